This is an optimization exercise on Yosys and OpenROAD, whose aim is small area, a short achievable clock period and few clock cycles, not a production implementation. RTL that was checked went through simulation tests only; none was proved equivalent to the original. Runs are listed by start time; runs that overlapped did not see each other's results, and the first one shown may already differ from the original design. Not every run is shown, and edits may drop behaviour that the tests do not exercise. Only the layout flow was run in runs 1 and 2; the RTL was not checked for function there.

[flow/config.mk]
export PLATFORM = sky130hd
export DESIGN_NAME = CHIP
export DESIGN_NICKNAME = CHIP
export VERILOG_FILES = /design/flow/design.v
export SDC_FILE = /design/flow/constraint.sdc
export NUM_CORES = 8
export LEC_CHECK = 0
export CAP_MARGIN = 20
export CORE_MARGIN = 2
export CORE_UTILIZATION = 40
export SLEW_MARGIN = 20
[flow/constraint.sdc]
create_clock -name core_clock -period 13.0 [get_ports {clk}]
set_input_delay 2.6000 -clock core_clock [delete_from_list [all_inputs] [get_ports {clk}]]
set_output_delay 2.6000 -clock core_clock [all_outputs]
set_load 0.01 [all_outputs]
[flow/design.v]
module alu_control (
    Funct7_i,
    Funct3_i,
    ALUOp_i,
    ALUCtrl_o
);
    input        Funct7_i;  
    input  [2:0] Funct3_i;
    input  [1:0] ALUOp_i;  
    output [3:0] ALUCtrl_o;
    wire isSUB = (Funct7_i == 1'b1) & (Funct3_i == 3'b000) & (ALUOp_i == 2'd0);  
    wire isBEQ = (Funct3_i[0] == 1'b0) & (ALUOp_i == 2'd2);  
    wire isAND = (Funct3_i == 3'b111);  
    wire isOR = (Funct3_i == 3'b110);  
    wire isSLT = (Funct3_i == 3'b010) & ((ALUOp_i == 2'd0) || (ALUOp_i == 2'd1));  
    wire isXOR = (Funct3_i == 3'b100);  
    wire isSLL = (Funct3_i == 3'b001) & (ALUOp_i == 2'd1);  
    wire isSRL = (Funct7_i == 1'b0) & (Funct3_i == 3'b101);  
    wire isSRA = (Funct7_i == 1'b1) & (Funct3_i == 3'b101);  
    wire isBNE = (Funct3_i[0] == 1'b1) & (ALUOp_i == 2'd2);  
    assign ALUCtrl_o = (isXOR || isBEQ) ? 4'd5 : 
                       isAND ? 4'd2 :
                       isOR  ? 4'd3 :
                       isSLT ? 4'd4 :
                       isSUB ? 4'd1 :
                       isSLL ? 4'd6 :
                       isSRL ? 4'd7 :
                       isSRA ? 4'd8 :
                       isBNE ? 4'd9 : 4'd0;  
endmodule
module alu (
    ALUCtrl_i,
    data1_i,
    data2_i,
    zero_o,
    data_o
);
    input      [31:0] data1_i, data2_i;
    input      [3:0]  ALUCtrl_i;
    output reg        zero_o;
    output reg [31:0] data_o;
    reg [31:0] add_result, sub_result, and_result, or_result, xor_result, sll_result, srl_result, sra_result;
    always @(*) begin
        add_result = data1_i + data2_i;
        sub_result = data1_i - data2_i;
        and_result = data1_i & data2_i;
        or_result  = data1_i | data2_i;
        xor_result = data1_i ^ data2_i;
        sll_result = data1_i << data2_i[4:0];
        srl_result = data1_i >> data2_i[4:0];
        sra_result = $signed(data1_i) >>> data2_i[4:0];
    end
    always @(*) begin
        case (ALUCtrl_i)
            4'd0: begin
                data_o = add_result;
                zero_o = 1'b0;
            end
            4'd1: begin
                data_o = sub_result;
                zero_o = 1'b0;
            end
            4'd2: begin
                data_o = and_result;
                zero_o = 1'b0;
            end
            4'd3: begin
                data_o = or_result;
                zero_o = 1'b0;
            end
            4'd4: begin
                data_o = {31'd0, sub_result[31]};
                zero_o = 1'b0;
            end
            4'd5: begin
                data_o = xor_result;
                zero_o = (xor_result == 32'd0) ? 1'b1 : 1'b0;  
            end
            4'd6: begin
                data_o = sll_result;
                zero_o = 1'b0;
            end
            4'd7: begin
                data_o = srl_result;
                zero_o = 1'b0;
            end
            4'd8: begin
                data_o = sra_result;
                zero_o = 1'b0;
            end
            default: begin  
                data_o = 32'd0;
                zero_o = (xor_result == 32'd0) ? 1'b0 : 1'b1;  
            end
        endcase
    end
endmodule
module control (
    Opcode_i,
    Jalr_o,
    Jal_o,
    Branch_o,
    MemtoReg_o,
    ALUOp_o,
    MemWrite_o,
    MemRead_o,
    ALUSrc_o,
    RegWrite_o
);
    input  [6:0] Opcode_i;
    output       Jalr_o, Jal_o, Branch_o;
    output       MemtoReg_o, MemWrite_o, MemRead_o;
    output       ALUSrc_o, RegWrite_o;
    output [1:0] ALUOp_o;
    assign Jalr_o = ((Opcode_i[2] == 1'b1) && (Opcode_i[3] == 1'b0)) ? 1'b1 : 1'b0;
    assign Jal_o = ((Opcode_i[2] == 1'b1) && (Opcode_i[3] == 1'b1)) ? 1'b1 : 1'b0;
    assign Branch_o = (Opcode_i == 7'b1100011) ? 1'b1 : 1'b0;
    assign MemtoReg_o = (Opcode_i == 7'b0000011) ? 1'b1 : 1'b0;
    assign MemWrite_o = (Opcode_i == 7'b0100011) ? 1'b1 : 1'b0;
    assign MemRead_o = (Opcode_i == 7'b0000011) ? 1'b1 : 1'b0;
    assign RegWrite_o = ((Opcode_i == 7'b0100011) | (Opcode_i == 7'b1100011)) ? 1'b0 : 1'b1;
    assign ALUSrc_o = ((Opcode_i == 7'b0110011) | (Opcode_i == 7'b1100011)) ? 1'b0 : 1'b1;
    assign ALUOp_o = ((Opcode_i[5] == 1'b1) && (Opcode_i[4] == 1'b1)) ? 2'd0 :
                     ((Opcode_i[5] == 1'b0) && (Opcode_i[4] == 1'b1)) ? 2'd1 :
                     ((Opcode_i[6] == 1'b1) && (Opcode_i[2] == 1'b0)) ? 2'd2 : 2'd3;
endmodule
module immgen (
    instruction_i,
    immgen_o
);
    input      [31:0] instruction_i;
    output reg [31:0] immgen_o;
    always @(*) begin
        if ((instruction_i[14:12] == 3'b101) || ((instruction_i[14:12] == 3'b001) && (instruction_i[6] == 1'b0))) begin  
            immgen_o = {{28{instruction_i[24]}}, instruction_i[23:20]};
        end
        else begin
            if (instruction_i[6:0] == 7'b1100011) begin  
                immgen_o = {{20{instruction_i[31]}}, instruction_i[7], instruction_i[30:25], instruction_i[11:8], 1'b0};
            end
            else begin
               if (instruction_i[6:0] == 7'b0100011) begin  
                    immgen_o = {{21{instruction_i[31]}}, instruction_i[30:25], instruction_i[11:7]};
                end
                else begin
                    if (instruction_i[3] == 1'b1) begin  
                        immgen_o = {{12{instruction_i[31]}}, instruction_i[19:12], instruction_i[20], instruction_i[30:21], 1'b0};
                    end
                    else begin  
                        immgen_o = {{21{instruction_i[31]}}, instruction_i[30:20]};
                    end
                end
            end
        end
    end
endmodule
module register_file (
    clk_i,
    rst_n_i,
    RegWrite_i,
    RD_address_i,
    RD_data_i,
    RS1_address_i,
    RS2_address_i,
    RS1_data_o,
    RS2_data_o
);
input             clk_i, rst_n_i;
input             RegWrite_i;
input      [4:0]  RD_address_i, RS1_address_i, RS2_address_i;
input      [31:0] RD_data_i;
output reg [31:0] RS1_data_o, RS2_data_o;
reg [31:0] reg_r[0:31];
integer i;
always@(*) begin
    RS1_data_o = reg_r[RS1_address_i];
    RS2_data_o = reg_r[RS2_address_i];
    if (RS1_address_i == RD_address_i && RegWrite_i == 1'b1 && RD_address_i != 5'd0) begin
        RS1_data_o = RD_data_i;
    end
    if (RS2_address_i == RD_address_i && RegWrite_i == 1'b1 && RD_address_i != 5'd0) begin
        RS2_data_o = RD_data_i;
    end
end
always@(posedge clk_i) begin
    if (rst_n_i == 1'b0) begin
        for (i = 0; i < 32; i = i+1) begin
            reg_r[i] = 32'd0;
        end
    end
    else begin
        for (i = 0; i < 32; i = i+1) begin
            reg_r[i] = reg_r[i];
        end
        if (RegWrite_i == 1'b1 && RD_address_i != 5'd0) begin
            reg_r[RD_address_i] = RD_data_i;
        end
    end
end	
endmodule
module IFID(
    clk,
    rst_n,
    Stall,
    Flush,
    instr_i,
    PC_i,
    instr_o,
    PC_o
);
    input             Stall, Flush, clk, rst_n;
    input      [31:0] PC_i;
    input      [31:0] instr_i;
    output reg [31:0] instr_o, PC_o;
    always @(posedge clk) begin
        if (!rst_n | Flush) begin
            instr_o <= {27'd0, 5'b10011};   
            PC_o    <= 32'd0;
        end
        else if (Stall) begin
            instr_o <= instr_o;
            PC_o    <= PC_o;
        end
        else begin
            instr_o <= instr_i;
            PC_o    <= PC_i;
        end
    end
endmodule
module IDEX( 
    clk,                   
    rst_n,
    compress_i,  
    Stall,
    Flush,
    PC_i,
    Jalr_i,
    Jal_i,
    Branch_i,
    ALUOp_i,               
    ALUSrc_i,
    MemRead_i,             
    MemWrite_i,
    RegWrite_i,            
    MemtoReg_i,
    RS1data_i,             
    RS2data_i,
    RS1addr_i,
    RS2addr_i,
    RDaddr_i,
    funct_i,               
    imm_i,
    PC_o,
    Jalr_o,
    Jal_o,
    Branch_o,
    ALUOp_o,
    ALUSrc_o,
    MemRead_o,
    MemWrite_o,
    RegWrite_o,
    MemtoReg_o,
    RS1data_o,
    RS2data_o,
    RS1addr_o,
    RS2addr_o,
    RDaddr_o,
    funct_o,
    imm_o,
    compress_o
);
    input             clk, rst_n, compress_i, Stall, Flush, Jalr_i, Jal_i, Branch_i, ALUSrc_i, RegWrite_i, MemtoReg_i, MemRead_i, MemWrite_i;
    input      [1:0]  ALUOp_i;
    input      [31:0] RS1data_i, RS2data_i, PC_i, imm_i;
    input      [3:0]  funct_i;
    input      [4:0]  RS1addr_i, RS2addr_i, RDaddr_i;
    output reg [1:0]  ALUOp_o;
    output reg        Jalr_o, Jal_o, Branch_o, ALUSrc_o, RegWrite_o, MemtoReg_o, MemRead_o, MemWrite_o, compress_o;
    output reg [31:0] RS1data_o, RS2data_o, PC_o, imm_o;
    output reg [3:0]  funct_o;
    output reg [4:0]  RS1addr_o, RS2addr_o, RDaddr_o;
    always @(posedge clk) begin
        if (!rst_n | Flush) begin
            compress_o <= 1'b0;
            Jalr_o     <= 1'b0;
            Jal_o      <= 1'b0;
            Branch_o   <= 1'b0;
            RegWrite_o <= 1'b0;
            MemtoReg_o <= 1'b0;
            MemRead_o  <= 1'b0;
            MemWrite_o <= 1'b0;
            ALUOp_o    <= 2'd0;
            ALUSrc_o   <= 1'b0;
            RS1data_o  <= 32'd0;
            RS2data_o  <= 32'd0;
            funct_o    <= 4'd0;
            RS1addr_o  <= 5'd0;
            RS2addr_o  <= 5'd0;
            RDaddr_o   <= 5'd0;
            PC_o       <= 32'd0;
            imm_o      <= 32'd0;
        end 
        else if (Stall) begin
            compress_o <= compress_o;
            Jalr_o     <= Jalr_o;
            Jal_o      <= Jal_o;
            Branch_o   <= Branch_o;
            RegWrite_o <= RegWrite_o;
            MemtoReg_o <= MemtoReg_o;
            MemRead_o  <= MemRead_o;
            MemWrite_o <= MemWrite_o;
            ALUOp_o    <= ALUOp_o;
            ALUSrc_o   <= ALUSrc_o;
            RS1data_o  <= RS1data_o;
            RS2data_o  <= RS2data_o;
            funct_o    <= funct_o;
            RS1addr_o  <= RS1addr_o;
            RS2addr_o  <= RS2addr_o;
            RDaddr_o   <= RDaddr_o;
            PC_o       <= PC_o;
            imm_o      <= imm_o;
        end
        else begin
            compress_o <= compress_i;
            Jalr_o     <= Jalr_i;
            Jal_o      <= Jal_i;
            Branch_o   <= Branch_i;
            RegWrite_o <= RegWrite_i;
            MemtoReg_o <= MemtoReg_i;
            MemRead_o  <= MemRead_i;
            MemWrite_o <= MemWrite_i;
            ALUOp_o    <= ALUOp_i;
            ALUSrc_o   <= ALUSrc_i;
            RS1data_o  <= RS1data_i;
            RS2data_o  <= RS2data_i;
            funct_o    <= funct_i;
            RS1addr_o  <= RS1addr_i;
            RS2addr_o  <= RS2addr_i;
            RDaddr_o   <= RDaddr_i;
            PC_o       <= PC_i;
            imm_o      <= imm_i;
        end
    end
endmodule
module EXMEM(
    clk,
    rst_n,
    Stall,
    PC_i,
    Jalr_i,
    Jal_i,
    RegWrite_i,
    MemtoReg_i,
    MemRead_i,
    MemWrite_i,
    ALUResult_i,
    RS2data_i,
    RDaddr_i,
    PC_o,
    Jalr_o,
    Jal_o,
    RegWrite_o,
    MemtoReg_o,
    MemRead_o,
    MemWrite_o,
    ALUResult_o,
    RS2data_o,
    RDaddr_o
);
    input             clk, rst_n, Stall, Jalr_i, Jal_i, RegWrite_i, MemtoReg_i, MemRead_i, MemWrite_i;
    input      [31:0] PC_i, ALUResult_i, RS2data_i;
    input      [4:0]  RDaddr_i;
    output reg        Jalr_o, Jal_o, RegWrite_o, MemtoReg_o, MemRead_o, MemWrite_o;
    output reg [31:0] PC_o, ALUResult_o, RS2data_o;
    output reg [4:0]  RDaddr_o;
    always @(posedge clk) begin
        if (!rst_n) begin
            Jalr_o      <= 1'b0; 
            Jal_o       <= 1'b0;
            RegWrite_o  <= 1'b0;
            MemtoReg_o  <= 1'b0;
            MemRead_o   <= 1'b0;
            MemWrite_o  <= 1'b0;
            ALUResult_o <= 32'd0;
            RS2data_o   <= 32'd0;
            RDaddr_o    <= 5'd0;
            PC_o        <= 32'd0;
        end
        else if (Stall) begin
            Jalr_o      <= Jalr_o; 
            Jal_o       <= Jal_o;
            RegWrite_o  <= RegWrite_o;
            MemtoReg_o  <= MemtoReg_o;
            MemRead_o   <= MemRead_o;
            MemWrite_o  <= MemWrite_o;
            ALUResult_o <= ALUResult_o;
            RS2data_o   <= RS2data_o;
            RDaddr_o    <= RDaddr_o;
            PC_o        <= PC_o;
        end
        else begin
            Jalr_o      <= Jalr_i; 
            Jal_o       <= Jal_i;
            RegWrite_o  <= RegWrite_i;
            MemtoReg_o  <= MemtoReg_i;
            MemRead_o   <= MemRead_i;
            MemWrite_o  <= MemWrite_i;
            ALUResult_o <= ALUResult_i;
            RS2data_o   <= RS2data_i;
            RDaddr_o    <= RDaddr_i;
            PC_o        <= PC_i;
        end
    end
endmodule
module MEMWB(
    clk,
    rst_n,
    Stall,
    PC_i,
    Jalr_i,
    Jal_i,
    RegWrite_i,
    MemtoReg_i,
    ALUResult_i,
    MemData_i,
    RDaddr_i,
    PC_o,
    Jalr_o,
    Jal_o,
    RegWrite_o,
    MemtoReg_o,
    ALUResult_o,
    MemData_o,
    RDaddr_o
);
    input             clk, rst_n, Stall, Jalr_i, Jal_i, RegWrite_i, MemtoReg_i;
    input      [31:0] PC_i, ALUResult_i, MemData_i;
    input      [4:0]  RDaddr_i;
    output reg        Jalr_o, Jal_o, RegWrite_o, MemtoReg_o;
    output reg [31:0] PC_o, ALUResult_o, MemData_o;
    output reg [4:0]  RDaddr_o;
    always @(posedge clk) begin
        if (!rst_n) begin
            Jalr_o      <= 1'b0;
            Jal_o       <= 1'b0;
            RegWrite_o  <= 1'b0;
            MemtoReg_o  <= 1'b0;
            ALUResult_o <= 32'd0;
            MemData_o   <= 32'd0;
            RDaddr_o    <= 5'd0;
            PC_o        <= 32'd0;
        end
        else if (Stall) begin
            Jalr_o      <= Jalr_o;
            Jal_o       <= Jal_o;
            RegWrite_o  <= RegWrite_o;
            MemtoReg_o  <= MemtoReg_o;
            ALUResult_o <= ALUResult_o;
            MemData_o   <= MemData_o;
            RDaddr_o    <= RDaddr_o;
            PC_o        <= PC_o;
        end
        else begin
            Jalr_o      <= Jalr_i;
            Jal_o       <= Jal_i;
            RegWrite_o  <= RegWrite_i;
            MemtoReg_o  <= MemtoReg_i;
            ALUResult_o <= ALUResult_i;
            MemData_o   <= MemData_i;
            RDaddr_o    <= RDaddr_i;
            PC_o        <= PC_i;
        end
    end
endmodule
module Forwarding_Unit(
    RS1addr_i,
    RS2addr_i,
    RDaddr_EXMEM_i,
    RegWrite_EXMEM_i,
    RDaddr_MEMWB_i,
    RegWrite_MEMWB_i,
    ForwardA_o,
    ForwardB_o
);
input        RegWrite_EXMEM_i, RegWrite_MEMWB_i;
input  [4:0] RDaddr_EXMEM_i, RDaddr_MEMWB_i, RS1addr_i, RS2addr_i;
output [1:0] ForwardA_o, ForwardB_o;
wire cA1 = RegWrite_EXMEM_i & (RDaddr_EXMEM_i != 5'b0) & (RDaddr_EXMEM_i == RS1addr_i);
wire cB1 = RegWrite_EXMEM_i & (RDaddr_EXMEM_i != 5'b0) & (RDaddr_EXMEM_i == RS2addr_i);
wire cA2 = RegWrite_MEMWB_i & (RDaddr_MEMWB_i != 5'b0) & (RDaddr_MEMWB_i == RS1addr_i);
wire cB2 = RegWrite_MEMWB_i & (RDaddr_MEMWB_i != 5'b0) & (RDaddr_MEMWB_i == RS2addr_i);
wire [1:0] tmpA = cA2 ? 2'b01 : 2'b00;
assign ForwardA_o = cA1 ? 2'b10 : tmpA;
wire [1:0] tmpB = cB2 ? 2'b01 : 2'b00;
assign ForwardB_o = cB1 ? 2'b10 : tmpB;
endmodule
module Hazard_Detection_Unit(
    MemRead_i,
    Jalr_ID_i,
    RDaddr_i,
    RS1addr_i,
    RS2addr_i,
    Branch_ID_i,
    Predict_wrong_i,
    Jal_IF_i,
    Jal_EX_i,
    Stall_load_use_o,
    Stall_jal_o,
    Flush_IFID_o,
    Flush_IDEX_o
);
    input        MemRead_i, Branch_ID_i, Jal_IF_i, Jal_EX_i, Jalr_ID_i, Predict_wrong_i;
    input  [4:0] RDaddr_i, RS1addr_i, RS2addr_i;
    output       Stall_load_use_o, Stall_jal_o, Flush_IFID_o, Flush_IDEX_o;
    wire RDRS1, RDRS2;
    assign RDRS1 = (RDaddr_i == RS1addr_i);
    assign RDRS2 = (RDaddr_i == RS2addr_i);
    assign tmp                 = RDRS1 | RDRS2;
    assign Stall_load_use_o    = (RDaddr_i != 5'd0) & (((MemRead_i | Jal_EX_i) & tmp));
    assign Stall_jal_o         = Jal_IF_i & (Jalr_ID_i | Branch_ID_i);
    assign Flush_IDEX_o        = Stall_load_use_o | Predict_wrong_i;
    assign Flush_IFID_o        = Stall_jal_o | Predict_wrong_i;
endmodule
module decompressor (
    instr_i,
    decompress_i,
    instr_o
);
    input  [31:0] instr_i;
    input         decompress_i;
    output [31:0] instr_o;
    reg    [31:0] decompressed_instr;
    wire          is_lw, is_sw, is_addi, is_jal, is_srli, is_srai, is_andi, is_j, is_beqz, is_bnez, is_slli, is_jr, is_mv, is_jalr, is_add;
    assign instr_o = (decompress_i == 1'b1) ? decompressed_instr : instr_i;
    assign is_lw = ((instr_i[1:0] == 2'b00) & (instr_i[15] == 1'b0));                                                         
    assign is_sw = ((instr_i[1:0] == 2'b00) & (instr_i[15] == 1'b1));                                                         
    assign is_addi = ((instr_i[1:0] == 2'b01) & (instr_i[15] == 1'b0) & (instr_i[13] == 1'b0));                               
    assign is_jal = ((instr_i[1:0] == 2'b01) & (instr_i[15] == 1'b0) & (instr_i[13] == 1'b1));                                
    assign is_srli = ((instr_i[1:0] == 2'b01) & (instr_i[15:13] == 3'b100) & (instr_i[11:10] == 2'b00));                      
    assign is_srai = ((instr_i[1:0] == 2'b01) & (instr_i[15:13] == 3'b100) & (instr_i[10] == 1'b1));                          
    assign is_andi = ((instr_i[1:0] == 2'b01) & (instr_i[15:13] == 3'b100) & (instr_i[11] == 1'b1));                          
    assign is_j = ((instr_i[1:0] == 2'b01) & (instr_i[15:13] == 3'b101));                                                     
    assign is_beqz = ((instr_i[1:0] == 2'b01) & (instr_i[14:13] == 2'b10));                                                   
    assign is_bnez = ((instr_i[1:0] == 2'b01) & (instr_i[14:13] == 2'b11));                                                   
    assign is_slli = ((instr_i[1:0] == 2'b10) & (instr_i[15] == 1'b0));                                                       
    assign is_jr = ((instr_i[1:0] == 2'b10) & (instr_i[15] == 1'b1) & (instr_i[12] == 1'b0) & (instr_i[6:2] == 5'd0));        
    assign is_mv = ((instr_i[1:0] == 2'b10) & (instr_i[15] == 1'b1) & (instr_i[12] == 1'b0) & (instr_i[6:2] != 5'd0));        
    assign is_jalr = ((instr_i[1:0] == 2'b10) & (instr_i[15] == 1'b1) & (instr_i[12] == 1'b1) & (instr_i[6:2] == 5'd0));      
    assign is_add = ((instr_i[1:0] == 2'b10) & (instr_i[15] == 1'b1) & (instr_i[12] == 1'b1) & (instr_i[6:2] != 5'd0));       
    always @(*) begin
        if (is_jr | is_mv | is_jalr | is_add) begin
            if (is_jr | is_mv) begin
                if (is_jr) begin  
                    decompressed_instr = {12'd0, instr_i[11:7], 3'd0, 5'd0, 7'b1100111};
                end
                else begin  
                    decompressed_instr = {7'd0, instr_i[6:2], 5'd0, 3'd0, instr_i[11:7], 7'b0110011};
                end
            end
            else begin
                if (is_jalr) begin  
                    decompressed_instr = {12'd0, instr_i[11:7], 3'd0, 5'd1, 7'b1100111};
                end
                else begin  
                    decompressed_instr = {7'd0, instr_i[6:2], instr_i[11:7], 3'd0, instr_i[11:7], 7'b0110011};
                end
            end
        end
        else if (is_srli | is_srai | is_andi) begin
            if (is_srli) begin  
                decompressed_instr = {7'd0, instr_i[6:2], 2'b01, instr_i[9:7], 3'b101, 2'b01, instr_i[9:7], 7'b0010011};
            end
            else if (is_srai) begin  
                decompressed_instr = {7'b0100000, instr_i[6:2], 2'b01, instr_i[9:7], 3'b101, 2'b01, instr_i[9:7], 7'b0010011};
            end
            else begin  
                decompressed_instr = {{7{instr_i[12]}}, instr_i[6:2], 2'b01, instr_i[9:7], 3'b111, 2'b01, instr_i[9:7], 7'b0010011};
            end
        end
        else begin
            if (is_lw | is_sw | is_addi | is_jal) begin
                if (is_lw | is_sw) begin
                    if (is_lw) begin  
                        decompressed_instr = {5'd0, instr_i[5], instr_i[12:10], instr_i[6], 2'd0, 2'b01, instr_i[9:7], 3'b010, 2'b01, instr_i[4:2], 7'b0000011};
                    end
                    else begin  
                        decompressed_instr = {5'd0, instr_i[5], instr_i[12], 2'b01, instr_i[4:2], 2'b01, instr_i[9:7], 3'b010, instr_i[11:10], instr_i[6], 2'd0, 7'b0100011};
                    end
                end
                else begin
                    if (is_addi) begin  
                        decompressed_instr = {{7{instr_i[12]}}, instr_i[6:2], instr_i[11:7], 3'b000, instr_i[11:7], 7'b0010011};
                    end
                    else begin  
                        decompressed_instr = {instr_i[12], instr_i[8], instr_i[10:9], instr_i[6], instr_i[7], instr_i[2], instr_i[11], instr_i[5:3], instr_i[12], {8{instr_i[12]}}, 5'd1, 7'b1101111};
                    end
                end
            end
            else begin
                if (is_slli | is_bnez) begin
                    if (is_slli) begin  
                        decompressed_instr = {7'd0, instr_i[6:2], instr_i[11:7], 3'b001, instr_i[11:7], 7'b0010011};
                    end
                    else begin  
                        decompressed_instr = {instr_i[12], {3{instr_i[12]}}, instr_i[6:5], instr_i[2], 5'd0, 2'b01, instr_i[9:7], 3'b001, instr_i[11:10], instr_i[4:3], instr_i[12], 7'b1100011};
                    end
                end
                else begin
                    if (is_beqz) begin  
                        decompressed_instr = {instr_i[12], {3{instr_i[12]}}, instr_i[6:5], instr_i[2], 5'd0, 2'b01, instr_i[9:7], 3'b000, instr_i[11:10], instr_i[4:3], instr_i[12], 7'b1100011};
                    end
                    else begin  
                        decompressed_instr = {instr_i[12], instr_i[8], instr_i[10:9], instr_i[6], instr_i[7], instr_i[2], instr_i[11], instr_i[5:3], instr_i[12], {8{instr_i[12]}}, 5'd0, 7'b1101111};
                    end
                end
            end
        end
    end
endmodule
module PC_predictor (
    PC,
    instr,         
    PC_predict
);
    input  [31:0] PC, instr;
    output signed [31:0] PC_predict;
    wire is_compress;
    reg [31:0] imm;
    assign is_compress = (instr[1] == 1'b0);
    assign PC_predict = $signed(PC) + $signed(imm);
    always @(*) begin
        if (is_compress) begin
            imm = {{21{instr[12]}}, instr[8], instr[10:9], instr[6], instr[7], instr[2], instr[11], instr[5:3], 1'b0};
        end
        else begin
            imm = {{12{instr[31]}}, instr[19:12], instr[20], instr[30:21], 1'b0};
        end
    end
endmodule
module RISCV_Pipeline (
		clk, 
		rst_n,
		ICACHE_ren,
		ICACHE_wen,
		ICACHE_addr,
		ICACHE_wdata,
		ICACHE_stall,
		ICACHE_rdata,
		DCACHE_ren,
		DCACHE_wen,
		DCACHE_addr,
		DCACHE_wdata,
		DCACHE_stall,
		DCACHE_rdata,
		PC
	);
    input         clk, rst_n ;
    output        ICACHE_ren;
    output        ICACHE_wen;
    output [29:0] ICACHE_addr;
    output [31:0] ICACHE_wdata;
    input         ICACHE_stall;
    input  [31:0] ICACHE_rdata;
    output        DCACHE_ren;
    output        DCACHE_wen;
    output [29:0] DCACHE_addr;
    output [31:0] DCACHE_wdata;
    input         DCACHE_stall;
    input  [31:0] DCACHE_rdata;
    output [31:0] PC;
    reg    [31:0] PC_r;
    wire   [4:0]  RS1addr_IDEX, RS2addr_IDEX, RDaddr_IDEX, RDaddr_EXMEM, RDaddr_MEMWB;
    wire   [31:0] instruction_w, PC_r_IFID, PC_r_IDEX, PC_r_IDEX_plus4, PC_r_EXMEM_plus4, PC_r_MEMWB_plus4, RS1_data_IDEX, PC_r_plus2;
    wire   [31:0] RS2_data_IDEX, RS2_data_EXMEM, immgen_result_IDEX, alu_result_EXMEM, alu_result_MEMWB, mem_data_MEMWB;
    wire   [1:0]  ALUOp, ALUOp_IDEX, ForwardA, ForwardB; 
    wire   [3:0]  ALUCtrl, ALUCtrl_in;
    wire   [31:0] RS1_data, RS2_data, immgen_result, mem_data, decompressed_instruction, mux9, mux10, instruction_IFID; 
    wire   [31:0] mux1, mux2, mux3, mux4, mux5, mux6, mux7, mux8, alu_result, PC_predict, PC_add_imm;
    wire          zero, stall_mem, branch_or_jump, stall, stall_load_use, Flush_IFID, Flush_IDEX, Stall_jal;
    wire          Jalr, Jal, Branch, MemtoReg, MemWrite, MemRead, ALUSrc, RegWrite;
    wire          Jalr_IDEX, Jal_IDEX, Branch_IDEX, ALUSrc_IDEX, MemRead_IDEX, MemWrite_IDEX, MemtoReg_IDEX, RegWrite_IDEX;
    wire          Jalr_EXMEM, Jal_EXMEM, MemRead_EXMEM, MemWrite_EXMEM, MemtoReg_EXMEM, RegWrite_EXMEM;
    wire          Jalr_MEMWB, Jal_MEMWB, MemtoReg_MEMWB, RegWrite_MEMWB;
    reg    [15:0] compression_buffer_r, compression_buffer_w;  
    reg    [1:0]  state_r, state_w;  
    reg    [31:0] true_instruction;
    wire          is_compress, is_jal;
    wire          compress_IDEX;
    wire          predict_wrong;
    parameter COMPLETE = 2'd0;    
    parameter INCOMPLETE = 2'd1;  
    parameter PREPARE = 2'd2;     
    assign ICACHE_ren = !branch_or_jump;
    assign ICACHE_wen = 1'b0;
    assign ICACHE_addr = (state_r == PREPARE) ? PC_r[31:2] : PC_r_plus2[31:2];
    assign ICACHE_wdata = 32'd0;
    assign DCACHE_ren = MemRead_EXMEM;
    assign DCACHE_wen = MemWrite_EXMEM;
    assign DCACHE_addr = alu_result_EXMEM[31:2];
    assign DCACHE_wdata = {RS2_data_EXMEM[7:0], RS2_data_EXMEM[15:8], RS2_data_EXMEM[23:16], RS2_data_EXMEM[31:24]};
    assign PC = PC_r;
    assign mem_data = {DCACHE_rdata[7:0], DCACHE_rdata[15:8], DCACHE_rdata[23:16], DCACHE_rdata[31:24]};
    assign instruction_w = {ICACHE_rdata[7:0], ICACHE_rdata[15:8], ICACHE_rdata[23:16], ICACHE_rdata[31:24]};
    assign mux1 = ((Jal_MEMWB | Jalr_MEMWB) == 1'b0) ? mux5 : PC_r_MEMWB_plus4;
    assign mux2 = (ALUSrc_IDEX == 1'b0) ? mux7 : immgen_result_IDEX;
    assign mux3 = (Jalr_IDEX) ? alu_result : PC_add_imm;
    assign mux4 = (branch_or_jump) ? mux3 : mux10; 
    assign mux5 = (MemtoReg_MEMWB == 1'b0) ? alu_result_MEMWB : mem_data_MEMWB;
    assign branch_or_jump = predict_wrong | Jalr_IDEX;
    assign predict_wrong = Branch_IDEX & zero;
    assign stall_mem = (ICACHE_stall & ~ branch_or_jump) | DCACHE_stall;  
    assign stall = stall_mem | stall_load_use | Stall_jal;       
    assign PC_r_IDEX_plus4 = (compress_IDEX == 1'b1) ? PC_r_IDEX + 2 : PC_r_IDEX + 4;
    assign mux6 = (ForwardA[1])? mux8 : (ForwardA[0])? mux1 : RS1_data_IDEX;  
    assign mux7 = (ForwardB[1])? mux8 : (ForwardB[0])? mux1 : RS2_data_IDEX; 
    assign mux8 = (Jal_EXMEM | Jalr_EXMEM) ? PC_r_EXMEM_plus4 : alu_result_EXMEM;
    assign is_compress = (instruction_IFID[1:0] != 2'b11);
    assign mux9 = (true_instruction[1:0] == 2'b11) ? PC_r + 4 : PC_r + 2;
    assign PC_r_plus2 = PC_r + 2;
    assign mux10 = (is_jal)? PC_predict : mux9;
    assign is_jal = (true_instruction[6:0] == 7'b1101111) | ((true_instruction[14:13] == 2'b01) & (true_instruction[1:0] == 2'b01));
    assign PC_add_imm = PC_r_IDEX + immgen_result_IDEX;
    always @(*) begin
        case (state_r)
            COMPLETE: begin
                if (branch_or_jump | is_jal) begin
                    if (mux4[1] == 1'b1) begin
                        state_w = PREPARE;
                    end
                    else begin
                        state_w = COMPLETE;
                    end
                    compression_buffer_w = 16'd0;
                end
                else if (instruction_w[1:0] == 2'b11) begin
                    state_w = COMPLETE;
                    compression_buffer_w = 16'd0;
                end
                else begin
                    state_w = INCOMPLETE;
                    compression_buffer_w = instruction_w[31:16];
                end
            end
            INCOMPLETE: begin
                if (branch_or_jump | is_jal) begin
                    if (mux4[1] == 1'b1) begin
                        state_w = PREPARE;
                    end
                    else begin
                        state_w = COMPLETE;
                    end
                    compression_buffer_w = 16'd0;
                end
                else if (compression_buffer_r[1:0] == 2'b11) begin
                    state_w = INCOMPLETE;
                    compression_buffer_w = instruction_w[31:16];
                end
                else begin
                    state_w = COMPLETE;
                    compression_buffer_w = 16'd0;
                end
            end
            PREPARE: begin
                state_w = INCOMPLETE;
                compression_buffer_w = instruction_w[31:16];
            end
            default: begin
                state_w = COMPLETE;
                compression_buffer_w = 16'd0;
            end
        endcase
    end
    always @(posedge clk) begin
        if(rst_n == 1'b0) begin
            state_r <= COMPLETE;
            compression_buffer_r <= 16'd0;
        end
        else if (stall) begin
            state_r <= state_r;
            compression_buffer_r <= compression_buffer_r;
        end
        else begin
            state_r <= state_w;
            compression_buffer_r <= compression_buffer_w;
        end
    end
    always @(*) begin
        case (state_r)
            COMPLETE: begin
                true_instruction = instruction_w;
            end
            INCOMPLETE: begin
                true_instruction = {instruction_w[15:0], compression_buffer_r};
            end
            PREPARE: begin
               true_instruction = 32'b000000000000_00000_000_00000_0010011;  
            end
            default: begin
               true_instruction = 32'b000000000000_00000_000_00000_0010011;  
            end
        endcase
    end
    always @(posedge clk) begin
        if(rst_n == 1'b0) begin
            PC_r <= 32'd0;
        end
        else if (stall | state_r == PREPARE) begin
            PC_r <= PC_r;
        end
        else begin
            PC_r <= mux4;
        end
    end
    decompressor decompressor (
        .instr_i(instruction_IFID),
        .decompress_i(is_compress),
        .instr_o(decompressed_instruction)
    );
    alu_control alu_control (
        .Funct7_i(ALUCtrl_in[3]),
        .Funct3_i(ALUCtrl_in[2:0]),
        .ALUOp_i(ALUOp_IDEX),
        .ALUCtrl_o(ALUCtrl)
    );
    alu alu (
        .ALUCtrl_i(ALUCtrl),
        .data1_i(mux6),
        .data2_i(mux2),
        .zero_o(zero),
        .data_o(alu_result)
    );
    control control (
        .Opcode_i(decompressed_instruction[6:0]),
        .Jalr_o(Jalr),
        .Jal_o(Jal),
        .Branch_o(Branch),
        .MemtoReg_o(MemtoReg),
        .ALUOp_o(ALUOp),
        .MemWrite_o(MemWrite),
        .MemRead_o(MemRead),
        .ALUSrc_o(ALUSrc),
        .RegWrite_o(RegWrite)
    );
    immgen immgen (
        .instruction_i(decompressed_instruction),
        .immgen_o(immgen_result)
    );
    register_file register_file (
        .clk_i(clk),
        .rst_n_i(rst_n),
        .RegWrite_i(RegWrite_MEMWB),
        .RD_address_i(RDaddr_MEMWB),
        .RD_data_i(mux1),
        .RS1_address_i(decompressed_instruction[19:15]),
        .RS2_address_i(decompressed_instruction[24:20]),
        .RS1_data_o(RS1_data),
        .RS2_data_o(RS2_data)
    );
    Forwarding_Unit Forwarding_Unit (
        .RS1addr_i(RS1addr_IDEX),
        .RS2addr_i(RS2addr_IDEX),
        .RDaddr_EXMEM_i(RDaddr_EXMEM),
        .RegWrite_EXMEM_i(RegWrite_EXMEM),
        .RDaddr_MEMWB_i(RDaddr_MEMWB),
        .RegWrite_MEMWB_i(RegWrite_MEMWB),
        .ForwardA_o(ForwardA),
        .ForwardB_o(ForwardB)
    );
    Hazard_Detection_Unit Hazard_Detection_Unit (
        .MemRead_i(MemRead_IDEX),
        .Jalr_ID_i(Jalr),
        .RDaddr_i(RDaddr_IDEX),
        .RS1addr_i(decompressed_instruction[19:15]),
        .RS2addr_i(decompressed_instruction[24:20]),
        .Branch_ID_i(Branch),
        .Predict_wrong_i(branch_or_jump),
        .Jal_IF_i(is_jal),
        .Jal_EX_i(Jal_IDEX),
        .Stall_load_use_o(stall_load_use),
        .Stall_jal_o(Stall_jal),
        .Flush_IFID_o(Flush_IFID),
        .Flush_IDEX_o(Flush_IDEX)
    );
    PC_predictor PC_predictor (
        .PC(PC_r),
        .instr(true_instruction),
        .PC_predict(PC_predict)
    );
    IFID IFID (
        .clk(clk),
        .rst_n(rst_n),
        .Stall(stall_mem | stall_load_use),
        .Flush(Flush_IFID & (~(stall_mem | stall_load_use))),
        .instr_i(true_instruction),
        .PC_i(PC_r),
        .instr_o(instruction_IFID),
        .PC_o(PC_r_IFID)
    );
    IDEX IDEX (
        .clk(clk),                   
        .rst_n(rst_n),
        .compress_i(is_compress),
        .Stall(stall_mem),
        .Flush(Flush_IDEX & (~stall_mem)),
        .PC_i(PC_r_IFID),
        .Jalr_i(Jalr),
        .Jal_i(Jal),
        .Branch_i(Branch),
        .ALUOp_i(ALUOp),               
        .ALUSrc_i(ALUSrc),
        .MemRead_i(MemRead),             
        .MemWrite_i(MemWrite),
        .RegWrite_i(RegWrite),            
        .MemtoReg_i(MemtoReg),
        .RS1data_i(RS1_data),             
        .RS2data_i(RS2_data),
        .RS1addr_i(decompressed_instruction[19:15]),
        .RS2addr_i(decompressed_instruction[24:20]),
        .RDaddr_i(decompressed_instruction[11:7]),
        .funct_i({decompressed_instruction[30], decompressed_instruction[14:12]}),               
        .imm_i(immgen_result),
        .PC_o(PC_r_IDEX),
        .Jalr_o(Jalr_IDEX),
        .Jal_o(Jal_IDEX),
        .Branch_o(Branch_IDEX),
        .ALUOp_o(ALUOp_IDEX),
        .ALUSrc_o(ALUSrc_IDEX),
        .MemRead_o(MemRead_IDEX),
        .MemWrite_o(MemWrite_IDEX),
        .RegWrite_o(RegWrite_IDEX),
        .MemtoReg_o(MemtoReg_IDEX),
        .RS1data_o(RS1_data_IDEX),
        .RS2data_o(RS2_data_IDEX),
        .RS1addr_o(RS1addr_IDEX),
        .RS2addr_o(RS2addr_IDEX),
        .RDaddr_o(RDaddr_IDEX),
        .funct_o(ALUCtrl_in),
        .imm_o(immgen_result_IDEX),
        .compress_o(compress_IDEX)
    );
    EXMEM EXMEM (
        .clk(clk),
        .rst_n(rst_n),
        .Stall(stall_mem),
        .PC_i(PC_r_IDEX_plus4),
        .Jalr_i(Jalr_IDEX),
        .Jal_i(Jal_IDEX),
        .RegWrite_i(RegWrite_IDEX),
        .MemtoReg_i(MemtoReg_IDEX),
        .MemRead_i(MemRead_IDEX),
        .MemWrite_i(MemWrite_IDEX),
        .ALUResult_i(alu_result),
        .RS2data_i(mux7),
        .RDaddr_i(RDaddr_IDEX),
        .PC_o(PC_r_EXMEM_plus4),
        .Jalr_o(Jalr_EXMEM),
        .Jal_o(Jal_EXMEM),
        .RegWrite_o(RegWrite_EXMEM),
        .MemtoReg_o(MemtoReg_EXMEM),
        .MemRead_o(MemRead_EXMEM),
        .MemWrite_o(MemWrite_EXMEM),
        .ALUResult_o(alu_result_EXMEM),
        .RS2data_o(RS2_data_EXMEM),
        .RDaddr_o(RDaddr_EXMEM)
    );
    MEMWB MEMWB (
        .clk(clk),
        .rst_n(rst_n),
        .Stall(stall_mem),
        .PC_i(PC_r_EXMEM_plus4),
        .Jalr_i(Jalr_EXMEM),
        .Jal_i(Jal_EXMEM),
        .RegWrite_i(RegWrite_EXMEM),
        .MemtoReg_i(MemtoReg_EXMEM),
        .ALUResult_i(alu_result_EXMEM),
        .MemData_i(mem_data),
        .RDaddr_i(RDaddr_EXMEM),
        .PC_o(PC_r_MEMWB_plus4),
        .Jalr_o(Jalr_MEMWB),
        .Jal_o(Jal_MEMWB),
        .RegWrite_o(RegWrite_MEMWB),
        .MemtoReg_o(MemtoReg_MEMWB),
        .ALUResult_o(alu_result_MEMWB),
        .MemData_o(mem_data_MEMWB),
        .RDaddr_o(RDaddr_MEMWB)
    );
endmodule
module cache(
    clk,
    proc_reset,
    proc_read,
    proc_write,
    proc_addr,
    proc_rdata,
    proc_wdata,
    proc_stall,
    mem_read,
    mem_write,
    mem_addr,
    mem_rdata,
    mem_wdata,
    mem_ready
);
    input          clk;
    input          proc_reset;
    input          proc_read, proc_write;
    input   [29:0] proc_addr;  
    input   [31:0] proc_wdata;
    output         proc_stall;
    output  [31:0] proc_rdata;
    input  [127:0] mem_rdata;
    input          mem_ready;
    output         mem_read, mem_write;
    output  [27:0] mem_addr;
    output [127:0] mem_wdata;
    reg    [2-1:0] state_r;
    reg    [2-1:0] state_w;
    reg  [128-1:0] cache_r[0:4-1][0:2-1];  
    reg  [128-1:0] cache_w[0:4-1][0:2-1];  
    reg            valid_r[0:4-1][0:2-1];  
    reg            valid_w[0:4-1][0:2-1];  
    reg            modified_r[0:4-1][0:2-1];  
    reg            modified_w[0:4-1][0:2-1];  
    reg   [26-1:0] tag_r[0:4-1][0:2-1];  
    reg   [26-1:0] tag_w[0:4-1][0:2-1];  
    reg            recent_r[0:4-1];  
    reg            recent_w[0:4-1];  
    wire  [26-1:0] proc_tag;
    wire   [2-1:0] proc_modulo;
    wire   [2-1:0] proc_offset;
    wire           hit;
    wire           read_miss;
    wire           read_hit;
    wire           write_miss;
    wire           write_hit;
    wire           old_valid_and_modified;
    wire           index;
    integer        i, j;
    parameter      STATE_READY = 2'd0;
    parameter      STATE_READ  = 2'd1;  
    parameter      STATE_WRITE = 2'd3;  
    assign proc_tag = proc_addr[26+2+2-1:2+2];
    assign proc_modulo = proc_addr[2+2-1:2];
    assign proc_offset = proc_addr[2-1:0];
    assign index = proc_tag == tag_r[proc_modulo][1];
    assign hit = (proc_tag == tag_r[proc_modulo][0] && valid_r[proc_modulo][0]) || (proc_tag == tag_r[proc_modulo][1] && valid_r[proc_modulo][1]);
    assign read_hit = proc_read && hit;
    assign read_miss = proc_read && !hit;
    assign write_hit = proc_write && hit;
    assign write_miss = proc_write && !hit;
    assign old_valid_and_modified = valid_r[proc_modulo][!recent_r[proc_modulo]] && modified_r[proc_modulo][!recent_r[proc_modulo]];
    always @(*) begin
        case (state_r)
            STATE_READY:
                if (read_miss || write_miss) begin
                    if (old_valid_and_modified) begin
                        state_w = STATE_WRITE;
                    end
                    else begin
                        state_w = STATE_READ;
                    end
                end
                else begin
                    state_w = STATE_READY;
                end
            STATE_WRITE:
                if (mem_ready) begin
                    state_w = STATE_READ;
                end
                else begin
                    state_w = STATE_WRITE;
                end
            STATE_READ:
                if (mem_ready) begin
                    state_w = STATE_READY;
                end
                else begin
                    state_w = STATE_READ;
                end
            default: 
                state_w = STATE_READY;
        endcase
    end
    always@(posedge clk) begin
        if(proc_reset) begin
            state_r <= STATE_READY;
        end
        else begin
            state_r <= state_w;
        end
    end
    always @(*) begin
        for (i = 0; i < 4; i = i + 1) begin
            for (j = 0; j < 2; j = j + 1) begin
                cache_w[i][j] = cache_r[i][j];
            end
        end
        if (state_r == STATE_READ && mem_ready) begin
            cache_w[proc_modulo][!recent_r[proc_modulo]] = mem_rdata;
        end
        else if (write_hit) begin
            cache_w[proc_modulo][index][(proc_offset+1)*32-1-:32] = proc_wdata;
        end
    end
    always@(posedge clk) begin
        if(proc_reset) begin
            for (i = 0; i < 4; i = i + 1) begin
                for (j = 0; j < 2; j = j + 1) begin
                    cache_r[i][j] <= 128'd0;
                end
            end
        end
        else begin
            for (i = 0; i < 4; i = i + 1) begin
                for (j = 0; j < 2; j = j + 1) begin
                    cache_r[i][j] <= cache_w[i][j];
                end
            end
        end
    end
    always @(*) begin
        for (i = 0; i < 4; i = i + 1) begin
            for (j = 0; j < 2; j = j + 1) begin
                valid_w[i][j] = valid_r[i][j];
            end
        end
        if (state_r == STATE_READ && mem_ready) begin
            valid_w[proc_modulo][!recent_r[proc_modulo]] = 1'b1;
        end
    end
    always@(posedge clk) begin
        if(proc_reset) begin
            for (i = 0; i < 4; i = i + 1) begin
                for (j = 0; j < 2; j = j + 1) begin
                    valid_r[i][j] <= 1'b0;
                end
            end
        end
        else begin
            for (i = 0; i < 4; i = i + 1) begin
                for (j = 0; j < 2; j = j + 1) begin
                    valid_r[i][j] <= valid_w[i][j];
                end
            end
        end
    end
    always @(*) begin
        for (i = 0; i < 4; i = i + 1) begin
            for (j = 0; j < 2; j = j + 1) begin
                tag_w[i][j] = tag_r[i][j];
            end
        end
        if (state_r == STATE_READ && mem_ready) begin
            tag_w[proc_modulo][!recent_r[proc_modulo]] = proc_tag;
        end
    end
    always@(posedge clk) begin
        if(proc_reset) begin
            for (i = 0; i < 4; i = i + 1) begin
                for (j = 0; j < 2; j = j + 1) begin
                    tag_r[i][j] <= 26'd0;
                end
            end
        end
        else begin
            for (i = 0; i < 4; i = i + 1) begin
                for (j = 0; j < 2; j = j + 1) begin
                    tag_r[i][j] <= tag_w[i][j];
                end
            end
        end
    end
    always @(*) begin
        for (i = 0; i < 4; i = i + 1) begin
            recent_w[i] = recent_r[i];
        end
        if (read_hit || write_hit) begin
            recent_w[proc_modulo] = index;
        end
    end
    always@(posedge clk) begin
        if(proc_reset) begin
            for (i = 0; i < 4; i = i + 1) begin
                recent_r[i] <= 1'b0;
            end
        end
        else begin
            for (i = 0; i < 4; i = i + 1) begin
                recent_r[i] <= recent_w[i];
            end
        end
    end
    always @(*) begin
        for (i = 0; i < 4; i = i + 1) begin
            for (j = 0; j < 2; j = j + 1) begin
                modified_w[i][j] = modified_r[i][j];
            end
        end
        if (state_r == STATE_READ && mem_ready) begin
            modified_w[proc_modulo][!recent_r[proc_modulo]] = 1'b0;
        end
        else 
        if (write_hit) begin
            modified_w[proc_modulo][index] = 1'b1;
        end
    end
    always@(posedge clk) begin
        if(proc_reset) begin
            for (i = 0; i < 4; i = i + 1) begin
                for (j = 0; j < 2; j = j + 1) begin
                    modified_r[i][j] <= 1'b0;
                end
            end
        end
        else begin
            for (i = 0; i < 4; i = i + 1) begin
                for (j = 0; j < 2; j = j + 1) begin
                    modified_r[i][j] <= modified_w[i][j];
                end
            end
        end
    end
    assign proc_stall = read_miss || write_miss;
    assign proc_rdata = cache_r[proc_modulo][index][(proc_offset+1)*32-1-:32];
    assign mem_read = state_r == STATE_READ & ~ mem_ready;
    assign mem_write = state_r == STATE_WRITE & ~ mem_ready;
    assign mem_addr = state_r == STATE_READ ? {proc_tag, proc_modulo} : {tag_r[proc_modulo][!recent_r[proc_modulo]], proc_modulo};
    assign mem_wdata = cache_r[proc_modulo][!recent_r[proc_modulo]];
endmodule
module cache_read_only(
    clk,
    proc_reset,
    proc_read,
    proc_write,
    proc_addr,
    proc_rdata,
    proc_wdata,
    proc_stall,
    mem_read,
    mem_write,
    mem_addr,
    mem_rdata,
    mem_wdata,
    mem_ready
);
    input          clk;
    input          proc_reset;
    input          proc_read, proc_write;
    input   [29:0] proc_addr;  
    input   [31:0] proc_wdata;
    output         proc_stall;
    output  [31:0] proc_rdata;
    input  [127:0] mem_rdata;
    input          mem_ready;
    output         mem_read, mem_write;
    output  [27:0] mem_addr;
    output [127:0] mem_wdata;
    reg            state_r;
    reg            state_w;
    reg  [128-1:0] cache_r[0:4-1][0:2-1];  
    reg  [128-1:0] cache_w[0:4-1][0:2-1];  
    reg            valid_r[0:4-1][0:2-1];  
    reg            valid_w[0:4-1][0:2-1];  
    reg   [26-1:0] tag_r[0:4-1][0:2-1];  
    reg   [26-1:0] tag_w[0:4-1][0:2-1];  
    reg            recent_r[0:4-1];  
    reg            recent_w[0:4-1];  
    wire  [26-1:0] proc_tag;
    wire   [2-1:0] proc_modulo;
    wire   [2-1:0] proc_offset;
    wire           hit;
    wire           read_miss;
    wire           read_hit;
    wire           index;
    reg   [26-1:0] miss_tag_r;     
    reg    [2-1:0] miss_modulo_r;  
    integer        i, j;
    parameter      STATE_READY = 1'd0;
    parameter      STATE_READ  = 1'd1;  
    assign proc_tag = proc_addr[26+2+2-1:2+2];
    assign proc_modulo = proc_addr[2+2-1:2];
    assign proc_offset = proc_addr[2-1:0];
    assign index = proc_tag == tag_r[proc_modulo][1];
    assign hit = (proc_tag == tag_r[proc_modulo][0] && valid_r[proc_modulo][0]) || (proc_tag == tag_r[proc_modulo][1] && valid_r[proc_modulo][1]);
    assign read_hit = proc_read && hit;
    assign read_miss = proc_read && !hit;
    always @(*) begin
        case (state_r)
            STATE_READY:
                if (read_miss) begin
                    state_w = STATE_READ;
                end
                else begin
                    state_w = STATE_READY;
                end
            STATE_READ:
                if (mem_ready) begin
                    state_w = STATE_READY;
                end
                else begin
                    state_w = STATE_READ;
                end
        endcase
    end
    always@(posedge clk) begin
        if(proc_reset) begin
            state_r <= STATE_READY;
        end
        else begin
            state_r <= state_w;
        end
    end
    always@(posedge clk) begin
        if(proc_reset) begin
            miss_tag_r <= 26'd0;
            miss_modulo_r <= 2'd0;
        end
        else if (state_r == STATE_READY && read_miss) begin
            miss_tag_r <= proc_tag;
            miss_modulo_r <= proc_modulo;
        end
    end
    always @(*) begin
        for (i = 0; i < 4; i = i + 1) begin
            for (j = 0; j < 2; j = j + 1) begin
                cache_w[i][j] = cache_r[i][j];
            end
        end
        if (state_r == STATE_READ && mem_ready) begin
            cache_w[miss_modulo_r][!recent_r[miss_modulo_r]] = mem_rdata;
        end
    end
    always@(posedge clk) begin
        if(proc_reset) begin
            for (i = 0; i < 4; i = i + 1) begin
                for (j = 0; j < 2; j = j + 1) begin
                    cache_r[i][j] <= 128'd0;
                end
            end
        end
        else begin
            for (i = 0; i < 4; i = i + 1) begin
                for (j = 0; j < 2; j = j + 1) begin
                    cache_r[i][j] <= cache_w[i][j];
                end
            end
        end
    end
    always @(*) begin
        for (i = 0; i < 4; i = i + 1) begin
            for (j = 0; j < 2; j = j + 1) begin
                valid_w[i][j] = valid_r[i][j];
            end
        end
        if (state_r == STATE_READ && mem_ready) begin
            valid_w[miss_modulo_r][!recent_r[miss_modulo_r]] = 1'b1;
        end
    end
    always@(posedge clk) begin
        if(proc_reset) begin
            for (i = 0; i < 4; i = i + 1) begin
                for (j = 0; j < 2; j = j + 1) begin
                    valid_r[i][j] <= 1'b0;
                end
            end
        end
        else begin
            for (i = 0; i < 4; i = i + 1) begin
                for (j = 0; j < 2; j = j + 1) begin
                    valid_r[i][j] <= valid_w[i][j];
                end
            end
        end
    end
    always @(*) begin
        for (i = 0; i < 4; i = i + 1) begin
            for (j = 0; j < 2; j = j + 1) begin
                tag_w[i][j] = tag_r[i][j];
            end
        end
        if (state_r == STATE_READ && mem_ready) begin
            tag_w[miss_modulo_r][!recent_r[miss_modulo_r]] = miss_tag_r;
        end
    end
    always@(posedge clk) begin
        if(proc_reset) begin
            for (i = 0; i < 4; i = i + 1) begin
                for (j = 0; j < 2; j = j + 1) begin
                    tag_r[i][j] <= 26'd0;
                end
            end
        end
        else begin
            for (i = 0; i < 4; i = i + 1) begin
                for (j = 0; j < 2; j = j + 1) begin
                    tag_r[i][j] <= tag_w[i][j];
                end
            end
        end
    end
    always @(*) begin
        for (i = 0; i < 4; i = i + 1) begin
            recent_w[i] = recent_r[i];
        end
        if (read_hit) begin
            recent_w[proc_modulo] = index;
        end
    end
    always@(posedge clk) begin
        if(proc_reset) begin
            for (i = 0; i < 4; i = i + 1) begin
                recent_r[i] <= 1'b0;
            end
        end
        else begin
            for (i = 0; i < 4; i = i + 1) begin
                recent_r[i] <= recent_w[i];
            end
        end
    end
    assign proc_stall = read_miss;
    assign proc_rdata = cache_r[proc_modulo][index][(proc_offset+1)*32-1-:32];
    assign mem_read = state_r == STATE_READ & ~ mem_ready;
    assign mem_write = 1'b0;
    assign mem_addr = {miss_tag_r, miss_modulo_r};
    assign mem_wdata = 128'd0;
endmodule
module CHIP (	clk,
				rst_n,
				mem_read_D,
				mem_write_D,
				mem_addr_D,
				mem_wdata_D,
				mem_rdata_D,
				mem_ready_D,
				mem_read_I,
				mem_write_I,
				mem_addr_I,
				mem_wdata_I,
				mem_rdata_I,
				mem_ready_I,
				DCACHE_addr, 
				DCACHE_wdata,
				DCACHE_wen,
				PC   
			);
input			clk, rst_n;
output			mem_read_D;
output			mem_write_D;
output	[31:4]	mem_addr_D;
output	[127:0]	mem_wdata_D;
input	[127:0]	mem_rdata_D;
input			mem_ready_D;
output			mem_read_I;
output			mem_write_I;
output	[31:4]	mem_addr_I;
output	[127:0]	mem_wdata_I;
input	[127:0]	mem_rdata_I;
input			mem_ready_I;
output	[29:0]	DCACHE_addr;
output	[31:0]	DCACHE_wdata;
output			DCACHE_wen;
output	[31:0]	PC;
wire        ICACHE_ren;
wire        ICACHE_wen;
wire [29:0] ICACHE_addr;
wire [31:0] ICACHE_wdata;
wire        ICACHE_stall;
wire [31:0] ICACHE_rdata;
wire        DCACHE_ren;
wire        DCACHE_wen;
wire [29:0] DCACHE_addr;
wire [31:0] DCACHE_wdata;
wire        DCACHE_stall;
wire [31:0] DCACHE_rdata;
wire [31:0] PC;
wire [127:0] mem_rdata_D_wire;
wire         mem_ready_D_wire;
wire [127:0] mem_rdata_I_wire;
wire         mem_ready_I_wire;
reg [127:0] mem_rdata_I_reg;
reg         mem_ready_I_reg;
reg [127:0] mem_rdata_D_reg;
reg         mem_ready_D_reg;
	RISCV_Pipeline i_RISCV(
		.clk            (clk)           , 
		.rst_n          (rst_n)         ,
		.ICACHE_ren     (ICACHE_ren)    ,
		.ICACHE_wen     (ICACHE_wen)    ,
		.ICACHE_addr    (ICACHE_addr)   ,
		.ICACHE_wdata   (ICACHE_wdata)  ,
		.ICACHE_stall   (ICACHE_stall)  ,
		.ICACHE_rdata   (ICACHE_rdata)  ,
		.DCACHE_ren     (DCACHE_ren)    ,
		.DCACHE_wen     (DCACHE_wen)    ,
		.DCACHE_addr    (DCACHE_addr)   ,
		.DCACHE_wdata   (DCACHE_wdata)  ,
		.DCACHE_stall   (DCACHE_stall)  ,
		.DCACHE_rdata   (DCACHE_rdata)	,
		.PC(PC)
	);
	cache D_cache(
        .clk        (clk)         ,
        .proc_reset (~rst_n)      ,
        .proc_read  (DCACHE_ren)  ,
        .proc_write (DCACHE_wen)  ,
        .proc_addr  (DCACHE_addr) ,
        .proc_rdata (DCACHE_rdata),
        .proc_wdata (DCACHE_wdata),
        .proc_stall (DCACHE_stall),
        .mem_read   (mem_read_D)  ,
        .mem_write  (mem_write_D) ,
        .mem_addr   (mem_addr_D)  ,
        .mem_wdata  (mem_wdata_D) ,
        .mem_rdata  (mem_rdata_D_wire) ,
        .mem_ready  (mem_ready_D_wire)
	);
	cache_read_only I_cache(
        .clk        (clk)         ,
        .proc_reset (~rst_n)      ,
        .proc_read  (ICACHE_ren)  ,
        .proc_write (ICACHE_wen)  ,
        .proc_addr  (ICACHE_addr) ,
        .proc_rdata (ICACHE_rdata),
        .proc_wdata (ICACHE_wdata),
        .proc_stall (ICACHE_stall),
        .mem_read   (mem_read_I)  ,
        .mem_write  (mem_write_I) ,
        .mem_addr   (mem_addr_I)  ,
        .mem_wdata  (mem_wdata_I) ,
        .mem_rdata  (mem_rdata_I_wire) ,
        .mem_ready  (mem_ready_I_wire)
	);
	assign mem_rdata_I_wire = mem_rdata_I_reg;
    assign mem_ready_I_wire = mem_ready_I_reg;
	assign mem_rdata_D_wire = mem_rdata_D_reg;
    assign mem_ready_D_wire = mem_ready_D_reg;
	always @(posedge clk) begin
		mem_rdata_I_reg <= mem_rdata_I;
		mem_ready_I_reg <= mem_ready_I;
		mem_rdata_D_reg <= mem_rdata_D;
		mem_ready_D_reg <= mem_ready_D;
	end
endmodule
[flow/run.sh]
#!/bin/bash
# synth_recipe.tcl (not shown) runs the flow's synth.tcl, then flattens the netlist and writes it again
# the make line also repeats each setting of config.mk as NAME=value (left out here)
make -C /OpenROAD-flow-scripts/flow DESIGN_CONFIG=/design/flow/config.mk WORK_HOME=/design/flow/orfs CLKGATE_MAP_FILE= SYNTH_SCRIPT=/design/flow/synth_recipe.tcl finish
==> reports/results.tsv, run 1 <==
metric	value	unit
final_max_slew_viol_count	0	
drv_cap	0	
dpl.cell_count	34800	
muxShareOfSynthArea	0.0598	
post_cts_resized	0	
antenna_found_initial	136	
first_pass_iters	17	
tritoncts	yes	
rsz0062_at_grt	false	
htreeDepth	5	
hpwl	720	mm
wl_per_cell	34.1	um
min_period	11250	ps
die_area	549000	sq um
fillers	53600	
path_clk_slew	60	ps
endpoint_kind	flop	
finClkSkew	111	ps
drt-total-wl	1220	mm
worstMarginPinSlew	1400	ps
layout-drive-gt1-share	0.0771	
ys_types	118	
hold_class	reg -> reg	
r2r_setup_slack	1750	ps
postCtsSetupRepairBufs	0	
pin_count	671	
overflow	0	
portBuffers	541	
multiInputGateArea	121000	sq um
ys_seq_area_frac	0.394	
grt_usage	0.420	
slowest_stage	a221oi_1	
grt_pass1_vias	217000	
finalSetupViolations	0	
nets	28500	
status	complete, no violations	
synth_fa_ha_area_frac	0.00999	
startpoint_type	flop	
ys_seq_elements	4280	
path_common_cell	a21oi_1	
synth_top_area_frac	0.394	
vias	243000	
yosys_warnings	33	
syn2layout_area_growth	12.6	%
antenna_left	0	
fp.dieW	741	um
die_h	741	um
numCtsBuffers	477	
cp_max_fo	70	
final-hold-violation-count	0	
yosysTopAreaCell	dfxtp_1	
drc	0	
synth_top_family_by_area	compound AO/OA/AOI/OAI gates	
grt_pass1_wl	1680	mm
tns	0	ps
core_area	541000	sq um
timing.fmax	88.9	MHz
clk-insertion-delay-late	1240	ps
clkSinkCount	4280	
max_stage_delay	860	ps
synth-edff-count	0	
async_flop_share	0	
crit_required	14050	ps
synthSimpleGateAreaFrac	0.197	
syn_area_per_cell	7.44	sq um
worstSetupPathType	reg -> reg	
clk_path_buf_depth	4	
yosys_most_used_dff	dfxtp_1	
grt_max_degree	254	
relSlewSlack	0.0670	
crit_arrival	12290	ps
synth_compound_area_frac	0.268	
synthCells	29200	
yosys.area_share.xor_xnor	0.0110	
cts_hold_buffers	0	
cts_root_buf	clkbuf_16	
netlist_area	217000	sq um
fin_util	0.452	
fin_cells	35900	
period_share	0.865	
initial_core_util	0.402	
rows	270	
regArea	85700	sq um
viasPerCell	6.78	
place_congestion	1.03	
drtIter0Drc	44100	
synth.area.top_cells	dfxtp_1 39%, nand2_1 12%, a21oi_1 10%	
[cell usage in the layout (no fill, tap or decap), types with 80 or more instances in the layout]
master           instances
dfxtp_1               4271
a22o_1                 292
o22ai_1                119
o21ai_0               2572
buf_4                  624
a22oi_1                561
clkdlybuf4s50_1        540
nor2b_1                133
xor2_1                  81
a221oi_1               450
clkbuf_16              484
conb_1                 129
mux2_2                 113
and3_1                  91
a21oi_1               4385
mux4_2                 196
ha_1                   163
nor2_1                2070
a211oi_1               368
o211ai_1               110
nand2_1               6771
mux2i_1                722
nor3_1                 161
nand2b_1               123
diode_2                136
clkbuf_1               103
inv_1                  150
a31oi_1                115
nand3_1                308
xnor2_1                181
nand4_1                281
and2_1                  80
clkbuf_8               108
nor2_4                 117
o31ai_1                168
[path summary, 6_finish.rpt]
| kind | start | endpoint | depth (start not counted) |
|---|---|---|---|
| min | i_RISCV.IFID.PC_o[14] | i_RISCV.IDEX.PC_o[14] | 2 |
| max | i_RISCV.PC_r[3] | i_RISCV.PC_r[28] | 37 |
| max reg2reg | i_RISCV.PC_r[3] | i_RISCV.PC_r[28] | 37 |
| min reg2reg | i_RISCV.IFID.PC_o[14] | i_RISCV.IDEX.PC_o[14] | 2 |
[cell type report]
type	count	share of cell area
multi-input combinational	22000	0.495
sequential	4280	0.350
clock buffer	695	0.0572
timing repair buffer	1215	0.0451
tap	7208	0.0369
clock inverter	189	0.0110
inverter	161	0.00251
antenna	136	0.00139
[cell usage after synthesis, drive strengths merged (120+ instances only)]
cell and count:
buf 628, o22ai 123, nand4 281, a221oi 454
ha 167, nand2b 128, a21oi 4394, o21ai 2635
nor3 172, mux2i 723, xnor2 183, a22o 292
inv 155, nand2 6837, mux4 198, nor2 2197
o31ai 175, nor2b 136, dfxtp 4280, a31oi 120
nand3 323, a22oi 562, a211oi 372, clkbuf 2296
[layer usage]
| metal | global-route usage | vias to the layer above | routed length (um) |
|---|---|---|---|
| met5 | 0.0148 | - | 1790 |
| met4 | 0.341 | 85 | 124000 |
| met3 | 0.178 | 6585 | 191000 |
| met2 | 0.579 | 21600 | 479000 |
| met1 | 0.504 | 115000 | 426000 |
| li1 | - | 100000 | - |
[stage by stage]
step | hold WS, ps | instance area [sq um] | worst slack (ps)
floorplan | 431 | 218000 | 5120
global placement | 438 | 227000 | 2210
detailed placement | 443 | 227000 | 2220
CTS | 376 | 244000 | 2160
global route | 410 | 244000 | 1390
finish | 413 | 245000 | 1750
[cells by family after synthesis]
family | Yosys count
compound gates | 9874
fa+ha+maj | 171
mux | 1035
simple gates | 10500
flops | 4280
other cells | 1
xor+xnor | 268
buf+inv | 3085
[critical path: cells and delay by family (launching register included)]
| kind | cells | cell delay [ps] |
|---|---|---|
| mux | 2 | 950 |
| buf+inv | 5 | 1690 |
| compound gates | 16 | 4340 |
| fa+ha+maj | 2 | 700 |
| flops | 1 | 450 |
| xor+xnor | 3 | 1060 |
| simple gates | 9 | 1770 |
Power of run 1 is not shown: the default activity estimate is doubtful for this run.
==> run 2, diff against run 1 <==
==> flow/design.v (replaced) <==
module alu (
    input      [31:0] a,
    input      [31:0] b,
    input             sub,      
    input             s_add,    
    input             s_and,
    input             s_or,
    input             s_xor,
    input             s_slt,
    input             s_sh,     
    input             sh_left,
    input             sh_arith,
    output     [31:0] y
);
    wire [31:0] sum = a + (b ^ {32{sub}}) + {31'd0, sub};
    wire [31:0] a_rev;
    genvar k;
    generate
        for (k = 0; k < 32; k = k + 1) begin : g_rev
            assign a_rev[k] = a[31-k];
        end
    endgenerate
    wire [31:0] sh_in = sh_left ? a_rev : a;
    wire        fill  = sh_arith & a[31];
    wire [63:0] sh_ext = {{32{fill}}, sh_in};
    wire [31:0] sh_r = sh_ext >> b[4:0];
    wire [31:0] sh_out;
    generate
        for (k = 0; k < 32; k = k + 1) begin : g_rev2
            assign sh_out[k] = sh_left ? sh_r[31-k] : sh_r[k];
        end
    endgenerate
    assign y = ({32{s_add}} & sum)
             | ({32{s_and}} & (a & b))
             | ({32{s_or}}  & (a | b))
             | ({32{s_xor}} & (a ^ b))
             | ({32{s_slt}} & {31'd0, sum[31]})
             | ({32{s_sh}}  & sh_out);
endmodule
module register_file (
    input             clk,
    input             rst_n,
    input             we,
    input      [4:0]  wa,
    input      [31:0] wd,
    input      [4:0]  ra1,
    input      [4:0]  ra2,
    output     [31:0] rd1,
    output     [31:0] rd2
);
    reg [31:0] r [1:31];
    reg [31:1] ok;
    integer i;
    always @(posedge clk) begin
        for (i = 1; i < 32; i = i + 1)
            if (we && wa == i) r[i] <= wd;
    end
    always @(posedge clk) begin
        if (!rst_n) ok <= 31'd0;
        else if (we) ok[wa] <= 1'b1;
    end
    wire [31:0] okz = {ok, 1'b0};
    wire [31:0] v1 = r[ra1] & {32{okz[ra1]}};
    wire [31:0] v2 = r[ra2] & {32{okz[ra2]}};
    assign rd1 = (we && wa == ra1) ? wd : v1;
    assign rd2 = (we && wa == ra2) ? wd : v2;
endmodule
module RISCV_Pipeline #(
    parameter IB  = 3,    
    parameter DSB = 2,    
    parameter DW  = 2     
) (
    input          clk,
    input          rst_n,
    output         mem_read_I,
    output [27:0]  mem_addr_I,
    input  [127:0] mem_rdata_I,
    input          mem_ready_I,
    output         mem_read_D,
    output         mem_write_D,
    output [27:0]  mem_addr_D,
    output [127:0] mem_wdata_D,
    input  [127:0] mem_rdata_D,
    input          mem_ready_D,
    output         st_en,
    output [29:0]  st_addr,
    output [31:0]  st_data,
    output [31:0]  pc_out
);
    function [31:0] bswap;
        input [31:0] w;
        bswap = {w[7:0], w[15:8], w[23:16], w[31:24]};
    endfunction
    reg  [31:0] pc;
    reg  [9:0]  fl;           
    reg  [15:0] stash;        
    reg         stash_v;
    reg         ifid_v;
    reg  [31:0] ifid_ins;
    reg  [31:0] ifid_pc;
    reg         idex_v;
    reg  [31:0] idex_a, idex_b, idex_t;
    reg  [4:0]  idex_rd;
    reg         idex_rw, idex_ld, idex_st, idex_br, idex_bne, idex_pred, idex_link, idex_jalr;
    reg         idex_sub, idex_sadd, idex_sand, idex_sor, idex_sxor, idex_sslt, idex_ssh, idex_shl, idex_sha;
    reg         idex_fa_ex, idex_fa_wb, idex_fb_ex, idex_fb_wb, idex_ft_ex, idex_ft_wb, idex_fs_late;
    reg         exmem_v;
    reg  [31:0] exmem_res;
    reg  [31:0] exmem_sd;
    reg  [4:0]  exmem_rd;
    reg         exmem_rw, exmem_ld, exmem_st, exmem_fs_late;
    reg         memwb_v;
    reg  [4:0]  memwb_rd;
    reg  [31:0] memwb_val;
    wire        freeze;       
    wire        ex_redir;
    wire [31:0] ex_tgt;
    wire        ld_use;
    wire        id_redir_raw, id_redir;
    wire [31:0] id_tgt;
    wire [2:0]  off       = pc[3:1];
    wire        at7       = &off;
    wire        use_stash = at7 & stash_v;
    wire        stash32   = &stash[1:0];
    wire        need_line = ~(use_stash & ~stash32);
    wire        ihit;
    wire [127:0] iline_m;     
    wire [127:0] iline;       
    genvar gw;
    generate
        for (gw = 0; gw < 4; gw = gw + 1) begin : g_iw
            assign iline[32*gw +: 32] = bswap(iline_m[32*gw +: 32]);
        end
    endgenerate
    wire [15:0] h_off  = iline[16*off +: 16];
    wire [2:0]  offn   = off + 3'd1;
    wire [15:0] h_next = iline[16*offn +: 16];
    wire [15:0] hw0    = use_stash ? stash : h_off;
    wire [15:0] hw1    = h_next;
    wire        is32   = &hw0[1:0];
    wire        split_wait = at7 & ~stash_v & is32;
    wire        if_ok  = (~need_line | ihit) & ~split_wait;
    wire [9:0]  pcl1   = pc[13:4] + 10'd1;
    wire        pc_hi  = |pc[31:14];
    cache_read_only #(.IB(IB)) I_cache (
        .clk       (clk),
        .rst_n     (rst_n),
        .fl        (fl),
        .pc_hi     (pc[31:14]),
        .hi        (pc_hi),
        .want      (need_line & ~ihit & ~ex_redir & ~id_redir_raw),
        .hit       (ihit),
        .line      (iline_m),
        .mem_read  (mem_read_I),
        .mem_addr  (mem_addr_I),
        .mem_rdata (mem_rdata_I),
        .mem_ready (mem_ready_I)
    );
    always @(posedge clk) begin
        if (!rst_n) begin
            pc      <= 32'd0;
            fl      <= 10'd0;
            stash_v <= 1'b0;
        end else if (!freeze) begin
            if (ex_redir) begin
                pc      <= ex_tgt;
                fl      <= ex_tgt[13:4];
                stash_v <= 1'b0;
            end else if (id_redir) begin
                pc      <= id_tgt;
                fl      <= id_tgt[13:4];
                stash_v <= 1'b0;
            end else if (!ld_use) begin
                if (if_ok) begin
                    pc <= pc + (is32 ? 32'd4 : 32'd2);
                    if (!at7) begin
                        if (off == 3'd6 && is32) begin
                            stash_v <= 1'b0;
                            fl      <= pcl1;
                        end else begin
                            stash   <= iline[127:112];
                            stash_v <= 1'b1;
                            if ((off == 3'd6) || (off == 3'd5 && is32)) fl <= pcl1;
                        end
                    end else if (stash_v) begin
                        stash   <= iline[127:112];
                        stash_v <= stash32;
                    end else begin
                        stash_v <= 1'b0;
                        fl      <= pcl1;
                    end
                end else if (split_wait & ihit) begin
                    stash   <= iline[127:112];
                    stash_v <= 1'b1;
                    fl      <= pcl1;
                end
            end
        end
    end
    always @(posedge clk) begin
        if (!rst_n) begin
            ifid_v <= 1'b0;
        end else if (!freeze) begin
            if (ex_redir | id_redir) begin
                ifid_v <= 1'b0;
            end else if (!ld_use) begin
                ifid_v <= if_ok;
                if (if_ok) begin
                    ifid_ins <= {hw1, hw0};
                    ifid_pc  <= pc;
                end
            end
        end
    end
    wire [31:0] ins = ifid_ins;
    wire        cmp = ~&ins[1:0];
    wire [2:0]  cf3 = ins[15:13];
    wire [4:0]  r_rd  = ins[11:7];
    wire [4:0]  r_rs1 = ins[19:15];
    wire [4:0]  r_rs2 = ins[24:20];
    wire [4:0]  c_r   = ins[11:7];
    wire [4:0]  c_r2  = ins[6:2];
    wire [4:0]  c_rp2 = {2'b01, ins[4:2]};
    wire [4:0]  c_rp1 = {2'b01, ins[9:7]};
    wire [31:0] imm_i  = {{20{ins[31]}}, ins[31:20]};
    wire [31:0] imm_s  = {{20{ins[31]}}, ins[31:25], ins[11:7]};
    wire [31:0] imm_b  = {{20{ins[31]}}, ins[7], ins[30:25], ins[11:8], 1'b0};
    wire [31:0] imm_j  = {{12{ins[31]}}, ins[19:12], ins[20], ins[30:21], 1'b0};
    wire [31:0] imm_cl = {25'd0, ins[5], ins[12:10], ins[6], 2'b00};
    wire [31:0] imm_ci = {{27{ins[12]}}, ins[6:2]};
    wire [31:0] imm_cj = {{21{ins[12]}}, ins[8], ins[10:9], ins[6], ins[7], ins[2], ins[11], ins[5:3], 1'b0};
    wire [31:0] imm_cb = {{24{ins[12]}}, ins[6:5], ins[2], ins[11:10], ins[4:3], 1'b0};
    reg  [4:0]  d_rs1, d_rs2, d_rd;
    reg  [31:0] d_imm;
    reg         d_ld, d_st, d_br, d_bne, d_jal, d_jalr, d_imm_b;
    reg  [2:0]  d_op;       
    reg         d_shl, d_sha;
    always @(*) begin
        d_rs1 = 5'd0; d_rs2 = 5'd0; d_rd = 5'd0; d_imm = imm_i;
        d_ld = 1'b0; d_st = 1'b0; d_br = 1'b0; d_bne = 1'b0; d_jal = 1'b0; d_jalr = 1'b0;
        d_imm_b = 1'b1; d_op = 3'd0; d_shl = 1'b0; d_sha = 1'b0;
        if (!cmp) begin
            case (ins[6:2])
                5'b01100: begin  
                    d_rs1 = r_rs1; d_rs2 = r_rs2; d_rd = r_rd; d_imm_b = 1'b0;
                    case (ins[14:12])
                        3'b000: d_op = ins[30] ? 3'd1 : 3'd0;
                        3'b111: d_op = 3'd2;
                        3'b110: d_op = 3'd3;
                        3'b100: d_op = 3'd4;
                        3'b010: d_op = 3'd5;
                        3'b001: begin d_op = 3'd6; d_shl = 1'b1; end
                        default: begin d_op = 3'd6; d_sha = ins[30]; end
                    endcase
                end
                5'b00100: begin  
                    d_rs1 = r_rs1; d_rd = r_rd;
                    case (ins[14:12])
                        3'b000: d_op = 3'd0;
                        3'b111: d_op = 3'd2;
                        3'b110: d_op = 3'd3;
                        3'b100: d_op = 3'd4;
                        3'b010: d_op = 3'd5;
                        3'b001: begin d_op = 3'd6; d_shl = 1'b1; end
                        default: begin d_op = 3'd6; d_sha = ins[30]; end
                    endcase
                end
                5'b00000: begin  
                    d_rs1 = r_rs1; d_rd = r_rd; d_ld = 1'b1;
                end
                5'b01000: begin  
                    d_rs1 = r_rs1; d_rs2 = r_rs2; d_st = 1'b1; d_imm = imm_s;
                end
                5'b11000: begin  
                    d_rs1 = r_rs1; d_rs2 = r_rs2; d_br = 1'b1; d_bne = ins[12]; d_imm = imm_b; d_imm_b = 1'b0;
                end
                5'b11011: begin  
                    d_rd = r_rd; d_jal = 1'b1; d_imm = imm_j;
                end
                5'b11001: begin  
                    d_rs1 = r_rs1; d_rd = r_rd; d_jalr = 1'b1;
                end
                default: ;
            endcase
        end else begin
            case ({ins[1:0], cf3})
                5'b00_010: begin  
                    d_rs1 = c_rp1; d_rd = c_rp2; d_ld = 1'b1; d_imm = imm_cl;
                end
                5'b00_110: begin  
                    d_rs1 = c_rp1; d_rs2 = c_rp2; d_st = 1'b1; d_imm = imm_cl;
                end
                5'b01_000: begin  
                    d_rs1 = c_r; d_rd = c_r; d_imm = imm_ci;
                end
                5'b01_001: begin  
                    d_rd = 5'd1; d_jal = 1'b1; d_imm = imm_cj;
                end
                5'b01_101: begin  
                    d_jal = 1'b1; d_imm = imm_cj;
                end
                5'b01_100: begin  
                    d_rs1 = c_rp1; d_rd = c_rp1; d_imm = imm_ci;
                    case (ins[11:10])
                        2'b00: d_op = 3'd6;
                        2'b01: begin d_op = 3'd6; d_sha = 1'b1; end
                        default: d_op = 3'd2;
                    endcase
                end
                5'b01_110: begin  
                    d_rs1 = c_rp1; d_br = 1'b1; d_imm = imm_cb; d_imm_b = 1'b0;
                end
                5'b01_111: begin  
                    d_rs1 = c_rp1; d_br = 1'b1; d_bne = 1'b1; d_imm = imm_cb; d_imm_b = 1'b0;
                end
                5'b10_000: begin  
                    d_rs1 = c_r; d_rd = c_r; d_imm = imm_ci; d_op = 3'd6; d_shl = 1'b1;
                end
                5'b10_100: begin
                    if (c_r2 == 5'd0) begin  
                        d_rs1 = c_r; d_rd = {4'd0, ins[12]}; d_jalr = 1'b1; d_imm = 32'd0;
                    end else begin           
                        d_rs1 = ins[12] ? c_r : 5'd0; d_rs2 = c_r2; d_rd = c_r; d_imm_b = 1'b0;
                    end
                end
                default: ;
            endcase
        end
    end
    wire        d_rw   = |d_rd;
    wire [31:0] rf1, rf2;
    register_file register_file (
        .clk   (clk),
        .rst_n (rst_n),
        .we    (memwb_v),
        .wa    (memwb_rd),
        .wd    (memwb_val),
        .ra1   (d_rs1),
        .ra2   (d_rs2),
        .rd1   (rf1),
        .rd2   (rf2)
    );
    wire [31:0] id_link = ifid_pc + (cmp ? 32'd2 : 32'd4);
    assign      id_tgt  = ifid_pc + d_imm;
    wire        d_pred  = d_br & d_imm[31];
    wire p1_ex = idex_v & idex_rw & (idex_rd == d_rs1);
    wire p2_ex = idex_v & idex_rw & (idex_rd == d_rs2);
    wire p1_wb = exmem_v & exmem_rw & (exmem_rd == d_rs1);
    wire p2_wb = exmem_v & exmem_rw & (exmem_rd == d_rs2);
    assign ld_use = ifid_v & idex_ld & (p1_ex | (p2_ex & ~d_st));
    assign id_redir_raw = ifid_v & (d_jal | d_pred);
    assign id_redir = id_redir_raw & ~ld_use & ~ex_redir;
    always @(posedge clk) begin
        if (!rst_n) begin
            idex_v <= 1'b0;
        end else if (!freeze) begin
            idex_v <= ifid_v & ~ld_use & ~ex_redir;
        end
    end
    always @(posedge clk) begin
        if (!freeze) begin
            idex_a    <= rf1;
            idex_b    <= d_imm_b ? d_imm : rf2;
            idex_t    <= d_st ? rf2 : ((d_br & ~d_pred) ? id_tgt : id_link);
            idex_rd   <= d_rd;
            idex_rw   <= d_rw;
            idex_ld   <= d_ld;
            idex_st   <= d_st;
            idex_br   <= d_br;
            idex_bne  <= d_bne;
            idex_pred <= d_pred;
            idex_link <= d_jal | d_jalr;
            idex_jalr <= d_jalr;
            idex_sub  <= (d_op == 3'd1) | (d_op == 3'd5);
            idex_sadd <= (d_op == 3'd0) | (d_op == 3'd1);
            idex_sand <= (d_op == 3'd2);
            idex_sor  <= (d_op == 3'd3);
            idex_sxor <= (d_op == 3'd4);
            idex_sslt <= (d_op == 3'd5);
            idex_ssh  <= (d_op == 3'd6);
            idex_shl  <= d_shl;
            idex_sha  <= d_sha;
            idex_fa_ex <= p1_ex;
            idex_fa_wb <= ~p1_ex & p1_wb;
            idex_fb_ex <= ~d_imm_b & p2_ex;
            idex_fb_wb <= ~d_imm_b & ~p2_ex & p2_wb;
            idex_ft_ex <= d_st & p2_ex & ~idex_ld;
            idex_ft_wb <= d_st & ~p2_ex & p2_wb;
            idex_fs_late <= d_st & p2_ex & idex_ld;
        end
    end
    wire [31:0] ex_a = idex_fa_ex ? exmem_res : idex_fa_wb ? memwb_val : idex_a;
    wire [31:0] ex_b = idex_fb_ex ? exmem_res : idex_fb_wb ? memwb_val : idex_b;
    wire [31:0] ex_t = idex_ft_ex ? exmem_res : idex_ft_wb ? memwb_val : idex_t;
    wire [31:0] alu_y;
    alu alu (
        .a        (ex_a),
        .b        (ex_b),
        .sub      (idex_sub),
        .s_add    (idex_sadd),
        .s_and    (idex_sand),
        .s_or     (idex_sor),
        .s_xor    (idex_sxor),
        .s_slt    (idex_sslt),
        .s_sh     (idex_ssh),
        .sh_left  (idex_shl),
        .sh_arith (idex_sha),
        .y        (alu_y)
    );
    wire ex_eq    = (ex_a == ex_b);
    wire ex_taken = ex_eq ^ idex_bne;
    assign ex_redir = idex_v & ((idex_br & (ex_taken ^ idex_pred)) | idex_jalr);
    assign ex_tgt   = idex_jalr ? alu_y : idex_t;
    always @(posedge clk) begin
        if (!rst_n) begin
            exmem_v <= 1'b0;
        end else if (!freeze) begin
            exmem_v <= idex_v;
        end
    end
    always @(posedge clk) begin
        if (!freeze) begin
            exmem_res     <= idex_link ? idex_t : alu_y;
            exmem_sd      <= ex_t;
            exmem_rd      <= idex_rd;
            exmem_rw      <= idex_rw;
            exmem_ld      <= idex_ld;
            exmem_st      <= idex_st;
            exmem_fs_late <= idex_fs_late;
        end
    end
    wire [31:0] m_sd = exmem_fs_late ? memwb_val : exmem_sd;
    wire [31:0] d_rdata;
    assign st_en   = exmem_v & exmem_st;
    assign st_addr = exmem_res[31:2];
    assign st_data = bswap(m_sd);
    cache #(.SB(DSB), .W(DW)) D_cache (
        .clk       (clk),
        .rst_n     (rst_n),
        .req       (exmem_v & (exmem_ld | exmem_st)),
        .st        (exmem_st),
        .addr      (exmem_res[31:2]),
        .wdata     (st_data),
        .stall     (freeze),
        .rdata     (d_rdata),
        .mem_read  (mem_read_D),
        .mem_write (mem_write_D),
        .mem_addr  (mem_addr_D),
        .mem_wdata (mem_wdata_D),
        .mem_rdata (mem_rdata_D),
        .mem_ready (mem_ready_D)
    );
    always @(posedge clk) begin
        if (!rst_n) begin
            memwb_v <= 1'b0;
        end else if (!freeze) begin
            memwb_v <= exmem_v & exmem_rw;
        end
    end
    always @(posedge clk) begin
        if (!freeze) begin
            memwb_rd  <= exmem_rd;
            memwb_val <= exmem_ld ? bswap(d_rdata) : exmem_res;
        end
    end
    assign pc_out = ifid_pc;
endmodule
module cache #(
    parameter SB = 2,
    parameter W  = 2
) (
    input              clk,
    input              rst_n,
    input              req,       
    input              st,        
    input      [31:2]  addr,
    input      [31:0]  wdata,     
    output             stall,
    output     [31:0]  rdata,     
    output reg         mem_read,
    output reg         mem_write,
    output reg [27:0]  mem_addr,
    output     [127:0] mem_wdata,
    input      [127:0] mem_rdata,
    input              mem_ready
);
    localparam S  = 1 << SB;
    localparam N  = S * W;
    localparam TW = 11 - SB;
    reg [127:0]  data  [0:N-1];
    reg [TW-1:0] tag   [0:N-1];
    reg [N-1:0]  valid;
    reg [N-1:0]  dirty;
    reg [S-1:0]  lru;             
    reg          vway;
    reg [17:0]   hipage;
    wire [31:0]   ba   = {addr, 2'b00};
    wire [SB-1:0] idx  = ba[4+SB-1:4];
    wire [1:0]    off  = ba[3:2];
    wire          hi   = |ba[31:14];
    wire [TW-1:0] ltag = {hi, ba[13:4+SB]};
    wire [SB:0] e0 = {1'b0, idx};
    wire [SB:0] e1 = {1'b1, idx};
    wire h0 = valid[e0] & (tag[e0] == ltag);
    wire h1 = (W == 2) ? (valid[e1] & (tag[e1] == ltag)) : 1'b0;
    wire dhit = h0 | h1;
    wire fill_now = mem_read & mem_ready;
    wire idle = ~mem_read & ~mem_write;
    assign stall = req & ~dhit & ~fill_now;
    wire [127:0] hline = h1 ? data[e1] : data[e0];
    wire [127:0] sline = fill_now ? mem_rdata : hline;
    assign rdata = sline[32*off +: 32];
    wire vw = (W == 2) ? (~valid[e0] ? 1'b0 : ~valid[e1] ? 1'b1 : lru[idx]) : 1'b0;
    wire [SB:0] ev = {vw, idx};
    wire [SB:0] ef = {vway, idx};
    wire [TW-1:0] vtag = tag[ev];
    wire [27:0] vaddr = {vtag[TW-1] ? hipage : 18'd0, vtag[TW-2:0], idx};
    assign mem_wdata = data[ef];
    reg [127:0] fline;
    always @(*) begin
        fline = mem_rdata;
        if (st) fline[32*off +: 32] = wdata;
    end
    wire [SB:0] eh = {h1, idx};
    always @(posedge clk) begin
        if (fill_now) begin
            data[ef] <= fline;
            tag[ef]  <= ltag;
            dirty[ef] <= st;
        end else if (req & st & dhit) begin
            data[eh][32*off +: 32] <= wdata;
            dirty[eh] <= 1'b1;
        end
    end
    always @(posedge clk) begin
        if (!rst_n) begin
            valid     <= {N{1'b0}};
            lru       <= {S{1'b0}};
            mem_read  <= 1'b0;
            mem_write <= 1'b0;
        end else begin
            if (fill_now) begin
                valid[ef] <= 1'b1;
                if (W == 2) lru[idx] <= ~vway;
                mem_read <= 1'b0;
            end else if (req & dhit) begin
                if (W == 2) lru[idx] <= ~h1;
            end
            if (idle & req & ~dhit) begin
                vway <= vw;
                if (valid[ev] & dirty[ev]) begin
                    mem_write <= 1'b1;
                    mem_addr  <= vaddr;
                end else begin
                    mem_read <= 1'b1;
                    mem_addr <= ba[31:4];
                    if (hi) hipage <= ba[31:14];
                end
            end
            if (mem_write & mem_ready) begin
                mem_write <= 1'b0;
                mem_read  <= 1'b1;
                mem_addr  <= ba[31:4];
                if (hi) hipage <= ba[31:14];
            end
        end
    end
endmodule
module cache_read_only #(
    parameter IB = 3
) (
    input              clk,
    input              rst_n,
    input      [9:0]   fl,        
    input      [17:0]  pc_hi,     
    input              hi,        
    input              want,      
    output             hit,
    output     [127:0] line,
    output reg         mem_read,
    output reg [27:0]  mem_addr,
    input      [127:0] mem_rdata,
    input              mem_ready
);
    localparam N  = 1 << IB;
    localparam TW = 11 - IB;
    reg [127:0]  data [0:N-1];
    reg [TW-1:0] tag  [0:N-1];
    reg [N-1:0]  valid;
    wire [IB-1:0] idx = fl[IB-1:0];
    wire [TW-1:0] ltag = {hi, fl[9:IB]};
    wire fill_hit = mem_read & mem_ready & (mem_addr == {pc_hi, fl});
    assign hit  = (valid[idx] & (tag[idx] == ltag)) | fill_hit;
    assign line = fill_hit ? mem_rdata : data[idx];
    wire [IB-1:0] fidx = mem_addr[IB-1:0];
    always @(posedge clk) begin
        if (mem_read & mem_ready) begin
            data[fidx] <= mem_rdata;
            tag[fidx]  <= {|mem_addr[27:10], mem_addr[9:IB]};
        end
    end
    always @(posedge clk) begin
        if (!rst_n) begin
            valid    <= {N{1'b0}};
            mem_read <= 1'b0;
        end else begin
            if (mem_read & mem_ready) valid[fidx] <= 1'b1;
            if (want & (~mem_read | mem_ready)) begin
                mem_read <= 1'b1;
                mem_addr <= {pc_hi, fl};
            end else if (mem_ready) begin
                mem_read <= 1'b0;
            end
        end
    end
endmodule
module CHIP (	clk,
				rst_n,
				mem_read_D,
				mem_write_D,
				mem_addr_D,
				mem_wdata_D,
				mem_rdata_D,
				mem_ready_D,
				mem_read_I,
				mem_write_I,
				mem_addr_I,
				mem_wdata_I,
				mem_rdata_I,
				mem_ready_I,
				DCACHE_addr,
				DCACHE_wdata,
				DCACHE_wen,
				PC
			);
input			clk, rst_n;
output			mem_read_D;
output			mem_write_D;
output	[31:4]	mem_addr_D;
output	[127:0]	mem_wdata_D;
input	[127:0]	mem_rdata_D;
input			mem_ready_D;
output			mem_read_I;
output			mem_write_I;
output	[31:4]	mem_addr_I;
output	[127:0]	mem_wdata_I;
input	[127:0]	mem_rdata_I;
input			mem_ready_I;
output	[29:0]	DCACHE_addr;
output	[31:0]	DCACHE_wdata;
output			DCACHE_wen;
output	[31:0]	PC;
	assign mem_write_I = 1'b0;
	assign mem_wdata_I = 128'd0;
	RISCV_Pipeline i_RISCV (
		.clk         (clk),
		.rst_n       (rst_n),
		.mem_read_I  (mem_read_I),
		.mem_addr_I  (mem_addr_I),
		.mem_rdata_I (mem_rdata_I),
		.mem_ready_I (mem_ready_I),
		.mem_read_D  (mem_read_D),
		.mem_write_D (mem_write_D),
		.mem_addr_D  (mem_addr_D),
		.mem_wdata_D (mem_wdata_D),
		.mem_rdata_D (mem_rdata_D),
		.mem_ready_D (mem_ready_D),
		.st_en       (DCACHE_wen),
		.st_addr     (DCACHE_addr),
		.st_data     (DCACHE_wdata),
		.pc_out      (PC)
	);
endmodule
==> run 2 against run 1 <==
Still clean on timing, DRC and antenna. Die area down 19%. Sequential cell count down 600. Critical path depth down 15. Routed wire length down 42%. Clock skew down 47 ps. Register-to-register slack better by 4100 ps. First-iteration DRC count down 51%. Maximum frequency up 46%. Core utilization up 0.76 points. Cell count down 48%. Global-route usage down 11 points. Synthesized area down 19%.
==> reports/results.tsv, run 2 <==
metric	value	unit	change
drv_cap	0		unchanged
crit_required	13900	ps	was 14,050 ps
cp_cell_sequence	clkdlybuf4s50_1 > nand2_1 > nor2_1 > nand4_1 > or3_2 > buf_4 > mux2_2 > a221o_1 > or2_2 > o22a_1 > nand2_1 > ha_1 > inv_1 > fa_1 > nor2b_1 > nand2b_1 > or2_2 > nor2_1 > nand4_1 > xnor2_1 > a221o_1 > o221a_1		
yosys_most_used_dff	edfxtp_1		was dfxtp_1
cts_root_buf	clkbuf_16		unchanged
initial_core_util	0.401		was 0.402
min_period	7680	ps	was 11,250 ps
die_h	667	um	was 741 um
drc	0		unchanged
synth-edff-count	3574		was 0
slowest_stage	clkdlybuf4s50_1		was a221oi_1
first_pass_iters	10		was 17
crit_arrival	8580	ps	was 12,290 ps
final-hold-violation-count	0		unchanged
die_area	445000	sq um	was 549,000 sq um
final_common_cell	edfxtp_1		was nand2_1
antenna_found_initial	88		was 136
viasPerCell	6.68		was 6.78
htreeDepth	5		unchanged
finClkSkew	64.3	ps	was 111 ps
timing.fmax	130	MHz	was 88.9 MHz
async_flop_share	0		unchanged
yosysTopAreaCell	edfxtp_1		was dfxtp_1
worstMarginPinSlew	1310	ps	was 1400 ps
grt_max_degree	143		was 254
hpwl	449	mm	was 720 mm
syn_area_per_cell	14.5	sq um	was 7.44 sq um
fp.dieW	667	um	was 741 um
drt-total-wl	703	mm	was 1220 mm
grt_usage	0.306		was 0.420
layout.cells.most_common_list	3,574 x edfxtp_1, 1,200 x nand2_1, 929 x mux4_2, 608 x nor2_1, 608 x a22oi_1		was 6,771 x nand2_1, 4,385 x a21oi_1, 4,271 x dfxtp_1, 2,572 x o21ai_0, 2,070 x nor2_1
synthCells	12100		was 29,200
clk-insertion-delay-late	1020	ps	was 1240 ps
grt_pass1_vias	117000		was 217,000
finalSetupViolations	0		unchanged
cp_max_fo	39		was 70
worstSetupPathType	in -> reg		was reg -> reg
rows	243		was 270
place_congestion	1.02		was 1.03
nets	13000		was 28,500
rsz0062_at_grt	false		unchanged
final_max_slew_viol_count	0		unchanged
ys_seq_elements	3680		was 4,280
numCtsBuffers	384		was 477
fillers	38300		was 53,600
grt_pass1_wl	956	mm	was 1680 mm
synth_top_area_frac	0.611		was 0.394
wl_per_cell	37.6	um	was 34.1 um
synth_common_cells	3,574 x edfxtp_1, 1,202 x nand2_1, 929 x mux4_2		was 6,837 x nand2_1, 4,394 x a21oi_1, 4,280 x dfxtp_1
hold_class	reg -> reg		unchanged
netlist_area	176000	sq um	was 217,000 sq um
yosysMostFrequentCell	edfxtp_1		was nand2_1
startpoint_type	input pin		was flop
synth.area.top_cells	edfxtp_1 61%, mux4_2 12%, mux2i_1 2.7%		was dfxtp_1 39%, nand2_1 12%, a21oi_1 10%
postCtsSetupRepairBufs	0		unchanged
tritoncts	yes		unchanged
clk_path_buf_depth	4		unchanged
pin_count	671		unchanged
antenna_left	0		unchanged
status	complete, no violations		unchanged
ys_types	94		was 118
layout-drive-gt1-share	0.170		was 0.0771
fin_util	0.460		was 0.452
portBuffers	541		unchanged
clkSinkCount	3680		was 4,280
ys_seq_area_frac	0.623		was 0.394
endpoint_kind	flop		unchanged
syn2layout_area_growth	14.5	%	was 12.6%
cts_hold_buffers	0		unchanged
drtIter0Drc	21800		was 44,100
yosys_warnings	37		was 33
relSlewSlack	0.124		was 0.0670
vias	125000		was 243,000
post_cts_resized	0		unchanged
core_area	438000	sq um	was 541,000 sq um
path_clk_slew	70	ps	was 60 ps
max_stage_delay	520	ps	was 860 ps
overflow	0		unchanged
period_share	0.591		was 0.865
tns	0	ps	unchanged
run 2: cell count changes in the layout (fill, tap and decap cells not counted), moves of 120 or more:
cell	before	now
nand3_1	308	180
mux2i_1	722	473
nand4_1	281	161
a221oi_1	450	151
edfxtp_1	0	3574
mux4_2	196	929
buf_4	624	390
dfxtp_1	4271	98
nor2_1	2070	608
o31ai_1	168	15
nand2_1	6771	1200
a21oi_1	4385	567
a211oi_1	368	42
o21ai_0	2572	441
run 2: cell type report:
cell class,instances,area (sq um),area share
Sequential cell,3680,109000,0.544
Clock buffer,470,10100,0.0500
Inverter,179,684,0.00340
Multi-Input combinational cell,7391,62800,0.312
Tap cell,5757,7200,0.0358
Antenna cell,36,90.1,0.000447
Clock inverter,234,2290,0.0114
Timing Repair Buffer,951,8740,0.0434
run 2: final timing paths:
path	startpoint	endpoint	slack, ps	cells past startpoint
max	mem_ready_I	i_RISCV.pc[25]	5320	22
min	i_RISCV.idex_fs_late	i_RISCV.exmem_fs_late	440	0
max reg2reg	i_RISCV.ifid_ins[3]	i_RISCV.idex_t[29]	5850	18
min reg2reg	i_RISCV.idex_fs_late	i_RISCV.exmem_fs_late	440	0
run 2: kinds of logic after synthesis:
logic type / after synthesis / share of synthesized area
other cells: 1 / 0.0000213
buf+inv: 1186 / 0.0294
simple gates: 2686 / 0.0676
compound gates: 2691 / 0.105
xor+xnor: 236 / 0.0118
fa+ha+maj: 166 / 0.0120
mux: 1483 / 0.151
flops: 3680 / 0.623
run 2: through the flow:
stage          std cells  instance area [sq um]  hold slack, ps  setup WS [ps]
5_1_grt            18700                 201000             444           4900
6_report           18700                 201000             437           5320
4_1_cts            18700                 201000             434           5410
2_1_floorplan      12300                 176000             400            162
3_5_place_dp       18000                 189000             419           4360
3_3_place_gp       18000                 189000             404           4350
run 2: layer usage:
| layer | global-route usage | routed length, um | share of wire | vias to the layer above |
|---|---|---|---|---|
| li1 | - | - | - | 49500 |
| met1 | 0.387 | 247000 | 0.35 | 63100 |
| met2 | 0.458 | 305000 | 0.43 | 9904 |
| met3 | 0.106 | 100000 | 0.14 | 2372 |
| met4 | 0.172 | 50700 | 0.072 | 90 |
| met5 | 0.000543 | 718 | 0.0010 | - |
run 2: worst max-delay path: cells and delay by family:
family                     cells  cell delay, ps
and+or+nand+nor               11            2660
AOI/OAI and AO/OA              4            1150
buffers and inverters          3             910
adders and majority gates      2             660
muxes                          1             400
xor gates and xnor gates       1             160
Power of run 2 is not shown: the default activity estimate is doubtful for this run.
==> run 3, diff against run 2 <==
--- a/flow/design.v
+++ b/flow/design.v
@@ -1,3 +1,29 @@
+module add32 (
+    input  [31:0] a,
+    input  [31:0] b,
+    input         cin,
+    output [31:0] s
+);
+    wire [32:0] g [0:5];
+    wire [32:0] p [0:5];
+    assign g[0] = {a & b, cin};
+    assign p[0] = {a ^ b, 1'b0};
+    genvar l, i;
+    generate
+        for (l = 0; l < 5; l = l + 1) begin : g_lvl
+            for (i = 0; i < 33; i = i + 1) begin : g_bit
+                if (i >= (1 << l)) begin : g_op
+                    assign g[l+1][i] = g[l][i] | (p[l][i] & g[l][i - (1 << l)]);
+                    assign p[l+1][i] = p[l][i] & p[l][i - (1 << l)];
+                end else begin : g_pass
+                    assign g[l+1][i] = g[l][i];
+                    assign p[l+1][i] = p[l][i];
+                end
+            end
+        end
+    endgenerate
+    assign s = (a ^ b) ^ g[5][31:0];
+endmodule
 module alu (
     input      [31:0] a,
     input      [31:0] b,
@@ -12,7 +38,13 @@
     input             sh_arith,
     output     [31:0] y
 );
-    wire [31:0] sum = a + (b ^ {32{sub}}) + {31'd0, sub};
+    wire [31:0] sum;
+    add32 add (
+        .a   (a),
+        .b   (b ^ {32{sub}}),
+        .cin (sub),
+        .s   (sum)
+    );
     wire [31:0] a_rev;
     genvar k;
     generate
@@ -59,15 +91,21 @@
         if (!rst_n) ok <= 31'd0;
         else if (we) ok[wa] <= 1'b1;
     end
-    wire [31:0] okz = {ok, 1'b0};
-    wire [31:0] v1 = r[ra1] & {32{okz[ra1]}};
-    wire [31:0] v2 = r[ra2] & {32{okz[ra2]}};
+    reg [31:0] v1, v2;
+    always @(*) begin
+        v1 = 32'd0;
+        v2 = 32'd0;
+        for (i = 1; i < 32; i = i + 1) begin
+            v1 = v1 | ({32{ra1 == i && ok[i]}} & r[i]);
+            v2 = v2 | ({32{ra2 == i && ok[i]}} & r[i]);
+        end
+    end
     assign rd1 = (we && wa == ra1) ? wd : v1;
     assign rd2 = (we && wa == ra2) ? wd : v2;
 endmodule
 module RISCV_Pipeline #(
     parameter IB  = 3,    
-    parameter DSB = 2,    
+    parameter DSB = 1,    
     parameter DW  = 2     
 ) (
     input          clk,
@@ -91,6 +129,27 @@
         input [31:0] w;
         bswap = {w[7:0], w[15:8], w[23:16], w[31:24]};
     endfunction
+    function [4:0] rs1_of;
+        input [31:0] i;
+        if (&i[1:0])
+            rs1_of = (i[6:2] == 5'b11011) ? 5'd0 : i[19:15];
+        else case ({i[1:0], i[15:13]})
+            5'b00_010, 5'b00_110, 5'b01_100, 5'b01_110, 5'b01_111: rs1_of = {2'b01, i[9:7]};
+            5'b01_000, 5'b10_000: rs1_of = i[11:7];
+            5'b10_100: rs1_of = (i[6:2] == 5'd0 || i[12]) ? i[11:7] : 5'd0;
+            default: rs1_of = 5'd0;
+        endcase
+    endfunction
+    function [4:0] rs2_of;
+        input [31:0] i;
+        if (&i[1:0])
+            rs2_of = (i[6:2] == 5'b01100 || i[6:2] == 5'b01000 || i[6:2] == 5'b11000) ? i[24:20] : 5'd0;
+        else case ({i[1:0], i[15:13]})
+            5'b00_110: rs2_of = {2'b01, i[4:2]};
+            5'b10_100: rs2_of = i[6:2];
+            default: rs2_of = 5'd0;
+        endcase
+    endfunction
     reg  [31:0] pc;
     reg  [9:0]  fl;           
     reg  [15:0] stash;        
@@ -98,6 +157,8 @@
     reg         ifid_v;
     reg  [31:0] ifid_ins;
     reg  [31:0] ifid_pc;
+    reg  [4:0]  ifid_rs1, ifid_rs2;
+    reg         ifid_bp;      
     reg         idex_v;
     reg  [31:0] idex_a, idex_b, idex_t;
     reg  [4:0]  idex_rd;
@@ -106,30 +167,37 @@
     reg         idex_fa_ex, idex_fa_wb, idex_fb_ex, idex_fb_wb, idex_ft_ex, idex_ft_wb, idex_fs_late;
     reg         exmem_v;
     reg  [31:0] exmem_res;
-    reg  [31:0] exmem_sd;
+    reg  [31:0] exmem_sd;     
     reg  [4:0]  exmem_rd;
-    reg         exmem_rw, exmem_ld, exmem_st, exmem_fs_late;
+    reg         exmem_rw, exmem_ld, exmem_st, exmem_wen;
     reg         memwb_v;
     reg  [4:0]  memwb_rd;
     reg  [31:0] memwb_val;
     wire        freeze;       
     wire        ex_redir;
+    wire        ex_taken;     
+    wire        id_hold;      
+    wire        sj;           
+    wire        if_adv;       
     wire [31:0] ex_tgt;
     wire        ld_use;
     wire        id_redir_raw, id_redir;
     wire [31:0] id_tgt;
+    wire [31:0] d_rdata;      
     wire [2:0]  off       = pc[3:1];
     wire        at7       = &off;
     wire        use_stash = at7 & stash_v;
     wire        stash32   = &stash[1:0];
-    wire        need_line = ~(use_stash & ~stash32);
     wire        ihit;
     wire [127:0] iline_m;     
     wire [127:0] iline;       
+    wire [127:0] vline_m;     
+    wire [127:0] vline;
     genvar gw;
     generate
         for (gw = 0; gw < 4; gw = gw + 1) begin : g_iw
             assign iline[32*gw +: 32] = bswap(iline_m[32*gw +: 32]);
+            assign vline[32*gw +: 32] = bswap(vline_m[32*gw +: 32]);
         end
     endgenerate
     wire [15:0] h_off  = iline[16*off +: 16];
@@ -138,80 +206,109 @@
     wire [15:0] hw0    = use_stash ? stash : h_off;
     wire [15:0] hw1    = h_next;
     wire        is32   = &hw0[1:0];
-    wire        split_wait = at7 & ~stash_v & is32;
-    wire        if_ok  = (~need_line | ihit) & ~split_wait;
+    wire        split_wait = at7 & ~stash_v;
+    wire        if_ok  = ihit & ~split_wait;
+    wire        if_jal = (hw0[6:0] == 7'b1101111) | ((hw0[14:13] == 2'b01) & (hw0[1:0] == 2'b01));
+    wire [15:0] v_off  = vline[16*off +: 16];
+    wire [15:0] vh0    = use_stash ? stash : v_off;
+    wire        v_jal  = (vh0[6:0] == 7'b1101111) | ((vh0[14:13] == 2'b01) & (vh0[1:0] == 2'b01));
     wire [9:0]  pcl1   = pc[13:4] + 10'd1;
+    wire [31:0] pc2    = pc + 32'd2;
+    wire [31:0] pc4    = pc + 32'd4;
     wire        pc_hi  = |pc[31:14];
-    cache_read_only #(.IB(IB)) I_cache (
+    cache_read_only I_cache (
         .clk       (clk),
         .rst_n     (rst_n),
         .fl        (fl),
         .pc_hi     (pc[31:14]),
         .hi        (pc_hi),
-        .want      (need_line & ~ihit & ~ex_redir & ~id_redir_raw),
+        .acc       (~ex_taken & ~id_redir_raw),
         .hit       (ihit),
         .line      (iline_m),
+        .vline     (vline_m),
         .mem_read  (mem_read_I),
         .mem_addr  (mem_addr_I),
         .mem_rdata (mem_rdata_I),
         .mem_ready (mem_ready_I)
     );
+    wire go_if = freeze ? ~ifid_v : ~id_hold;
+    localparam BK = 2;
+    reg  [BK-1:0] bv;
+    reg  [13:0]   btag [0:BK-1];
+    reg  [13:0]   btgt [0:BK-1];
+    reg           bptr;
+    wire [13:0]   f_tag = {pc_hi, pc[13:1]};
+    reg           bhit;
+    reg  [13:0]   bt;
+    integer bk;
+    always @(*) begin
+        bhit = 1'b0;
+        bt   = 14'd0;
+        for (bk = 0; bk < BK; bk = bk + 1)
+            if (bv[bk] && btag[bk] == f_tag) begin
+                bhit = 1'b1;
+                bt   = bt | btgt[bk];
+            end
+    end
+    wire [31:0] b_tgt = {pc[31:14], bt};
     always @(posedge clk) begin
         if (!rst_n) begin
             pc      <= 32'd0;
             fl      <= 10'd0;
             stash_v <= 1'b0;
-        end else if (!freeze) begin
-            if (ex_redir) begin
-                pc      <= ex_tgt;
-                fl      <= ex_tgt[13:4];
-                stash_v <= 1'b0;
-            end else if (id_redir) begin
-                pc      <= id_tgt;
-                fl      <= id_tgt[13:4];
+        end else if (!freeze & ex_redir) begin
+            pc      <= ex_tgt;
+            fl      <= ex_tgt[13:4];
+            stash_v <= 1'b0;
+        end else if (!freeze & id_redir) begin
+            pc      <= id_tgt;
+            fl      <= id_tgt[13:4];
+            stash_v <= 1'b0;
+        end else if (go_if & ~ex_taken) begin
+            if (if_adv & bhit) begin
+                pc      <= b_tgt;
+                fl      <= bt[13:4];
                 stash_v <= 1'b0;
-            end else if (!ld_use) begin
-                if (if_ok) begin
-                    pc <= pc + (is32 ? 32'd4 : 32'd2);
-                    if (!at7) begin
-                        if (off == 3'd6 && is32) begin
-                            stash_v <= 1'b0;
-                            fl      <= pcl1;
-                        end else begin
-                            stash   <= iline[127:112];
-                            stash_v <= 1'b1;
-                            if ((off == 3'd6) || (off == 3'd5 && is32)) fl <= pcl1;
-                        end
-                    end else if (stash_v) begin
-                        stash   <= iline[127:112];
-                        stash_v <= stash32;
-                    end else begin
+            end else if (if_adv) begin
+                pc <= is32 ? pc4 : pc2;
+                if (!at7) begin
+                    if (off == 3'd6 && is32) begin
                         stash_v <= 1'b0;
                         fl      <= pcl1;
+                    end else begin
+                        stash_v <= 1'b1;
+                        if ((off == 3'd6) || (off == 3'd5 && is32)) fl <= pcl1;
                     end
-                end else if (split_wait & ihit) begin
-                    stash   <= iline[127:112];
-                    stash_v <= 1'b1;
-                    fl      <= pcl1;
+                end else begin
+                    stash_v <= stash32;
                 end
+            end else if (split_wait & ihit) begin
+                stash_v <= 1'b1;
+                fl      <= pcl1;
             end
         end
     end
     always @(posedge clk) begin
+        if (go_if & ~ex_taken & ihit & (if_adv | split_wait)) stash <= iline[127:112];
+    end
+    always @(posedge clk) begin
         if (!rst_n) begin
             ifid_v <= 1'b0;
-        end else if (!freeze) begin
-            if (ex_redir | id_redir) begin
-                ifid_v <= 1'b0;
-            end else if (!ld_use) begin
-                ifid_v <= if_ok;
-                if (if_ok) begin
-                    ifid_ins <= {hw1, hw0};
-                    ifid_pc  <= pc;
-                end
-            end
+        end else if (!freeze & (ex_taken | id_redir)) begin
+            ifid_v <= 1'b0;
+        end else if (go_if) begin
+            ifid_v <= if_adv;
         end
     end
+    always @(posedge clk) begin
+        if (go_if) begin
+            ifid_bp  <= bhit;
+            ifid_ins <= {hw1, hw0};
+            ifid_rs1 <= rs1_of({hw1, hw0});
+            ifid_rs2 <= rs2_of({hw1, hw0});
+        end
+        if (go_if & ~id_redir_raw) ifid_pc <= pc;
+    end
     wire [31:0] ins = ifid_ins;
     wire        cmp = ~&ins[1:0];
     wire [2:0]  cf3 = ins[15:13];
@@ -335,26 +432,50 @@
         .we    (memwb_v),
         .wa    (memwb_rd),
         .wd    (memwb_val),
-        .ra1   (d_rs1),
-        .ra2   (d_rs2),
+        .ra1   (ifid_rs1),
+        .ra2   (ifid_rs2),
         .rd1   (rf1),
         .rd2   (rf2)
     );
     wire [31:0] id_link = ifid_pc + (cmp ? 32'd2 : 32'd4);
-    assign      id_tgt  = ifid_pc + d_imm;
-    wire        d_pred  = d_br & d_imm[31];
-    wire p1_ex = idex_v & idex_rw & (idex_rd == d_rs1);
-    wire p2_ex = idex_v & idex_rw & (idex_rd == d_rs2);
-    wire p1_wb = exmem_v & exmem_rw & (exmem_rd == d_rs1);
-    wire p2_wb = exmem_v & exmem_rw & (exmem_rd == d_rs2);
+    wire [31:0] tgt32, tgt16;
+    add32 add_t32 (.a(ifid_pc), .b(ins[2]  ? imm_j  : imm_b),  .cin(1'b0), .s(tgt32));
+    add32 add_t16 (.a(ifid_pc), .b(ins[14] ? imm_cb : imm_cj), .cin(1'b0), .s(tgt16));
+    assign      id_tgt  = cmp ? tgt16 : tgt32;
+    wire        d_pred  = 1'b0;    
+    wire        d_brj   = d_br | d_jalr;
+    wire p1_ex = idex_v & idex_rw & (idex_rd == ifid_rs1);
+    wire p2_ex = idex_v & idex_rw & (idex_rd == ifid_rs2);
+    wire p1_wb = exmem_v & exmem_rw & (exmem_rd == ifid_rs1);
+    wire p2_wb = exmem_v & exmem_rw & (exmem_rd == ifid_rs2);
     assign ld_use = ifid_v & idex_ld & (p1_ex | (p2_ex & ~d_st));
-    assign id_redir_raw = ifid_v & (d_jal | d_pred);
-    assign id_redir = id_redir_raw & ~ld_use & ~ex_redir;
+    assign sj      = ifid_v & d_brj & ihit & if_jal;
+    assign if_adv  = if_ok & ~sj;
+    wire   brj_hold = ifid_v & d_brj & ~if_ok & ~sj;
+    assign id_hold = ld_use | brj_hold;
+    assign id_redir_raw = ifid_v & ~ifid_bp & (d_jal | d_pred);
+    assign id_redir = id_redir_raw & ~id_hold & ~ex_taken;
+    reg bpend;
+    always @(posedge clk) begin
+        if (!rst_n) begin
+            bv    <= {BK{1'b0}};
+            bptr  <= 1'b0;
+            bpend <= 1'b0;
+        end else begin
+            bpend <= ~freeze & id_redir;
+            if (bpend && (pc_hi == (|ifid_pc[31:14]))) begin
+                bv[bptr]   <= 1'b1;
+                btag[bptr] <= {|ifid_pc[31:14], ifid_pc[13:1]};
+                btgt[bptr] <= pc[13:0];
+                bptr       <= ~bptr;
+            end
+        end
+    end
     always @(posedge clk) begin
         if (!rst_n) begin
             idex_v <= 1'b0;
         end else if (!freeze) begin
-            idex_v <= ifid_v & ~ld_use & ~ex_redir;
+            idex_v <= ifid_v & ~id_hold & ~ex_taken;
         end
     end
     always @(posedge clk) begin
@@ -408,32 +529,33 @@
         .y        (alu_y)
     );
     wire ex_eq    = (ex_a == ex_b);
-    wire ex_taken = ex_eq ^ idex_bne;
-    assign ex_redir = idex_v & ((idex_br & (ex_taken ^ idex_pred)) | idex_jalr);
+    wire ex_cond  = ex_eq ^ idex_bne;
+    assign ex_taken = idex_v & ((idex_br & ex_cond) | idex_jalr);
+    wire   e1       = ex_taken & ifid_v & d_brj & v_jal;
+    assign ex_redir = ex_taken & ~e1;
     assign ex_tgt   = idex_jalr ? alu_y : idex_t;
     always @(posedge clk) begin
         if (!rst_n) begin
-            exmem_v <= 1'b0;
+            exmem_v   <= 1'b0;
+            exmem_wen <= 1'b0;
         end else if (!freeze) begin
-            exmem_v <= idex_v;
+            exmem_v   <= idex_v;
+            exmem_wen <= idex_v & idex_st;
         end
     end
     always @(posedge clk) begin
         if (!freeze) begin
             exmem_res     <= idex_link ? idex_t : alu_y;
-            exmem_sd      <= ex_t;
+            exmem_sd      <= idex_fs_late ? d_rdata : bswap(ex_t);
             exmem_rd      <= idex_rd;
             exmem_rw      <= idex_rw;
             exmem_ld      <= idex_ld;
             exmem_st      <= idex_st;
-            exmem_fs_late <= idex_fs_late;
         end
     end
-    wire [31:0] m_sd = exmem_fs_late ? memwb_val : exmem_sd;
-    wire [31:0] d_rdata;
-    assign st_en   = exmem_v & exmem_st;
+    assign st_en   = exmem_wen;
     assign st_addr = exmem_res[31:2];
-    assign st_data = bswap(m_sd);
+    assign st_data = exmem_sd;
     cache #(.SB(DSB), .W(DW)) D_cache (
         .clk       (clk),
         .rst_n     (rst_n),
@@ -466,7 +588,7 @@
     assign pc_out = ifid_pc;
 endmodule
 module cache #(
-    parameter SB = 2,
+    parameter SB = 1,
     parameter W  = 2
 ) (
     input              clk,
@@ -480,7 +602,7 @@
     output reg         mem_read,
     output reg         mem_write,
     output reg [27:0]  mem_addr,
-    output     [127:0] mem_wdata,
+    output reg [127:0] mem_wdata,
     input      [127:0] mem_rdata,
     input              mem_ready
 );
@@ -494,6 +616,8 @@
     reg [S-1:0]  lru;             
     reg          vway;
     reg [17:0]   hipage;
+    reg          wbp;             
+    reg [27:0]   wb_addr;
     wire [31:0]   ba   = {addr, 2'b00};
     wire [SB-1:0] idx  = ba[4+SB-1:4];
     wire [1:0]    off  = ba[3:2];
@@ -505,7 +629,6 @@
     wire h1 = (W == 2) ? (valid[e1] & (tag[e1] == ltag)) : 1'b0;
     wire dhit = h0 | h1;
     wire fill_now = mem_read & mem_ready;
-    wire idle = ~mem_read & ~mem_write;
     assign stall = req & ~dhit & ~fill_now;
     wire [127:0] hline = h1 ? data[e1] : data[e0];
     wire [127:0] sline = fill_now ? mem_rdata : hline;
@@ -515,21 +638,34 @@
     wire [SB:0] ef = {vway, idx};
     wire [TW-1:0] vtag = tag[ev];
     wire [27:0] vaddr = {vtag[TW-1] ? hipage : 18'd0, vtag[TW-2:0], idx};
-    assign mem_wdata = data[ef];
-    reg [127:0] fline;
+    wire free  = (~mem_read & ~mem_write) | mem_ready;
+    wire start = free & ~wbp & stall;
+    reg [127:0] wbus;
+    reg [3:0]   wsel;             
+    integer w;
     always @(*) begin
-        fline = mem_rdata;
-        if (st) fline[32*off +: 32] = wdata;
+        for (w = 0; w < 4; w = w + 1) begin
+            wbus[32*w +: 32] = (fill_now & ~(st & off == w)) ? mem_rdata[32*w +: 32] : wdata;
+            wsel[w] = fill_now | (off == w);
+        end
     end
     wire [SB:0] eh = {h1, idx};
+    wire [SB:0] ew = fill_now ? ef : eh;          
+    wire        wr = fill_now | (req & st & dhit);
     always @(posedge clk) begin
-        if (fill_now) begin
-            data[ef] <= fline;
-            tag[ef]  <= ltag;
-            dirty[ef] <= st;
-        end else if (req & st & dhit) begin
-            data[eh][32*off +: 32] <= wdata;
-            dirty[eh] <= 1'b1;
+        for (w = 0; w < 4; w = w + 1)
+            if (wr & wsel[w]) data[ew][32*w +: 32] <= wbus[32*w +: 32];
+        if (fill_now) tag[ef] <= ltag;
+        if (wr) dirty[ew] <= st;
+    end
+    always @(posedge clk) begin
+        if (start) begin
+            vway <= vw;
+            if (hi) hipage <= ba[31:14];
+            if (valid[ev] & dirty[ev]) begin
+                mem_wdata <= data[ev];
+                wb_addr   <= vaddr;
+            end
         end
     end
     always @(posedge clk) begin
@@ -538,76 +674,123 @@
             lru       <= {S{1'b0}};
             mem_read  <= 1'b0;
             mem_write <= 1'b0;
+            wbp       <= 1'b0;
         end else begin
             if (fill_now) begin
                 valid[ef] <= 1'b1;
                 if (W == 2) lru[idx] <= ~vway;
-                mem_read <= 1'b0;
             end else if (req & dhit) begin
                 if (W == 2) lru[idx] <= ~h1;
             end
-            if (idle & req & ~dhit) begin
-                vway <= vw;
-                if (valid[ev] & dirty[ev]) begin
-                    mem_write <= 1'b1;
-                    mem_addr  <= vaddr;
-                end else begin
-                    mem_read <= 1'b1;
-                    mem_addr <= ba[31:4];
-                    if (hi) hipage <= ba[31:14];
-                end
-            end
-            if (mem_write & mem_ready) begin
+            if (mem_ready) begin
+                mem_read  <= 1'b0;
                 mem_write <= 1'b0;
-                mem_read  <= 1'b1;
-                mem_addr  <= ba[31:4];
-                if (hi) hipage <= ba[31:14];
+            end
+            if (free & wbp) begin
+                mem_write <= 1'b1;
+                mem_addr  <= wb_addr;
+                wbp       <= 1'b0;
+            end else if (start) begin
+                mem_read <= 1'b1;
+                mem_addr <= ba[31:4];
+                wbp      <= valid[ev] & dirty[ev];
             end
         end
     end
 endmodule
-module cache_read_only #(
-    parameter IB = 3
-) (
+module cache_read_only (
     input              clk,
     input              rst_n,
     input      [9:0]   fl,        
     input      [17:0]  pc_hi,     
     input              hi,        
-    input              want,      
-    output             hit,
+    input              acc,       
+    output             hit,       
     output     [127:0] line,
+    output     [127:0] vline,     
     output reg         mem_read,
     output reg [27:0]  mem_addr,
     input      [127:0] mem_rdata,
     input              mem_ready
 );
-    localparam N  = 1 << IB;
-    localparam TW = 11 - IB;
-    reg [127:0]  data [0:N-1];
-    reg [TW-1:0] tag  [0:N-1];
-    reg [N-1:0]  valid;
-    wire [IB-1:0] idx = fl[IB-1:0];
-    wire [TW-1:0] ltag = {hi, fl[9:IB]};
-    wire fill_hit = mem_read & mem_ready & (mem_addr == {pc_hi, fl});
-    assign hit  = (valid[idx] & (tag[idx] == ltag)) | fill_hit;
-    assign line = fill_hit ? mem_rdata : data[idx];
-    wire [IB-1:0] fidx = mem_addr[IB-1:0];
-    always @(posedge clk) begin
-        if (mem_read & mem_ready) begin
-            data[fidx] <= mem_rdata;
-            tag[fidx]  <= {|mem_addr[27:10], mem_addr[9:IB]};
+    reg [127:0] data0 [0:3];
+    reg [127:0] data1 [0:3];
+    reg [8:0]   tag0  [0:3];
+    reg [8:0]   tag1  [0:3];
+    reg [3:0]   v0, v1;
+    reg [3:0]   recent;
+    reg         dem;              
+    reg         sb_v;             
+    reg [10:0]  sb_a;             
+    reg [127:0] sb_d;
+    wire [1:0] s    = fl[1:0];
+    wire [8:0] ltag = {hi, fl[9:2]};
+    wire [8:0] t1   = v1[s] ? tag1[s] : 9'd0;       
+    wire       way  = (ltag == t1);
+    wire       h0   = v0[s] & (tag0[s] == ltag);
+    wire       h1   = v1[s] & (tag1[s] == ltag);
+    wire       chit = h0 | h1;
+    wire       dbusy = mem_read & dem;
+    wire       sb_hit = sb_v & (sb_a == {hi, fl});
+    assign vline = way ? (v1[s] ? data1[s] : 128'd0) : (v0[s] ? data0[s] : 128'd0);
+    assign hit   = (chit | sb_hit) & ~dbusy;
+    assign line  = chit ? vline : sb_d;
+    wire       miss   = acc & ~dbusy & ~chit;
+    wire       ffill  = miss & sb_hit;              
+    wire       mfill  = mem_read & mem_ready & dem;
+    wire       pfill  = mem_read & mem_ready & ~dem;
+    wire [1:0]   fs = ffill ? s : mem_addr[1:0];
+    wire         fw = ~recent[fs];                   
+    wire [8:0]   ft = ffill ? ltag : {|mem_addr[27:10], mem_addr[9:2]};
+    wire [127:0] fd = ffill ? sb_d : mem_rdata;
+    wire         fill = ffill | mfill;
+    always @(posedge clk) begin
+        if (fill & ~fw) begin
+            data0[fs] <= fd;
+            tag0[fs]  <= ft;
+        end
+        if (fill & fw) begin
+            data1[fs] <= fd;
+            tag1[fs]  <= ft;
+        end
+    end
+    wire [9:0] nl   = fl + 10'd1;
+    wire [1:0] ns   = nl[1:0];
+    wire [8:0] ntag = {hi, nl[9:2]};
+    wire       n_in = (v0[ns] & (tag0[ns] == ntag)) | (v1[ns] & (tag1[ns] == ntag));
+    wire       n_sb = sb_v & (sb_a == {hi, nl});
+    wire       free = ~mem_read | mem_ready;
+    wire       pf   = acc & chit & ~&fl & ~n_in & ~n_sb &
+                      ~(mem_read & ~dem & (mem_addr[9:0] == nl));
+    always @(posedge clk) begin
+        if (pfill) begin
+            sb_d <= mem_rdata;
+            sb_a <= {|mem_addr[27:10], mem_addr[9:0]};
         end
     end
     always @(posedge clk) begin
         if (!rst_n) begin
-            valid    <= {N{1'b0}};
+            v0       <= 4'd0;
+            v1       <= 4'd0;
+            recent   <= 4'd0;
             mem_read <= 1'b0;
+            dem      <= 1'b0;
+            sb_v     <= 1'b0;
         end else begin
-            if (mem_read & mem_ready) valid[fidx] <= 1'b1;
-            if (want & (~mem_read | mem_ready)) begin
+            if (fill & ~fw) v0[fs] <= 1'b1;
+            if (fill & fw)  v1[fs] <= 1'b1;
+            if (fill) recent[fs] <= fw;
+            if (acc & ~dbusy & chit) recent[s] <= way;
+            if (pfill) sb_v <= 1'b1;
+            else if (ffill) sb_v <= 1'b0;
+            if (miss & ~sb_hit & free & ~(mem_read & ~dem & (mem_addr[9:0] == fl))) begin
                 mem_read <= 1'b1;
                 mem_addr <= {pc_hi, fl};
+                dem      <= 1'b1;
+            end else if (pf & free) begin
+                mem_read <= 1'b1;
+                mem_addr <= {pc_hi, nl};
+                dem      <= 1'b0;
             end else if (mem_ready) begin
                 mem_read <= 1'b0;
             end
==> flow/flow/run.sh (new file) <==
#!/bin/bash
# Layout flow: the standard ORFS flow (standard.sh, unchanged synthesis
# and steps) with these make variables:
#  - BUFFER_PORTS_ARGS: every port still gets its own buffer, a plain
#    sky130_fd_sc_hd__buf_4 instead of the default delay-cell buffer;
set -euo pipefail
bash standard.sh \
    SETUP_SLACK_MARGIN=8.0 \
    'BUFFER_PORTS_ARGS=-buffer_cell sky130_fd_sc_hd__buf_4' \
    CTS_CLUSTER_SIZE=20 \
    CTS_CLUSTER_DIAMETER=100 \
    finish > standard.log 2>&1
==> flow/standard.sh (new file) <==
#!/bin/bash
# synth_recipe.tcl (not shown) runs the flow's synth.tcl, then flattens the netlist and writes it again
# the make line also repeats each setting of config.mk as NAME=value (left out here)
make -C /OpenROAD-flow-scripts/flow DESIGN_CONFIG=/design/flow/config.mk WORK_HOME=/design/flow/orfs CLKGATE_MAP_FILE= SYNTH_SCRIPT=/design/flow/synth_recipe.tcl "${@:-finish}"
removed: flow/run.sh
==> run 3 against run 2 <==
Count of clock-buffer cells in the layout decreased by 225. First-iteration DRC count grew 0.13%. Sequential share of layout area down 1.8 points. Maximum frequency rose by 32%. Sequential cell count decreased by 176. Non-clock buffer count rose by 772. Critical path depth is 3 higher. Largest cell class unchanged.
==> reports/results.tsv, run 3 <==
metric	value	unit	change
status	complete, no violations		unchanged
tritoncts	yes		unchanged
ys_types	117		was 94
ys_seq_area_frac	0.629		was 0.623
design_area	198000	sq um	was 201,000 sq um
largest_reg_flops	992		
die_area	419000	sq um	was 445,000 sq um
wl_per_cell	39.9	um	was 37.6 um
worstSetupPathType	reg -> reg		was in -> reg
overflow	0		unchanged
yosys_warnings	6		was 37
synth.area.top_cells	edfxtp_1 62%, mux4_2 8.5%, mux2_2 2.6%		was edfxtp_1 61%, mux4_2 12%, mux2i_1 2.7%
fp.dieW	647	um	was 667 um
muxShareOfSynthArea	0.127		was 0.151
nets	13000		about the same
synth-edff-count	3394		was 3,574
reg2regPathDepth	25		was 18
startpoint_type	flop		was input pin
ys_seq_elements	3504		was 3,680
yosys_most_used_dff	edfxtp_1		unchanged
final-hold-violation-count	0		unchanged
grt_max_degree	142		was 143
antenna_found_initial	52		was 88
grt_pass1_vias	117000		about the same
post_dp_cell_area	176000	sq um	was 189,000 sq um
clk-insertion-delay-late	1020	ps	about the same
timing.fmax	172	MHz	was 130 MHz
first_pass_iters	14		was 10
period_share	0.447		was 0.591
layout.cells.most_common_list	3,394 x edfxtp_1, 1,163 x buf_4, 742 x nand2_1, 658 x nor2_1, 625 x mux4_2		was 3,574 x edfxtp_1, 1,200 x nand2_1, 929 x mux4_2, 608 x nor2_1, 608 x a22oi_1
dpl_worst_slack	4760	ps	was 4360 ps
numCtsBuffers	204		was 384
yosysMostFrequentCell	edfxtp_1		unchanged
path_clk_slew	90	ps	was 70 ps
synth_top_area_frac	0.616		was 0.611
layout-drive-gt1-share	0.277		was 0.170
endpoint_kind	flop		unchanged
die_h	647	um	was 667 um
dpl.cell_count	17000		was 18,000
drv_cap	0		unchanged
min_period	5820	ps	was 7680 ps
slowest_stage	edfxtp_1		was clkdlybuf4s50_1
hpwl	420	mm	was 449 mm
place_congestion	0.997		was 1.02
async_flop_share	0		unchanged
whs_path_depth	0		unchanged
antenna_left	0		unchanged
yosysTopAreaCell	edfxtp_1		unchanged
yosys.area_share.xor_xnor	0.0175		was 0.0118
cts_hold_buffers	0		unchanged
crit_arrival	6500	ps	was 8580 ps
cp.depth	25		was 22
syn2layout_area_growth	19.7	%	was 14.5%
drt-total-wl	724	mm	was 703 mm
max_stage_delay	410	ps	was 520 ps
cts_root_buf	clkbuf_16		unchanged
layout_setup_ws	7180	ps	was 5320 ps
crit_buf_inv	10		was 3
viasPerCell	6.82		was 6.68
drc	0		unchanged
r2r_setup_slack	7180	ps	was 5850 ps
synthCells	11500		was 12,100
rows	236		was 243
clk_path_buf_depth	4		unchanged
path_common_cell	buf_12		
crit_family	buffers and inverters		was simple AND/OR/NAND/NOR gates
portBuffers	541		unchanged
fin_cells	18200		was 18,700
drtIter0Drc	21800		about the same
initial_core_util	0.401		about the same
rsz0062_at_grt	true		was false
cp_max_fo	7		was 39
finClkSkew	85.1	ps	was 64.3 ps
core_area	413000	sq um	was 438,000 sq um
grt_pass1_wl	962	mm	was 956 mm
final_max_slew_viol_count	0		unchanged
synth_top_family_by_area	multiplexers		unchanged
synthSimpleGateAreaFrac	0.0671		was 0.0676
hold_class	reg -> reg		unchanged
finalSetupViolations	0		unchanged
vias	124000		was 125,000
grt_usage	0.329		was 0.306
synth_common_cells	3,394 x edfxtp_1, 758 x nand2_1, 731 x nor2_1		was 3,574 x edfxtp_1, 1,202 x nand2_1, 929 x mux4_2
synth_fa_ha_area_frac	0.0145		was 0.0120
largest_register	i_RISCV.register_file.r		
final_common_cell	edfxtp_1		unchanged
fin_util	0.480		was 0.460
crit_required	13690	ps	was 13,900 ps
worstMarginPinSlew	1380	ps	was 1310 ps
relSlewSlack	0.0711		was 0.124
netlist_area	165000	sq um	was 176,000 sq um
htreeDepth	4		was 5
synth_compound_area_frac	0.114		was 0.105
pin_count	671		unchanged
clkSinkCount	3504		was 3,680
syn_area_per_cell	14.4	sq um	was 14.5 sq um
[run 3: cell count changes in the layout (fill, tap and decap cells not counted), sizes merged, moves of 82 or more]
cell / previous run / this run
o21ai: 465 / 363
clkdlybuf4s50: 540 / 0
mux4: 929 / 625
clkbuf: 470 / 285
edfxtp: 3574 / 3394
mux2i: 479 / 249
buf: 411 / 1659
nand2: 1203 / 759
a22o: 229 / 311
clkinv: 172 / 20
mux2: 75 / 390
a22oi: 611 / 472
a221oi: 152 / 306
[run 3: repair_timing]
action,in CTS,in global routing
endpoints found under the setup margin,2976,2299
setup buffers,455,159
gates resized for setup,780,329
pin swaps,139,117
cloned,166,43
[run 3: routing by layer]
| metal | wire length [um] | global-route usage | vias to the layer above | share of wire |
|---|---|---|---|---|
| li1 | - | - | 47800 | - |
| met1 | 250000 | 0.412 | 62600 | 0.35 |
| met2 | 314000 | 0.499 | 10800 | 0.43 |
| met3 | 99300 | 0.104 | 2680 | 0.14 |
| met4 | 60000 | 0.196 | 42 | 0.083 |
| met5 | 480 | 0.00197 | - | 0.00066 |
[run 3: worst paths after layout]
check | start | to
setup / recovery | i_RISCV.idex_fa_wb | i_RISCV.I_cache.data1[1][69]
hold / removal | i_RISCV.idex_rw | i_RISCV.exmem_rw
setup reg to reg | i_RISCV.idex_fa_wb | i_RISCV.I_cache.data1[1][69]
hold reg to reg | i_RISCV.idex_rw | i_RISCV.exmem_rw
[run 3: logic make-up (layout without fill, tap and decap cells)]
group,after synthesis,after routing
flops,3504,3504
buf+inv,1159,2176
simple gates,2403,2406
compound gates,2645,2649
fa+ha+maj,190,190
mux,1263,1264
other cells,1,160
xor+xnor,331,331
[run 3: metrics by stage]
step	hold slack (ps)	TNS (ps)
6_report	458	0
5_1_grt	476	0
4_1_cts	456	0
3_5_place_dp	443	0
3_3_place_gp	441	0
2_1_floorplan	427	-17520
[run 3: cell type report]
class	count	area (sq um)
diodes	31	77.6
clock buffers	245	5370
clock inverters	24	342
fillers	34800	214000
inverters	177	719
multi-input cells	6969	60300
flip-flops and latches	3504	104000
well taps	5474	6850
repair buffers	1723	20200
repair inverters	7	101
[run 3: worst register-to-register path: stages, from the launching register on]
cell	delay, ps
edfxtp_1	410
buf_8	180
buf_16	170
buf_12	140
buf_4	130
mux2_2	290
mux2i_4	170
ha_1	290
nor4_2	320
nand4_1	190
nor2_4	210
xor2_2	110
a21o_4	250
a21oi_4	170
nand2_2	110
nor3_4	250
buf_12	160
mux2i_4	350
mux2i_2	330
buf_4	170
mux2_4	200
nor2b_4	200
buf_12	160
clkbuf_16	230
buf_12	150
clkbuf_16	170
Testbench counts for the RTL of run 3, summed over its fixed seeds: cycles 288,050.
Power of run 3 is not shown: the default activity estimate is doubtful for this run.
==> run 4, diff against run 3 <==
--- a/flow/design.v
+++ b/flow/design.v
@@ -36,9 +36,9 @@
     input             s_sh,     
     input             sh_left,
     input             sh_arith,
-    output     [31:0] y
+    output     [31:0] y,
+    output     [31:0] sum       
 );
-    wire [31:0] sum;
     add32 add (
         .a   (a),
         .b   (b ^ {32{sub}}),
@@ -104,7 +104,6 @@
     assign rd2 = (we && wa == ra2) ? wd : v2;
 endmodule
 module RISCV_Pipeline #(
-    parameter IB  = 3,    
     parameter DSB = 1,    
     parameter DW  = 2     
 ) (
@@ -129,6 +128,21 @@
         input [31:0] w;
         bswap = {w[7:0], w[15:8], w[23:16], w[31:24]};
     endfunction
+    function hi_of_sum;
+        input [31:0] a;
+        input [31:0] b;
+        reg   [17:0] x, y;
+        reg   [14:0] lo;
+        reg          z0, z1;
+        begin
+            x  = a[31:14];
+            y  = b[31:14];
+            lo = {1'b0, a[13:0]} + {1'b0, b[13:0]};
+            z0 = ((x ^ y) == {x[16:0] | y[16:0], 1'b0});
+            z1 = (~(x ^ y) == {x[16:0] & y[16:0], 1'b0});
+            hi_of_sum = ~(lo[14] ? z1 : z0);
+        end
+    endfunction
     function [4:0] rs1_of;
         input [31:0] i;
         if (&i[1:0])
@@ -161,8 +175,9 @@
     reg         ifid_bp;      
     reg         idex_v;
     reg  [31:0] idex_a, idex_b, idex_t;
+    reg         idex_thi;     
     reg  [4:0]  idex_rd;
-    reg         idex_rw, idex_ld, idex_st, idex_br, idex_bne, idex_pred, idex_link, idex_jalr;
+    reg         idex_rw, idex_ld, idex_st, idex_br, idex_bne, idex_link, idex_jalr;
     reg         idex_sub, idex_sadd, idex_sand, idex_sor, idex_sxor, idex_sslt, idex_ssh, idex_shl, idex_sha;
     reg         idex_fa_ex, idex_fa_wb, idex_fb_ex, idex_fb_wb, idex_ft_ex, idex_ft_wb, idex_fs_late;
     reg         exmem_v;
@@ -184,38 +199,51 @@
     wire        id_redir_raw, id_redir;
     wire [31:0] id_tgt;
     wire [31:0] d_rdata;      
+    wire [31:0] alu_y;
+    wire [31:0] alu_sum;
+    wire [31:0] ex_a;         
+    wire        id_thi;       
     wire [2:0]  off       = pc[3:1];
     wire        at7       = &off;
     wire        use_stash = at7 & stash_v;
     wire        stash32   = &stash[1:0];
     wire        ihit;
-    wire [127:0] iline_m;     
-    wire [127:0] iline;       
-    wire [127:0] vline_m;     
-    wire [127:0] vline;
-    genvar gw;
-    generate
-        for (gw = 0; gw < 4; gw = gw + 1) begin : g_iw
-            assign iline[32*gw +: 32] = bswap(iline_m[32*gw +: 32]);
-            assign vline[32*gw +: 32] = bswap(vline_m[32*gw +: 32]);
+    wire [127:0] c_d0, c_d1, c_sb;     
+    wire        c_hit, c_way, c_v0, c_v1;
+    function [15:0] hw_of;
+        input [127:0] m;
+        input [2:0]   o;
+        reg   [31:0]  w;
+        begin
+            w = m[32*o[2:1] +: 32];
+            hw_of = o[0] ? {w[7:0], w[15:8]} : {w[23:16], w[31:24]};
         end
-    endgenerate
-    wire [15:0] h_off  = iline[16*off +: 16];
-    wire [2:0]  offn   = off + 3'd1;
-    wire [15:0] h_next = iline[16*offn +: 16];
-    wire [15:0] hw0    = use_stash ? stash : h_off;
-    wire [15:0] hw1    = h_next;
-    wire        is32   = &hw0[1:0];
+    endfunction
+    function is_jal16;        
+        input [15:0] h;
+        is_jal16 = (h[6:0] == 7'b1101111) | ((h[14:13] == 2'b01) & (h[1:0] == 2'b01));
+    endfunction
+    wire [2:0]  offn  = off + 3'd1;
+    wire [15:0] ho0 = hw_of(c_d0, off),  ho1 = hw_of(c_d1, off),  ho2 = hw_of(c_sb, off);
+    wire [15:0] hn0 = hw_of(c_d0, offn), hn1 = hw_of(c_d1, offn), hn2 = hw_of(c_sb, offn);
+    wire [15:0] h70 = hw_of(c_d0, 3'd7), h71 = hw_of(c_d1, 3'd7), h72 = hw_of(c_sb, 3'd7);
+    wire        s0 = c_hit & ~c_way, s1 = c_hit & c_way, s2 = ~c_hit;
+    wire [15:0] h_off = ({16{s0}} & ho0) | ({16{s1}} & ho1) | ({16{s2}} & ho2);
+    wire [15:0] h_next = ({16{s0}} & hn0) | ({16{s1}} & hn1) | ({16{s2}} & hn2);
+    wire [15:0] h_7   = ({16{s0}} & h70) | ({16{s1}} & h71) | ({16{s2}} & h72);
+    wire [15:0] hw0   = use_stash ? stash : h_off;
+    wire [15:0] hw1   = h_next;
+    wire        is32  = use_stash ? stash32 : ((s0 & (&ho0[1:0])) | (s1 & (&ho1[1:0])) | (s2 & (&ho2[1:0])));
     wire        split_wait = at7 & ~stash_v;
     wire        if_ok  = ihit & ~split_wait;
-    wire        if_jal = (hw0[6:0] == 7'b1101111) | ((hw0[14:13] == 2'b01) & (hw0[1:0] == 2'b01));
-    wire [15:0] v_off  = vline[16*off +: 16];
-    wire [15:0] vh0    = use_stash ? stash : v_off;
-    wire        v_jal  = (vh0[6:0] == 7'b1101111) | ((vh0[14:13] == 2'b01) & (vh0[1:0] == 2'b01));
+    wire        j_st   = is_jal16(stash);
+    wire        j0 = is_jal16(ho0), j1 = is_jal16(ho1), j2 = is_jal16(ho2);
+    wire        if_jal = use_stash ? j_st : ((s0 & j0) | (s1 & j1) | (s2 & j2));
+    wire        v_jal  = use_stash ? j_st : (c_way ? (c_v1 & j1) : (c_v0 & j0));
     wire [9:0]  pcl1   = pc[13:4] + 10'd1;
     wire [31:0] pc2    = pc + 32'd2;
     wire [31:0] pc4    = pc + 32'd4;
-    wire        pc_hi  = |pc[31:14];
+    reg         pc_hi;        
     cache_read_only I_cache (
         .clk       (clk),
         .rst_n     (rst_n),
@@ -223,9 +251,16 @@
         .pc_hi     (pc[31:14]),
         .hi        (pc_hi),
         .acc       (~ex_taken & ~id_redir_raw),
+        .bx        (idex_v & (idex_br | idex_jalr)),
+        .idr       (id_redir_raw),
         .hit       (ihit),
-        .line      (iline_m),
-        .vline     (vline_m),
+        .d0        (c_d0),
+        .d1        (c_d1),
+        .sbd       (c_sb),
+        .chit      (c_hit),
+        .way       (c_way),
+        .v0s       (c_v0),
+        .v1s       (c_v1),
         .mem_read  (mem_read_I),
         .mem_addr  (mem_addr_I),
         .mem_rdata (mem_rdata_I),
@@ -254,14 +289,17 @@
     always @(posedge clk) begin
         if (!rst_n) begin
             pc      <= 32'd0;
+            pc_hi   <= 1'b0;
             fl      <= 10'd0;
             stash_v <= 1'b0;
         end else if (!freeze & ex_redir) begin
             pc      <= ex_tgt;
+            pc_hi   <= idex_jalr ? hi_of_sum(ex_a, idex_b) : idex_thi;
             fl      <= ex_tgt[13:4];
             stash_v <= 1'b0;
         end else if (!freeze & id_redir) begin
             pc      <= id_tgt;
+            pc_hi   <= id_thi;
             fl      <= id_tgt[13:4];
             stash_v <= 1'b0;
         end else if (go_if & ~ex_taken) begin
@@ -270,7 +308,8 @@
                 fl      <= bt[13:4];
                 stash_v <= 1'b0;
             end else if (if_adv) begin
-                pc <= is32 ? pc4 : pc2;
+                pc    <= is32 ? pc4 : pc2;
+                pc_hi <= is32 ? |pc4[31:14] : |pc2[31:14];
                 if (!at7) begin
                     if (off == 3'd6 && is32) begin
                         stash_v <= 1'b0;
@@ -289,7 +328,7 @@
         end
     end
     always @(posedge clk) begin
-        if (go_if & ~ex_taken & ihit & (if_adv | split_wait)) stash <= iline[127:112];
+        if (go_if & ~ex_taken & ihit & (if_adv | split_wait)) stash <= h_7;
     end
     always @(posedge clk) begin
         if (!rst_n) begin
@@ -327,19 +366,19 @@
     wire [31:0] imm_ci = {{27{ins[12]}}, ins[6:2]};
     wire [31:0] imm_cj = {{21{ins[12]}}, ins[8], ins[10:9], ins[6], ins[7], ins[2], ins[11], ins[5:3], 1'b0};
     wire [31:0] imm_cb = {{24{ins[12]}}, ins[6:5], ins[2], ins[11:10], ins[4:3], 1'b0};
-    reg  [4:0]  d_rs1, d_rs2, d_rd;
+    reg  [4:0]  d_rd;
     reg  [31:0] d_imm;
     reg         d_ld, d_st, d_br, d_bne, d_jal, d_jalr, d_imm_b;
     reg  [2:0]  d_op;       
     reg         d_shl, d_sha;
     always @(*) begin
-        d_rs1 = 5'd0; d_rs2 = 5'd0; d_rd = 5'd0; d_imm = imm_i;
+        d_rd = 5'd0; d_imm = imm_i;
         d_ld = 1'b0; d_st = 1'b0; d_br = 1'b0; d_bne = 1'b0; d_jal = 1'b0; d_jalr = 1'b0;
         d_imm_b = 1'b1; d_op = 3'd0; d_shl = 1'b0; d_sha = 1'b0;
         if (!cmp) begin
             case (ins[6:2])
                 5'b01100: begin  
-                    d_rs1 = r_rs1; d_rs2 = r_rs2; d_rd = r_rd; d_imm_b = 1'b0;
+                    d_rd = r_rd; d_imm_b = 1'b0;
                     case (ins[14:12])
                         3'b000: d_op = ins[30] ? 3'd1 : 3'd0;
                         3'b111: d_op = 3'd2;
@@ -351,7 +390,7 @@
                     endcase
                 end
                 5'b00100: begin  
-                    d_rs1 = r_rs1; d_rd = r_rd;
+                    d_rd = r_rd;
                     case (ins[14:12])
                         3'b000: d_op = 3'd0;
                         3'b111: d_op = 3'd2;
@@ -363,32 +402,32 @@
                     endcase
                 end
                 5'b00000: begin  
-                    d_rs1 = r_rs1; d_rd = r_rd; d_ld = 1'b1;
+                    d_rd = r_rd; d_ld = 1'b1;
                 end
                 5'b01000: begin  
-                    d_rs1 = r_rs1; d_rs2 = r_rs2; d_st = 1'b1; d_imm = imm_s;
+                    d_st = 1'b1; d_imm = imm_s;
                 end
                 5'b11000: begin  
-                    d_rs1 = r_rs1; d_rs2 = r_rs2; d_br = 1'b1; d_bne = ins[12]; d_imm = imm_b; d_imm_b = 1'b0;
+                    d_br = 1'b1; d_bne = ins[12]; d_imm = imm_b; d_imm_b = 1'b0;
                 end
                 5'b11011: begin  
                     d_rd = r_rd; d_jal = 1'b1; d_imm = imm_j;
                 end
                 5'b11001: begin  
-                    d_rs1 = r_rs1; d_rd = r_rd; d_jalr = 1'b1;
+                    d_rd = r_rd; d_jalr = 1'b1;
                 end
                 default: ;
             endcase
         end else begin
             case ({ins[1:0], cf3})
                 5'b00_010: begin  
-                    d_rs1 = c_rp1; d_rd = c_rp2; d_ld = 1'b1; d_imm = imm_cl;
+                    d_rd = c_rp2; d_ld = 1'b1; d_imm = imm_cl;
                 end
                 5'b00_110: begin  
-                    d_rs1 = c_rp1; d_rs2 = c_rp2; d_st = 1'b1; d_imm = imm_cl;
+                    d_st = 1'b1; d_imm = imm_cl;
                 end
                 5'b01_000: begin  
-                    d_rs1 = c_r; d_rd = c_r; d_imm = imm_ci;
+                    d_rd = c_r; d_imm = imm_ci;
                 end
                 5'b01_001: begin  
                     d_rd = 5'd1; d_jal = 1'b1; d_imm = imm_cj;
@@ -397,7 +436,7 @@
                     d_jal = 1'b1; d_imm = imm_cj;
                 end
                 5'b01_100: begin  
-                    d_rs1 = c_rp1; d_rd = c_rp1; d_imm = imm_ci;
+                    d_rd = c_rp1; d_imm = imm_ci;
                     case (ins[11:10])
                         2'b00: d_op = 3'd6;
                         2'b01: begin d_op = 3'd6; d_sha = 1'b1; end
@@ -405,19 +444,19 @@
                     endcase
                 end
                 5'b01_110: begin  
-                    d_rs1 = c_rp1; d_br = 1'b1; d_imm = imm_cb; d_imm_b = 1'b0;
+                    d_br = 1'b1; d_imm = imm_cb; d_imm_b = 1'b0;
                 end
                 5'b01_111: begin  
-                    d_rs1 = c_rp1; d_br = 1'b1; d_bne = 1'b1; d_imm = imm_cb; d_imm_b = 1'b0;
+                    d_br = 1'b1; d_bne = 1'b1; d_imm = imm_cb; d_imm_b = 1'b0;
                 end
                 5'b10_000: begin  
-                    d_rs1 = c_r; d_rd = c_r; d_imm = imm_ci; d_op = 3'd6; d_shl = 1'b1;
+                    d_rd = c_r; d_imm = imm_ci; d_op = 3'd6; d_shl = 1'b1;
                 end
                 5'b10_100: begin
                     if (c_r2 == 5'd0) begin  
-                        d_rs1 = c_r; d_rd = {4'd0, ins[12]}; d_jalr = 1'b1; d_imm = 32'd0;
+                        d_rd = {4'd0, ins[12]}; d_jalr = 1'b1; d_imm = 32'd0;
                     end else begin           
-                        d_rs1 = ins[12] ? c_r : 5'd0; d_rs2 = c_r2; d_rd = c_r; d_imm_b = 1'b0;
+                        d_rd = c_r; d_imm_b = 1'b0;
                     end
                 end
                 default: ;
@@ -442,7 +481,8 @@
     add32 add_t32 (.a(ifid_pc), .b(ins[2]  ? imm_j  : imm_b),  .cin(1'b0), .s(tgt32));
     add32 add_t16 (.a(ifid_pc), .b(ins[14] ? imm_cb : imm_cj), .cin(1'b0), .s(tgt16));
     assign      id_tgt  = cmp ? tgt16 : tgt32;
-    wire        d_pred  = 1'b0;    
+    assign      id_thi  = cmp ? hi_of_sum(ifid_pc, ins[14] ? imm_cb : imm_cj)
+                              : hi_of_sum(ifid_pc, ins[2]  ? imm_j  : imm_b);
     wire        d_brj   = d_br | d_jalr;
     wire p1_ex = idex_v & idex_rw & (idex_rd == ifid_rs1);
     wire p2_ex = idex_v & idex_rw & (idex_rd == ifid_rs2);
@@ -453,7 +493,7 @@
     assign if_adv  = if_ok & ~sj;
     wire   brj_hold = ifid_v & d_brj & ~if_ok & ~sj;
     assign id_hold = ld_use | brj_hold;
-    assign id_redir_raw = ifid_v & ~ifid_bp & (d_jal | d_pred);
+    assign id_redir_raw = ifid_v & ~ifid_bp & d_jal;
     assign id_redir = id_redir_raw & ~id_hold & ~ex_taken;
     reg bpend;
     always @(posedge clk) begin
@@ -482,14 +522,14 @@
         if (!freeze) begin
             idex_a    <= rf1;
             idex_b    <= d_imm_b ? d_imm : rf2;
-            idex_t    <= d_st ? rf2 : ((d_br & ~d_pred) ? id_tgt : id_link);
+            idex_t    <= d_st ? rf2 : (d_br ? id_tgt : id_link);
+            idex_thi  <= id_thi;
             idex_rd   <= d_rd;
             idex_rw   <= d_rw;
             idex_ld   <= d_ld;
             idex_st   <= d_st;
             idex_br   <= d_br;
             idex_bne  <= d_bne;
-            idex_pred <= d_pred;
             idex_link <= d_jal | d_jalr;
             idex_jalr <= d_jalr;
             idex_sub  <= (d_op == 3'd1) | (d_op == 3'd5);
@@ -510,10 +550,9 @@
             idex_fs_late <= d_st & p2_ex & idex_ld;
         end
     end
-    wire [31:0] ex_a = idex_fa_ex ? exmem_res : idex_fa_wb ? memwb_val : idex_a;
+    assign      ex_a = idex_fa_ex ? exmem_res : idex_fa_wb ? memwb_val : idex_a;
     wire [31:0] ex_b = idex_fb_ex ? exmem_res : idex_fb_wb ? memwb_val : idex_b;
     wire [31:0] ex_t = idex_ft_ex ? exmem_res : idex_ft_wb ? memwb_val : idex_t;
-    wire [31:0] alu_y;
     alu alu (
         .a        (ex_a),
         .b        (ex_b),
@@ -526,14 +565,15 @@
         .s_sh     (idex_ssh),
         .sh_left  (idex_shl),
         .sh_arith (idex_sha),
-        .y        (alu_y)
+        .y        (alu_y),
+        .sum      (alu_sum)
     );
     wire ex_eq    = (ex_a == ex_b);
     wire ex_cond  = ex_eq ^ idex_bne;
     assign ex_taken = idex_v & ((idex_br & ex_cond) | idex_jalr);
     wire   e1       = ex_taken & ifid_v & d_brj & v_jal;
     assign ex_redir = ex_taken & ~e1;
-    assign ex_tgt   = idex_jalr ? alu_y : idex_t;
+    assign ex_tgt   = idex_jalr ? alu_sum : idex_t;
     always @(posedge clk) begin
         if (!rst_n) begin
             exmem_v   <= 1'b0;
@@ -705,9 +745,16 @@
     input      [17:0]  pc_hi,     
     input              hi,        
     input              acc,       
+    input              bx,        
+    input              idr,       
     output             hit,       
-    output     [127:0] line,
-    output     [127:0] vline,     
+    output     [127:0] d0,        
+    output     [127:0] d1,        
+    output     [127:0] sbd,       
+    output             chit,
+    output             way,       
+    output             v0s,       
+    output             v1s,
     output reg         mem_read,
     output reg [27:0]  mem_addr,
     input      [127:0] mem_rdata,
@@ -726,17 +773,20 @@
     wire [1:0] s    = fl[1:0];
     wire [8:0] ltag = {hi, fl[9:2]};
     wire [8:0] t1   = v1[s] ? tag1[s] : 9'd0;       
-    wire       way  = (ltag == t1);
+    assign     way  = (ltag == t1);
     wire       h0   = v0[s] & (tag0[s] == ltag);
     wire       h1   = v1[s] & (tag1[s] == ltag);
-    wire       chit = h0 | h1;
+    assign     chit = h0 | h1;
     wire       dbusy = mem_read & dem;
     wire       sb_hit = sb_v & (sb_a == {hi, fl});
-    assign vline = way ? (v1[s] ? data1[s] : 128'd0) : (v0[s] ? data0[s] : 128'd0);
-    assign hit   = (chit | sb_hit) & ~dbusy;
-    assign line  = chit ? vline : sb_d;
-    wire       miss   = acc & ~dbusy & ~chit;
-    wire       ffill  = miss & sb_hit;              
+    assign d0  = data0[s];
+    assign d1  = data1[s];
+    assign sbd = sb_d;
+    assign v0s = v0[s];
+    assign v1s = v1[s];
+    assign hit   = (chit | (sb_hit & ~bx)) & ~dbusy;
+    wire       miss   = ~idr & ~dbusy & ~chit;
+    wire       ffill  = ~dbusy & ~chit & sb_hit & ~bx & ~idr;    
     wire       mfill  = mem_read & mem_ready & dem;
     wire       pfill  = mem_read & mem_ready & ~dem;
     wire [1:0]   fs = ffill ? s : mem_addr[1:0];
@@ -760,7 +810,7 @@
     wire       n_in = (v0[ns] & (tag0[ns] == ntag)) | (v1[ns] & (tag1[ns] == ntag));
     wire       n_sb = sb_v & (sb_a == {hi, nl});
     wire       free = ~mem_read | mem_ready;
-    wire       pf   = acc & chit & ~&fl & ~n_in & ~n_sb &
+    wire       pf   = ~bx & ~idr & chit & ~&fl & ~n_in & ~n_sb &
                       ~(mem_read & ~dem & (mem_addr[9:0] == nl));
     always @(posedge clk) begin
         if (pfill) begin
@@ -783,7 +833,7 @@
             if (acc & ~dbusy & chit) recent[s] <= way;
             if (pfill) sb_v <= 1'b1;
             else if (ffill) sb_v <= 1'b0;
-            if (miss & ~sb_hit & free & ~(mem_read & ~dem & (mem_addr[9:0] == fl))) begin
+            if (miss & ~bx & ~sb_hit & free & ~(mem_read & ~dem & (mem_addr[9:0] == fl))) begin
                 mem_read <= 1'b1;
                 mem_addr <= {pc_hi, fl};
                 dem      <= 1'b1;
==> run 4 against run 3 <==
Critical endpoint is now i_RISCV.pc[30]. Die area is 3.0% higher. Still clean on timing, DRC and antenna. Non-clock buffer count decreased by 633. Sequential cell count grew 2. Highest routed layer unchanged. Routed wire length down 7.2%. Cell count decreased by 0.86%. Critical path type unchanged. First-iteration DRC count is 10% lower.
==> reports/results.tsv, run 4 <==
metric	value	unit	change
status	complete, no violations		unchanged
initial_core_util	0.402		was 0.401
worstSetupPathType	reg -> reg		unchanged
synth_common_cells	3,395 x edfxtp_1, 892 x nand2_1, 746 x mux4_2		was 3,394 x edfxtp_1, 758 x nand2_1, 731 x nor2_1
endpoint_kind	flop		unchanged
wl_per_cell	37.3	um	was 39.9 um
synth.area.top_cells	edfxtp_1 60%, mux4_2 9.9%, mux2i_1 2.4%		was edfxtp_1 62%, mux4_2 8.5%, mux2_2 2.6%
netlist_area	170000	sq um	was 165,000 sq um
fp.dieW	657	um	was 647 um
tritoncts	yes		unchanged
relSlewSlack	0.149		was 0.0711
yosys_warnings	6		unchanged
path_clk_slew	90	ps	about the same
rsz0062_at_grt	true		unchanged
crit_start	i_RISCV.idex_fa_wb		unchanged
timing.fmax	199	MHz	was 172 MHz
numCtsBuffers	203		was 204
async_flop_share	0		unchanged
layout-drive-gt1-share	0.213		was 0.277
ys_seq_area_frac	0.611		was 0.629
antenna_left	0		unchanged
post_dp_cell_area	181000	sq um	was 176,000 sq um
die_h	657	um	was 647 um
worstMarginPinSlew	1260	ps	was 1380 ps
r2r-end	i_RISCV.pc[30]		was i_RISCV.I_cache.data1[1][69]
grt_pass1_wl	922	mm	was 962 mm
overflow	0		unchanged
slowest_stage	edfxtp_1		unchanged
largest_reg_flops	992		unchanged
yosysMostFrequentCell	edfxtp_1		unchanged
cp_cell_sequence	buf_12 > clkbuf_16 > mux2_2 > mux2i_4 > ha_1 > nor4_4 > nand4_1 > nor2_4 > o211ai_1 > buf_4 > or3_1 > o22ai_1 > nand3_2 > o21ai_1 > buf_6 > o211ai_1 > o221a_2		
finClkSkew	136	ps	was 85.1 ps
hold_class	reg -> reg		unchanged
synth_top_area_frac	0.598		was 0.616
min_period	5020	ps	was 5820 ps
cts_root_buf	clkbuf_16		unchanged
place_congestion	0.983		was 0.997
drtIter0Drc	19600		was 21,800
antenna_found_initial	48		was 52
pin_count	671		unchanged
nets	12800		was 13,000
drv_cap	0		unchanged
syn_area_per_cell	14.5	sq um	was 14.4 sq um
drt-total-wl	672	mm	was 724 mm
first_pass_iters	14		unchanged
syn2layout_area_growth	11.8	%	was 19.7%
cp_max_fo	21		was 7
design_area	191000	sq um	was 198,000 sq um
largest_register	i_RISCV.register_file.r		unchanged
synthCells	11800		was 11,500
rows	239		was 236
clkSinkCount	3506		was 3,504
drc	0		unchanged
r2r_setup_slack	7980	ps	was 7180 ps
ys_seq_elements	3506		was 3,504
vias	120000		was 124,000
period_share	0.386		was 0.447
hpwl	428	mm	was 420 mm
yosys_most_used_dff	edfxtp_1		unchanged
portBuffers	541		unchanged
finalSetupViolations	0		unchanged
crit_arrival	5860	ps	was 6500 ps
worstHoldStart	i_RISCV.D_cache.valid[0]		was i_RISCV.idex_rw
final_common_cell	edfxtp_1		unchanged
min_to	i_RISCV.D_cache.valid[0]		was i_RISCV.exmem_rw
viasPerCell	6.65		was 6.82
max_stage_delay	460	ps	was 410 ps
crit_required	13840	ps	was 13,690 ps
whs_path_depth	2		was 0
startpoint_type	flop		unchanged
htreeDepth	4		unchanged
clk-insertion-delay-late	1060	ps	was 1020 ps
hold_ws	479	ps	was 458 ps
synth-edff-count	3395		was 3,394
grt_pass1_vias	116000		was 117,000
path_common_cell	o211ai_1		was buf_12
reg2regPathDepth	17		was 25
grt_usage	0.301		was 0.329
yosysTopAreaCell	edfxtp_1		unchanged
final_max_slew_viol_count	0		unchanged
grt_max_degree	137		was 142
layout.cells.most_common_list	3,395 x edfxtp_1, 986 x buf_4, 885 x nand2_1, 746 x mux4_2, 545 x nor2_1		was 3,394 x edfxtp_1, 1,163 x buf_4, 742 x nand2_1, 658 x nor2_1, 625 x mux4_2
clk_path_buf_depth	4		unchanged
core_area	424000	sq um	was 413,000 sq um
final-hold-violation-count	0		unchanged
timing.rr.start	i_RISCV.idex_fa_wb		unchanged
ys_types	108		was 117
die_area	431000	sq um	was 419,000 sq um
[run 4: cell count changes after synthesis, moves of 32 or more]
cell / previous run / this run
mux2i_1: 249 / 415
a21oi_1: 566 / 486
fa_1: 3 / 35
mux2_2: 389 / 239
ha_1: 187 / 270
nor2_1: 731 / 603
nand2_1: 758 / 892
mux4_2: 625 / 746
a22oi_1: 472 / 368
inv_1: 165 / 216
nand4_1: 127 / 174
xnor2_1: 201 / 281
o21ai_0: 348 / 272
a211oi_1: 44 / 79
[run 4: per-layer routing]
layer | up-vias | track usage | routed length [um]
met4 | 2 | 0.166 | 46400
li1 | 47400 | - | -
met5 | - | 0 | 37
met1 | 60900 | 0.393 | 244000
met2 | 9268 | 0.463 | 300000
met3 | 2069 | 0.0716 | 80900
[run 4: layout make-up]
class	instances	area [sq um]
fillers	37400	234000
clock inverters	22	300
inverters	224	880
multi-input cells	7189	63000
well taps	5663	7090
repair buffers	1090	9570
flip-flops and latches	3506	104000
clock buffers	267	5430
diodes	37	92.6
[run 4: worst max-delay path by stage]
| stage | end | cells past startpoint |
|---|---|---|
| after floorplan | i_RISCV.D_cache.mem_wdata[0] | 7 |
| after global placement | i_RISCV.pc[3] | 14 |
| after detailed placement | i_RISCV.pc[9] | 14 |
| after CTS | i_RISCV.pc[28] | 18 |
| after global routing | i_RISCV.ifid_rs1[2] | 16 |
| final | i_RISCV.pc[30] | 17 |
[run 4: cell families (layout without fill, tap and decap cells)]
group | Yosys count | after routing | share of synthesized area
compound gates | 2389 | 2389 | 0.101
xor+xnor | 431 | 431 | 0.0221
fa+ha+maj | 305 | 305 | 0.0239
buf+inv | 1209 | 1603 | 0.0324
flops | 3506 | 3506 | 0.611
mux | 1417 | 1417 | 0.141
other cells | 1 | 166 | 0.0000220
simple gates | 2514 | 2518 | 0.0687
[run 4: per-stage QoR]
step | worst slack, ps | setup TNS [ps] | instances | util
after global routing | 7890 | 0 | 18000 | 0.449
after detailed placement | 5640 | 0 | 17500 | 0.428
final | 7980 | 0 | 18000 | 0.449
after CTS | 7990 | 0 | 17900 | 0.446
after floorplan | -312 | -48850 | 11900 | -
after global placement | 5510 | 0 | 17500 | 0.427
[run 4: critical path, delay by kind of cell, from the launching register on]
family	cells	cell delay, ps
compound gates	5	1070
fa+ha+maj	1	300
buf+inv	4	790
flops	1	460
mux	2	550
simple gates	5	1630
[run 4: repair_timing]
action / in CTS / in global routing
setup buffers: 56 / 68
gates cloned: 19 / 5
hold buffers: 0 / 0
gates resized for setup: 243 / 102
endpoints found under the setup margin: 2079 / 1003
pin swaps: 26 / 27
Testbench counts for the RTL of run 4, summed over its fixed seeds: cycles 288,146.
Power of run 4 is not shown: the default activity estimate is doubtful for this run.
==> run 5, diff against run 4 <==
--- a/flow/design.v
+++ b/flow/design.v
@@ -208,8 +208,8 @@
     wire        use_stash = at7 & stash_v;
     wire        stash32   = &stash[1:0];
     wire        ihit;
-    wire [127:0] c_d0, c_d1, c_sb;     
-    wire        c_hit, c_way, c_v0, c_v1;
+    wire [127:0] c_line;      
+    wire [7:0]  c_vjw;        
     function [15:0] hw_of;
         input [127:0] m;
         input [2:0]   o;
@@ -224,22 +224,17 @@
         is_jal16 = (h[6:0] == 7'b1101111) | ((h[14:13] == 2'b01) & (h[1:0] == 2'b01));
     endfunction
     wire [2:0]  offn  = off + 3'd1;
-    wire [15:0] ho0 = hw_of(c_d0, off),  ho1 = hw_of(c_d1, off),  ho2 = hw_of(c_sb, off);
-    wire [15:0] hn0 = hw_of(c_d0, offn), hn1 = hw_of(c_d1, offn), hn2 = hw_of(c_sb, offn);
-    wire [15:0] h70 = hw_of(c_d0, 3'd7), h71 = hw_of(c_d1, 3'd7), h72 = hw_of(c_sb, 3'd7);
-    wire        s0 = c_hit & ~c_way, s1 = c_hit & c_way, s2 = ~c_hit;
-    wire [15:0] h_off = ({16{s0}} & ho0) | ({16{s1}} & ho1) | ({16{s2}} & ho2);
-    wire [15:0] h_next = ({16{s0}} & hn0) | ({16{s1}} & hn1) | ({16{s2}} & hn2);
-    wire [15:0] h_7   = ({16{s0}} & h70) | ({16{s1}} & h71) | ({16{s2}} & h72);
+    wire [15:0] h_off = hw_of(c_line, off);
+    wire [15:0] h_next = hw_of(c_line, offn);
+    wire [15:0] h_7   = hw_of(c_line, 3'd7);
     wire [15:0] hw0   = use_stash ? stash : h_off;
     wire [15:0] hw1   = h_next;
-    wire        is32  = use_stash ? stash32 : ((s0 & (&ho0[1:0])) | (s1 & (&ho1[1:0])) | (s2 & (&ho2[1:0])));
+    wire        is32  = use_stash ? stash32 : (&h_off[1:0]);
     wire        split_wait = at7 & ~stash_v;
     wire        if_ok  = ihit & ~split_wait;
     wire        j_st   = is_jal16(stash);
-    wire        j0 = is_jal16(ho0), j1 = is_jal16(ho1), j2 = is_jal16(ho2);
-    wire        if_jal = use_stash ? j_st : ((s0 & j0) | (s1 & j1) | (s2 & j2));
-    wire        v_jal  = use_stash ? j_st : (c_way ? (c_v1 & j1) : (c_v0 & j0));
+    wire        if_jal = use_stash ? j_st : is_jal16(h_off);
+    wire        v_jal  = use_stash ? j_st : c_vjw[off];
     wire [9:0]  pcl1   = pc[13:4] + 10'd1;
     wire [31:0] pc2    = pc + 32'd2;
     wire [31:0] pc4    = pc + 32'd4;
@@ -254,13 +249,8 @@
         .bx        (idex_v & (idex_br | idex_jalr)),
         .idr       (id_redir_raw),
         .hit       (ihit),
-        .d0        (c_d0),
-        .d1        (c_d1),
-        .sbd       (c_sb),
-        .chit      (c_hit),
-        .way       (c_way),
-        .v0s       (c_v0),
-        .v1s       (c_v1),
+        .line      (c_line),
+        .vjw       (c_vjw),
         .mem_read  (mem_read_I),
         .mem_addr  (mem_addr_I),
         .mem_rdata (mem_rdata_I),
@@ -748,104 +738,100 @@
     input              bx,        
     input              idr,       
     output             hit,       
-    output     [127:0] d0,        
-    output     [127:0] d1,        
-    output     [127:0] sbd,       
-    output             chit,
-    output             way,       
-    output             v0s,       
-    output             v1s,
+    output     [127:0] line,      
+    output     [7:0]   vjw,       
     output reg         mem_read,
     output reg [27:0]  mem_addr,
     input      [127:0] mem_rdata,
     input              mem_ready
 );
-    reg [127:0] data0 [0:3];
-    reg [127:0] data1 [0:3];
-    reg [8:0]   tag0  [0:3];
-    reg [8:0]   tag1  [0:3];
-    reg [3:0]   v0, v1;
-    reg [3:0]   recent;
-    reg         dem;              
-    reg         sb_v;             
-    reg [10:0]  sb_a;             
-    reg [127:0] sb_d;
-    wire [1:0] s    = fl[1:0];
-    wire [8:0] ltag = {hi, fl[9:2]};
-    wire [8:0] t1   = v1[s] ? tag1[s] : 9'd0;       
-    assign     way  = (ltag == t1);
-    wire       h0   = v0[s] & (tag0[s] == ltag);
-    wire       h1   = v1[s] & (tag1[s] == ltag);
-    assign     chit = h0 | h1;
-    wire       dbusy = mem_read & dem;
-    wire       sb_hit = sb_v & (sb_a == {hi, fl});
-    assign d0  = data0[s];
-    assign d1  = data1[s];
-    assign sbd = sb_d;
-    assign v0s = v0[s];
-    assign v1s = v1[s];
-    assign hit   = (chit | (sb_hit & ~bx)) & ~dbusy;
-    wire       miss   = ~idr & ~dbusy & ~chit;
-    wire       ffill  = ~dbusy & ~chit & sb_hit & ~bx & ~idr;    
-    wire       mfill  = mem_read & mem_ready & dem;
-    wire       pfill  = mem_read & mem_ready & ~dem;
-    wire [1:0]   fs = ffill ? s : mem_addr[1:0];
-    wire         fw = ~recent[fs];                   
-    wire [8:0]   ft = ffill ? ltag : {|mem_addr[27:10], mem_addr[9:2]};
-    wire [127:0] fd = ffill ? sb_d : mem_rdata;
-    wire         fill = ffill | mfill;
-    always @(posedge clk) begin
-        if (fill & ~fw) begin
-            data0[fs] <= fd;
-            tag0[fs]  <= ft;
-        end
-        if (fill & fw) begin
-            data1[fs] <= fd;
-            tag1[fs]  <= ft;
+    function is_jal16;        
+        input [15:0] h;
+        is_jal16 = (h[6:0] == 7'b1101111) | ((h[14:13] == 2'b01) & (h[1:0] == 2'b01));
+    endfunction
+    reg [127:0] data [0:7];
+    reg [7:0]   stag [0:7];
+    reg [7:0]   sv;
+    wire [2:0] si   = fl[2:0];
+    wire [7:0] stg  = {hi, fl[9:3]};
+    assign hit  = sv[si] & (stag[si] == stg);
+    assign line = data[si];
+    wire [2:0] fi   = mem_addr[2:0];
+    wire       fill = mem_read & mem_ready;
+    always @(posedge clk) begin
+        if (fill) begin
+            data[fi] <= mem_rdata;
+            stag[fi] <= {|mem_addr[27:10], mem_addr[9:3]};
         end
     end
     wire [9:0] nl   = fl + 10'd1;
-    wire [1:0] ns   = nl[1:0];
-    wire [8:0] ntag = {hi, nl[9:2]};
-    wire       n_in = (v0[ns] & (tag0[ns] == ntag)) | (v1[ns] & (tag1[ns] == ntag));
-    wire       n_sb = sb_v & (sb_a == {hi, nl});
+    wire [2:0] ni   = nl[2:0];
+    wire       n_in = sv[ni] & (stag[ni] == {hi, nl[9:3]});
     wire       free = ~mem_read | mem_ready;
-    wire       pf   = ~bx & ~idr & chit & ~&fl & ~n_in & ~n_sb &
-                      ~(mem_read & ~dem & (mem_addr[9:0] == nl));
-    always @(posedge clk) begin
-        if (pfill) begin
-            sb_d <= mem_rdata;
-            sb_a <= {|mem_addr[27:10], mem_addr[9:0]};
-        end
-    end
+    wire       calm = ~bx & ~idr;
+    wire       dem  = calm & ~hit & ~(mem_read & (mem_addr == {pc_hi, fl}));
+    wire       pf   = calm & hit & ~&fl & ~n_in & ~(mem_read & (mem_addr == {pc_hi, nl}));
     always @(posedge clk) begin
         if (!rst_n) begin
-            v0       <= 4'd0;
-            v1       <= 4'd0;
-            recent   <= 4'd0;
+            sv       <= 8'd0;
             mem_read <= 1'b0;
-            dem      <= 1'b0;
-            sb_v     <= 1'b0;
         end else begin
-            if (fill & ~fw) v0[fs] <= 1'b1;
-            if (fill & fw)  v1[fs] <= 1'b1;
-            if (fill) recent[fs] <= fw;
-            if (acc & ~dbusy & chit) recent[s] <= way;
-            if (pfill) sb_v <= 1'b1;
-            else if (ffill) sb_v <= 1'b0;
-            if (miss & ~bx & ~sb_hit & free & ~(mem_read & ~dem & (mem_addr[9:0] == fl))) begin
+            if (fill) sv[fi] <= 1'b1;
+            if (dem & free) begin
                 mem_read <= 1'b1;
                 mem_addr <= {pc_hi, fl};
-                dem      <= 1'b1;
             end else if (pf & free) begin
                 mem_read <= 1'b1;
                 mem_addr <= {pc_hi, nl};
-                dem      <= 1'b0;
             end else if (mem_ready) begin
                 mem_read <= 1'b0;
             end
         end
     end
+    reg [8:0] tag0 [0:3];
+    reg [8:0] tag1 [0:3];
+    reg [7:0] jw0  [0:3];
+    reg [7:0] jw1  [0:3];
+    reg [3:0] v0, v1, recent;
+    wire [1:0] s    = fl[1:0];
+    wire [8:0] ltag = {hi, fl[9:2]};
+    wire [8:0] t1   = v1[s] ? tag1[s] : 9'd0;        
+    wire       way  = (ltag == t1);
+    wire       dh   = (v0[s] & (tag0[s] == ltag)) | (v1[s] & (tag1[s] == ltag));
+    assign vjw = way ? (v1[s] ? jw1[s] : 8'd0) : (v0[s] ? jw0[s] : 8'd0);
+    reg [7:0] ljw;
+    integer k;
+    always @(*) begin
+        for (k = 0; k < 8; k = k + 1)
+            ljw[k] = is_jal16(k[0] ? {line[32*(k/2)+7 -: 8], line[32*(k/2)+15 -: 8]}
+                                   : {line[32*(k/2)+23 -: 8], line[32*(k/2)+31 -: 8]});
+    end
+    wire       da   = acc & hit;                     
+    wire       dw   = ~recent[s];                    
+    always @(posedge clk) begin
+        if (da & ~dh & ~dw) begin
+            tag0[s] <= ltag;
+            jw0[s]  <= ljw;
+        end
+        if (da & ~dh & dw) begin
+            tag1[s] <= ltag;
+            jw1[s]  <= ljw;
+        end
+    end
+    always @(posedge clk) begin
+        if (!rst_n) begin
+            v0     <= 4'd0;
+            v1     <= 4'd0;
+            recent <= 4'd0;
+        end else if (da) begin
+            if (dh) begin
+                recent[s] <= way;
+            end else begin
+                if (dw) v1[s] <= 1'b1; else v0[s] <= 1'b1;
+                recent[s] <= dw;
+            end
+        end
+    end
 endmodule
 module CHIP (	clk,
 				rst_n,
==> run 5 against run 4 <==
Non-clock buffer count is 59 lower. Global-route usage decreased by 0.57 points. Cell area decreased by 2.9%. Core utilization fell by 0.21 points. Die area down 2.4%. First-iteration DRC count is 5.9% lower. Maximum frequency rose by 0.23%. Critical endpoint is now i_RISCV.idex_t[24]. Clock skew is 66 ps lower.
==> reports/results.tsv, run 5 <==
metric	value	unit	change
netlist_area	166000	sq um	was 170,000 sq um
place_congestion	0.993		was 0.983
synth.area.top_cells	edfxtp_1 61%, mux4_2 8.9%, mux2i_1 2.5%		was edfxtp_1 60%, mux4_2 9.9%, mux2i_1 2.4%
layout-drive-gt1-share	0.207		was 0.213
numCtsBuffers	202		was 203
grt_pass1_vias	111000		was 116,000
crit_required	13700	ps	was 13,840 ps
yosys_warnings	6		unchanged
portBuffers	541		unchanged
synthCells	11300		was 11,800
first_pass_iters	10		was 14
drtIter0Drc	18500		was 19,600
clkSinkCount	3502		was 3,506
syn2layout_area_growth	11.2	%	was 11.8%
synth_compound_area_frac	0.104		was 0.101
startpoint_type	flop		unchanged
hold_ws	467	ps	was 479 ps
rsz0062_at_grt	true		unchanged
drv_cap	0		unchanged
synthSimpleGateAreaFrac	0.0621		was 0.0687
ys_seq_area_frac	0.625		was 0.611
grt_max_degree	158		was 137
synth_top_family_by_area	multiplexers		unchanged
timing.fmax	200	MHz	was 199 MHz
pin_count	671		unchanged
hpwl	413	mm	was 428 mm
final_common_cell	edfxtp_1		unchanged
max_stage_delay	590	ps	was 460 ps
yosysTopAreaCell	edfxtp_1		unchanged
clk_path_buf_depth	4		unchanged
drc	0		unchanged
crit_arrival	5700	ps	was 5860 ps
cts_hold_buffers	0		unchanged
yosys.area_share.xor_xnor	0.0224		was 0.0221
relSlewSlack	0.0712		was 0.149
final-hold-violation-count	0		unchanged
ys_seq_elements	3502		was 3,506
core_area	414000	sq um	was 424,000 sq um
cp_cell_sequence	buf_6 > clkinvlp_4 > nor2_2 > a21oi_1 > inv_1 > ha_1 > fa_1 > nor3_1 > o211ai_1 > o21ai_0 > o2111a_1 > nor2_1 > a31oi_1 > xnor2_1 > nand2_1 > o21ai_0 > a21oi_2 > o21ai_0		was buf_12 > clkbuf_16 > mux2_2 > mux2i_4 > ha_1 > nor4_4 > nand4_1 > nor2_4 > o211ai_1 > buf_4 > or3_1 > o22ai_1 > nand3_2 > o21ai_1 > buf_6 > o211ai_1 > o221a_2
min_period	5000	ps	was 5020 ps
grt_usage	0.295		was 0.301
yosys_most_used_dff	edfxtp_1		unchanged
cp_max_fo	28		was 21
die_h	649	um	was 657 um
drt-total-wl	644	mm	was 672 mm
die_area	421000	sq um	was 431,000 sq um
path_clk_slew	90	ps	about the same
worstSetupPathType	reg -> reg		unchanged
hold_class	reg -> reg		unchanged
synth_top_area_frac	0.611		was 0.598
synth-edff-count	3384		was 3,395
largest_register	i_RISCV.I_cache.data		was i_RISCV.register_file.r
htreeDepth	4		unchanged
grt_pass1_wl	885	mm	was 922 mm
largest_reg_flops	1024		was 992
crit_buf_inv	3		was 4
finClkSkew	70.2	ps	was 136 ps
period_share	0.385		was 0.386
ys_types	102		was 108
antenna_left	0		unchanged
syn_area_per_cell	14.7	sq um	was 14.5 sq um
finalSetupViolations	0		unchanged
antenna_found_initial	80		was 48
clk-insertion-delay-late	1000	ps	was 1060 ps
slowest_stage	a21oi_2		was edfxtp_1
muxShareOfSynthArea	0.131		was 0.141
wl_per_cell	37.3	um	about the same
overflow	0		unchanged
worstMarginPinSlew	1380	ps	was 1260 ps
endpoint_kind	flop		unchanged
layout.cells.most_common_list	3,384 x edfxtp_1, 970 x buf_4, 656 x mux4_2, 592 x nand2_1, 524 x nor2_1		was 3,395 x edfxtp_1, 986 x buf_4, 885 x nand2_1, 746 x mux4_2, 545 x nor2_1
tritoncts	yes		unchanged
initial_core_util	0.402		about the same
tns	0	ps	unchanged
cts_root_buf	clkbuf_16		unchanged
async_flop_share	0		unchanged
status	complete, no violations		unchanged
rows	236		was 239
synth_fa_ha_area_frac	0.0243		was 0.0239
final_max_slew_viol_count	0		unchanged
path_common_cell	o21ai_0		was o211ai_1
synth_common_cells	3,384 x edfxtp_1, 656 x mux4_2, 600 x clkbuf_1		was 3,395 x edfxtp_1, 892 x nand2_1, 746 x mux4_2
yosysMostFrequentCell	edfxtp_1		unchanged
viasPerCell	6.65		about the same
vias	115000		was 120,000
crit_family	compound AO/OA/AOI/OAI gates		was simple AND/OR/NAND/NOR gates
nets	12300		was 12,800
fp.dieW	649	um	was 657 um
-- run 5: cell type report --
cell class / instances / area (sq um)
Tap cell: 5474 / 6850
Timing Repair inverter: 1 / 5.00
Clock buffer: 244 / 5230
Multi-Input combinational cell: 6739 / 59200
Sequential cell: 3502 / 104000
Inverter: 216 / 856
Timing Repair Buffer: 1031 / 8490
Antenna cell: 32 / 80.1
Fill cell: 36300 / 229000
Clock inverter: 25 / 333
-- run 5: logic make-up after synthesis --
group | count (synthesis)
other cells | 1
flops | 3502
xor+xnor | 425
fa+ha+maj | 302
buf+inv | 1176
compound gates | 2389
simple gates | 2173
mux | 1318
-- run 5: per-layer routing --
| layer | vias up | wire length [um] | track usage |
|---|---|---|---|
| met4 | 50 | 39300 | 0.142 |
| met3 | 1982 | 84100 | 0.0896 |
| met2 | 8738 | 286000 | 0.450 |
| li1 | 45600 | - | - |
| met5 | - | 433 | 0.00464 |
| met1 | 58500 | 235000 | 0.383 |
-- run 5: worst register-to-register path, cell delays in order (launching register included) --
cell and delay [ps]:
edfxtp_1 410, buf_6 210, clkinvlp_4 180, nor2_2 70, a21oi_1 450, inv_1 160, ha_1 240, fa_1 490
nor3_1 270, o211ai_1 130, o21ai_0 150, o2111a_1 370, nor2_1 120, a31oi_1 220, xnor2_1 110, nand2_1 90
o21ai_0 330, a21oi_2 600, o21ai_0 150
-- run 5: worst paths after layout --
kind         slack (ps)  depth (start not counted)            endpoint                  from
max reg2reg        8000                         18  i_RISCV.idex_t[24]  i_RISCV.ifid_ins[31]
min                 470                          2                flop                  flop
max                8000                         18  i_RISCV.idex_t[24]  i_RISCV.ifid_ins[31]
min reg2reg         470                          2                flop                  flop
-- run 5: through the flow --
step	cell area, sq um	cells	setup slack, ps	utilization
2_1_floorplan	167000	11400	3330	-
3_3_place_gp	177000	16900	6010	0.428
3_5_place_dp	177000	16900	5930	0.428
4_1_cts	184000	17200	7890	0.445
5_1_grt	185000	17200	7940	0.447
6_report	185000	17300	8000	0.447
-- run 5: what timing repair did --
action / CTS / global route
cloned: 10 / 4
buffers inserted: 41 / 36
pin swaps: 15 / 10
endpoints found under the setup margin: 1263 / 380
gates resized for setup: 166 / 80
Testbench counts for the RTL of run 5, summed over its fixed seeds: cycles 283,817.
Power of run 5 is not shown: the default activity estimate is doubtful for this run.
==> run 6, diff against run 5 <==
--- a/flow/design.v
+++ b/flow/design.v
@@ -202,6 +202,7 @@
     wire [31:0] alu_y;
     wire [31:0] alu_sum;
     wire [31:0] ex_a;         
+    wire        jr_hi;        
     wire        id_thi;       
     wire [2:0]  off       = pc[3:1];
     wire        at7       = &off;
@@ -284,7 +285,7 @@
             stash_v <= 1'b0;
         end else if (!freeze & ex_redir) begin
             pc      <= ex_tgt;
-            pc_hi   <= idex_jalr ? hi_of_sum(ex_a, idex_b) : idex_thi;
+            pc_hi   <= idex_jalr ? jr_hi : idex_thi;
             fl      <= ex_tgt[13:4];
             stash_v <= 1'b0;
         end else if (!freeze & id_redir) begin
@@ -563,6 +564,9 @@
     assign ex_taken = idex_v & ((idex_br & ex_cond) | idex_jalr);
     wire   e1       = ex_taken & ifid_v & d_brj & v_jal;
     assign ex_redir = ex_taken & ~e1;
+    assign jr_hi = idex_fa_ex ? hi_of_sum(exmem_res, idex_b)
+                 : idex_fa_wb ? hi_of_sum(memwb_val, idex_b)
+                              : hi_of_sum(idex_a, idex_b);
     assign ex_tgt   = idex_jalr ? alu_sum : idex_t;
     always @(posedge clk) begin
         if (!rst_n) begin
--- a/flow/flow/run.sh
+++ b/flow/flow/run.sh
@@ -5,7 +5,7 @@
 #    sky130_fd_sc_hd__buf_4 instead of the default delay-cell buffer;
 set -euo pipefail
 bash standard.sh \
-    SETUP_SLACK_MARGIN=8.0 \
+    SETUP_SLACK_MARGIN=8.5 \
     'BUFFER_PORTS_ARGS=-buffer_cell sky130_fd_sc_hd__buf_4' \
     CTS_CLUSTER_SIZE=20 \
     CTS_CLUSTER_DIAMETER=100 \
==> run 6 against run 5 <==
Routed wire length is 2.4% higher. Synthesized cell count is 0.47% higher. Cell count is 2.7% higher. Global-route usage is 0.27 points higher. Sequential share of layout area is 1.9 points lower. Synthesized area is 1.5% higher. Die area is 1.5% higher. Non-clock buffer count is 188 higher. Count of clock-buffer cells in the layout is 26 higher. Via count is 1.3% higher. Sequential cell count stayed put. Maximum frequency is 6.3% higher. Highest routed layer unchanged.
==> reports/results.tsv, run 6 <==
metric	value	unit	change
clk-insertion-delay-late	1050	ps	was 1000 ps
yosysMostFrequentCell	edfxtp_1		unchanged
grt_max_degree	106		was 158
path_common_cell	buf_4		was o21ai_0
viasPerCell	6.56		was 6.65
core_area	420000	sq um	was 414,000 sq um
r2r_setup_slack	8290	ps	was 8000 ps
tns	0	ps	unchanged
dpl.cell_count	17100		was 16,900
die_h	654	um	was 649 um
synthCells	11300		about the same
fin_cells	17700		was 17,300
wl_per_cell	37.2	um	was 37.3 um
relSlewSlack	0.0765		was 0.0712
first_pass_iters	11		was 10
yosys_most_used_dff	edfxtp_1		unchanged
worstSetupPathType	reg -> reg		unchanged
rows	238		was 236
rsz0062_at_grt	true		unchanged
grt_pass1_wl	897	mm	was 885 mm
timing.fmax	212	MHz	was 200 MHz
worstMarginPinSlew	1370	ps	was 1380 ps
antenna_left	0		unchanged
endpoint_kind	flop		unchanged
final-hold-violation-count	0		unchanged
period_share	0.362		was 0.385
final_max_slew_viol_count	0		unchanged
path_clk_slew	80	ps	was 90 ps
synth_top_area_frac	0.602		was 0.611
startpoint_type	flop		unchanged
overflow	0		unchanged
layout.cells.most_common_list	3,384 x edfxtp_1, 1,075 x buf_4, 704 x mux4_2, 531 x nor2_1, 489 x nand2_1		was 3,384 x edfxtp_1, 970 x buf_4, 656 x mux4_2, 592 x nand2_1, 524 x nor2_1
drt-total-wl	660	mm	was 644 mm
crit_family	simple AND/OR/NAND/NOR gates		was compound AO/OA/AOI/OAI gates
largest_register	i_RISCV.I_cache.data		unchanged
final_common_cell	edfxtp_1		unchanged
antenna_found_initial	92		was 80
clkSinkCount	3502		unchanged
vias	116000		was 115,000
async_flop_share	0		unchanged
syn2layout_area_growth	13.3	%	was 11.2%
finClkSkew	135	ps	was 70.2 ps
crit_buf_inv	2		was 3
tritoncts	yes		unchanged
reg2regPathDepth	11		was 18
max_stage_delay	1060	ps	was 590 ps
largest_reg_flops	1024		unchanged
fin_util	0.455		was 0.447
cts_root_buf	clkbuf_16		unchanged
use_met1	0.390		was 0.383
place_congestion	0.983		was 0.993
grt_most_used_layer	met2		unchanged
status	complete, no violations		unchanged
crit_arrival	5370	ps	was 5700 ps
drv_cap	0		unchanged
nets	12600		was 12,300
syn_area_per_cell	14.9	sq um	was 14.7 sq um
synth_common_cells	3,384 x edfxtp_1, 700 x mux4_2, 601 x nor2_1		was 3,384 x edfxtp_1, 656 x mux4_2, 600 x clkbuf_1
finalSetupViolations	0		unchanged
timing.rr.start	i_RISCV.ifid_rs2[0]		was i_RISCV.ifid_ins[31]
r2r-end	i_RISCV.idex_t[7]		was i_RISCV.idex_t[24]
ys_seq_elements	3502		unchanged
fp.dieW	654	um	was 649 um
ys_seq_area_frac	0.616		was 0.625
layout-drive-gt1-share	0.239		was 0.207
yosysTopAreaCell	edfxtp_1		unchanged
synth-edff-count	3384		unchanged
met2_usage	0.455		was 0.450
drtIter0Drc	18700		was 18,500
min_period	4710	ps	was 5000 ps
grt_usage	0.298		was 0.295
netlist_area	169000	sq um	was 166,000 sq um
hpwl	414	mm	was 413 mm
grt_pass1_vias	113000		was 111,000
use_met3	0.0815		was 0.0896
cp_cell_sequence	and2_0 > and3_1 > buf_4 > buf_4 > a22o_1 > a221oi_1 > nand4_1 > nor3_1 > a21oi_1 > nand2_1 > o21ai_0		was buf_6 > clkinvlp_4 > nor2_2 > a21oi_1 > inv_1 > ha_1 > fa_1 > nor3_1 > o211ai_1 > o21ai_0 > o2111a_1 > nor2_1 > a31oi_1 > xnor2_1 > nand2_1 > o21ai_0 > a21oi_2 > o21ai_0
numCtsBuffers	204		was 202
ys_types	110		was 102
pin_count	671		unchanged
synth.area.top_cells	edfxtp_1 60%, mux4_2 9.3%, ha_1 2.7%		was edfxtp_1 61%, mux4_2 8.9%, mux2i_1 2.5%
cp_max_fo	19		was 28
yosys_warnings	6		unchanged
drc	0		unchanged
htreeDepth	4		unchanged
whs_path_depth	2		unchanged
clk_path_buf_depth	4		unchanged
hold_class	reg -> reg		unchanged
die_area	427000	sq um	was 421,000 sq um
slowest_stage	nor3_1		was a21oi_2
portBuffers	541		unchanged
initial_core_util	0.402		about the same
crit_required	13660	ps	was 13,700 ps
-- run 6: cell types whose count changed after synthesis, sizes merged, moves of 30 or more --
| cell | before | now |
|---|---|---|
| nand2 | 599 | 500 |
| ha | 267 | 362 |
| a21oi | 499 | 406 |
| inv | 210 | 275 |
| mux4 | 659 | 718 |
| xnor2 | 267 | 304 |
| a311oi | 40 | 6 |
| nor3 | 176 | 145 |
| nand4 | 171 | 201 |
-- run 6: routing by layer --
| metal | wire length [um] | part of all wire |
|---|---|---|
| met3 | 79300 | 0.12 |
| met1 | 246000 | 0.37 |
| met4 | 40200 | 0.061 |
| met2 | 294000 | 0.45 |
| met5 | 387 | 0.00059 |
-- run 6: worst min-delay path, cell delays in order, from the launching register on --
cell and delay [ps]:
dfxtp_1 310, nand2_1 50, a21oi_1 60
-- run 6: layout make-up --
cell class,instances,area (sq um)
fillers,36600,229000
flip-flops and latches,3502,104000
multi-input cells,6755,62400
repair buffers,1219,10900
well taps,5640,7060
clock buffers,270,5450
inverters,282,1080
clock inverters,24,345
diodes,41,103
repair inverters,2,12.5
-- run 6: through the flow --
stage	area (sq um)	hold slack, ps	setup slack, ps
2_1_floorplan	169000	418	4110
3_3_place_gp	179000	428	5920
3_5_place_dp	180000	446	5870
4_1_cts	189000	471	8290
5_1_grt	191000	490	8380
6_report	191000	465	8290
-- run 6: cells by family (layout without fill, tap and decap cells) --
group,count (synthesis),in the layout,synth area share
DFF,3502,3502,0.616
AOI/OAI and AO/OA,2239,2243,0.0967
adders and majority gates,397,397,0.0310
buffers and inverters,1218,1797,0.0327
and+or+nand+nor,2098,2102,0.0600
xor gates and xnor gates,487,487,0.0253
other,1,170,0.0000222
muxes,1397,1397,0.138
-- run 6: timing repair --
action	CTS	global route
buffers inserted	174	100
cloned	34	13
resized for setup	318	269
endpoints found under the setup margin	1575	766
pin swaps	27	42
hold buffers	0	0
-- run 6: how the worst max path moves through the flow --
stage / startpoint / to / slack, ps / depth (start not counted)
finish: i_RISCV.ifid_rs2[0] / i_RISCV.idex_t[7] / 8290 / 11
global route: i_RISCV.pc[2] / i_RISCV.pc_hi / 8380 / 14
CTS: i_RISCV.idex_fb_wb / i_RISCV.pc[26] / 8290 / 20
detailed placement: i_RISCV.idex_fa_ex / i_RISCV.pc[1] / 5870 / 16
global placement: i_RISCV.idex_fa_ex / i_RISCV.pc[1] / 5920 / 16
floorplan: mem_ready_D / i_RISCV.D_cache.mem_wdata[0] / 4110 / 5
Testbench counts for the RTL of run 6, summed over its fixed seeds: cycles 283,817.
Power of run 6 is not shown: the default activity estimate is doubtful for this run.

[re-timing with driven ports]
No port has a modelled driver above. Below, the same layouts with a new extraction and two added sets of constraints. Step 1 assumes that a clkbuf_16 drives the clock port and a buf_2 every other input. Step 2 times the ports against the registers' clock, not the clock port: input delays grow and output delays shrink by t, the midpoint of the rising clock arrivals with the driver on. Three values: ideal, step 1, step 2; two values: the first two.
| run | t (ns) | slack for setup (ns) | slew at the worst register clock pin (ns) | worst data-port slew with drivers (ns) | cell pins on the clock port's net |
|---|---|---|---|---|---|
| run 1 | 1.303 | 1.752 / 1.752 / 1.752 | 0.08 / 0.08 | 0.22 | 1 |
| run 2 | 1.121 | 5.318 / 5.365 / 4.244 | 0.07 / 0.07 | 0.21 | 1 |
| run 3 | 1.089 | 7.183 / 7.183 / 6.912 | 0.10 / 0.10 | 0.21 | 1 |
| run 4 | 1.110 | 7.984 / 7.944 / 7.132 | 0.10 / 0.10 | 0.16 | 1 |
| run 5 | 1.074 | 7.995 / 7.995 / 7.066 | 0.10 / 0.10 | 0.19 | 1 |
| run 6 | 1.099 | 8.292 / 8.292 / 7.429 | 0.10 / 0.10 | 0.23 | 1 |
After both steps setup and hold are still met in every run listed. For run 2, which loses most, drivers alone change the setup slack by +0.047 ns; drivers and shift together by -1.074 ns.
